This is an optimization exercise on Yosys and OpenROAD, whose aim is small area, not a production implementation. RTL that was checked went through simulation tests only; none was proved equivalent to the original. Runs are listed by start time; runs that overlapped did not see each other's results, and the first one shown may already differ from the original design. Not every run is shown, and edits may drop behaviour that the tests do not exercise. The RTL of runs 1, 6 to 8, 15 and 16 was laid out without a check of its function. The clock cells of runs 14 to 17 come from the design's own scripts or RTL, not from TritonCTS. The clock port is modelled as an ideal driver, which makes a skipped or thinned clock tree look cheaper than it is; a real chip needs a root buffer or a tree.

===== design/flow/run.sh =====
#!/bin/bash
# synth_recipe.tcl (not shown) runs the flow's synth.tcl, then flattens the netlist and writes it again
# the make line also repeats each setting of config.mk as NAME=value (left out here)
make -C /OpenROAD-flow-scripts/flow DESIGN_CONFIG=/design/flow/config.mk WORK_HOME=/design/flow/orfs CLKGATE_MAP_FILE= SYNTH_SCRIPT=/design/flow/synth_recipe.tcl finish

===== design/flow/config.mk =====
export PLATFORM = sky130hd
export DESIGN_NAME = top_logic_n_packs
export DESIGN_NICKNAME = top_logic_n_packs
export VERILOG_FILES = /design/flow/design.v
export SDC_FILE = /design/flow/constraint.sdc
export NUM_CORES = 4
export LEC_CHECK = 0
export CAP_MARGIN = 20
export CORE_MARGIN = 2
export CORE_UTILIZATION = 40
export PLACE_DENSITY = 0.6
export SLEW_MARGIN = 20

===== design/flow/constraint.sdc =====
create_clock -name core_clock -period 5.0 [get_ports {tx_clk}]
set_input_delay 1.0000 -clock core_clock [delete_from_list [all_inputs] [get_ports {tx_clk}]]
set_output_delay 1.0000 -clock core_clock [all_outputs]
set_load 0.01 [all_outputs]

===== design/flow/design.v =====
module top_logic_n_packs(
	input we,				 
	output led0,			 
	input led1,				 
	output reg led2,		 
	output reg led3,		 
	input reset,
	input tx_clk,			 
	input txinit_done,		 
	output [31:0] tx_data, 	 
	output tx_k				 
);
wire link_ready1;
wire link_ready;
reg link_ready2;
reg [31:0] data_in;
reg [1:0] data_type_in;
reg [31:0] data_out;
wire fifo_empty0 = 1'd0;
wire fifo_re;
wire tx_init_done0;
reg k;
reg [31:0] crc_encoder_i_data_payload;
reg crc_encoder_i_data_strobe;
wire [19:0] crc_encoder_o_crc;
wire crc_encoder_reset;
wire [31:0] crc_encoder_crc_dat;
reg [19:0] crc_encoder_crc_cur;
reg [19:0] crc_encoder_crc_next;
wire stream_controller_link_ready;
wire stream_controller_fifo_empty;
wire [1:0] stream_controller_data_type;
wire stream_controller_tx_init_done;
reg stream_controller_sop;
reg stream_controller_eop;
reg stream_controller_ign;
reg stream_controller_idle;
reg stream_controller_intermediate;
reg stream_controller_encoder_ready;
reg stream_controller_fifo_re;
reg stream_controller_strobe_crc;
reg stream_controller_reset_crc;
reg stream_controller_aux_ign;
wire stream_controller_reset = 1'd0;
wire tx_init_done1;
wire fifo_empty1;
wire tx_clk_1;
wire tx_rst;
reg [31:0] o;
wire enable;
reg [6:0] state;
reg prbs_en;
reg [1:0] data_type;
reg [63:0] index;
reg [31:0] pack_index;
wire [9:0] i_ignored;
reg write_fifo;
reg [15:0] idle_counter;
reg aux;
reg done_packs;
reg [2:0] tx_state;
reg [2:0] tx_next_state;
reg stream_controller_fifo_re_clockdomainsrenamer0_t_next_value0;
reg stream_controller_fifo_re_clockdomainsrenamer0_t_next_value_ce0;
reg stream_controller_sop_clockdomainsrenamer0_t_next_value1;
reg stream_controller_sop_clockdomainsrenamer0_t_next_value_ce1;
reg stream_controller_idle_clockdomainsrenamer0_t_next_value2;
reg stream_controller_idle_clockdomainsrenamer0_t_next_value_ce2;
reg stream_controller_encoder_ready_clockdomainsrenamer0_next_value0;
reg stream_controller_encoder_ready_clockdomainsrenamer0_next_value_ce0;
reg stream_controller_intermediate_clockdomainsrenamer0_next_value1;
reg stream_controller_intermediate_clockdomainsrenamer0_next_value_ce1;
reg stream_controller_strobe_crc_clockdomainsrenamer0_next_value2;
reg stream_controller_strobe_crc_clockdomainsrenamer0_next_value_ce2;
reg stream_controller_aux_ign_clockdomainsrenamer0_cases_next_value0;
reg stream_controller_aux_ign_clockdomainsrenamer0_cases_next_value_ce0;
reg stream_controller_eop_clockdomainsrenamer0_cases_next_value1;
reg stream_controller_eop_clockdomainsrenamer0_cases_next_value_ce1;
reg stream_controller_reset_crc_clockdomainsrenamer0_cases_next_value2;
reg stream_controller_reset_crc_clockdomainsrenamer0_cases_next_value_ce2;
reg [2:0] fsm_state;
reg [2:0] fsm_next_state;
reg [1:0] data_type_clockdomainsrenamer1_t_next_value0;
reg data_type_clockdomainsrenamer1_t_next_value_ce0;
reg write_fifo_clockdomainsrenamer1_t_next_value1;
reg write_fifo_clockdomainsrenamer1_t_next_value_ce1;
reg prbs_en_clockdomainsrenamer1_t_next_value2;
reg prbs_en_clockdomainsrenamer1_t_next_value_ce2;
reg [63:0] index_clockdomainsrenamer1_next_value;
reg index_clockdomainsrenamer1_next_value_ce;
reg [15:0] idle_counter_clockdomainsrenamer1_t_next_value3;
reg idle_counter_clockdomainsrenamer1_t_next_value_ce3;
reg [31:0] pack_index_clockdomainsrenamer1_f_next_value;
reg pack_index_clockdomainsrenamer1_f_next_value_ce;
reg aux_clockdomainsrenamer1_f_t_next_value;
reg aux_clockdomainsrenamer1_f_t_next_value_ce;
reg done_packs_clockdomainsrenamer1_f_f_next_value;
reg done_packs_clockdomainsrenamer1_f_f_next_value_ce;
(* no_retiming = "true" *) reg multiregimpl0_regs0;
(* no_retiming = "true" *) reg multiregimpl0_regs1;
(* no_retiming = "true" *) reg multiregimpl1_regs0;
(* no_retiming = "true" *) reg multiregimpl1_regs1;
assign tx_rst = reset;
assign tx_clk_1 = tx_clk;
assign i_ignored = 9'd359;
assign enable = prbs_en;
assign link_ready1 = link_ready2;
assign tx_init_done0 = txinit_done;
assign link_ready = link_ready2;
always @(*) begin
	data_in <= 32'd0;
	data_type_in <= 2'd0;
	if (link_ready2) begin
		data_type_in <= data_type;
		data_in <= o;
	end
end
assign tx_k = k;
assign led0 = txinit_done;
always @(*) begin
	led3 <= 1'd0;
	if (we) begin
		led3 <= 1'd1;
	end
end
assign tx_data = data_out;
always @(*) begin
	led2 <= 1'd0;
	if (link_ready2) begin
		led2 <= 1'd1;
	end
end
assign stream_controller_link_ready = link_ready1;
assign stream_controller_fifo_empty = fifo_empty1;
assign stream_controller_data_type = data_type_in;
assign stream_controller_tx_init_done = tx_init_done1;
assign fifo_re = stream_controller_fifo_re;
always @(*) begin
	crc_encoder_i_data_strobe <= 1'd0;
	if ((data_type_in != 2'd3)) begin
		crc_encoder_i_data_strobe <= stream_controller_strobe_crc;
	end
end
assign crc_encoder_reset = stream_controller_reset_crc;
always @(*) begin
	crc_encoder_i_data_payload <= 32'd0;
	if (stream_controller_encoder_ready) begin
		crc_encoder_i_data_payload <= data_in;
	end
end
always @(*) begin
	data_out <= 32'd0;
	k <= 1'd0;
	if (stream_controller_idle) begin
		data_out <= 8'd188;
		k <= 1'd1;
	end
	if (stream_controller_sop) begin
		data_out <= 6'd60;
		k <= 1'd1;
	end
	if (stream_controller_intermediate) begin
		data_out <= data_in;
	end
	if (stream_controller_ign) begin
		data_out <= 7'd92;
		k <= 1'd1;
	end
	if (stream_controller_eop) begin
		data_out <= {crc_encoder_o_crc, 8'd220};
		k <= 1'd1;
	end
	if (((((~stream_controller_idle) & (~stream_controller_eop)) & (~stream_controller_sop)) & (~stream_controller_ign))) begin
		k <= 1'd0;
	end
end
assign crc_encoder_crc_dat = crc_encoder_i_data_payload;
assign crc_encoder_o_crc = crc_encoder_crc_cur;
always @(*) begin
	crc_encoder_crc_next <= 20'd151419;
	crc_encoder_crc_next[0] <= ((((((((((((((((((((((((((((crc_encoder_crc_dat[0] ^ crc_encoder_crc_dat[1]) ^ crc_encoder_crc_dat[3]) ^ crc_encoder_crc_dat[4]) ^ crc_encoder_crc_dat[6]) ^ crc_encoder_crc_dat[7]) ^ crc_encoder_crc_dat[8]) ^ crc_encoder_crc_dat[12]) ^ crc_encoder_crc_dat[13]) ^ crc_encoder_crc_dat[15]) ^ crc_encoder_crc_dat[21]) ^ crc_encoder_crc_dat[22]) ^ crc_encoder_crc_dat[23]) ^ crc_encoder_crc_dat[24]) ^ crc_encoder_crc_dat[26]) ^ crc_encoder_crc_dat[28]) ^ crc_encoder_crc_dat[30]) ^ crc_encoder_crc_dat[31]) ^ crc_encoder_crc_cur[0]) ^ crc_encoder_crc_cur[1]) ^ crc_encoder_crc_cur[3]) ^ crc_encoder_crc_cur[9]) ^ crc_encoder_crc_cur[10]) ^ crc_encoder_crc_cur[11]) ^ crc_encoder_crc_cur[12]) ^ crc_encoder_crc_cur[14]) ^ crc_encoder_crc_cur[16]) ^ crc_encoder_crc_cur[18]) ^ crc_encoder_crc_cur[19]);
	crc_encoder_crc_next[1] <= (((((((((((((((((((((((((((crc_encoder_crc_dat[0] ^ crc_encoder_crc_dat[2]) ^ crc_encoder_crc_dat[3]) ^ crc_encoder_crc_dat[5]) ^ crc_encoder_crc_dat[6]) ^ crc_encoder_crc_dat[9]) ^ crc_encoder_crc_dat[12]) ^ crc_encoder_crc_dat[14]) ^ crc_encoder_crc_dat[15]) ^ crc_encoder_crc_dat[16]) ^ crc_encoder_crc_dat[21]) ^ crc_encoder_crc_dat[25]) ^ crc_encoder_crc_dat[26]) ^ crc_encoder_crc_dat[27]) ^ crc_encoder_crc_dat[28]) ^ crc_encoder_crc_dat[29]) ^ crc_encoder_crc_dat[30]) ^ crc_encoder_crc_cur[0]) ^ crc_encoder_crc_cur[2]) ^ crc_encoder_crc_cur[3]) ^ crc_encoder_crc_cur[4]) ^ crc_encoder_crc_cur[9]) ^ crc_encoder_crc_cur[13]) ^ crc_encoder_crc_cur[14]) ^ crc_encoder_crc_cur[15]) ^ crc_encoder_crc_cur[16]) ^ crc_encoder_crc_cur[17]) ^ crc_encoder_crc_cur[18]);
	crc_encoder_crc_next[2] <= ((((((((((((((((((crc_encoder_crc_dat[0] ^ crc_encoder_crc_dat[8]) ^ crc_encoder_crc_dat[10]) ^ crc_encoder_crc_dat[12]) ^ crc_encoder_crc_dat[16]) ^ crc_encoder_crc_dat[17]) ^ crc_encoder_crc_dat[21]) ^ crc_encoder_crc_dat[23]) ^ crc_encoder_crc_dat[24]) ^ crc_encoder_crc_dat[27]) ^ crc_encoder_crc_dat[29]) ^ crc_encoder_crc_cur[0]) ^ crc_encoder_crc_cur[4]) ^ crc_encoder_crc_cur[5]) ^ crc_encoder_crc_cur[9]) ^ crc_encoder_crc_cur[11]) ^ crc_encoder_crc_cur[12]) ^ crc_encoder_crc_cur[15]) ^ crc_encoder_crc_cur[17]);
	crc_encoder_crc_next[3] <= (((((((((((((((((((((((((crc_encoder_crc_dat[0] ^ crc_encoder_crc_dat[3]) ^ crc_encoder_crc_dat[4]) ^ crc_encoder_crc_dat[6]) ^ crc_encoder_crc_dat[7]) ^ crc_encoder_crc_dat[8]) ^ crc_encoder_crc_dat[9]) ^ crc_encoder_crc_dat[11]) ^ crc_encoder_crc_dat[12]) ^ crc_encoder_crc_dat[15]) ^ crc_encoder_crc_dat[17]) ^ crc_encoder_crc_dat[18]) ^ crc_encoder_crc_dat[21]) ^ crc_encoder_crc_dat[23]) ^ crc_encoder_crc_dat[25]) ^ crc_encoder_crc_dat[26]) ^ crc_encoder_crc_dat[31]) ^ crc_encoder_crc_cur[0]) ^ crc_encoder_crc_cur[3]) ^ crc_encoder_crc_cur[5]) ^ crc_encoder_crc_cur[6]) ^ crc_encoder_crc_cur[9]) ^ crc_encoder_crc_cur[11]) ^ crc_encoder_crc_cur[13]) ^ crc_encoder_crc_cur[14]) ^ crc_encoder_crc_cur[19]);
	crc_encoder_crc_next[4] <= ((((((((((((((((((((((((crc_encoder_crc_dat[1] ^ crc_encoder_crc_dat[4]) ^ crc_encoder_crc_dat[5]) ^ crc_encoder_crc_dat[7]) ^ crc_encoder_crc_dat[8]) ^ crc_encoder_crc_dat[9]) ^ crc_encoder_crc_dat[10]) ^ crc_encoder_crc_dat[12]) ^ crc_encoder_crc_dat[13]) ^ crc_encoder_crc_dat[16]) ^ crc_encoder_crc_dat[18]) ^ crc_encoder_crc_dat[19]) ^ crc_encoder_crc_dat[22]) ^ crc_encoder_crc_dat[24]) ^ crc_encoder_crc_dat[26]) ^ crc_encoder_crc_dat[27]) ^ crc_encoder_crc_cur[0]) ^ crc_encoder_crc_cur[1]) ^ crc_encoder_crc_cur[4]) ^ crc_encoder_crc_cur[6]) ^ crc_encoder_crc_cur[7]) ^ crc_encoder_crc_cur[10]) ^ crc_encoder_crc_cur[12]) ^ crc_encoder_crc_cur[14]) ^ crc_encoder_crc_cur[15]);
	crc_encoder_crc_next[5] <= ((((((((((((((((((((((((crc_encoder_crc_dat[2] ^ crc_encoder_crc_dat[5]) ^ crc_encoder_crc_dat[6]) ^ crc_encoder_crc_dat[8]) ^ crc_encoder_crc_dat[9]) ^ crc_encoder_crc_dat[10]) ^ crc_encoder_crc_dat[11]) ^ crc_encoder_crc_dat[13]) ^ crc_encoder_crc_dat[14]) ^ crc_encoder_crc_dat[17]) ^ crc_encoder_crc_dat[19]) ^ crc_encoder_crc_dat[20]) ^ crc_encoder_crc_dat[23]) ^ crc_encoder_crc_dat[25]) ^ crc_encoder_crc_dat[27]) ^ crc_encoder_crc_dat[28]) ^ crc_encoder_crc_cur[1]) ^ crc_encoder_crc_cur[2]) ^ crc_encoder_crc_cur[5]) ^ crc_encoder_crc_cur[7]) ^ crc_encoder_crc_cur[8]) ^ crc_encoder_crc_cur[11]) ^ crc_encoder_crc_cur[13]) ^ crc_encoder_crc_cur[15]) ^ crc_encoder_crc_cur[16]);
	crc_encoder_crc_next[6] <= ((((((((((((((((((((((((crc_encoder_crc_dat[0] ^ crc_encoder_crc_dat[1]) ^ crc_encoder_crc_dat[4]) ^ crc_encoder_crc_dat[8]) ^ crc_encoder_crc_dat[9]) ^ crc_encoder_crc_dat[10]) ^ crc_encoder_crc_dat[11]) ^ crc_encoder_crc_dat[13]) ^ crc_encoder_crc_dat[14]) ^ crc_encoder_crc_dat[18]) ^ crc_encoder_crc_dat[20]) ^ crc_encoder_crc_dat[22]) ^ crc_encoder_crc_dat[23]) ^ crc_encoder_crc_dat[29]) ^ crc_encoder_crc_dat[30]) ^ crc_encoder_crc_dat[31]) ^ crc_encoder_crc_cur[1]) ^ crc_encoder_crc_cur[2]) ^ crc_encoder_crc_cur[6]) ^ crc_encoder_crc_cur[8]) ^ crc_encoder_crc_cur[10]) ^ crc_encoder_crc_cur[11]) ^ crc_encoder_crc_cur[17]) ^ crc_encoder_crc_cur[18]) ^ crc_encoder_crc_cur[19]);
	crc_encoder_crc_next[7] <= ((((((((((((((((((((((crc_encoder_crc_dat[0] ^ crc_encoder_crc_dat[2]) ^ crc_encoder_crc_dat[3]) ^ crc_encoder_crc_dat[4]) ^ crc_encoder_crc_dat[5]) ^ crc_encoder_crc_dat[6]) ^ crc_encoder_crc_dat[7]) ^ crc_encoder_crc_dat[8]) ^ crc_encoder_crc_dat[9]) ^ crc_encoder_crc_dat[10]) ^ crc_encoder_crc_dat[11]) ^ crc_encoder_crc_dat[13]) ^ crc_encoder_crc_dat[14]) ^ crc_encoder_crc_dat[19]) ^ crc_encoder_crc_dat[22]) ^ crc_encoder_crc_dat[26]) ^ crc_encoder_crc_dat[28]) ^ crc_encoder_crc_cur[1]) ^ crc_encoder_crc_cur[2]) ^ crc_encoder_crc_cur[7]) ^ crc_encoder_crc_cur[10]) ^ crc_encoder_crc_cur[14]) ^ crc_encoder_crc_cur[16]);
	crc_encoder_crc_next[8] <= (((((((((((((((((((((((crc_encoder_crc_dat[1] ^ crc_encoder_crc_dat[3]) ^ crc_encoder_crc_dat[4]) ^ crc_encoder_crc_dat[5]) ^ crc_encoder_crc_dat[6]) ^ crc_encoder_crc_dat[7]) ^ crc_encoder_crc_dat[8]) ^ crc_encoder_crc_dat[9]) ^ crc_encoder_crc_dat[10]) ^ crc_encoder_crc_dat[11]) ^ crc_encoder_crc_dat[12]) ^ crc_encoder_crc_dat[14]) ^ crc_encoder_crc_dat[15]) ^ crc_encoder_crc_dat[20]) ^ crc_encoder_crc_dat[23]) ^ crc_encoder_crc_dat[27]) ^ crc_encoder_crc_dat[29]) ^ crc_encoder_crc_cur[0]) ^ crc_encoder_crc_cur[2]) ^ crc_encoder_crc_cur[3]) ^ crc_encoder_crc_cur[8]) ^ crc_encoder_crc_cur[11]) ^ crc_encoder_crc_cur[15]) ^ crc_encoder_crc_cur[17]);
	crc_encoder_crc_next[9] <= (((((((((((((((((crc_encoder_crc_dat[0] ^ crc_encoder_crc_dat[1]) ^ crc_encoder_crc_dat[2]) ^ crc_encoder_crc_dat[3]) ^ crc_encoder_crc_dat[5]) ^ crc_encoder_crc_dat[9]) ^ crc_encoder_crc_dat[10]) ^ crc_encoder_crc_dat[11]) ^ crc_encoder_crc_dat[16]) ^ crc_encoder_crc_dat[22]) ^ crc_encoder_crc_dat[23]) ^ crc_encoder_crc_dat[26]) ^ crc_encoder_crc_dat[31]) ^ crc_encoder_crc_cur[4]) ^ crc_encoder_crc_cur[10]) ^ crc_encoder_crc_cur[11]) ^ crc_encoder_crc_cur[14]) ^ crc_encoder_crc_cur[19]);
	crc_encoder_crc_next[10] <= ((((((((((((((((crc_encoder_crc_dat[1] ^ crc_encoder_crc_dat[2]) ^ crc_encoder_crc_dat[3]) ^ crc_encoder_crc_dat[4]) ^ crc_encoder_crc_dat[6]) ^ crc_encoder_crc_dat[10]) ^ crc_encoder_crc_dat[11]) ^ crc_encoder_crc_dat[12]) ^ crc_encoder_crc_dat[17]) ^ crc_encoder_crc_dat[23]) ^ crc_encoder_crc_dat[24]) ^ crc_encoder_crc_dat[27]) ^ crc_encoder_crc_cur[0]) ^ crc_encoder_crc_cur[5]) ^ crc_encoder_crc_cur[11]) ^ crc_encoder_crc_cur[12]) ^ crc_encoder_crc_cur[15]);
	crc_encoder_crc_next[11] <= ((((((((((((((((((((((((crc_encoder_crc_dat[0] ^ crc_encoder_crc_dat[1]) ^ crc_encoder_crc_dat[2]) ^ crc_encoder_crc_dat[5]) ^ crc_encoder_crc_dat[6]) ^ crc_encoder_crc_dat[8]) ^ crc_encoder_crc_dat[11]) ^ crc_encoder_crc_dat[15]) ^ crc_encoder_crc_dat[18]) ^ crc_encoder_crc_dat[21]) ^ crc_encoder_crc_dat[22]) ^ crc_encoder_crc_dat[23]) ^ crc_encoder_crc_dat[25]) ^ crc_encoder_crc_dat[26]) ^ crc_encoder_crc_dat[30]) ^ crc_encoder_crc_dat[31]) ^ crc_encoder_crc_cur[3]) ^ crc_encoder_crc_cur[6]) ^ crc_encoder_crc_cur[9]) ^ crc_encoder_crc_cur[10]) ^ crc_encoder_crc_cur[11]) ^ crc_encoder_crc_cur[13]) ^ crc_encoder_crc_cur[14]) ^ crc_encoder_crc_cur[18]) ^ crc_encoder_crc_cur[19]);
	crc_encoder_crc_next[12] <= ((((((((((((((((((((crc_encoder_crc_dat[0] ^ crc_encoder_crc_dat[2]) ^ crc_encoder_crc_dat[4]) ^ crc_encoder_crc_dat[8]) ^ crc_encoder_crc_dat[9]) ^ crc_encoder_crc_dat[13]) ^ crc_encoder_crc_dat[15]) ^ crc_encoder_crc_dat[16]) ^ crc_encoder_crc_dat[19]) ^ crc_encoder_crc_dat[21]) ^ crc_encoder_crc_dat[27]) ^ crc_encoder_crc_dat[28]) ^ crc_encoder_crc_dat[30]) ^ crc_encoder_crc_cur[1]) ^ crc_encoder_crc_cur[3]) ^ crc_encoder_crc_cur[4]) ^ crc_encoder_crc_cur[7]) ^ crc_encoder_crc_cur[9]) ^ crc_encoder_crc_cur[15]) ^ crc_encoder_crc_cur[16]) ^ crc_encoder_crc_cur[18]);
	crc_encoder_crc_next[13] <= ((((((((((((((((((((crc_encoder_crc_dat[1] ^ crc_encoder_crc_dat[3]) ^ crc_encoder_crc_dat[5]) ^ crc_encoder_crc_dat[9]) ^ crc_encoder_crc_dat[10]) ^ crc_encoder_crc_dat[14]) ^ crc_encoder_crc_dat[16]) ^ crc_encoder_crc_dat[17]) ^ crc_encoder_crc_dat[20]) ^ crc_encoder_crc_dat[22]) ^ crc_encoder_crc_dat[28]) ^ crc_encoder_crc_dat[29]) ^ crc_encoder_crc_dat[31]) ^ crc_encoder_crc_cur[2]) ^ crc_encoder_crc_cur[4]) ^ crc_encoder_crc_cur[5]) ^ crc_encoder_crc_cur[8]) ^ crc_encoder_crc_cur[10]) ^ crc_encoder_crc_cur[16]) ^ crc_encoder_crc_cur[17]) ^ crc_encoder_crc_cur[19]);
	crc_encoder_crc_next[14] <= ((((((((((((((((((crc_encoder_crc_dat[2] ^ crc_encoder_crc_dat[4]) ^ crc_encoder_crc_dat[6]) ^ crc_encoder_crc_dat[10]) ^ crc_encoder_crc_dat[11]) ^ crc_encoder_crc_dat[15]) ^ crc_encoder_crc_dat[17]) ^ crc_encoder_crc_dat[18]) ^ crc_encoder_crc_dat[21]) ^ crc_encoder_crc_dat[23]) ^ crc_encoder_crc_dat[29]) ^ crc_encoder_crc_dat[30]) ^ crc_encoder_crc_cur[3]) ^ crc_encoder_crc_cur[5]) ^ crc_encoder_crc_cur[6]) ^ crc_encoder_crc_cur[9]) ^ crc_encoder_crc_cur[11]) ^ crc_encoder_crc_cur[17]) ^ crc_encoder_crc_cur[18]);
	crc_encoder_crc_next[15] <= (((((((((((((((((((crc_encoder_crc_dat[3] ^ crc_encoder_crc_dat[5]) ^ crc_encoder_crc_dat[7]) ^ crc_encoder_crc_dat[11]) ^ crc_encoder_crc_dat[12]) ^ crc_encoder_crc_dat[16]) ^ crc_encoder_crc_dat[18]) ^ crc_encoder_crc_dat[19]) ^ crc_encoder_crc_dat[22]) ^ crc_encoder_crc_dat[24]) ^ crc_encoder_crc_dat[30]) ^ crc_encoder_crc_dat[31]) ^ crc_encoder_crc_cur[0]) ^ crc_encoder_crc_cur[4]) ^ crc_encoder_crc_cur[6]) ^ crc_encoder_crc_cur[7]) ^ crc_encoder_crc_cur[10]) ^ crc_encoder_crc_cur[12]) ^ crc_encoder_crc_cur[18]) ^ crc_encoder_crc_cur[19]);
	crc_encoder_crc_next[16] <= ((((((((((((((((((crc_encoder_crc_dat[4] ^ crc_encoder_crc_dat[6]) ^ crc_encoder_crc_dat[8]) ^ crc_encoder_crc_dat[12]) ^ crc_encoder_crc_dat[13]) ^ crc_encoder_crc_dat[17]) ^ crc_encoder_crc_dat[19]) ^ crc_encoder_crc_dat[20]) ^ crc_encoder_crc_dat[23]) ^ crc_encoder_crc_dat[25]) ^ crc_encoder_crc_dat[31]) ^ crc_encoder_crc_cur[0]) ^ crc_encoder_crc_cur[1]) ^ crc_encoder_crc_cur[5]) ^ crc_encoder_crc_cur[7]) ^ crc_encoder_crc_cur[8]) ^ crc_encoder_crc_cur[11]) ^ crc_encoder_crc_cur[13]) ^ crc_encoder_crc_cur[19]);
	crc_encoder_crc_next[17] <= ((((((((((((((((crc_encoder_crc_dat[5] ^ crc_encoder_crc_dat[7]) ^ crc_encoder_crc_dat[9]) ^ crc_encoder_crc_dat[13]) ^ crc_encoder_crc_dat[14]) ^ crc_encoder_crc_dat[18]) ^ crc_encoder_crc_dat[20]) ^ crc_encoder_crc_dat[21]) ^ crc_encoder_crc_dat[24]) ^ crc_encoder_crc_dat[26]) ^ crc_encoder_crc_cur[1]) ^ crc_encoder_crc_cur[2]) ^ crc_encoder_crc_cur[6]) ^ crc_encoder_crc_cur[8]) ^ crc_encoder_crc_cur[9]) ^ crc_encoder_crc_cur[12]) ^ crc_encoder_crc_cur[14]);
	crc_encoder_crc_next[18] <= (((((((((((((((((((((((((((((crc_encoder_crc_dat[0] ^ crc_encoder_crc_dat[1]) ^ crc_encoder_crc_dat[3]) ^ crc_encoder_crc_dat[4]) ^ crc_encoder_crc_dat[7]) ^ crc_encoder_crc_dat[10]) ^ crc_encoder_crc_dat[12]) ^ crc_encoder_crc_dat[13]) ^ crc_encoder_crc_dat[14]) ^ crc_encoder_crc_dat[19]) ^ crc_encoder_crc_dat[23]) ^ crc_encoder_crc_dat[24]) ^ crc_encoder_crc_dat[25]) ^ crc_encoder_crc_dat[26]) ^ crc_encoder_crc_dat[27]) ^ crc_encoder_crc_dat[28]) ^ crc_encoder_crc_dat[30]) ^ crc_encoder_crc_dat[31]) ^ crc_encoder_crc_cur[0]) ^ crc_encoder_crc_cur[1]) ^ crc_encoder_crc_cur[2]) ^ crc_encoder_crc_cur[7]) ^ crc_encoder_crc_cur[11]) ^ crc_encoder_crc_cur[12]) ^ crc_encoder_crc_cur[13]) ^ crc_encoder_crc_cur[14]) ^ crc_encoder_crc_cur[15]) ^ crc_encoder_crc_cur[16]) ^ crc_encoder_crc_cur[18]) ^ crc_encoder_crc_cur[19]);
	crc_encoder_crc_next[19] <= ((((((((((((((((((((((((((crc_encoder_crc_dat[0] ^ crc_encoder_crc_dat[2]) ^ crc_encoder_crc_dat[3]) ^ crc_encoder_crc_dat[5]) ^ crc_encoder_crc_dat[6]) ^ crc_encoder_crc_dat[7]) ^ crc_encoder_crc_dat[11]) ^ crc_encoder_crc_dat[12]) ^ crc_encoder_crc_dat[14]) ^ crc_encoder_crc_dat[20]) ^ crc_encoder_crc_dat[21]) ^ crc_encoder_crc_dat[22]) ^ crc_encoder_crc_dat[23]) ^ crc_encoder_crc_dat[25]) ^ crc_encoder_crc_dat[27]) ^ crc_encoder_crc_dat[29]) ^ crc_encoder_crc_dat[30]) ^ crc_encoder_crc_cur[0]) ^ crc_encoder_crc_cur[2]) ^ crc_encoder_crc_cur[8]) ^ crc_encoder_crc_cur[9]) ^ crc_encoder_crc_cur[10]) ^ crc_encoder_crc_cur[11]) ^ crc_encoder_crc_cur[13]) ^ crc_encoder_crc_cur[15]) ^ crc_encoder_crc_cur[17]) ^ crc_encoder_crc_cur[18]);
end
always @(*) begin
	stream_controller_ign <= 1'd0;
	tx_next_state <= 3'd0;
	stream_controller_fifo_re_clockdomainsrenamer0_t_next_value0 <= 1'd0;
	stream_controller_fifo_re_clockdomainsrenamer0_t_next_value_ce0 <= 1'd0;
	stream_controller_sop_clockdomainsrenamer0_t_next_value1 <= 1'd0;
	stream_controller_sop_clockdomainsrenamer0_t_next_value_ce1 <= 1'd0;
	stream_controller_idle_clockdomainsrenamer0_t_next_value2 <= 1'd0;
	stream_controller_idle_clockdomainsrenamer0_t_next_value_ce2 <= 1'd0;
	stream_controller_encoder_ready_clockdomainsrenamer0_next_value0 <= 1'd0;
	stream_controller_encoder_ready_clockdomainsrenamer0_next_value_ce0 <= 1'd0;
	stream_controller_intermediate_clockdomainsrenamer0_next_value1 <= 1'd0;
	stream_controller_intermediate_clockdomainsrenamer0_next_value_ce1 <= 1'd0;
	stream_controller_strobe_crc_clockdomainsrenamer0_next_value2 <= 1'd0;
	stream_controller_strobe_crc_clockdomainsrenamer0_next_value_ce2 <= 1'd0;
	stream_controller_aux_ign_clockdomainsrenamer0_cases_next_value0 <= 1'd0;
	stream_controller_aux_ign_clockdomainsrenamer0_cases_next_value_ce0 <= 1'd0;
	stream_controller_eop_clockdomainsrenamer0_cases_next_value1 <= 1'd0;
	stream_controller_eop_clockdomainsrenamer0_cases_next_value_ce1 <= 1'd0;
	stream_controller_reset_crc_clockdomainsrenamer0_cases_next_value2 <= 1'd0;
	stream_controller_reset_crc_clockdomainsrenamer0_cases_next_value_ce2 <= 1'd0;
	tx_next_state <= tx_state;
	case (tx_state)
		1'd1: begin
			stream_controller_encoder_ready_clockdomainsrenamer0_next_value0 <= 1'd1;
			stream_controller_encoder_ready_clockdomainsrenamer0_next_value_ce0 <= 1'd1;
			if (stream_controller_fifo_empty) begin
				tx_next_state <= 1'd1;
			end else begin
				if ((stream_controller_link_ready & (stream_controller_data_type == 1'd1))) begin
					tx_next_state <= 2'd2;
					stream_controller_fifo_re_clockdomainsrenamer0_t_next_value0 <= 1'd1;
					stream_controller_fifo_re_clockdomainsrenamer0_t_next_value_ce0 <= 1'd1;
					stream_controller_sop_clockdomainsrenamer0_t_next_value1 <= 1'd1;
					stream_controller_sop_clockdomainsrenamer0_t_next_value_ce1 <= 1'd1;
					stream_controller_idle_clockdomainsrenamer0_t_next_value2 <= 1'd0;
					stream_controller_idle_clockdomainsrenamer0_t_next_value_ce2 <= 1'd1;
				end
			end
		end
		2'd2: begin
			tx_next_state <= 2'd3;
			stream_controller_encoder_ready_clockdomainsrenamer0_next_value0 <= 1'd1;
			stream_controller_encoder_ready_clockdomainsrenamer0_next_value_ce0 <= 1'd1;
			stream_controller_intermediate_clockdomainsrenamer0_next_value1 <= 1'd1;
			stream_controller_intermediate_clockdomainsrenamer0_next_value_ce1 <= 1'd1;
			stream_controller_fifo_re_clockdomainsrenamer0_t_next_value0 <= 1'd1;
			stream_controller_fifo_re_clockdomainsrenamer0_t_next_value_ce0 <= 1'd1;
			stream_controller_sop_clockdomainsrenamer0_t_next_value1 <= 1'd0;
			stream_controller_sop_clockdomainsrenamer0_t_next_value_ce1 <= 1'd1;
			stream_controller_strobe_crc_clockdomainsrenamer0_next_value2 <= 1'd1;
			stream_controller_strobe_crc_clockdomainsrenamer0_next_value_ce2 <= 1'd1;
		end
		2'd3: begin
			if (stream_controller_fifo_empty) begin
				tx_next_state <= 1'd0;
			end else begin
				stream_controller_fifo_re_clockdomainsrenamer0_t_next_value0 <= 1'd1;
				stream_controller_fifo_re_clockdomainsrenamer0_t_next_value_ce0 <= 1'd1;
			end
			if ((~stream_controller_fifo_empty)) begin
				case (stream_controller_data_type)
					1'd0: begin
						stream_controller_encoder_ready_clockdomainsrenamer0_next_value0 <= 1'd1;
						stream_controller_encoder_ready_clockdomainsrenamer0_next_value_ce0 <= 1'd1;
						stream_controller_intermediate_clockdomainsrenamer0_next_value1 <= 1'd1;
						stream_controller_intermediate_clockdomainsrenamer0_next_value_ce1 <= 1'd1;
						stream_controller_strobe_crc_clockdomainsrenamer0_next_value2 <= 1'd1;
						stream_controller_strobe_crc_clockdomainsrenamer0_next_value_ce2 <= 1'd1;
						stream_controller_fifo_re_clockdomainsrenamer0_t_next_value0 <= 1'd1;
						stream_controller_fifo_re_clockdomainsrenamer0_t_next_value_ce0 <= 1'd1;
						stream_controller_aux_ign_clockdomainsrenamer0_cases_next_value0 <= 1'd0;
						stream_controller_aux_ign_clockdomainsrenamer0_cases_next_value_ce0 <= 1'd1;
					end
					1'd1: begin
						tx_next_state <= 2'd2;
						stream_controller_fifo_re_clockdomainsrenamer0_t_next_value0 <= 1'd1;
						stream_controller_fifo_re_clockdomainsrenamer0_t_next_value_ce0 <= 1'd1;
						stream_controller_sop_clockdomainsrenamer0_t_next_value1 <= 1'd1;
						stream_controller_sop_clockdomainsrenamer0_t_next_value_ce1 <= 1'd1;
					end
					2'd2: begin
						tx_next_state <= 3'd4;
						stream_controller_eop_clockdomainsrenamer0_cases_next_value1 <= 1'd1;
						stream_controller_eop_clockdomainsrenamer0_cases_next_value_ce1 <= 1'd1;
						stream_controller_strobe_crc_clockdomainsrenamer0_next_value2 <= 1'd0;
						stream_controller_strobe_crc_clockdomainsrenamer0_next_value_ce2 <= 1'd1;
						stream_controller_reset_crc_clockdomainsrenamer0_cases_next_value2 <= 1'd1;
						stream_controller_reset_crc_clockdomainsrenamer0_cases_next_value_ce2 <= 1'd1;
						stream_controller_intermediate_clockdomainsrenamer0_next_value1 <= 1'd0;
						stream_controller_intermediate_clockdomainsrenamer0_next_value_ce1 <= 1'd1;
						stream_controller_aux_ign_clockdomainsrenamer0_cases_next_value0 <= 1'd0;
						stream_controller_aux_ign_clockdomainsrenamer0_cases_next_value_ce0 <= 1'd1;
					end
					2'd3: begin
						tx_next_state <= 2'd3;
						stream_controller_ign <= 1'd1;
					end
				endcase
			end
		end
		3'd4: begin
			stream_controller_eop_clockdomainsrenamer0_cases_next_value1 <= 1'd0;
			stream_controller_eop_clockdomainsrenamer0_cases_next_value_ce1 <= 1'd1;
			stream_controller_reset_crc_clockdomainsrenamer0_cases_next_value2 <= 1'd0;
			stream_controller_reset_crc_clockdomainsrenamer0_cases_next_value_ce2 <= 1'd1;
			if (((~stream_controller_fifo_empty) & (stream_controller_data_type == 1'd1))) begin
				tx_next_state <= 2'd2;
				stream_controller_fifo_re_clockdomainsrenamer0_t_next_value0 <= 1'd1;
				stream_controller_fifo_re_clockdomainsrenamer0_t_next_value_ce0 <= 1'd1;
				stream_controller_sop_clockdomainsrenamer0_t_next_value1 <= 1'd1;
				stream_controller_sop_clockdomainsrenamer0_t_next_value_ce1 <= 1'd1;
			end else begin
				stream_controller_idle_clockdomainsrenamer0_t_next_value2 <= 1'd1;
				stream_controller_idle_clockdomainsrenamer0_t_next_value_ce2 <= 1'd1;
				stream_controller_fifo_re_clockdomainsrenamer0_t_next_value0 <= 1'd0;
				stream_controller_fifo_re_clockdomainsrenamer0_t_next_value_ce0 <= 1'd1;
				tx_next_state <= 1'd1;
			end
		end
		default: begin
			if (stream_controller_tx_init_done) begin
				if (stream_controller_link_ready) begin
					if (((stream_controller_link_ready & (~stream_controller_fifo_empty)) & (stream_controller_data_type == 1'd1))) begin
						tx_next_state <= 2'd2;
						stream_controller_fifo_re_clockdomainsrenamer0_t_next_value0 <= 1'd1;
						stream_controller_fifo_re_clockdomainsrenamer0_t_next_value_ce0 <= 1'd1;
						stream_controller_sop_clockdomainsrenamer0_t_next_value1 <= 1'd1;
						stream_controller_sop_clockdomainsrenamer0_t_next_value_ce1 <= 1'd1;
						stream_controller_idle_clockdomainsrenamer0_t_next_value2 <= 1'd0;
						stream_controller_idle_clockdomainsrenamer0_t_next_value_ce2 <= 1'd1;
					end else begin
						tx_next_state <= 1'd1;
						stream_controller_idle_clockdomainsrenamer0_t_next_value2 <= 1'd1;
						stream_controller_idle_clockdomainsrenamer0_t_next_value_ce2 <= 1'd1;
					end
				end else begin
					tx_next_state <= 1'd1;
					stream_controller_idle_clockdomainsrenamer0_t_next_value2 <= 1'd1;
					stream_controller_idle_clockdomainsrenamer0_t_next_value_ce2 <= 1'd1;
				end
			end else begin
				tx_next_state <= 1'd0;
			end
		end
	endcase
end
always @(*) begin
	fsm_next_state <= 3'd0;
	data_type_clockdomainsrenamer1_t_next_value0 <= 2'd0;
	data_type_clockdomainsrenamer1_t_next_value_ce0 <= 1'd0;
	write_fifo_clockdomainsrenamer1_t_next_value1 <= 1'd0;
	write_fifo_clockdomainsrenamer1_t_next_value_ce1 <= 1'd0;
	prbs_en_clockdomainsrenamer1_t_next_value2 <= 1'd0;
	prbs_en_clockdomainsrenamer1_t_next_value_ce2 <= 1'd0;
	index_clockdomainsrenamer1_next_value <= 64'd0;
	index_clockdomainsrenamer1_next_value_ce <= 1'd0;
	idle_counter_clockdomainsrenamer1_t_next_value3 <= 16'd0;
	idle_counter_clockdomainsrenamer1_t_next_value_ce3 <= 1'd0;
	pack_index_clockdomainsrenamer1_f_next_value <= 32'd0;
	pack_index_clockdomainsrenamer1_f_next_value_ce <= 1'd0;
	aux_clockdomainsrenamer1_f_t_next_value <= 1'd0;
	aux_clockdomainsrenamer1_f_t_next_value_ce <= 1'd0;
	done_packs_clockdomainsrenamer1_f_f_next_value <= 1'd0;
	done_packs_clockdomainsrenamer1_f_f_next_value_ce <= 1'd0;
	fsm_next_state <= fsm_state;
	case (fsm_state)
		1'd1: begin
			if ((~aux)) begin
				prbs_en_clockdomainsrenamer1_t_next_value2 <= 1'd1;
				prbs_en_clockdomainsrenamer1_t_next_value_ce2 <= 1'd1;
			end
			data_type_clockdomainsrenamer1_t_next_value0 <= 1'd0;
			data_type_clockdomainsrenamer1_t_next_value_ce0 <= 1'd1;
			index_clockdomainsrenamer1_next_value <= (index + 1'd1);
			index_clockdomainsrenamer1_next_value_ce <= 1'd1;
			fsm_next_state <= 2'd2;
		end
		2'd2: begin
			prbs_en_clockdomainsrenamer1_t_next_value2 <= 1'd1;
			prbs_en_clockdomainsrenamer1_t_next_value_ce2 <= 1'd1;
			if ((index < 64'd10000)) begin
				data_type_clockdomainsrenamer1_t_next_value0 <= 1'd0;
				data_type_clockdomainsrenamer1_t_next_value_ce0 <= 1'd1;
				index_clockdomainsrenamer1_next_value <= (index + 1'd1);
				index_clockdomainsrenamer1_next_value_ce <= 1'd1;
				fsm_next_state <= 2'd2;
			end else begin
				fsm_next_state <= 2'd3;
				data_type_clockdomainsrenamer1_t_next_value0 <= 2'd2;
				data_type_clockdomainsrenamer1_t_next_value_ce0 <= 1'd1;
				index_clockdomainsrenamer1_next_value <= 1'd0;
				index_clockdomainsrenamer1_next_value_ce <= 1'd1;
			end
		end
		2'd3: begin
			prbs_en_clockdomainsrenamer1_t_next_value2 <= 1'd0;
			prbs_en_clockdomainsrenamer1_t_next_value_ce2 <= 1'd1;
			write_fifo_clockdomainsrenamer1_t_next_value1 <= 1'd0;
			write_fifo_clockdomainsrenamer1_t_next_value_ce1 <= 1'd1;
			fsm_next_state <= 3'd4;
		end
		3'd4: begin
			if ((idle_counter <= 16'd0)) begin
				idle_counter_clockdomainsrenamer1_t_next_value3 <= (idle_counter + 1'd1);
				idle_counter_clockdomainsrenamer1_t_next_value_ce3 <= 1'd1;
			end else begin
				pack_index_clockdomainsrenamer1_f_next_value <= (pack_index + 1'd1);
				pack_index_clockdomainsrenamer1_f_next_value_ce <= 1'd1;
				idle_counter_clockdomainsrenamer1_t_next_value3 <= 1'd0;
				idle_counter_clockdomainsrenamer1_t_next_value_ce3 <= 1'd1;
				if ((pack_index <= 32'd6)) begin
					data_type_clockdomainsrenamer1_t_next_value0 <= 1'd1;
					data_type_clockdomainsrenamer1_t_next_value_ce0 <= 1'd1;
					aux_clockdomainsrenamer1_f_t_next_value <= 1'd1;
					aux_clockdomainsrenamer1_f_t_next_value_ce <= 1'd1;
					write_fifo_clockdomainsrenamer1_t_next_value1 <= 1'd1;
					write_fifo_clockdomainsrenamer1_t_next_value_ce1 <= 1'd1;
					fsm_next_state <= 1'd1;
				end else begin
					fsm_next_state <= 1'd0;
					done_packs_clockdomainsrenamer1_f_f_next_value <= 1'd1;
					done_packs_clockdomainsrenamer1_f_f_next_value_ce <= 1'd1;
				end
			end
		end
		default: begin
			if ((we & (~done_packs))) begin
				data_type_clockdomainsrenamer1_t_next_value0 <= 1'd1;
				data_type_clockdomainsrenamer1_t_next_value_ce0 <= 1'd1;
				write_fifo_clockdomainsrenamer1_t_next_value1 <= 1'd1;
				write_fifo_clockdomainsrenamer1_t_next_value_ce1 <= 1'd1;
				fsm_next_state <= 1'd1;
			end
		end
	endcase
end
always @(posedge tx_clk_1) begin
	if (((fsm_state == 1'd0) & we) & (~done_packs)) begin
		link_ready2 <= 1'd1;
	end
	if ((((fsm_state == 3'd4) & (idle_counter > 16'd0)) & (pack_index > 32'd6))) begin
		link_ready2 <= 1'd0;
	end
	if (tx_rst) begin
		link_ready2 <= 1'd0;
	end
end
assign tx_init_done1 = multiregimpl0_regs1;
assign fifo_empty1 = multiregimpl1_regs1;
always @(posedge tx_clk_1) begin
	if (crc_encoder_i_data_strobe) begin
		crc_encoder_crc_cur <= crc_encoder_crc_next;
	end
	if (crc_encoder_reset) begin
		crc_encoder_crc_cur <= 20'd1048575;
	end
	tx_state <= tx_next_state;
	if (stream_controller_fifo_re_clockdomainsrenamer0_t_next_value_ce0) begin
		stream_controller_fifo_re <= stream_controller_fifo_re_clockdomainsrenamer0_t_next_value0;
	end
	if (stream_controller_sop_clockdomainsrenamer0_t_next_value_ce1) begin
		stream_controller_sop <= stream_controller_sop_clockdomainsrenamer0_t_next_value1;
	end
	if (stream_controller_idle_clockdomainsrenamer0_t_next_value_ce2) begin
		stream_controller_idle <= stream_controller_idle_clockdomainsrenamer0_t_next_value2;
	end
	if (stream_controller_encoder_ready_clockdomainsrenamer0_next_value_ce0) begin
		stream_controller_encoder_ready <= stream_controller_encoder_ready_clockdomainsrenamer0_next_value0;
	end
	if (stream_controller_intermediate_clockdomainsrenamer0_next_value_ce1) begin
		stream_controller_intermediate <= stream_controller_intermediate_clockdomainsrenamer0_next_value1;
	end
	if (stream_controller_strobe_crc_clockdomainsrenamer0_next_value_ce2) begin
		stream_controller_strobe_crc <= stream_controller_strobe_crc_clockdomainsrenamer0_next_value2;
	end
	if (stream_controller_aux_ign_clockdomainsrenamer0_cases_next_value_ce0) begin
		stream_controller_aux_ign <= stream_controller_aux_ign_clockdomainsrenamer0_cases_next_value0;
	end
	if (stream_controller_eop_clockdomainsrenamer0_cases_next_value_ce1) begin
		stream_controller_eop <= stream_controller_eop_clockdomainsrenamer0_cases_next_value1;
	end
	if (stream_controller_reset_crc_clockdomainsrenamer0_cases_next_value_ce2) begin
		stream_controller_reset_crc <= stream_controller_reset_crc_clockdomainsrenamer0_cases_next_value2;
	end
	if (stream_controller_reset) begin
		stream_controller_sop <= 1'd0;
		stream_controller_eop <= 1'd0;
		stream_controller_idle <= 1'd0;
		stream_controller_intermediate <= 1'd0;
		stream_controller_encoder_ready <= 1'd0;
		stream_controller_fifo_re <= 1'd0;
		stream_controller_strobe_crc <= 1'd0;
		stream_controller_reset_crc <= 1'd0;
		stream_controller_aux_ign <= 1'd0;
		tx_state <= 3'd0;
	end
	if (enable) begin
		state <= {(((((state[4] ^ state[5]) ^ (state[5] ^ state[6])) ^ ((state[5] ^ state[6]) ^ state[0])) ^ (((state[5] ^ state[6]) ^ state[0]) ^ (state[0] ^ state[1]))) ^ ((((state[5] ^ state[6]) ^ state[0]) ^ (state[0] ^ state[1])) ^ ((state[0] ^ state[1]) ^ (state[1] ^ state[2])))), (((((state[3] ^ state[4]) ^ (state[4] ^ state[5])) ^ ((state[4] ^ state[5]) ^ (state[5] ^ state[6]))) ^ (((state[4] ^ state[5]) ^ (state[5] ^ state[6])) ^ ((state[5] ^ state[6]) ^ state[0]))) ^ ((((state[4] ^ state[5]) ^ (state[5] ^ state[6])) ^ ((state[5] ^ state[6]) ^ state[0])) ^ (((state[5] ^ state[6]) ^ state[0]) ^ (state[0] ^ state[1])))), (((((state[2] ^ state[3]) ^ (state[3] ^ state[4])) ^ ((state[3] ^ state[4]) ^ (state[4] ^ state[5]))) ^ (((state[3] ^ state[4]) ^ (state[4] ^ state[5])) ^ ((state[4] ^ state[5]) ^ (state[5] ^ state[6])))) ^ ((((state[3] ^ state[4]) ^ (state[4] ^ state[5])) ^ ((state[4] ^ state[5]) ^ (state[5] ^ state[6]))) ^ (((state[4] ^ state[5]) ^ (state[5] ^ state[6])) ^ ((state[5] ^ state[6]) ^ state[0])))), (((((state[1] ^ state[2]) ^ (state[2] ^ state[3])) ^ ((state[2] ^ state[3]) ^ (state[3] ^ state[4]))) ^ (((state[2] ^ state[3]) ^ (state[3] ^ state[4])) ^ ((state[3] ^ state[4]) ^ (state[4] ^ state[5])))) ^ ((((state[2] ^ state[3]) ^ (state[3] ^ state[4])) ^ ((state[3] ^ state[4]) ^ (state[4] ^ state[5]))) ^ (((state[3] ^ state[4]) ^ (state[4] ^ state[5])) ^ ((state[4] ^ state[5]) ^ (state[5] ^ state[6]))))), (((((state[0] ^ state[1]) ^ (state[1] ^ state[2])) ^ ((state[1] ^ state[2]) ^ (state[2] ^ state[3]))) ^ (((state[1] ^ state[2]) ^ (state[2] ^ state[3])) ^ ((state[2] ^ state[3]) ^ (state[3] ^ state[4])))) ^ ((((state[1] ^ state[2]) ^ (state[2] ^ state[3])) ^ ((state[2] ^ state[3]) ^ (state[3] ^ state[4]))) ^ (((state[2] ^ state[3]) ^ (state[3] ^ state[4])) ^ ((state[3] ^ state[4]) ^ (state[4] ^ state[5]))))), ((((((state[5] ^ state[6]) ^ state[0]) ^ (state[0] ^ state[1])) ^ ((state[0] ^ state[1]) ^ (state[1] ^ state[2]))) ^ (((state[0] ^ state[1]) ^ (state[1] ^ state[2])) ^ ((state[1] ^ state[2]) ^ (state[2] ^ state[3])))) ^ ((((state[0] ^ state[1]) ^ (state[1] ^ state[2])) ^ ((state[1] ^ state[2]) ^ (state[2] ^ state[3]))) ^ (((state[1] ^ state[2]) ^ (state[2] ^ state[3])) ^ ((state[2] ^ state[3]) ^ (state[3] ^ state[4]))))), ((((((state[4] ^ state[5]) ^ (state[5] ^ state[6])) ^ ((state[5] ^ state[6]) ^ state[0])) ^ (((state[5] ^ state[6]) ^ state[0]) ^ (state[0] ^ state[1]))) ^ ((((state[5] ^ state[6]) ^ state[0]) ^ (state[0] ^ state[1])) ^ ((state[0] ^ state[1]) ^ (state[1] ^ state[2])))) ^ (((((state[5] ^ state[6]) ^ state[0]) ^ (state[0] ^ state[1])) ^ ((state[0] ^ state[1]) ^ (state[1] ^ state[2]))) ^ (((state[0] ^ state[1]) ^ (state[1] ^ state[2])) ^ ((state[1] ^ state[2]) ^ (state[2] ^ state[3])))))};
		o <= {(state[5] ^ state[6]), (state[4] ^ state[5]), (state[3] ^ state[4]), (state[2] ^ state[3]), (state[1] ^ state[2]), (state[0] ^ state[1]), ((state[5] ^ state[6]) ^ state[0]), ((state[4] ^ state[5]) ^ (state[5] ^ state[6])), ((state[3] ^ state[4]) ^ (state[4] ^ state[5])), ((state[2] ^ state[3]) ^ (state[3] ^ state[4])), ((state[1] ^ state[2]) ^ (state[2] ^ state[3])), ((state[0] ^ state[1]) ^ (state[1] ^ state[2])), (((state[5] ^ state[6]) ^ state[0]) ^ (state[0] ^ state[1])), (((state[4] ^ state[5]) ^ (state[5] ^ state[6])) ^ ((state[5] ^ state[6]) ^ state[0])), (((state[3] ^ state[4]) ^ (state[4] ^ state[5])) ^ ((state[4] ^ state[5]) ^ (state[5] ^ state[6]))), (((state[2] ^ state[3]) ^ (state[3] ^ state[4])) ^ ((state[3] ^ state[4]) ^ (state[4] ^ state[5]))), (((state[1] ^ state[2]) ^ (state[2] ^ state[3])) ^ ((state[2] ^ state[3]) ^ (state[3] ^ state[4]))), (((state[0] ^ state[1]) ^ (state[1] ^ state[2])) ^ ((state[1] ^ state[2]) ^ (state[2] ^ state[3]))), ((((state[5] ^ state[6]) ^ state[0]) ^ (state[0] ^ state[1])) ^ ((state[0] ^ state[1]) ^ (state[1] ^ state[2]))), ((((state[4] ^ state[5]) ^ (state[5] ^ state[6])) ^ ((state[5] ^ state[6]) ^ state[0])) ^ (((state[5] ^ state[6]) ^ state[0]) ^ (state[0] ^ state[1]))), ((((state[3] ^ state[4]) ^ (state[4] ^ state[5])) ^ ((state[4] ^ state[5]) ^ (state[5] ^ state[6]))) ^ (((state[4] ^ state[5]) ^ (state[5] ^ state[6])) ^ ((state[5] ^ state[6]) ^ state[0]))), ((((state[2] ^ state[3]) ^ (state[3] ^ state[4])) ^ ((state[3] ^ state[4]) ^ (state[4] ^ state[5]))) ^ (((state[3] ^ state[4]) ^ (state[4] ^ state[5])) ^ ((state[4] ^ state[5]) ^ (state[5] ^ state[6])))), ((((state[1] ^ state[2]) ^ (state[2] ^ state[3])) ^ ((state[2] ^ state[3]) ^ (state[3] ^ state[4]))) ^ (((state[2] ^ state[3]) ^ (state[3] ^ state[4])) ^ ((state[3] ^ state[4]) ^ (state[4] ^ state[5])))), ((((state[0] ^ state[1]) ^ (state[1] ^ state[2])) ^ ((state[1] ^ state[2]) ^ (state[2] ^ state[3]))) ^ (((state[1] ^ state[2]) ^ (state[2] ^ state[3])) ^ ((state[2] ^ state[3]) ^ (state[3] ^ state[4])))), (((((state[5] ^ state[6]) ^ state[0]) ^ (state[0] ^ state[1])) ^ ((state[0] ^ state[1]) ^ (state[1] ^ state[2]))) ^ (((state[0] ^ state[1]) ^ (state[1] ^ state[2])) ^ ((state[1] ^ state[2]) ^ (state[2] ^ state[3])))), (((((state[4] ^ state[5]) ^ (state[5] ^ state[6])) ^ ((state[5] ^ state[6]) ^ state[0])) ^ (((state[5] ^ state[6]) ^ state[0]) ^ (state[0] ^ state[1]))) ^ ((((state[5] ^ state[6]) ^ state[0]) ^ (state[0] ^ state[1])) ^ ((state[0] ^ state[1]) ^ (state[1] ^ state[2])))), (((((state[3] ^ state[4]) ^ (state[4] ^ state[5])) ^ ((state[4] ^ state[5]) ^ (state[5] ^ state[6]))) ^ (((state[4] ^ state[5]) ^ (state[5] ^ state[6])) ^ ((state[5] ^ state[6]) ^ state[0]))) ^ ((((state[4] ^ state[5]) ^ (state[5] ^ state[6])) ^ ((state[5] ^ state[6]) ^ state[0])) ^ (((state[5] ^ state[6]) ^ state[0]) ^ (state[0] ^ state[1])))), (((((state[2] ^ state[3]) ^ (state[3] ^ state[4])) ^ ((state[3] ^ state[4]) ^ (state[4] ^ state[5]))) ^ (((state[3] ^ state[4]) ^ (state[4] ^ state[5])) ^ ((state[4] ^ state[5]) ^ (state[5] ^ state[6])))) ^ ((((state[3] ^ state[4]) ^ (state[4] ^ state[5])) ^ ((state[4] ^ state[5]) ^ (state[5] ^ state[6]))) ^ (((state[4] ^ state[5]) ^ (state[5] ^ state[6])) ^ ((state[5] ^ state[6]) ^ state[0])))), (((((state[1] ^ state[2]) ^ (state[2] ^ state[3])) ^ ((state[2] ^ state[3]) ^ (state[3] ^ state[4]))) ^ (((state[2] ^ state[3]) ^ (state[3] ^ state[4])) ^ ((state[3] ^ state[4]) ^ (state[4] ^ state[5])))) ^ ((((state[2] ^ state[3]) ^ (state[3] ^ state[4])) ^ ((state[3] ^ state[4]) ^ (state[4] ^ state[5]))) ^ (((state[3] ^ state[4]) ^ (state[4] ^ state[5])) ^ ((state[4] ^ state[5]) ^ (state[5] ^ state[6]))))), (((((state[0] ^ state[1]) ^ (state[1] ^ state[2])) ^ ((state[1] ^ state[2]) ^ (state[2] ^ state[3]))) ^ (((state[1] ^ state[2]) ^ (state[2] ^ state[3])) ^ ((state[2] ^ state[3]) ^ (state[3] ^ state[4])))) ^ ((((state[1] ^ state[2]) ^ (state[2] ^ state[3])) ^ ((state[2] ^ state[3]) ^ (state[3] ^ state[4]))) ^ (((state[2] ^ state[3]) ^ (state[3] ^ state[4])) ^ ((state[3] ^ state[4]) ^ (state[4] ^ state[5]))))), ((((((state[5] ^ state[6]) ^ state[0]) ^ (state[0] ^ state[1])) ^ ((state[0] ^ state[1]) ^ (state[1] ^ state[2]))) ^ (((state[0] ^ state[1]) ^ (state[1] ^ state[2])) ^ ((state[1] ^ state[2]) ^ (state[2] ^ state[3])))) ^ ((((state[0] ^ state[1]) ^ (state[1] ^ state[2])) ^ ((state[1] ^ state[2]) ^ (state[2] ^ state[3]))) ^ (((state[1] ^ state[2]) ^ (state[2] ^ state[3])) ^ ((state[2] ^ state[3]) ^ (state[3] ^ state[4]))))), ((((((state[4] ^ state[5]) ^ (state[5] ^ state[6])) ^ ((state[5] ^ state[6]) ^ state[0])) ^ (((state[5] ^ state[6]) ^ state[0]) ^ (state[0] ^ state[1]))) ^ ((((state[5] ^ state[6]) ^ state[0]) ^ (state[0] ^ state[1])) ^ ((state[0] ^ state[1]) ^ (state[1] ^ state[2])))) ^ (((((state[5] ^ state[6]) ^ state[0]) ^ (state[0] ^ state[1])) ^ ((state[0] ^ state[1]) ^ (state[1] ^ state[2]))) ^ (((state[0] ^ state[1]) ^ (state[1] ^ state[2])) ^ ((state[1] ^ state[2]) ^ (state[2] ^ state[3])))))};
	end
	fsm_state <= fsm_next_state;
	if (data_type_clockdomainsrenamer1_t_next_value_ce0) begin
		data_type <= data_type_clockdomainsrenamer1_t_next_value0;
	end
	if (write_fifo_clockdomainsrenamer1_t_next_value_ce1) begin
		write_fifo <= write_fifo_clockdomainsrenamer1_t_next_value1;
	end
	if (prbs_en_clockdomainsrenamer1_t_next_value_ce2) begin
		prbs_en <= prbs_en_clockdomainsrenamer1_t_next_value2;
	end
	if (index_clockdomainsrenamer1_next_value_ce) begin
		index <= index_clockdomainsrenamer1_next_value;
	end
	if (idle_counter_clockdomainsrenamer1_t_next_value_ce3) begin
		idle_counter <= idle_counter_clockdomainsrenamer1_t_next_value3;
	end
	if (pack_index_clockdomainsrenamer1_f_next_value_ce) begin
		pack_index <= pack_index_clockdomainsrenamer1_f_next_value;
	end
	if (aux_clockdomainsrenamer1_f_t_next_value_ce) begin
		aux <= aux_clockdomainsrenamer1_f_t_next_value;
	end
	if (done_packs_clockdomainsrenamer1_f_f_next_value_ce) begin
		done_packs <= done_packs_clockdomainsrenamer1_f_f_next_value;
	end
	if (tx_rst) begin
		crc_encoder_crc_cur <= 20'd1048575;
		stream_controller_sop <= 1'd0;
		stream_controller_eop <= 1'd0;
		stream_controller_idle <= 1'd0;
		stream_controller_intermediate <= 1'd0;
		stream_controller_encoder_ready <= 1'd0;
		stream_controller_fifo_re <= 1'd0;
		stream_controller_strobe_crc <= 1'd0;
		stream_controller_reset_crc <= 1'd0;
		stream_controller_aux_ign <= 1'd0;
		o <= 32'd0;
		state <= 7'd1;
		prbs_en <= 1'd0;
		data_type <= 2'd0;
		index <= 64'd0;
		pack_index <= 32'd0;
		write_fifo <= 1'd0;
		idle_counter <= 16'd0;
		aux <= 1'd0;
		done_packs <= 1'd0;
		tx_state <= 3'd0;
		fsm_state <= 3'd0;
	end
	multiregimpl0_regs0 <= tx_init_done0;
	multiregimpl0_regs1 <= multiregimpl0_regs0;
	multiregimpl1_regs0 <= fifo_empty0;
	multiregimpl1_regs1 <= multiregimpl1_regs0;
end
endmodule

==> impl_metrics.env, run 1 <==
export IMPL_hold_viol=0
export IMPL_clkSlewWorstSetupHoldPaths_ps=70
export IMPL_grt_remaining_overflow=0
export IMPL_holdPathStages=0
export IMPL_cp_arrival_ps=2950
export IMPL_stdcell_area_sq_um=12330
export IMPL_cts_sinks=184
export IMPL_synth_edff_count=0
export IMPL_io_buffer_count=39
export IMPL_core_area_sq_um=27710
export IMPL_crit_slowest_cell="and2_1"
export IMPL_whs_ps=330.2
export IMPL_rows=61
export IMPL_grt_max_degree=62
export IMPL_max_slew_worst_pin_slew_ps=1009
export IMPL_post_dp_cell_area_sq_um=11720
export IMPL_yosys_warnings=1
export IMPL_final_cell_count_no_fill=1712
export IMPL_initial_core_util_pct=40.49
export IMPL_die_area_sq_um=29400
export IMPL_synthCells=1358
export IMPL_end_kind="primary output"
export IMPL_reg2reg_slack_ps=2070
export IMPL_io_pins=41
export IMPL_rsz0062_at_grt="no"
export IMPL_period_needed_ps=3950
export IMPL_hold_start="multiregimpl0_regs0"
export IMPL_via_count=8712
export IMPL_routabilityCongestion=0.8874
export IMPL_routedWlPerCell_um=15.33
export IMPL_path_class="reg -> out"
export IMPL_fin_skew_ps=14.48
export IMPL_vias_per_cell=5.089
export IMPL_die_y_um=171.5
export IMPL_setup_viol=0
export IMPL_grt_pass1_vias=8140
export IMPL_start_kind="flop"
export IMPL_worstSkewPairLatency_ps=440
export IMPL_worstHoldEndpoint="multiregimpl0_regs1"
export IMPL_cts_buffers=17
export IMPL_dp_cells=1680
export IMPL_drc=0
export IMPL_cts_resized=0
export IMPL_grt_usage_pct=18.34
export IMPL_antenna_found_initial=0
export IMPL_path_buf_inv=2
export IMPL_drtAntennaViolNets=0
export IMPL_slowest_delay_ps=640
export IMPL_path_cells="buf_4, and2_1, and2_1, a22o_1, clkdlybuf4s50_1"
export IMPL_area_growth_pct=9.916
export IMPL_syn_area_sq_um=11220
export IMPL_hold_class="reg -> reg"
export IMPL_crit_required_ps=4000
export IMPL_diodes=0
export IMPL_root_buffer="clkbuf_16"
export IMPL_reg2reg_to="crc_encoder_crc_cur[18]"
export IMPL_slew_viol_final=0
export IMPL_dr_pass1_iters=5
export IMPL_grt_pass1_wl_mm=42.63
export IMPL_critPathTopFamily="simple AND/OR/NAND/NOR gates"
export IMPL_ys_ff_latch=184
export IMPL_worstRegToRegCells=7
export IMPL_drv_cap=0
export IMPL_syn_nets=1368
export IMPL_synth_flop_cell="dfxtp_1"
export IMPL_hpwl_mm=18.45
export IMPL_die_w_um=171.5
export IMPL_clockBufferDepth=2
export IMPL_async_flop_share_pct=0
export IMPL_max_slew_margin_pct=32.16
export IMPL_synth_cell_types=47
export IMPL_fmaxAchievable_mhz=253.2
export IMPL_htreeDepth=4
export IMPL_ys_seq_area_share_pct=32.84
export IMPL_critPathMaxFanout=20
export IMPL_status="complete, no violations"
export IMPL_finalSetupTns_ps=0
export IMPL_r2r_start="crc_encoder_crc_cur[11]"
export IMPL_avgSynthCellArea_sq_um=8.260
export IMPL_crit_top_cell="and2_1"
export IMPL_hold_buffers=0
export IMPL_period_share_pct=79.00
export IMPL_drive_gt1_share_pct=4.273
export IMPL_drtIter0Drc=674
export IMPL_nNetsFinal=1331
export IMPL_cp_startpoint="link_ready2"
export IMPL_cts_tree="built"
export IMPL_routed_wl_mm=26.25
export IMPL_post_cts_buffers=0
[metal layers]
metal  vias to the layer above  part of all wire, %  global-route usage [%]
li1                       4433                    -                       -
met1                      4075                   48                   24.37
met2                       169                   46                   30.19
met3                        35                  4.3                   3.336
met4                         0                  1.9                   5.711
met5                         -                    0                       0
[worst max path at each step]
stage / to / slack [ps] / depth (start not counted)
2_1_floorplan: tx_data[11] / 2450 / 5
3_3_place_gp: tx_data[26] / 1570 / 5
3_5_place_dp: tx_data[16] / 1510 / 5
4_1_cts: tx_data[16] / 1040 / 5
5_1_grt: tx_data[16] / 830 / 5
6_report: tx_data[16] / 1050 / 5
[cell usage after synthesis, drive strengths merged, types with 27 or more instances]
master / count / area share, %
xor2: 76 / 5.9
a21oi: 37 / 1.7
dfxtp: 184 / 33
nand3: 47 / 2.1
inv: 31 / 1.0
xnor2: 270 / 21
nand4: 27 / 1.5
clkbuf: 83 / 2.8
nand2: 77 / 2.6
nor2: 236 / 7.9
nor3: 33 / 1.5
nor4: 28 / 1.7
[layout by cell type, fill, tap and decap left out, types with 31 or more instances in the layout]
cell type / instances
xnor2_1: 267
nor2_1: 236
dfxtp_1: 183
nand2_1: 76
xor2_1: 76
nand3_1: 47
clkdlybuf4s50_1: 38
a21oi_1: 37
nor3_1: 33
inv_1: 31
[state kept, by name, summed over array words and instances, names as in the netlist, 2 cells and up]
register,count
o,27
state,6
data_type,2
index,64
pack_index,32
idle_counter,16
tx_state,3
fsm_state,3
crc_encoder_crc_cur,20
[per-stage QoR]
step	setup slack, ps	util, %
global placement	1571	42.31
CTS	1037	44.50
floorplan	2452	-
global route	833.7	44.50
finish	1050	44.50
detailed placement	1506	42.32
[kinds of logic after synthesis]
family | synth area share (%)
xor gates and xnor gates | 31.25
DFF | 32.84
muxes | 0.8924
adders and majority gates | 0.5577
buffers and inverters | 4.741
AOI/OAI and AO/OA | 8.188
and+or+nand+nor | 21.53
[final cells by class]
type                            instances  area (sq um)
Inverter                               31         116.4
Clock inverter                         15         180.2
Fill cell                            2739         15380
Tap cell                              378         473.0
Multi-Input combinational cell       1040          7004
Sequential cell                       184          3685
Timing Repair Buffer                   47         445.4
Clock buffer                           17         425.4
Power of run 1 is not shown: the default activity estimate is doubtful for this run.
==> run 2: changes to the inputs <==
==> design/flow/design.v (replaced) <==
module top_logic_n_packs(
	input we,
	output led0,
	input led1,
	output reg led2,
	output reg led3,
	input reset,
	input tx_clk,
	input txinit_done,
	output [31:0] tx_data,
	output tx_k
);
localparam [2:0] S0 = 3'd0, S1 = 3'd1, S2F = 3'd2, S2 = 3'd3, S3 = 3'd4, S4A = 3'd5, S4B = 3'd6, SD = 3'd7;
reg [2:0] fsm;
reg [2:0] pk;         
reg [13:0] cnt;       
reg [6:0] r;          
reg sync0, sync1;     
reg st, al;           
wire [38:0] x;
assign x[38:32] = r;
genvar gi;
generate for (gi = 0; gi < 32; gi = gi + 1) begin : g_prbs
	assign x[gi] = x[gi+7] ^ x[gi+6];
end endgenerate
wire [19:0] crc;
assign crc[0] = ~x[26];
assign crc[1] = ~(x[2] ^ x[29]);
assign crc[2] = ~(x[2] ^ x[3]);
assign crc[3] = ~(x[0] ^ x[5]);
assign crc[4] = ~(x[1] ^ x[5]);
assign crc[5] = ~(x[1] ^ x[24]);
assign crc[6] = (x[0] ^ x[4]);
assign crc[7] = x[31];
assign crc[8] = ~(x[3] ^ x[11]);
assign crc[9] = (x[0] ^ (x[3] ^ x[11]));
assign crc[10] = (x[2] ^ x[22]);
assign crc[11] = ~(x[0] ^ x[8]);
assign crc[12] = (x[0] ^ x[34]);
assign crc[13] = ~(x[1] ^ x[35]);
assign crc[14] = (x[2] ^ x[36]);
assign crc[15] = ~(x[0] ^ x[5]);
assign crc[16] = ~(x[0] ^ x[8]);
assign crc[17] = (x[0] ^ (x[1] ^ x[24]));
assign crc[18] = ~x[27];
assign crc[19] = (x[1] ^ (x[0] ^ x[34]));
wire in_s2 = (fsm == S2);
wire term = cnt[0] & cnt[1] & cnt[2] & cnt[3] & cnt[4] & cnt[5] & cnt[6] & cnt[7] & cnt[10] & cnt[11] & cnt[12] & cnt[13];
wire en = in_s2 | (fsm == S3) | ((fsm == S2F) & (pk == 3'd0));
wire link = (fsm != S0) & (fsm != SD);
always @(posedge tx_clk) begin
	sync0 <= txinit_done;
	sync1 <= sync0;
	cnt <= in_s2 ? {cnt[12:0], cnt[13] ^ cnt[4] ^ cnt[2] ^ cnt[0]} : 14'd11303;
	if (en) r <= x[6:0];
	case (fsm)
		S0: if (we) fsm <= S1;
		S1: fsm <= S2F;
		S2F: fsm <= S2;
		S2: if (term) fsm <= S3;
		S3: fsm <= S4A;
		S4A: fsm <= S4B;
		S4B: begin pk <= pk + 3'd1; fsm <= (pk == 3'd7) ? SD : S1; end
		default: ;
	endcase
	if (sync1) st <= 1'b1;
	if ((fsm == S1) & (st | sync1)) al <= 1'b1;
	if (reset) begin
		fsm <= S0;
		pk <= 3'd0;
		r <= 7'd110;
		st <= 1'b0;
		al <= 1'b0;
	end
end
wire eop = al & (fsm == S4A);
wire sop = al & (fsm == S2F);
wire dat = al & ((fsm == S2) | (fsm == S3));
wire idle = st & ~eop & ~sop & ~dat;
assign tx_k = eop | sop | idle;
assign tx_data[31:28] = {4{dat}} & x[38:35];
assign tx_data[27:8] = ({20{eop}} & crc) | ({20{dat}} & x[34:15]);
assign tx_data[7:0] = ({8{eop}} & 8'hDC) | ({8{sop}} & 8'h3C) | ({8{idle}} & 8'hBC) | ({8{dat}} & x[14:7]);
assign led0 = txinit_done;
always @(*) begin
	led2 = link;
	led3 = we;
end
endmodule
==> impl_metrics.env, run 2 <==
export IMPL_grt_usage_pct=16.93
export IMPL_clkSlewWorstSetupHoldPaths_ps=70
export IMPL_cts_tree="built"
export IMPL_core_area_sq_um=5075
export IMPL_synth_most_common_cell="dfxtp_1"
export IMPL_ys_ff_latch=31
export IMPL_syn_area_sq_um=2100
export IMPL_grt_max_degree=22
export IMPL_hold_viol=0
export IMPL_synth_edff_count=0
export IMPL_drtAntennaViolNets=0
export IMPL_fmaxAchievable_mhz=258.6
export IMPL_final_cell_mix="clkdlybuf4s50_1 (39), dfxtp_1 (31), xnor2_1 (27), a21oi_1 (20), nand2_1 (16)"
export IMPL_critPathMaxFanout=17
export IMPL_ys_seq_area_share_pct=29.56
export IMPL_synth_flop_cell="dfxtp_1"
export IMPL_hpwl_mm=3.403
export IMPL_period_share_pct=77.35
export IMPL_drc=0
export IMPL_setup_viol=0
export IMPL_path_class="reg -> out"
export IMPL_status="complete, no violations"
export IMPL_grt_pass1_vias=1721
export IMPL_max_slew_worst_pin_slew_ps=650.6
export IMPL_max_slew_margin_pct=56.57
export IMPL_end_kind="primary output"
export IMPL_nNetsFinal=288
export IMPL_via_count=1792
export IMPL_async_flop_share_pct=0
export IMPL_die_area_sq_um=5845
export IMPL_synthCells=253
export IMPL_synth_common_cells="dfxtp_1 (31), xnor2_1 (27), a21oi_1 (20)"
export IMPL_routedWlPerCell_um=13.64
export IMPL_start_kind="flop"
export IMPL_final_common_cell="clkdlybuf4s50_1"
export IMPL_worstSkewPairLatency_ps=280
export IMPL_clockBufferDepth=2
export IMPL_largest_register_ffs=14
export IMPL_cts_buffers=5
export IMPL_rows=26
export IMPL_path_buf_inv=1
export IMPL_initial_core_util_pct=41.37
export IMPL_drtIter0Drc=95
export IMPL_finalSetupTns_ps=0
export IMPL_die_y_um=76.45
export IMPL_root_buffer="clkbuf_8"
export IMPL_syn_nets=261
export IMPL_htreeDepth=2
export IMPL_grt_pass1_wl_mm=8.100
export IMPL_crit_required_ps=4000
export IMPL_dr_pass1_iters=4
export IMPL_rsz0062_at_grt="no"
export IMPL_die_w_um=76.45
export IMPL_hold_buffers=0
export IMPL_cts_resized=0
export IMPL_synthTopCellsByArea="dfxtp_1 (30%), xnor2_1 (11%), xor2_1 (5.0%)"
export IMPL_hold_class="reg -> reg"
export IMPL_crit_slowest_cell="dfxtp_1"
export IMPL_diodes=0
export IMPL_io_buffer_count=39
export IMPL_top_register="cnt"
export IMPL_routed_wl_mm=4.789
export IMPL_slowest_delay_ps=630
export IMPL_critPathTopFamily="compound AO/OA/AOI/OAI gates"
export IMPL_drive_gt1_share_pct=7.473
export IMPL_area_growth_pct=23.72
export IMPL_synth_largest_area_cell="dfxtp_1"
export IMPL_yosys_warnings=1
export IMPL_drv_cap=0
export IMPL_synth_top_cell_area_share_pct=29.56
export IMPL_fin_skew_ps=3.306
export IMPL_path_cells="and3b_1, o21a_1, a221oi_1, a21oi_1, clkdlybuf4s50_1"
export IMPL_avgSynthCellArea_sq_um=8.298
export IMPL_antenna_found_initial=0
export IMPL_cp_arrival_ps=2870
export IMPL_routabilityCongestion=0.7952
export IMPL_synth_cell_types=45
export IMPL_period_needed_ps=3867
export IMPL_post_cts_buffers=0
export IMPL_slew_viol_final=0
export IMPL_io_pins=41
export IMPL_grt_remaining_overflow=0
export IMPL_vias_per_cell=5.105
export IMPL_reg_top3="cnt x14, r x7"
export IMPL_cts_sinks=31
==> run 2: cell type report <==
cell class,count,area [sq um]
clock buffers,6,82.58
fillers,514,2477
repair buffers,41,405.4
multi-input cells,192,1333
flip-flops and latches,31,620.6
well taps,70,87.58
clock inverters,2,35.03
inverters,9,33.78
==> run 2: per-layer routing <==
layer / track usage [%] / part of all wire [%]
met5: 0 / 0
met4: 6.364 / 1.8
met3: 4.384 / 4.3
met2: 27.79 / 45
met1: 21.32 / 48
==> run 2: worst paths after layout <==
path                              from          end  slack (ps)  depth (start not counted)
worst max-delay path            fsm[0]  tx_data[19]        1130                          5
worst min-delay path             sync0        sync1         330                          0
worst max register to register    r[2]         r[6]        3260                          4
worst min register to register   sync0        sync1         330                          0
==> run 2: logic make-up (layout without fill, tap and decap cells) <==
family / count (synthesis) / in the layout / synth area share (%)
flops: 31 / 31 / 29.56
fa+ha+maj: 3 / 3 / 1.788
compound gates: 70 / 70 / 20.56
simple gates: 72 / 72 / 18.65
xor+xnor: 47 / 47 / 22.47
buf+inv: 30 / 58 / 6.972
==> run 2: metrics by stage <==
step                area [sq um]  hold WS, ps  utilization [%]  setup slack (ps)  cells
floorplan                   2100        309.6                -              2481    253
global placement            2480        313.1            48.87              1422    343
detailed placement          2480        312.1            48.87              1414    343
CTS                         2597        327.3            51.18              1093    351
global route                2597        331.7            51.18             916.8    351
finish                      2597        326.3            51.18              1133    351
Power of run 2 is not shown: the default activity estimate is doubtful for this run.
==> run 3: changes to the inputs <==
--- a/design/flow/config.mk
+++ b/design/flow/config.mk
@@ -7,2 +7,3 @@
 export LEC_CHECK = 0
+export ABC_AREA = 1
 export CAP_MARGIN = 20
==> impl_metrics.env, run 3 <==
export IMPL_path_buf_inv=4
export IMPL_nNetsFinal=397
export IMPL_cts_sinks=31
export IMPL_clkSlewWorstSetupHoldPaths_ps=60
export IMPL_syn_area_sq_um=2414
export IMPL_htreeDepth=2
export IMPL_initial_core_util_pct=41.01
export IMPL_fin_skew_ps=2.951
export IMPL_drtIter0Drc=77
export IMPL_vias_per_cell=4.918
export IMPL_io_pins=41
export IMPL_top_register="cnt"
export IMPL_area_growth_pct=19.34
export IMPL_hpwl_mm=4.609
export IMPL_rsz0062_at_grt="no"
export IMPL_crit_required_ps=4000
export IMPL_synth_top_cell_area_share_pct=25.71
export IMPL_die_y_um=81.68
export IMPL_drive_gt1_share_pct=18.25
export IMPL_synth_common_cells="nand2_1 (93), inv_1 (32), dfxtp_1 (31)"
export IMPL_avgSynthCellArea_sq_um=6.818
export IMPL_fmaxAchievable_mhz=259.8
export IMPL_cts_buffers=5
export IMPL_via_count=2282
export IMPL_grt_usage_pct=18.77
export IMPL_hold_viol=0
export IMPL_drtAntennaViolNets=0
export IMPL_synth_most_common_cell="nand2_1"
export IMPL_synth_edff_count=0
export IMPL_multi_input_area_sq_um=1496
export IMPL_path_class="reg -> out"
export IMPL_yosys_warnings=1
export IMPL_synth_largest_area_cell="dfxtp_1"
export IMPL_critPathMaxFanout=13
export IMPL_start_kind="flop"
export IMPL_io_buffer_count=39
export IMPL_final_common_cell="nand2_1"
export IMPL_max_slew_margin_pct=56.65
export IMPL_clockBufferDepth=2
export IMPL_routabilityCongestion=0.8899
export IMPL_drv_cap=0
export IMPL_routedWlPerCell_um=12.61
export IMPL_ys_seq_area_share_pct=25.71
export IMPL_root_buffer="clkbuf_8"
export IMPL_path_cells="inv_1, nor2_1, inv_1, nor2_1, nand2_1, inv_1, nand2_1, o221ai_1, clkdlybuf4s50_1"
export IMPL_grt_remaining_overflow=0
export IMPL_cts_resized=0
export IMPL_antenna_found_initial=0
export IMPL_period_share_pct=76.98
export IMPL_grt_pass1_wl_mm=9.701
export IMPL_grt_pass1_vias=2115
export IMPL_drc=0
export IMPL_slew_viol_final=0
export IMPL_setup_viol=0
export IMPL_grt_max_degree=26
export IMPL_core_area_sq_um=5886
export IMPL_synthTopCellsByArea="dfxtp_1 (26%), nand2_1 (14%), nand2_4 (7.9%)"
export IMPL_hold_class="reg -> reg"
export IMPL_ff_latch_area_sq_um=620.6
export IMPL_crit_top_cell="inv_1"
export IMPL_post_cts_buffers=0
export IMPL_async_flop_share_pct=0
export IMPL_cp_arrival_ps=2850
export IMPL_synth_cell_types=34
export IMPL_cts_tree="built"
export IMPL_diodes=0
export IMPL_crit_slowest_cell="clkdlybuf4s50_1"
export IMPL_end_kind="primary output"
export IMPL_period_needed_ps=3849
export IMPL_synthCells=354
export IMPL_slowest_delay_ps=590
export IMPL_final_cell_mix="nand2_1 (93), clkdlybuf4s50_1 (39), inv_1 (32), dfxtp_1 (31), nand3_1 (26)"
export IMPL_fillers=631
export IMPL_syn_nets=362
export IMPL_hold_buffers=0
export IMPL_reg_top3="cnt x14, r x7"
export IMPL_die_area_sq_um=6672
export IMPL_largest_register_ffs=14
export IMPL_status="complete, no violations"
export IMPL_routed_wl_mm=5.851
export IMPL_critPathTopFamily="buffers and inverters"
export IMPL_die_w_um=81.68
export IMPL_rows=28
export IMPL_max_slew_worst_pin_slew_ps=645.7
export IMPL_synth_flop_cell="dfxtp_1"
export IMPL_dr_pass1_iters=4
export IMPL_ys_ff_latch=31
export IMPL_worstSkewPairLatency_ps=270
export IMPL_finalSetupTns_ps=0
## run 3: cell count changes in the layout (fill, tap and decap cells not counted), moves of 17 or more
cell     delta
inv_1      +23
nand3_1    +22
nand2_1    +77
nand2_2    +18
xnor2_1    -20
nand2_4    +17
## run 3: cells by family after synthesis
| logic type | synth area share (%) |
|---|---|
| compound gates | 12.03 |
| xor+xnor | 4.355 |
| buf+inv | 12.29 |
| fa+ha+maj | 1.555 |
| flops | 25.71 |
| simple gates | 44.06 |
## run 3: area by class of cell
cell class | count | area share (%)
clock buffer | 6 | 2.867
sequential | 31 | 21.55
tap | 75 | 3.258
timing repair buffer | 39 | 13.55
inverter | 47 | 6.646
multi-input combinational | 265 | 51.96
clock inverter | 1 | 0.1738
## run 3: per-stage QoR
step	hold WS [ps]	setup WS, ps	utilization [%]	area (sq um)	instances
after global routing	335.1	959.9	48.94	2880	464
after global placement	311.8	1556	47.45	2793	457
final	332.8	1151	48.94	2880	464
after CTS	331.2	1211	48.94	2880	464
after detailed placement	316.5	1520	47.45	2793	457
after floorplan	309.6	2503	-	2414	354
## run 3: layer usage
metal / global-route usage [%] / routed length [um] / vias to the layer above
met5: 0 / 0 / -
met4: 6.333 / 116 / 0
met3: 2.418 / 208 / 11
met2: 33.44 / 2808 / 38
met1: 23.26 / 2717 / 1033
li1: - / - / 1200
## run 3: path summary, 6_finish.rpt
path	slack, ps	end	cells past startpoint	start
worst min-delay path	330	sync1	0	sync0
worst min register to register	330	sync1	0	sync0
worst max-delay path	1150	tx_data[14]	9	fsm[0]
worst max register to register	3200	r[1]	13	r[0]
Power of run 3 is not shown: the default activity estimate is doubtful for this run.
==> run 4: changes to the inputs <==
==> design/flow/flow/run.sh (new file) <==
#!/bin/bash
# Own layout flow: the standard flow, with small port buffers and no CTS dummy loads.
set -euo pipefail
export BUFFER_PORTS_ARGS="-buffer_cell sky130_fd_sc_hd__buf_1"
export CTS_ARGS="-sink_clustering_enable -repair_clock_nets -dont_use_dummy_load"
bash standard.sh > standard.log 2>&1
==> design/flow/standard.sh (new file) <==
#!/bin/bash
# synth_recipe.tcl (not shown) runs the flow's synth.tcl, then flattens the netlist and writes it again
# the make line also repeats each setting of config.mk as NAME=value (left out here)
make -C /OpenROAD-flow-scripts/flow DESIGN_CONFIG=/design/flow/config.mk WORK_HOME=/design/flow/orfs CLKGATE_MAP_FILE= SYNTH_SCRIPT=/design/flow/synth_recipe.tcl "${@:-finish}"
--- a/design/flow/config.mk
+++ b/design/flow/config.mk
@@ -7,3 +7,2 @@
 export LEC_CHECK = 0
-export ABC_AREA = 1
 export CAP_MARGIN = 20
removed: design/flow/run.sh
==> impl_metrics.env, run 4 <==
export IMPL_grt_max_degree=22
export IMPL_setup_viol=0
export IMPL_io_pins=41
export IMPL_period_needed_ps=3448
export IMPL_htreeDepth=2
export IMPL_worstSkewPairLatency_ps=280
export IMPL_ys_ff_latch=31
export IMPL_start_kind="flop"
export IMPL_crit_slowest_cell="dfxtp_1"
export IMPL_hpwl_mm=3.305
export IMPL_clockBufferDepth=2
export IMPL_finalSetupTns_ps=0
export IMPL_root_buffer="clkbuf_8"
export IMPL_max_slew_margin_pct=54.51
export IMPL_synth_largest_area_cell="dfxtp_1"
export IMPL_async_flop_share_pct=0
export IMPL_ys_seq_area_share_pct=29.56
export IMPL_nNetsFinal=287
export IMPL_antenna_found_initial=0
export IMPL_slowest_delay_ps=620
export IMPL_reg_top3="cnt x14, r x7"
export IMPL_critPathMaxFanout=17
export IMPL_synth_most_common_cell="dfxtp_1"
export IMPL_initial_core_util_pct=41.37
export IMPL_cts_tree="built"
export IMPL_period_share_pct=68.97
export IMPL_hold_class="reg -> reg"
export IMPL_cts_resized=0
export IMPL_final_cell_mix="buf_1 (39), dfxtp_1 (31), xnor2_1 (27), a21oi_1 (20), nand2_1 (16)"
export IMPL_cp_arrival_ps=2450
export IMPL_critPathTopFamily="compound AO/OA/AOI/OAI gates"
export IMPL_clkSlewWorstSetupHoldPaths_ps=60
export IMPL_drv_cap=0
export IMPL_max_slew_worst_pin_slew_ps=682.3
export IMPL_area_growth_pct=9.416
export IMPL_drtIter0Drc=101
export IMPL_drive_gt1_share_pct=6.137
export IMPL_grt_pass1_vias=1670
export IMPL_fillers=531
export IMPL_diodes=0
export IMPL_cts_buffers=5
export IMPL_largest_register_ffs=14
export IMPL_synth_common_cells="dfxtp_1 (31), xnor2_1 (27), a21oi_1 (20)"
export IMPL_die_y_um=76.45
export IMPL_fmaxAchievable_mhz=290.0
export IMPL_drtAntennaViolNets=0
export IMPL_slew_viol_final=0
export IMPL_routedWlPerCell_um=13.49
export IMPL_rsz0062_at_grt="no"
export IMPL_crit_required_ps=4000
export IMPL_path_class="reg -> out"
export IMPL_top_register="cnt"
export IMPL_status="complete, no violations"
export IMPL_grt_usage_pct=16.55
export IMPL_drc=0
export IMPL_cts_sinks=31
export IMPL_core_area_sq_um=5075
export IMPL_end_kind="primary output"
export IMPL_yosys_warnings=1
export IMPL_synthTopCellsByArea="dfxtp_1 (30%), xnor2_1 (11%), xor2_1 (5.0%)"
export IMPL_routed_wl_mm=4.681
export IMPL_final_common_cell="buf_1"
export IMPL_grt_remaining_overflow=0
export IMPL_synthCells=253
export IMPL_via_count=1801
export IMPL_io_buffer_count=39
export IMPL_avgSynthCellArea_sq_um=8.298
export IMPL_hold_viol=0
export IMPL_path_buf_inv=1
export IMPL_synth_edff_count=0
export IMPL_die_area_sq_um=5845
export IMPL_vias_per_cell=5.190
export IMPL_synth_cell_types=45
export IMPL_synth_flop_cell="dfxtp_1"
export IMPL_syn_nets=261
export IMPL_routabilityCongestion=0.7746
export IMPL_syn_area_sq_um=2100
export IMPL_post_cts_buffers=0
export IMPL_path_cells="and3b_1, o21a_1, a221oi_1, a21oi_1, buf_1"
export IMPL_die_w_um=76.45
export IMPL_dr_pass1_iters=4
export IMPL_fin_skew_ps=11.88
export IMPL_hold_buffers=0
export IMPL_rows=26
export IMPL_synth_top_cell_area_share_pct=29.56
export IMPL_grt_pass1_wl_mm=7.838
==> run 4: layer usage <==
metal	vias to the layer above	wire length [um]	track usage, %
met3	11	255	4.147
met4	0	97	8.000
met2	61	2056	26.11
li1	915	-	-
met1	814	2270	21.08
met5	-	0	0
==> run 4: logic make-up (layout without fill, tap and decap cells) <==
group,Yosys count,after routing,share of synthesized area [%]
AOI/OAI and AO/OA,70,70,20.56
xor gates and xnor gates,47,47,22.47
adders and majority gates,3,3,1.788
buffers and inverters,30,54,6.972
DFF,31,31,29.56
and+or+nand+nor,72,72,18.65
==> run 4: final cells by class <==
| cell class | count | area, sq um | share of cell area [%] |
|---|---|---|---|
| Sequential cell | 31 | 620.6 | 27.02 |
| Clock buffer | 5 | 68.82 | 2.996 |
| Inverter | 9 | 33.78 | 1.471 |
| Tap cell | 70 | 87.58 | 3.813 |
| Timing Repair Buffer | 40 | 153.9 | 6.699 |
| Multi-Input combinational cell | 192 | 1333 | 58.01 |
==> run 4: through the flow <==
stage	cells	setup slack (ps)	util [%]	hold WS, ps	cell area [sq um]
after global routing	347	1319	45.27	341.3	2297
after floorplan	253	2481	-	309.6	2100
final	347	1552	45.27	325.0	2297
after global placement	342	1836	43.91	312.3	2228
after CTS	347	1549	45.27	328.1	2297
after detailed placement	342	1845	43.91	313.2	2228
==> run 4: path summary, 6_finish.rpt <==
check	startpoint	to	slack, ps	cells past startpoint
worst max register to register	r[2]	r[6]	3270	4
worst min-delay path	sync0	sync1	330	0
worst max-delay path	fsm[0]	tx_data[19]	1550	5
worst min register to register	sync0	sync1	330	0
Power of run 4 is not shown: the default activity estimate is doubtful for this run.
==> run 5: changes to the inputs <==
==> design/flow/flow/run.sh (replaced) <==
#!/bin/bash
# Own layout flow: the standard flow (standard.sh) with
#  - synthesis mapped by ABC with an area-recovery script (flow/area.abc) instead of the
#    speed script; everything else in the synthesis script is the standard flow's (synth_recipe.tcl),
#  - small port buffers (buf_1),
#  - a clock tree without dummy loads.
set -euo pipefail
W=$PWD
{
  echo "proc abc {args} {"
  echo "  set i [lsearch -exact \$args -script]"
  echo "  if {\$i >= 0} { lset args [expr {\$i + 1}] $W/flow/area.abc }"
  echo "  yosys abc {*}\$args"
  echo "}"
  cat synth_recipe.tcl
} > own_synth.tcl
sed "s#SYNTH_SCRIPT=[^ ]*#SYNTH_SCRIPT=$W/own_synth.tcl#" standard.sh > own_standard.sh
grep -q "SYNTH_SCRIPT=$W/own_synth.tcl" own_standard.sh
export BUFFER_PORTS_ARGS="-buffer_cell sky130_fd_sc_hd__buf_1"
export CTS_ARGS="-sink_clustering_enable -repair_clock_nets -dont_use_dummy_load"
bash own_standard.sh > standard.log 2>&1
==> design/flow/flow/area.abc (new file) <==
strash
&get -n
&st
&dch -f
&nf -R 1000
&put
==> impl_metrics.env, run 5 <==
export IMPL_status="complete, no violations"
export IMPL_cp_arrival_ps=2920
export IMPL_crit_top_cell="nand2_1"
export IMPL_async_flop_share_pct=0
export IMPL_slew_viol_final=0
export IMPL_routabilityCongestion=0.7981
export IMPL_htreeDepth=2
export IMPL_hold_class="reg -> reg"
export IMPL_worstHoldEndpoint="sync1"
export IMPL_dp_cells=297
export IMPL_clkSlewWorstSetupHoldPaths_ps=60
export IMPL_final_cell_count_no_fill=302
export IMPL_end_kind="primary output"
export IMPL_final_cell_mix="buf_1 (39), xnor2_1 (33), dfxtp_1 (31), nand2_1 (19), nor2_1 (19)"
export IMPL_avgSynthCellArea_sq_um=8.422
export IMPL_max_slew_worst_pin_slew_ps=762.0
export IMPL_start_kind="flop"
export IMPL_ff_latch_area_sq_um=620.6
export IMPL_setup_viol=0
export IMPL_vias_per_cell=5.238
export IMPL_antenna_found_initial=0
export IMPL_initial_core_util_pct=40.79
export IMPL_path_class="reg -> out"
export IMPL_critPathMaxFanout=22
export IMPL_diodes=0
export IMPL_post_cts_buffers=0
export IMPL_drtAntennaViolNets=0
export IMPL_period_share_pct=78.37
export IMPL_yosys_warnings=1
export IMPL_synthTopCellsByArea="dfxtp_1 (35%), xnor2_1 (16%), xor2_1 (8.0%)"
export IMPL_die_w_um=70.18
export IMPL_holdPathStages=0
export IMPL_cts_tree="built"
export IMPL_synth_common_cells="xnor2_1 (33), dfxtp_1 (31), nand2_1 (19), nor2_1 (19), o21ai_0 (17)"
export IMPL_drc=0
export IMPL_synth_cell_types=30
export IMPL_path_cells="nand2_1, nor2_1, a21o_1, nand2_1, nand4_1, and3_1, o21ai_0, buf_1"
export IMPL_r2r_start="r[4]"
export IMPL_fmaxAchievable_mhz=255.2
export IMPL_synth_most_common_cell="xnor2_1"
export IMPL_multi_input_area_sq_um=1100
export IMPL_synth_edff_count=0
export IMPL_fillers=440
export IMPL_hold_viol=0
export IMPL_synthCells=208
export IMPL_drv_cap=0
export IMPL_rows=24
export IMPL_max_slew_margin_pct=49.20
export IMPL_io_buffer_count=39
export IMPL_grt_remaining_overflow=0
export IMPL_grt_pass1_wl_mm=6.672
export IMPL_synth_top_cell_area_share_pct=35.43
export IMPL_io_pins=41
export IMPL_worstRegToRegCells=6
export IMPL_synth_largest_area_cell="dfxtp_1"
export IMPL_reg2reg_to="r[0]"
export IMPL_die_y_um=70.18
export IMPL_ys_ff_latch=31
export IMPL_hold_start="sync0"
export IMPL_synth_flop_cell="dfxtp_1"
export IMPL_reg_top3="cnt x14, r x7"
export IMPL_fin_skew_ps=16.95
export IMPL_dr_pass1_iters=5
export IMPL_drive_gt1_share_pct=2.400
export IMPL_slowest_delay_ps=480
export IMPL_ys_seq_area_share_pct=35.43
export IMPL_grt_usage_pct=17.10
export IMPL_rsz0062_at_grt="no"
export IMPL_fin_ws_ps=1082
export IMPL_crit_slowest_cell="dfxtp_1"
export IMPL_syn_area_sq_um=1752
export IMPL_finalSetupTns_ps=0
export IMPL_root_buffer="clkbuf_8"
export IMPL_routed_wl_mm=4.088
export IMPL_period_needed_ps=3918
export IMPL_grt_max_degree=23
export IMPL_nNetsFinal=260
export IMPL_grt_pass1_vias=1414
export IMPL_core_area_sq_um=4294
export IMPL_hpwl_mm=2.945
export IMPL_crit_required_ps=4000
export IMPL_via_count=1582
export IMPL_area_growth_pct=15.50
export IMPL_largest_register_ffs=14
export IMPL_syn_nets=216
export IMPL_hold_buffers=0
export IMPL_cts_resized=0
export IMPL_post_place_ws_ps=1435
export IMPL_die_area_sq_um=4925
export IMPL_cts_sinks=31
export IMPL_drtIter0Drc=84
export IMPL_final_common_cell="buf_1"
export IMPL_clockBufferDepth=2
export IMPL_worstSkewPairLatency_ps=280
export IMPL_critPathTopFamily="simple AND/OR/NAND/NOR gates"
export IMPL_cts_buffers=5
export IMPL_path_buf_inv=1
export IMPL_top_register="cnt"
export IMPL_routedWlPerCell_um=13.54
export IMPL_reg2reg_slack_ps=2570
[run 5: cell types whose count changed after synthesis, moves of 6 or more]
cell      delta
nand2b_1     -7
clkbuf_1     -6
xnor2_1      +6
and2_1      -13
o21ai_0     +10
inv_1        -9
clkinv_1     +6
and2_0       +8
a21oi_1     -11
buf_2        -9
nor2_1       +8
o21ai_1     -13
[run 5: worst max-delay path by stage]
| stage | from | endpoint | slack [ps] | cells past startpoint |
|---|---|---|---|---|
| 6_report | fsm[0] | tx_data[3] | 1080 | 8 |
| 5_1_grt | fsm[0] | tx_data[2] | 760 | 8 |
| 4_1_cts | fsm[0] | tx_data[3] | 1120 | 8 |
| 3_5_place_dp | fsm[0] | tx_data[3] | 1440 | 8 |
| 3_3_place_gp | fsm[0] | tx_data[3] | 1400 | 8 |
| 2_1_floorplan | r[5] | tx_data[25] | 1990 | 6 |
[run 5: logic make-up after synthesis]
kind of cell,count (synthesis),share of synthesized area [%]
and+or+nand+nor,69,19.14
AOI/OAI and AO/OA,48,16.64
xor gates and xnor gates,49,24.50
adders and majority gates,3,2.143
buffers and inverters,8,2.143
DFF,31,35.43
[run 5: through the flow]
| step | hold slack [ps] | utilization [%] | instance area (sq um) |
|---|---|---|---|
| after global placement | 313.1 | 45.37 | 1948 |
| after CTS | 330.5 | 46.97 | 2017 |
| final | 330.1 | 47.12 | 2023 |
| after floorplan | 309.6 | - | 1752 |
| after global routing | 345.0 | 47.12 | 2023 |
| after detailed placement | 317.8 | 45.37 | 1948 |
[run 5: area by class of cell]
| class | instances | area share (%) |
|---|---|---|
| inverters | 6 | 1.113 |
| well taps | 52 | 3.216 |
| multi-input cells | 169 | 54.36 |
| clock buffers | 5 | 3.401 |
| repair buffers | 39 | 7.236 |
| flip-flops and latches | 31 | 30.67 |
[run 5: routing by layer]
metal  wire (um)  track usage (%)
met1        2046            23.66
met4          58            6.410
met2        1736            25.71
met3         246            4.185
met5           0                0
Power of run 5 is not shown: the default activity estimate is doubtful for this run.
==> run 6: changes to the inputs <==
==> design/flow/design.v (replaced) <==
module top_logic_n_packs(
	input we,
	output led0,
	input led1,
	output reg led2,
	output reg led3,
	input reset,
	input tx_clk,
	input txinit_done,
	output [31:0] tx_data,
	output tx_k
);
localparam [2:0] S0 = 3'd0, S1 = 3'd1, S2F = 3'd2, S2 = 3'd3, S3 = 3'd4, S4A = 3'd5, S4B = 3'd6, SD = 3'd7;
reg [2:0] fsm;
reg [2:0] pk;         
reg [13:0] cnt;       
reg [6:0] r;          
reg sync0, sync1;     
reg st, al;           
wire f7 = r[5] ^ r[6];
wire f9 = r[4] ^ r[6];
wire f12 = r[5] ^ r[0];
wire f13 = r[4] ^ r[1];
wire f6 = f12 ^ f13;
wire f0 = f6 ^ f7;
wire f14 = f0 ^ f12;
wire f15 = r[5] ^ f13;
wire f16 = r[4] ^ f14;
wire f19 = f7 ^ r[3];
wire f18 = f12 ^ f19;
wire f4 = f16 ^ f18;
wire f20 = f6 ^ f18;
wire f22 = r[6] ^ f20;
wire f11 = f22 ^ r[2];
wire f5 = f11 ^ f12;
wire f10 = f4 ^ f11;
wire f3 = f9 ^ f10;
wire f17 = f3 ^ f15;
wire f23 = f9 ^ r[3];
wire f24 = f4 ^ r[2];
wire f25 = f11 ^ f23;
wire f26 = f12 ^ f24;
wire f27 = f13 ^ f25;
wire f28 = f0 ^ f24;
wire f29 = f0 ^ f10;
wire f30 = r[5] ^ f11;
wire f31 = f0 ^ f16;
wire f68 = f0 ^ f23;
wire f69 = r[5] ^ f24;
wire f70 = r[4] ^ f25;
wire f71 = f3 ^ f26;
wire f72 = f4 ^ f27;
wire f75 = f7 ^ f30;
wire f82 = f3 ^ f11;
wire f83 = f4 ^ f12;
wire f96 = r[5] ^ f31;
wire f97 = f3 ^ r[1];
wire f103 = f0 ^ f4;
wire f116 = r[5] ^ f3;
wire [31:0] o = {f31, f30, f29, f28, f27, f26, f25, f24, f23, f22, r[3], f20, f19, f18, f17, f16, f15, f14, f13, f12, f11, f10, f9, r[6], f7, f6, f5, f4, f3, r[4], r[5], f0};   
wire [19:0] crc;
assign crc[0] = ~f19;
assign crc[1] = ~f83;
assign crc[2] = ~f116;
assign crc[3] = ~f71;
assign crc[4] = ~f97;
assign crc[5] = ~r[2];
assign crc[6] = f96;
assign crc[7] = f24;
assign crc[8] = ~f75;
assign crc[9] = r[0];
assign crc[10] = r[1];
assign crc[11] = ~f72;
assign crc[12] = f68;
assign crc[13] = ~f69;
assign crc[14] = f70;
assign crc[15] = ~f71;
assign crc[16] = ~f72;
assign crc[17] = f82;
assign crc[18] = ~f20;
assign crc[19] = f103;
wire in_s2 = (fsm == S2);
wire term = cnt[0] & cnt[1] & cnt[2] & cnt[3] & cnt[4] & cnt[5] & cnt[6] & cnt[7] & cnt[10] & cnt[11] & cnt[12] & cnt[13];
wire en = in_s2 | (fsm == S3) | ((fsm == S2F) & (pk == 3'd0));
wire link = (fsm != S0) & (fsm != SD);
always @(posedge tx_clk) begin
	sync0 <= txinit_done;
	sync1 <= sync0;
	cnt <= in_s2 ? {cnt[12:0], cnt[13] ^ cnt[4] ^ cnt[2] ^ cnt[0]} : 14'd11303;
	if (en) r <= {f103, f96, f97, f116, f30, r[3], f20};
	case (fsm)
		S0: if (we) fsm <= S1;
		S1: fsm <= S2F;
		S2F: fsm <= S2;
		S2: if (term) fsm <= S3;
		S3: fsm <= S4A;
		S4A: fsm <= S4B;
		S4B: begin pk <= pk + 3'd1; fsm <= (pk == 3'd7) ? SD : S1; end
		default: ;
	endcase
	if (sync1) st <= 1'b1;
	if ((fsm == S1) & (st | sync1)) al <= 1'b1;
	if (reset) begin
		fsm <= S0;
		pk <= 3'd0;
		r <= 7'd67;
		st <= 1'b0;
		al <= 1'b0;
	end
end
wire eop = al & (fsm == S4A);
wire sop = al & (fsm == S2F);
wire dat = al & ((fsm == S2) | (fsm == S3));
wire idle = st & ~eop & ~sop & ~dat;
assign tx_k = eop | sop | idle;
assign tx_data[31:28] = {4{dat}} & o[31:28];
assign tx_data[27:8] = ({20{eop}} & crc) | ({20{dat}} & o[27:8]);
assign tx_data[7:0] = ({8{eop}} & 8'hDC) | ({8{sop}} & 8'h3C) | ({8{idle}} & 8'hBC) | ({8{dat}} & o[7:0]);
assign led0 = txinit_done;
always @(*) begin
	led2 = link;
	led3 = we;
end
endmodule
==> impl_metrics.env, run 6 <==
export IMPL_synth_cell_types=32
export IMPL_grt_remaining_overflow=0
export IMPL_path_cells="xor2_1, xnor2_1, xor2_1, xnor2_1, xnor2_1, xor2_1, xor2_1, buf_4, xnor2_1, o21ai_0, buf_1"
export IMPL_drc=0
export IMPL_drive_gt1_share_pct=4.743
export IMPL_status="complete, no violations"
export IMPL_cts_buffers=5
export IMPL_rsz0062_at_grt="no"
export IMPL_hold_class="reg -> reg"
export IMPL_post_dp_cell_area_sq_um=1942
export IMPL_synth_common_cells="dfxtp_1 (31), xnor2_1 (26), nand2_1 (22)"
export IMPL_routedWlPerCell_um=12.90
export IMPL_synth_most_common_cell="dfxtp_1"
export IMPL_top_register="cnt"
export IMPL_htreeDepth=2
export IMPL_async_flop_share_pct=0
export IMPL_crit_required_ps=4000
export IMPL_multi_input_area_sq_um=1037
export IMPL_grt_pass1_wl_mm=6.568
export IMPL_synthCells=204
export IMPL_routabilityCongestion=0.8478
export IMPL_vias_per_cell=5.132
export IMPL_post_cts_buffers=0
export IMPL_fillers=452
export IMPL_yosys_warnings=1
export IMPL_cp_arrival_ps=3230
export IMPL_rows=23
export IMPL_hold_viol=0
export IMPL_start_kind="flop"
export IMPL_cts_resized=0
export IMPL_diodes=0
export IMPL_slowest_delay_ps=540
export IMPL_io_buffer_count=39
export IMPL_finalSetupTns_ps=0
export IMPL_grt_max_degree=25
export IMPL_synthTopCellsByArea="dfxtp_1 (37%), xnor2_1 (13%), xor2_1 (7.7%)"
export IMPL_syn_nets=212
export IMPL_avgSynthCellArea_sq_um=8.311
export IMPL_ys_ff_latch=31
export IMPL_synth_largest_area_cell="dfxtp_1"
export IMPL_synth_top_cell_area_share_pct=36.61
export IMPL_synth_flop_cell="dfxtp_1"
export IMPL_drtIter0Drc=68
export IMPL_core_area_sq_um=4029
export IMPL_largest_register_ffs=14
export IMPL_post_place_ws_ps=1057
export IMPL_cts_tree="built"
export IMPL_final_cell_mix="buf_1 (39), dfxtp_1 (31), xnor2_1 (26), nand2_1 (22), o21ai_0 (20)"
export IMPL_grt_pass1_vias=1358
export IMPL_grt_usage_pct=16.76
export IMPL_period_needed_ps=4232
export IMPL_syn_area_sq_um=1695
export IMPL_drv_cap=0
export IMPL_clockBufferDepth=2
export IMPL_antenna_found_initial=0
export IMPL_die_y_um=69.11
export IMPL_area_growth_pct=18.60
export IMPL_final_common_cell="buf_1"
export IMPL_fmaxAchievable_mhz=236.3
export IMPL_end_kind="primary output"
export IMPL_stdcell_area_sq_um=2011
export IMPL_path_class="reg -> out"
export IMPL_via_count=1555
export IMPL_nNetsFinal=263
export IMPL_crit_slowest_cell="dfxtp_1"
export IMPL_period_share_pct=84.65
export IMPL_worstSkewPairLatency_ps=270
export IMPL_setup_viol=0
export IMPL_root_buffer="clkbuf_8"
export IMPL_clkSlewWorstSetupHoldPaths_ps=60
export IMPL_max_slew_worst_pin_slew_ps=1017
export IMPL_max_slew_margin_pct=31.90
export IMPL_synth_edff_count=0
export IMPL_ff_latch_area_sq_um=620.6
export IMPL_hold_buffers=0
export IMPL_initial_core_util_pct=42.08
export IMPL_die_w_um=69.11
export IMPL_slew_viol_final=0
export IMPL_fin_skew_ps=8.595
export IMPL_die_area_sq_um=4776
export IMPL_fin_ws_ps=767.5
export IMPL_hpwl_mm=2.872
export IMPL_ys_seq_area_share_pct=36.61
export IMPL_routed_wl_mm=3.908
export IMPL_dr_pass1_iters=4
export IMPL_critPathMaxFanout=9
export IMPL_cts_sinks=31
export IMPL_drtAntennaViolNets=0
export IMPL_reg_top3="cnt x14, r x7"
export IMPL_io_pins=41
[run 6: cell types whose count changed after synthesis, moves of 2 or more]
cell,change
nand2_1,+3
o22ai_1,-2
xnor2_1,-7
o211ai_1,-2
o21ai_0,+3
mux2i_1,+2
nand3_1,+2
and3_1,-2
[run 6: cell type report]
| type | count | share of cell area (%) |
|---|---|---|
| clock buffers | 5 | 3.423 |
| flip-flops and latches | 31 | 30.86 |
| repair buffers | 46 | 9.894 |
| inverters | 6 | 1.120 |
| multi-input cells | 165 | 51.59 |
| well taps | 50 | 3.111 |
[run 6: metrics by stage]
stage,utilization [%],hold slack (ps),std cells
CTS,49.91,333.0,303
global route,49.91,348.4,303
detailed placement,48.20,317.5,298
floorplan,-,309.6,204
finish,49.91,330.2,303
global placement,48.20,310.6,298
[run 6: critical path, delay by kind of cell (launching register included)]
kind | cells | cell delay [ps]
XOR/XNOR | 8 | 1850
buffers and inverters | 2 | 390
AO/OA/AOI/OAI | 1 | 170
flip-flops | 1 | 540
[run 6: final timing paths]
path / startpoint / endpoint / slack, ps / depth (start not counted)
setup / recovery: r[5] / tx_data[10] / 770 / 11
setup reg to reg: r[5] / r[3] / 2060 / 11
hold reg to reg: sync0 / sync1 / 330 / 0
hold / removal: sync0 / sync1 / 330 / 0
[run 6: kinds of logic (layout without fill, tap and decap cells)]
group                    after synthesis  in the layout  synth area share, %
AO/OA/AOI/OAI                         47             47                16.46
XOR/XNOR                              41             41                21.18
adder cells (fa/ha/maj)                3              3                2.214
buffers and inverters                  8             57                2.214
flip-flops                            31             31                36.61
multiplexers                           2              2                1.181
AND/OR/NAND/NOR                       72             72                20.15
[run 6: per-layer routing]
| metal | track usage (%) | vias to the layer above | wire length (um) |
|---|---|---|---|
| met1 | 25.41 | 705 | 2050 |
| met5 | 0 | - | 0 |
| met3 | 3.801 | 4 | 195 |
| met2 | 24.15 | 37 | 1640 |
| li1 | - | 809 | - |
| met4 | 3.486 | 0 | 21 |
Power of run 6 is not shown: the default activity estimate is doubtful for this run.
==> run 7: changes to the inputs <==
--- a/design/flow/flow/run.sh
+++ b/design/flow/flow/run.sh
@@ -19,3 +19,3 @@
 export BUFFER_PORTS_ARGS="-buffer_cell sky130_fd_sc_hd__buf_1"
-export CTS_ARGS="-sink_clustering_enable -repair_clock_nets -dont_use_dummy_load"
+export CTS_ARGS="-sink_clustering_enable -sink_clustering_size 40 -sink_clustering_max_diameter 500 -repair_clock_nets -dont_use_dummy_load -buf_list sky130_fd_sc_hd__clkbuf_8"
 bash own_standard.sh > standard.log 2>&1
--- a/design/flow/config.mk
+++ b/design/flow/config.mk
@@ -10,2 +10,3 @@
 export CORE_UTILIZATION = 40
+export GPL_TIMING_DRIVEN = 0
 export PLACE_DENSITY = 0.6
==> impl_metrics.env, run 7 <==
export IMPL_root_buffer="clkbuf_8"
export IMPL_drtIter0Drc=52
export IMPL_crit_required_ps=4000
export IMPL_clockBufferDepth=2
export IMPL_ys_seq_area_share_pct=36.61
export IMPL_r2r_start="r[5]"
export IMPL_antenna_found_initial=0
export IMPL_diodes=0
export IMPL_final_common_cell="buf_1"
export IMPL_avgSynthCellArea_sq_um=8.311
export IMPL_vias_per_cell=5.235
export IMPL_hpwl_mm=2.789
export IMPL_grt_max_degree=25
export IMPL_async_flop_share_pct=0
export IMPL_syn_area_sq_um=1695
export IMPL_area_growth_pct=18.15
export IMPL_htreeDepth=2
export IMPL_holdPathStages=0
export IMPL_io_pins=41
export IMPL_synth_top_family_by_area="XOR/XNOR gates"
export IMPL_critPathMaxFanout=9
export IMPL_slew_viol_final=0
export IMPL_grt_pass1_vias=1431
export IMPL_hold_class="reg -> reg"
export IMPL_post_dp_cell_area_sq_um=1904
export IMPL_dr_pass1_iters=4
export IMPL_initial_core_util_pct=42.08
export IMPL_hold_viol=0
export IMPL_grt_remaining_overflow=0
export IMPL_grt_usage_pct=16.75
export IMPL_synth_compound_area_share_pct=16.46
export IMPL_hold_start="sync0"
export IMPL_routed_wl_mm=3.833
export IMPL_synth_edff_count=0
export IMPL_nNetsFinal=258
export IMPL_syn_nets=212
export IMPL_reg_top3="cnt x14, r x7"
export IMPL_fmaxAchievable_mhz=210.3
export IMPL_via_count=1560
export IMPL_reg2reg_to="r[3]"
export IMPL_die_y_um=69.11
export IMPL_synthTopCellsByArea="dfxtp_1 (37%), xnor2_1 (13%), xor2_1 (7.7%)"
export IMPL_routedWlPerCell_um=12.86
export IMPL_worstSkewPairLatency_ps=280
export IMPL_die_area_sq_um=4776
export IMPL_cts_buffers=5
export IMPL_cp_arrival_ps=3760
export IMPL_largest_register_ffs=14
export IMPL_yosys_area_share_simple_pct=20.15
export IMPL_status="complete, no violations"
export IMPL_ys_ff_latch=31
export IMPL_core_area_sq_um=4029
export IMPL_drive_gt1_share_pct=4.435
export IMPL_cts_sinks=31
export IMPL_grt_pass1_wl_mm=6.555
export IMPL_drv_cap=0
export IMPL_synthMuxAreaShare_pct=1.181
export IMPL_die_w_um=69.11
export IMPL_drc=0
export IMPL_final_cell_mix="buf_1 (39), dfxtp_1 (31), xnor2_1 (25), nand2_1 (22), o21ai_0 (20)"
export IMPL_synth_largest_area_cell="dfxtp_1"
export IMPL_period_share_pct=95.12
export IMPL_fillers=422
export IMPL_path_class="reg -> out"
export IMPL_rows=23
export IMPL_top_register="cnt"
export IMPL_max_slew_margin_pct=32.22
export IMPL_synthCells=204
export IMPL_routabilityCongestion=0.8096
export IMPL_max_slew_worst_pin_slew_ps=1012
export IMPL_cts_tree="built"
export IMPL_clkSlewWorstSetupHoldPaths_ps=60
export IMPL_worstHoldEndpoint="sync1"
export IMPL_start_kind="flop"
export IMPL_synth_xor_area_share_pct=21.18
export IMPL_synth_common_cells="dfxtp_1 (31), xnor2_1 (26), nand2_1 (22)"
export IMPL_drtAntennaViolNets=0
export IMPL_fin_skew_ps=14.09
export IMPL_worstRegToRegCells=10
export IMPL_yosys_warnings=1
export IMPL_period_needed_ps=4756
export IMPL_reg2reg_slack_ps=1560
export IMPL_synth_flop_cell="dfxtp_1"
export IMPL_setup_viol=0
export IMPL_synth_most_common_cell="dfxtp_1"
export IMPL_rsz0062_at_grt="no"
export IMPL_post_cts_buffers=0
export IMPL_end_kind="primary output"
export IMPL_io_buffer_count=39
export IMPL_synth_top_cell_area_share_pct=36.61
export IMPL_synthAdderAreaFrac_pct=2.214
export IMPL_stdcell_area_sq_um=2003
export IMPL_synth_cell_types=32
run 7: changes by cell type in the layout (fill, tap and decap cells not counted):
cell     delta
xor2_2      +3
buf_4       -5
xor2_1      -3
xnor2_1     -1
xnor2_2     +1
run 7: layout make-up:
class / instances / area [sq um] / area share, %
multi-input cells: 165 / 1067 / 53.28
flip-flops and latches: 31 / 620.6 / 30.98
repair buffers: 39 / 146.4 / 7.308
clock buffers: 5 / 68.82 / 3.435
well taps: 50 / 62.56 / 3.123
inverters: 6 / 22.52 / 1.124
plain buffers: 2 / 15.01 / 0.7495
run 7: logic make-up after synthesis:
kind of cell | count (synthesis)
compound gates | 47
xor+xnor | 41
simple gates | 72
flops | 31
mux | 2
fa+ha+maj | 3
buf+inv | 8
run 7: repair_timing:
action | 4_1_cts | 5_1_grt
gates resized for setup | 3 | 1
hold buffers | 0 | 0
setup endpoints to repair | 6 | 5
run 7: worst max-delay path by stage:
stage / start / endpoint / slack (ps) / cells past startpoint
2_1_floorplan: r[5] / tx_data[10] / 820 / 9
3_3_place_gp: r[5] / tx_data[10] / -140 / 10
3_5_place_dp: r[5] / tx_data[10] / -90 / 10
4_1_cts: r[5] / tx_data[10] / 100 / 10
5_1_grt: r[5] / tx_data[11] / 2 / 11
6_report: r[5] / tx_data[10] / 240 / 10
run 7: layer usage:
metal	track usage [%]	part of all wire, %	vias up	wire length [um]
met5	0	0	-	0
met2	25.00	42	34	1602
met1	23.84	52	728	1998
met3	4.825	5.3	4	205
li1	-	-	794	-
met4	3.922	0.70	0	27
run 7: worst max-delay path: stages (launching register included):
cell and delay, ps:
dfxtp_1 580, xor2_2 390, xnor2_1 300, xor2_2 330
xnor2_1 180, xnor2_2 380, xor2_1 370, xor2_2 390
xnor2_1 160, o21ai_0 200, buf_1 190
run 7: stage by stage:
step                instances  hold slack [ps]  setup TNS, ps  utilization (%)  setup slack, ps
floorplan                 204            309.6              0                -            822.5
detailed placement        293            318.9         -236.3            47.27           -90.59
finish                    298            329.3              0            49.72            244.2
global route              298            354.5              0            49.72            1.625
global placement          293            310.6         -382.0            47.27           -136.9
CTS                       298            334.0              0            49.53            96.04
Power of run 7 is not shown: the default activity estimate is doubtful for this run.
==> run 8: changes to the inputs <==
--- a/design/flow/flow/run.sh
+++ b/design/flow/flow/run.sh
@@ -19,3 +19,3 @@
 export BUFFER_PORTS_ARGS="-buffer_cell sky130_fd_sc_hd__buf_1"
-export CTS_ARGS="-sink_clustering_enable -sink_clustering_size 40 -sink_clustering_max_diameter 500 -repair_clock_nets -dont_use_dummy_load -buf_list sky130_fd_sc_hd__clkbuf_8"
+export CTS_ARGS="-sink_clustering_enable -sink_clustering_size 40 -sink_clustering_max_diameter 500 -repair_clock_nets -dont_use_dummy_load -buf_list sky130_fd_sc_hd__clkbuf_4"
 bash own_standard.sh > standard.log 2>&1
==> impl_metrics.env, run 8 <==
export IMPL_status="complete, no violations"
export IMPL_rsz0062_at_grt="no"
export IMPL_diodes=0
export IMPL_io_buffer_count=39
export IMPL_synth_cell_types=32
export IMPL_antenna_found_initial=0
export IMPL_ys_ff_latch=31
export IMPL_end_kind="primary output"
export IMPL_drc=0
export IMPL_crit_required_ps=4000
export IMPL_area_growth_pct=17.20
export IMPL_final_cell_mix="buf_1 (39), dfxtp_1 (31), xnor2_1 (24), nand2_1 (22), o21ai_0 (20)"
export IMPL_critPathMaxFanout=9
export IMPL_cts_sinks=31
export IMPL_drv_cap=0
export IMPL_slew_viol_final=0
export IMPL_drtIter0Drc=43
export IMPL_synth_xor_area_share_pct=21.18
export IMPL_htreeDepth=2
export IMPL_max_slew_worst_pin_slew_ps=1008
export IMPL_yosys_area_share_simple_pct=20.15
export IMPL_top_register="cnt"
export IMPL_grt_pass1_vias=1433
export IMPL_grt_pass1_wl_mm=6.548
export IMPL_initial_core_util_pct=42.08
export IMPL_cts_buffers=5
export IMPL_clkSlewWorstSetupHoldPaths_ps=100
export IMPL_syn_nets=212
export IMPL_synth_top_cell_area_share_pct=36.61
export IMPL_synthMuxAreaShare_pct=1.181
export IMPL_synth_common_cells="dfxtp_1 (31), xnor2_1 (26), nand2_1 (22)"
export IMPL_drive_gt1_share_pct=5.242
export IMPL_hpwl_mm=2.789
export IMPL_synthTopCellsByArea="dfxtp_1 (37%), xnor2_1 (13%), xor2_1 (7.7%)"
export IMPL_finalSetupTns_ps=0
export IMPL_max_slew_margin_pct=32.49
export IMPL_syn_area_sq_um=1695
export IMPL_grt_remaining_overflow=0
export IMPL_core_area_sq_um=4029
export IMPL_die_w_um=69.11
export IMPL_path_class="reg -> out"
export IMPL_fin_ws_ps=223.6
export IMPL_largest_register_ffs=14
export IMPL_period_needed_ps=4776
export IMPL_routed_wl_mm=3.796
export IMPL_nNetsFinal=258
export IMPL_utilization_pct=49.32
export IMPL_hold_viol=0
export IMPL_fin_skew_ps=21.94
export IMPL_dr_pass1_iters=5
export IMPL_worstSkewPairLatency_ps=330
export IMPL_synth_largest_area_cell="dfxtp_1"
export IMPL_post_place_ws_ps=-90.59
export IMPL_start_kind="flop"
export IMPL_synthAdderAreaFrac_pct=2.214
export IMPL_yosys_warnings=1
export IMPL_grt_usage_pct=16.72
export IMPL_hold_buffers=0
export IMPL_via_count=1545
export IMPL_synth_most_common_cell="dfxtp_1"
export IMPL_fmaxAchievable_mhz=209.4
export IMPL_avgSynthCellArea_sq_um=8.311
export IMPL_reg_top3="cnt x14, r x7"
export IMPL_hold_class="reg -> reg"
export IMPL_vias_per_cell=5.185
export IMPL_final_common_cell="buf_1"
export IMPL_die_y_um=69.11
export IMPL_clockBufferDepth=2
export IMPL_async_flop_share_pct=0
export IMPL_routedWlPerCell_um=12.74
export IMPL_synth_flop_cell="dfxtp_1"
export IMPL_drtAntennaViolNets=0
export IMPL_reg2reg_slack_ps=1590
export IMPL_die_area_sq_um=4776
export IMPL_synth_edff_count=0
export IMPL_grt_max_degree=25
export IMPL_io_pins=41
export IMPL_synth_compound_area_share_pct=16.46
export IMPL_root_buffer="clkbuf_4"
export IMPL_synthCells=204
export IMPL_setup_viol=0
export IMPL_rows=23
export IMPL_cp_arrival_ps=3780
export IMPL_ys_seq_area_share_pct=36.61
export IMPL_period_share_pct=95.53
export IMPL_cts_tree="built"
export IMPL_routabilityCongestion=0.8096
export IMPL_synth_top_family_by_area="XOR/XNOR gates"
-- run 8: cell types whose count changed in the layout (fill, tap and decap cells not counted) --
cell      before  now
clkbuf_4       0    5
clkbuf_8       5    0
xor2_1        12   11
xnor2_2        1    2
xnor2_1       25   24
xor2_2         3    4
-- run 8: metrics by stage --
stage | instances | hold WS [ps] | area [sq um]
global placement | 293 | 310.6 | 1904
global route | 298 | 360.7 | 1987
detailed placement | 293 | 318.9 | 1904
finish | 298 | 337.4 | 1987
floorplan | 204 | 309.6 | 1695
CTS | 298 | 342.1 | 1964
-- run 8: path summary, 6_finish.rpt --
path	from	cells past startpoint	to
max	r[5]	10	tx_data[10]
min	sync0	0	sync1
max reg2reg	r[5]	10	r[3]
min reg2reg	sync0	0	sync1
-- run 8: layout make-up --
cell class,instances,area [sq um]
fill,420,2042
multi-input combinational,165,1082
sequential,31,620.6
timing repair buffer,39,146.4
tap,50,62.56
clock buffer,5,37.54
inverter,6,22.52
buffer,2,15.01
-- run 8: logic make-up (layout without fill, tap and decap cells) --
kind of cell             count (synthesis)  in the layout
XOR/XNOR                                41             41
flip-flops                              31             31
multiplexers                             2              2
adder cells (fa/ha/maj)                  3              3
AO/OA/AOI/OAI                           47             47
buffers and inverters                    8             52
AND/OR/NAND/NOR                         72             72
-- run 8: worst max-delay path, stage by stage (launching register included) --
cell and delay [ps]:
dfxtp_1 600, xor2_2 410, xnor2_2 220, xor2_2 330, xnor2_1 180, xnor2_2 390, xor2_1 370, xor2_2 390
xnor2_1 160, o21ai_0 200, buf_1 190
-- run 8: repair_timing --
item	in CTS	in global routing
gates resized for setup	3	3
endpoints found under the setup margin	8	5
pin swaps	0	0
setup buffers	0	0
-- run 8: per-layer routing --
| metal | global-route usage [%] | share of wire [%] | up-vias |
|---|---|---|---|
| li1 | - | - | 789 |
| met1 | 23.84 | 53 | 720 |
| met2 | 24.89 | 41 | 32 |
| met3 | 4.825 | 4.9 | 4 |
| met4 | 3.922 | 0.76 | 0 |
| met5 | 0 | 0 | - |
Power of run 8 is not shown: the default activity estimate is doubtful for this run.
==> run 9: changes to the inputs <==
--- a/design/flow/design.v
+++ b/design/flow/design.v
@@ -12,3 +12,3 @@
 );
-localparam [2:0] S0 = 3'd0, S1 = 3'd1, S2F = 3'd2, S2 = 3'd3, S3 = 3'd4, S4A = 3'd5, S4B = 3'd6, SD = 3'd7;
+localparam [2:0] S0 = 3'b000, S1 = 3'b001, S2F = 3'b011, S2 = 3'b010, S3 = 3'b110, S4A = 3'b111, S4B = 3'b101, SD = 3'b100;
 reg [2:0] fsm;
@@ -23,37 +23,37 @@
 wire f13 = r[4] ^ r[1];
+wire f83 = r[3] ^ r[1];
+wire f96 = r[4] ^ r[0];
+wire f4 = f12 ^ f83;
 wire f6 = f12 ^ f13;
+wire f10 = r[2] ^ f96;
+wire f14 = f7 ^ f13;
+wire f15 = r[5] ^ f13;
+wire f16 = f7 ^ r[1];
+wire f19 = f7 ^ r[3];
+wire f23 = f9 ^ r[3];
+wire f26 = r[2] ^ f83;
+wire f31 = r[5] ^ f96;
+wire f68 = r[0] ^ f83;
 wire f0 = f6 ^ f7;
-wire f14 = f0 ^ f12;
-wire f15 = r[5] ^ f13;
-wire f16 = r[4] ^ f14;
-wire f19 = f7 ^ r[3];
-wire f18 = f12 ^ f19;
-wire f4 = f16 ^ f18;
-wire f20 = f6 ^ f18;
-wire f22 = r[6] ^ f20;
-wire f11 = f22 ^ r[2];
-wire f5 = f11 ^ f12;
-wire f10 = f4 ^ f11;
 wire f3 = f9 ^ f10;
-wire f17 = f3 ^ f15;
-wire f23 = f9 ^ r[3];
+wire f5 = f10 ^ f83;
+wire f11 = f4 ^ f10;
+wire f17 = f10 ^ f16;
+wire f18 = f4 ^ f16;
+wire f20 = f13 ^ f19;
+wire f22 = f4 ^ f96;
 wire f24 = f4 ^ r[2];
-wire f25 = f11 ^ f23;
-wire f26 = f12 ^ f24;
-wire f27 = f13 ^ f25;
-wire f28 = f0 ^ f24;
+wire f25 = f16 ^ r[2];
+wire f28 = f14 ^ f26;
+wire f30 = r[4] ^ f26;
+wire f69 = f26 ^ r[0];
+wire f70 = f14 ^ r[2];
+wire f71 = f4 ^ f7;
+wire f82 = f4 ^ f9;
+wire f103 = r[5] ^ f23;
+wire f27 = f3 ^ f31;
 wire f29 = f0 ^ f10;
-wire f30 = r[5] ^ f11;
-wire f31 = f0 ^ f16;
-wire f68 = f0 ^ f23;
-wire f69 = r[5] ^ f24;
-wire f70 = r[4] ^ f25;
-wire f71 = f3 ^ f26;
-wire f72 = f4 ^ f27;
+wire f72 = f5 ^ r[6];
 wire f75 = f7 ^ f30;
-wire f82 = f3 ^ f11;
-wire f83 = f4 ^ f12;
-wire f96 = r[5] ^ f31;
 wire f97 = f3 ^ r[1];
-wire f103 = f0 ^ f4;
 wire f116 = r[5] ^ f3;
@@ -114,3 +114,3 @@
 wire idle = st & ~eop & ~sop & ~dat;
-assign tx_k = eop | sop | idle;
+assign tx_k = st & ~dat;   
 assign tx_data[31:28] = {4{dat}} & o[31:28];
==> impl_metrics.env, run 9 <==
export IMPL_status="complete, no violations"
export IMPL_finalSetupTns_ps=0
export IMPL_setup_viol=0
export IMPL_cts_resized=0
export IMPL_stdcell_area_sq_um=1924
export IMPL_synth_common_cells="dfxtp_1 (31), xnor2_1 (24), nor2_1 (20)"
export IMPL_syn_nets=205
export IMPL_start_kind="flop"
export IMPL_synth_cell_types=33
export IMPL_final_common_cell="buf_1"
export IMPL_critPathMaxFanout=7
export IMPL_area_growth_pct=14.69
export IMPL_fillers=424
export IMPL_synth_largest_area_cell="dfxtp_1"
export IMPL_yosys_warnings=1
export IMPL_final_cell_mix="buf_1 (39), dfxtp_1 (31), xnor2_1 (24), nor2_1 (20), o21ai_0 (17)"
export IMPL_cp_arrival_ps=2750
export IMPL_post_dp_cell_area_sq_um=1887
export IMPL_period_share_pct=75.01
export IMPL_grt_max_degree=26
export IMPL_drv_cap=0
export IMPL_largest_register_ffs=14
export IMPL_cts_tree="built"
export IMPL_io_buffer_count=39
export IMPL_synth_top_cell_area_share_pct=36.99
export IMPL_die_y_um=68.77
export IMPL_end_kind="primary output"
export IMPL_synthTopCellsByArea="dfxtp_1 (37%), xnor2_1 (13%), xor2_1 (8.4%)"
export IMPL_synth_flop_cell="dfxtp_1"
export IMPL_grt_pass1_vias=1239
export IMPL_dr_pass1_iters=4
export IMPL_core_area_sq_um=4029
export IMPL_rows=23
export IMPL_routabilityCongestion=0.8242
export IMPL_routedWlPerCell_um=12.77
export IMPL_die_area_sq_um=4729
export IMPL_hpwl_mm=2.711
export IMPL_grt_remaining_overflow=0
export IMPL_ys_ff_latch=31
export IMPL_clkSlewWorstSetupHoldPaths_ps=100
export IMPL_io_pins=41
export IMPL_vias_per_cell=5.189
export IMPL_path_class="reg -> out"
export IMPL_routed_wl_mm=3.715
export IMPL_die_w_um=68.77
export IMPL_hold_buffers=0
export IMPL_grt_pass1_wl_mm=5.651
export IMPL_nNetsFinal=251
export IMPL_reg_top3="cnt x14, r x7, pk x3"
export IMPL_top_register="cnt"
export IMPL_hold_viol=0
export IMPL_htreeDepth=2
export IMPL_drive_gt1_share_pct=2.905
export IMPL_rsz0062_at_grt="no"
export IMPL_async_flop_share_pct=0
export IMPL_clockBufferDepth=2
export IMPL_initial_core_util_pct=41.65
export IMPL_drc=0
export IMPL_fmaxAchievable_mhz=266.6
export IMPL_via_count=1510
export IMPL_whs_ps=330.5
export IMPL_post_cts_buffers=0
export IMPL_fin_skew_ps=30.55
export IMPL_crit_required_ps=4000
export IMPL_worstSkewPairLatency_ps=320
export IMPL_diodes=0
export IMPL_synth_edff_count=0
export IMPL_avgSynthCellArea_sq_um=8.517
export IMPL_synthCells=197
export IMPL_antenna_found_initial=0
export IMPL_period_needed_ps=3750
export IMPL_synth_most_common_cell="dfxtp_1"
export IMPL_root_buffer="clkbuf_4"
export IMPL_drtIter0Drc=66
export IMPL_slew_viol_final=0
export IMPL_syn_area_sq_um=1678
export IMPL_max_slew_margin_pct=41.16
export IMPL_ys_seq_area_share_pct=36.99
export IMPL_cts_buffers=5
export IMPL_max_slew_worst_pin_slew_ps=876.3
export IMPL_drtAntennaViolNets=0
export IMPL_hold_class="reg -> reg"
export IMPL_grt_usage_pct=16.02
export IMPL_cts_sinks=31
-- run 9: changes by cell type after synthesis, sizes merged, moves of 2 or more --
cell / before / now
and3: 4 / 1
o22ai: 7 / 9
clkinv: 6 / 3
nand3: 4 / 0
xnor2: 26 / 24
nand2: 22 / 16
o21ai: 20 / 17
nand2b: 0 / 4
-- run 9: cell type report --
class	count	area, sq um	share of cell area (%)
clock buffers	5	37.54	1.951
inverters	3	11.26	0.5852
multi-input cells	161	1031	53.58
flip-flops and latches	31	620.6	32.25
repair buffers	39	146.4	7.607
plain buffers	2	15.01	0.7802
well taps	50	62.56	3.251
-- run 9: stage by stage --
stage	util, %	worst slack (ps)	instances
after floorplan	-	2176	197
after global placement	46.83	1649	286
after detailed placement	46.83	1631	286
after CTS	47.76	1255	291
after global routing	47.76	1037	291
final	47.76	1250	291
-- run 9: layer usage --
| metal | global-route usage, % | share of wire (%) | routed length (um) |
|---|---|---|---|
| met4 | 4.412 | 0.59 | 22 |
| met2 | 24.64 | 45 | 1654 |
| met5 | 0 | 0 | 0 |
| met3 | 4.383 | 4.4 | 165 |
| met1 | 22.04 | 50 | 1872 |
-- run 9: final timing paths --
check | from | end | slack (ps) | cells after the start
max | r[0] | tx_data[12] | 1250 | 6
min | sync0 | sync1 | 330 | 0
max reg2reg | r[0] | r[3] | 2510 | 6
min reg2reg | sync0 | sync1 | 330 | 0
-- run 9: kinds of logic after synthesis --
group / Yosys count / share of synthesized area (%)
flops: 31 / 36.99
xor+xnor: 40 / 20.88
mux: 1 / 0.5966
compound gates: 47 / 16.85
fa+ha+maj: 3 / 2.237
buf+inv: 5 / 1.566
simple gates: 70 / 20.88
-- run 9: worst max-delay path, stage by stage, from the launching register on --
cell and delay, ps:
dfxtp_1 490, xor2_1 530, xnor2_1 380, xnor2_1 520
xnor2_1 150, o22ai_1 180, buf_1 180
Power of run 9 is not shown: the default activity estimate is doubtful for this run.
==> run 10: changes to the inputs <==
==> design/flow/flow/run.sh (replaced) <==
#!/bin/bash
# Own layout flow: the standard flow (standard.sh) with these changes:
#  - synthesis maps the logic with ABC using an area-recovery script (flow/area.abc) instead of
#    the speed script, and without buffers on pass-through wires (SYNTH_INSBUF=0); everything
#    else in the synthesis script is the standard flow's (synth_recipe.tcl), so the registers are the same;
#  - every flip-flop then gets the instance name the standard synthesis gives it (flow/rename_ffs.py,
#    matched by the register net it drives), as Yosys numbers some of them;
#  - ports get small buffers (buf_1), and the clock tree has no dummy loads.
# Logs: ref_synth.log (standard synthesis), standard.log (the make run), orfs/logs (each step).
set -euo pipefail
W=$PWD
# 1. the standard synthesis, for its register names
sed "s#WORK_HOME=[^ ]*#WORK_HOME=$W/ref_orfs#" standard.sh > ref_standard.sh
grep -q "WORK_HOME=$W/ref_orfs" ref_standard.sh
bash ref_standard.sh synth > ref_synth.log 2>&1
REF=$(ls $W/ref_orfs/results/*/top_logic_n_packs/base/1_2_yosys.v)
# 2. own synthesis
{
  echo "proc abc {args} {"
  echo "  set i [lsearch -exact \$args -script]"
  echo "  if {\$i >= 0} { lset args [expr {\$i + 1}] $W/flow/area.abc }"
  echo "  yosys abc {*}\$args"
  echo "}"
  cat synth_recipe.tcl
} > own_synth.tcl
sed "s#SYNTH_SCRIPT=[^ ]*#SYNTH_SCRIPT=$W/own_synth.tcl#" standard.sh > own_standard.sh
grep -q "SYNTH_SCRIPT=$W/own_synth.tcl" own_standard.sh
bash own_standard.sh SYNTH_INSBUF=0 synth > standard.log 2>&1
RES=$(dirname $(ls $W/orfs/results/*/top_logic_n_packs/base/1_2_yosys.v))
python3 flow/rename_ffs.py $REF $RES/1_2_yosys.v $RES/1_2_yosys.renamed.v > rename.log 2>&1
mv $RES/1_2_yosys.renamed.v $RES/1_2_yosys.v
rm -f $RES/1_synth.odb $RES/1_synth.sdc
# 3. the rest of the flow
export BUFFER_PORTS_ARGS="-buffer_cell sky130_fd_sc_hd__buf_1"
export CTS_ARGS="-sink_clustering_enable -sink_clustering_size 40 -sink_clustering_max_diameter 500 -repair_clock_nets -dont_use_dummy_load -buf_list sky130_fd_sc_hd__clkbuf_4"
bash own_standard.sh SYNTH_INSBUF=0 finish >> standard.log 2>&1
==> design/flow/flow/rename_ffs.py (new file) <==
#!/usr/bin/env python3
"""rename_ffs.py REF.v IN.v OUT.v: give every flip-flop in IN.v (a Yosys netlist) the instance
name that the flip-flop driving the same Q net has in REF.v (bench's standard synthesis of the
same RTL), so that the layout's registers pair with the standard synthesis's by name."""
import re, sys
CELL = re.compile(r'^(\s*)(sky130_fd_sc_hd__\w+) (\S+) \((.*?)\);', re.S | re.M)
def flops(text):
    out = {}
    for m in CELL.finditer(text):
        if re.match(r'sky130_fd_sc_hd__(e|s)?df', m.group(2)):
            q = re.search(r'\.Q\(\s*(\S+)\s*\)', m.group(4)).group(1)
            out[q] = m.group(3)
    return out
ref = flops(open(sys.argv[1]).read())
text = open(sys.argv[2]).read()
mine = flops(text)
assert sorted(ref) == sorted(mine), (set(ref) ^ set(mine))
want = {mine[q]: ref[q] for q in mine}           # my flop name -> standard name
taken = set(want.values())
def fix(m):
    name = m.group(3)
    if name in want:
        new = want[name]
    elif name in taken:                          # another cell already has that name
        new = name.rstrip() + '_c'
    else:
        return m.group(0)
    return '%s%s %s (%s);' % (m.group(1), m.group(2), new, m.group(4))
text = CELL.sub(fix, text)
assert flops(text) == ref
open(sys.argv[3], 'w').write(text)
print('renamed %d of %d flip-flops' % (sum(1 for k, v in want.items() if k != v), len(want)))
==> impl_metrics.env, run 10 <==
export IMPL_status="complete, no violations"
export IMPL_core_area_sq_um=4000
export IMPL_synthTopCellsByArea="dfxtp_1 (37%), xnor2_1 (13%), xor2_1 (8.4%)"
export IMPL_routed_top_layer="met4"
export IMPL_cp_endpoint="tx_data[12]"
export IMPL_hold_class="reg -> reg"
export IMPL_cts_resized=0
export IMPL_drive_gt1_share_pct=2.092
export IMPL_drt_met1_wl_mm=1.845
export IMPL_synth_largest_area_cell="dfxtp_1"
export IMPL_synth_common_cells="dfxtp_1 (31), xnor2_1 (24), nor2_1 (20)"
export IMPL_cts_buffers=5
export IMPL_slew_viol_final=0
export IMPL_worstRegToRegCells=6
export IMPL_synth_most_common_cell="dfxtp_1"
export IMPL_path_class="reg -> out"
export IMPL_critPathMaxFanout=7
export IMPL_start_kind="flop"
export IMPL_clkSlewWorstSetupHoldPaths_ps=90
export IMPL_grt_pass1_vias=1281
export IMPL_synth_top_cell_area_share_pct=37.32
export IMPL_synth_edff_count=0
export IMPL_ys_ff_latch=31
export IMPL_reg2reg_to="r[4]"
export IMPL_die_area_sq_um=4689
export IMPL_drtAntennaViolNets=0
export IMPL_diodes=0
export IMPL_fmaxAchievable_mhz=270.1
export IMPL_antenna_found_initial=0
export IMPL_root_buffer="clkbuf_4"
export IMPL_nNetsFinal=249
export IMPL_max_slew_margin_pct=42.73
export IMPL_reg2reg_slack_ps=2600
export IMPL_hold_buffers=0
export IMPL_fin_skew_ps=16.65
export IMPL_fillers=412
export IMPL_dr_wl_met3_um=158
export IMPL_die_y_um=68.48
export IMPL_dr_pass1_iters=4
export IMPL_io_pins=41
export IMPL_async_flop_share_pct=0
export IMPL_vias_per_cell=5.131
export IMPL_yosys_warnings=1
export IMPL_period_share_pct=74.06
export IMPL_hold_viol=0
export IMPL_finalSetupTns_ps=0
export IMPL_ff_latch_area_sq_um=620.6
export IMPL_cts_sinks=31
export IMPL_multi_input_area_sq_um=1031
export IMPL_cts_tree="built"
export IMPL_worstSkewPairLatency_ps=320
export IMPL_setup_viol=0
export IMPL_synth_flop_cell="dfxtp_1"
export IMPL_area_growth_pct=14.82
export IMPL_reg_top3="cnt x14, r x7, pk x3"
export IMPL_initial_core_util_pct=41.57
export IMPL_drc=0
export IMPL_grt_pass1_wl_mm=5.830
export IMPL_drv_cap=0
export IMPL_final_common_cell="buf_1"
export IMPL_htreeDepth=2
export IMPL_synth_cell_types=32
export IMPL_grt_remaining_overflow=0
export IMPL_routabilityCongestion=0.8113
export IMPL_io_buffer_count=39
export IMPL_max_slew_worst_pin_slew_ps=856.1
export IMPL_end_kind="primary output"
export IMPL_synthCells=195
export IMPL_routedWlPerCell_um=12.66
export IMPL_rows=23
export IMPL_drtIter0Drc=97
export IMPL_syn_nets=203
export IMPL_largest_register_ffs=14
export IMPL_via_count=1483
export IMPL_clockBufferDepth=2
export IMPL_rsz0062_at_grt="no"
export IMPL_hpwl_mm=2.709
export IMPL_crit_required_ps=4000
export IMPL_avgSynthCellArea_sq_um=8.527
export IMPL_grt_usage_pct=16.61
export IMPL_r2r_start="r[0]"
export IMPL_wl_met2_mm=1.625
export IMPL_final_cell_mix="buf_1 (39), dfxtp_1 (31), xnor2_1 (24), nor2_1 (20), o21ai_0 (17)"
export IMPL_top_register="cnt"
export IMPL_ys_seq_area_share_pct=37.32
export IMPL_cp_startpoint="r[0]"
export IMPL_cp_arrival_ps=2700
export IMPL_grt_max_degree=26
export IMPL_period_needed_ps=3703
export IMPL_post_place_ws_ps=1639
export IMPL_routed_wl_mm=3.660
export IMPL_fin_ws_ps=1297
export IMPL_post_cts_buffers=0
export IMPL_syn_area_sq_um=1663
export IMPL_die_w_um=68.48
run 10: changes by cell type after synthesis:
cell / before / now
buf_4: 2 / 0
run 10: cells by family (layout without fill, tap and decap cells):
kind of cell | count (synthesis) | count (layout) | synth area share (%)
XOR/XNOR | 40 | 40 | 21.07
adder cells (fa/ha/maj) | 3 | 3 | 2.258
AND/OR/NAND/NOR | 70 | 70 | 21.07
multiplexers | 1 | 1 | 0.6020
AO/OA/AOI/OAI | 47 | 47 | 17.01
buffers and inverters | 3 | 47 | 0.6772
flip-flops | 31 | 31 | 37.32
run 10: critical path, stage by stage (launching register included):
cell and delay, ps:
dfxtp_1 480, xor2_1 510, xnor2_1 380, xnor2_1 510, xnor2_1 160, o22ai_1 170, buf_1 180
run 10: cell type report:
type / count / area share, %
Sequential cell: 31 / 32.50
Inverter: 3 / 0.5898
Tap cell: 50 / 3.277
Clock buffer: 5 / 1.966
Multi-Input combinational cell: 161 / 54.00
Timing Repair Buffer: 39 / 7.667
run 10: worst min-delay path by stage:
stage                     depth (start not counted)  endpoint  slack (ps)   from
after global routing                              0     sync1         350  sync0
after CTS                                         0     sync1         330  sync0
after floorplan                                   0     sync1         310  sync0
after detailed placement                          0     sync1         320  sync0
after global placement                            0     sync1         310  sync0
final                                             0     sync1         330  sync0
run 10: metal layers:
metal	track usage, %	up-vias
met1	22.23	676
li1	-	773
met5	0	-
met4	5.250	0
met2	26.20	30
met3	3.947	4
run 10: through the flow:
stage                     instance area (sq um)  hold slack, ps  util (%)  instances
after detailed placement                   1872           315.3     46.79        284
after global routing                       1909           350.2     47.73        289
final                                      1909           329.3     47.73        289
after CTS                                  1909           334.1     47.73        289
after floorplan                            1663           309.6         -        195
after global placement                     1872           314.0     46.79        284
Power of run 10 is not shown: the default activity estimate is doubtful for this run.
==> run 11: changes to the inputs <==
--- a/design/flow/flow/rename_ffs.py
+++ b/design/flow/flow/rename_ffs.py
@@ -5,3 +5,3 @@
 import re, sys
-CELL = re.compile(r'^(\s*)(sky130_fd_sc_hd__\w+) (\S+) \((.*?)\);', re.S | re.M)
+CELL = re.compile(r'^([ \t]*)(sky130_fd_sc_hd__\w+) +(\S+) +\((.*?)\);', re.S | re.M)
 def flops(text):
@@ -27,2 +27,4 @@
         return m.group(0)
+    if new == name:
+        return m.group(0)
     return '%s%s %s (%s);' % (m.group(1), m.group(2), new, m.group(4))
==> impl_metrics.env, run 11 <==
export IMPL_via_count=1483
export IMPL_routabilityCongestion=0.8113
export IMPL_end_kind="primary output"
export IMPL_period_share_pct=74.06
export IMPL_root_buffer="clkbuf_4"
export IMPL_critPathMaxFanout=7
export IMPL_cp_arrival_ps=2700
export IMPL_grt_usage_pct=16.61
export IMPL_cts_buffers=5
export IMPL_rows=23
export IMPL_drv_cap=0
export IMPL_max_slew_margin_pct=42.73
export IMPL_max_slew_worst_pin_slew_ps=856.1
export IMPL_grt_pass1_vias=1281
export IMPL_yosys_warnings=1
export IMPL_die_area_sq_um=4689
export IMPL_antenna_found_initial=0
export IMPL_slew_viol_final=0
export IMPL_async_flop_share_pct=0
export IMPL_crit_required_ps=4000
export IMPL_routedWlPerCell_um=12.66
export IMPL_drtIter0Drc=97
export IMPL_drtAntennaViolNets=0
export IMPL_drc=0
export IMPL_area_growth_pct=14.82
export IMPL_multi_input_area_sq_um=1031
export IMPL_hpwl_mm=2.709
export IMPL_grt_max_degree=26
export IMPL_synth_common_cells="dfxtp_1 (31), xnor2_1 (24), nor2_1 (20)"
export IMPL_core_area_sq_um=4000
export IMPL_setup_viol=0
export IMPL_synth_flop_cell="dfxtp_1"
export IMPL_cts_tree="built"
export IMPL_final_common_cell="buf_1"
export IMPL_rsz0062_at_grt="no"
export IMPL_io_pins=41
export IMPL_dr_pass1_iters=4
export IMPL_htreeDepth=2
export IMPL_top_register="cnt"
export IMPL_worstSkewPairLatency_ps=320
export IMPL_path_class="reg -> out"
export IMPL_avgSynthCellArea_sq_um=8.527
export IMPL_largest_register_ffs=14
export IMPL_initial_core_util_pct=41.57
export IMPL_drive_gt1_share_pct=2.092
export IMPL_r2r_start="r[0]"
export IMPL_hold_viol=0
export IMPL_fmaxAchievable_mhz=270.1
export IMPL_nNetsFinal=249
export IMPL_final_cell_mix="buf_1 (39), dfxtp_1 (31), xnor2_1 (24), nor2_1 (20), o21ai_0 (17)"
export IMPL_grt_remaining_overflow=0
export IMPL_cts_sinks=31
export IMPL_synth_most_common_cell="dfxtp_1"
export IMPL_ys_seq_area_share_pct=37.32
export IMPL_grt_pass1_wl_mm=5.830
export IMPL_fin_skew_ps=16.65
export IMPL_syn_area_sq_um=1663
export IMPL_reg_top3="cnt x14, r x7, pk x3"
export IMPL_hold_start="sync0"
export IMPL_synthCells=195
export IMPL_final_cell_count_no_fill=289
export IMPL_hold_buffers=0
export IMPL_synthTopCellsByArea="dfxtp_1 (37%), xnor2_1 (13%), xor2_1 (8.4%)"
export IMPL_fillers=412
export IMPL_status="complete, no violations"
export IMPL_ff_latch_area_sq_um=620.6
export IMPL_syn_nets=203
export IMPL_dp_cells=284
export IMPL_period_needed_ps=3703
export IMPL_synth_largest_area_cell="dfxtp_1"
export IMPL_clkSlewWorstSetupHoldPaths_ps=90
export IMPL_finalSetupTns_ps=0
export IMPL_cts_resized=0
export IMPL_synth_top_cell_area_share_pct=37.32
export IMPL_io_buffer_count=39
export IMPL_start_kind="flop"
export IMPL_cp_startpoint="r[0]"
export IMPL_die_w_um=68.48
export IMPL_vias_per_cell=5.131
export IMPL_die_y_um=68.48
export IMPL_synth_cell_types=32
export IMPL_ys_ff_latch=31
export IMPL_clockBufferDepth=2
export IMPL_routed_wl_mm=3.660
export IMPL_synth_edff_count=0
export IMPL_hold_class="reg -> reg"
export IMPL_diodes=0
export IMPL_post_cts_buffers=0
## run 11: layer usage
metal | up-vias | part of all wire [%] | GRT usage, %
li1 | 773 | - | -
met1 | 676 | 50 | 22.23
met2 | 30 | 44 | 26.20
met3 | 4 | 4.3 | 3.947
met4 | 0 | 0.85 | 5.250
met5 | - | 0 | 0
## run 11: kinds of logic (layout without fill, tap and decap cells)
group / count (synthesis) / after routing / share of synthesized area (%)
AO/OA/AOI/OAI: 47 / 47 / 17.01
XOR/XNOR: 40 / 40 / 21.07
adder cells (fa/ha/maj): 3 / 3 / 2.258
buffers and inverters: 3 / 47 / 0.6772
flip-flops: 31 / 31 / 37.32
multiplexers: 1 / 1 / 0.6020
AND/OR/NAND/NOR: 70 / 70 / 21.07
## run 11: worst paths after layout
kind	endpoint	slack, ps	depth (start not counted)
max	tx_data[12]	1300	6
min	sync1	330	0
max reg2reg	r[4]	2600	6
min reg2reg	sync1	330	0
## run 11: area by class of cell
class,count,share of cell area (%)
Sequential cell,31,32.50
Inverter,3,0.5898
Clock buffer,5,1.966
Multi-Input combinational cell,161,54.00
Timing Repair Buffer,39,7.667
Tap cell,50,3.277
## run 11: stage by stage
stage / util (%) / worst slack [ps] / hold WS, ps / area, sq um
finish: 47.73 / 1297 / 329.3 / 1909
global route: 47.73 / 1099 / 350.2 / 1909
CTS: 47.73 / 1274 / 334.1 / 1909
detailed placement: 46.79 / 1639 / 315.3 / 1872
floorplan: - / 2176 / 309.6 / 1663
global placement: 46.79 / 1638 / 314.0 / 1872
## run 11: worst max-delay path, cell delays in order, from the launching register on
cell and delay (ps):
dfxtp_1 480, xor2_1 510, xnor2_1 380, xnor2_1 510, xnor2_1 160, o22ai_1 170
buf_1 180
Power of run 11 is not shown: the default activity estimate is doubtful for this run.
==> run 12: changes to the inputs <==
--- a/design/flow/design.v
+++ b/design/flow/design.v
@@ -12,6 +12,7 @@
 );
-localparam [2:0] S0 = 3'b000, S1 = 3'b001, S2F = 3'b011, S2 = 3'b010, S3 = 3'b110, S4A = 3'b111, S4B = 3'b101, SD = 3'b100;
-reg [2:0] fsm;
+localparam [1:0] F0 = 2'b00, FS2 = 2'b01, FP = 2'b11, FD = 2'b10;
+reg [1:0] fsm;
 reg [2:0] pk;         
-reg [13:0] cnt;       
+reg [13:0] cq;        
+wire [13:0] cnt = cq ^ 14'h2aaa;
 reg [6:0] r;          
@@ -81,6 +82,28 @@
 assign crc[19] = f103;
-wire in_s2 = (fsm == S2);
-wire term = cnt[0] & cnt[1] & cnt[2] & cnt[3] & cnt[4] & cnt[5] & cnt[6] & cnt[7] & cnt[10] & cnt[11] & cnt[12] & cnt[13];
-wire en = in_s2 | (fsm == S3) | ((fsm == S2F) & (pk == 3'd0));
-wire link = (fsm != S0) & (fsm != SD);
+wire in_s2 = (fsm == FS2);
+wire post = (fsm == FP);
+wire ph_s1 = post & ~cnt[0] & ~cnt[2];
+wire ph_s2f = post & cnt[0] & cnt[2];
+wire ph_s3 = post & cnt[1] & cnt[2];
+wire ph_s4a = post & ~cnt[0] & ~cnt[1];
+wire ph_s4b = post & cnt[0] & ~cnt[2];
+wire term = cnt[0] & cnt[1] & cnt[2] & ~cnt[3] & cnt[4] & cnt[6] & cnt[7] & cnt[8] & cnt[10] & cnt[11] & cnt[12];   
+wire first = (pk == 3'b000);
+wire last = (pk == 3'b111);
+wire en = in_s2 | ph_s3 | (ph_s2f & first);
+wire link = post | in_s2;
+reg [2:0] pk_next;
+always @(*) begin
+	case (pk)
+		3'b000: pk_next = 3'b001;
+		3'b001: pk_next = 3'b010;
+		3'b010: pk_next = 3'b011;
+		3'b011: pk_next = 3'b100;
+		3'b100: pk_next = 3'b101;
+		3'b101: pk_next = 3'b110;
+		3'b110: pk_next = 3'b111;
+		3'b111: pk_next = 3'b000;
+		default: pk_next = pk;
+	endcase
+end
 always @(posedge tx_clk) begin
@@ -88,19 +111,16 @@
 	sync1 <= sync0;
-	cnt <= in_s2 ? {cnt[12:0], cnt[13] ^ cnt[4] ^ cnt[2] ^ cnt[0]} : 14'd11303;
+	cq <= (((fsm == F0) | ph_s4b) ? 14'h2aaa : {cnt[12:0], cnt[13] ^ cnt[4] ^ cnt[2] ^ cnt[0]}) ^ 14'h2aaa;
 	if (en) r <= {f103, f96, f97, f116, f30, r[3], f20};
 	case (fsm)
-		S0: if (we) fsm <= S1;
-		S1: fsm <= S2F;
-		S2F: fsm <= S2;
-		S2: if (term) fsm <= S3;
-		S3: fsm <= S4A;
-		S4A: fsm <= S4B;
-		S4B: begin pk <= pk + 3'd1; fsm <= (pk == 3'd7) ? SD : S1; end
+		F0: if (we) fsm <= FP;
+		FP: if (ph_s2f) fsm <= FS2; else if (ph_s4b & last) fsm <= FD;
+		FS2: if (term) fsm <= FP;
 		default: ;
 	endcase
+	if (ph_s4b) pk <= pk_next;
 	if (sync1) st <= 1'b1;
-	if ((fsm == S1) & (st | sync1)) al <= 1'b1;
+	if (ph_s1 & (st | sync1)) al <= 1'b1;
 	if (reset) begin
-		fsm <= S0;
-		pk <= 3'd0;
+		fsm <= F0;
+		pk <= 3'b000;
 		r <= 7'd67;
@@ -110,5 +130,5 @@
 end
-wire eop = al & (fsm == S4A);
-wire sop = al & (fsm == S2F);
-wire dat = al & ((fsm == S2) | (fsm == S3));
+wire eop = al & ph_s4a;
+wire sop = al & ph_s2f;
+wire dat = al & (in_s2 | ph_s3);
 wire idle = st & ~eop & ~sop & ~dat;
==> impl_metrics.env, run 12 <==
export IMPL_status="complete, no violations"
export IMPL_grt_pass1_wl_mm=5.789
export IMPL_ys_seq_area_share_pct=37.09
export IMPL_avgSynthCellArea_sq_um=8.260
export IMPL_synth_largest_area_cell="dfxtp_1"
export IMPL_drv_cap=0
export IMPL_final_common_cell="buf_1"
export IMPL_period_share_pct=76.13
export IMPL_grt_usage_pct=17.02
export IMPL_worstSkewPairLatency_ps=330
export IMPL_fin_skew_ps=24.19
export IMPL_max_slew_margin_pct=40.25
export IMPL_core_area_sq_um=3943
export IMPL_htreeDepth=2
export IMPL_die_y_um=67.62
export IMPL_synth_cell_types=30
export IMPL_diodes=0
export IMPL_final_cell_mix="buf_1 (40), nor2_1 (36), dfxtp_1 (30), xnor2_1 (29), o21ai_0 (17)"
export IMPL_top_register="cq"
export IMPL_fillers=419
export IMPL_async_flop_share_pct=0
export IMPL_post_cts_buffers=0
export IMPL_clockBufferDepth=2
export IMPL_hold_buffers=0
export IMPL_die_w_um=67.62
export IMPL_hpwl_mm=2.753
export IMPL_routedWlPerCell_um=12.90
export IMPL_finalSetupTns_ps=0
export IMPL_ys_ff_latch=30
export IMPL_cts_tree="built"
export IMPL_syn_nets=205
export IMPL_grt_pass1_vias=1242
export IMPL_period_needed_ps=3806
export IMPL_synth_edff_count=0
export IMPL_worstRegToRegCells=6
export IMPL_via_count=1483
export IMPL_holdPathStages=0
export IMPL_antenna_found_initial=0
export IMPL_root_buffer="clkbuf_4"
export IMPL_hold_viol=0
export IMPL_largest_register_ffs=14
export IMPL_synth_top_cell_area_share_pct=37.09
export IMPL_routabilityCongestion=0.8130
export IMPL_crit_required_ps=4000
export IMPL_rows=23
export IMPL_nNetsFinal=251
export IMPL_max_slew_worst_pin_slew_ps=894.3
export IMPL_io_pins=41
export IMPL_setup_viol=0
export IMPL_cp_arrival_ps=2810
export IMPL_io_buffer_count=39
export IMPL_cts_sinks=30
export IMPL_slew_viol_final=0
export IMPL_end_kind="primary output"
export IMPL_drive_gt1_share_pct=2.500
export IMPL_synthTopCellsByArea="dfxtp_1 (37%), xnor2_1 (16%), nor2_1 (8.3%)"
export IMPL_synth_common_cells="nor2_1 (36), dfxtp_1 (30), xnor2_1 (29)"
export IMPL_initial_core_util_pct=41.07
export IMPL_drc=0
export IMPL_clkSlewWorstSetupHoldPaths_ps=80
export IMPL_grt_remaining_overflow=0
export IMPL_start_kind="flop"
export IMPL_critPathMaxFanout=29
export IMPL_dr_pass1_iters=4
export IMPL_grt_max_degree=30
export IMPL_drtIter0Drc=101
export IMPL_syn_area_sq_um=1619
export IMPL_synth_flop_cell="dfxtp_1"
export IMPL_path_class="reg -> out"
export IMPL_synthCells=196
export IMPL_hold_class="reg -> reg"
export IMPL_vias_per_cell=5.114
export IMPL_reg_top3="cq x14, r x7, pk x3"
export IMPL_cts_buffers=5
export IMPL_die_area_sq_um=4572
export IMPL_yosys_warnings=1
export IMPL_fmaxAchievable_mhz=262.7
export IMPL_rsz0062_at_grt="no"
export IMPL_synth_most_common_cell="nor2_1"
export IMPL_area_growth_pct=15.61
export IMPL_routed_wl_mm=3.742
export IMPL_drtAntennaViolNets=0
export IMPL_cts_resized=0
-- run 12: layout make-up --
type                    instances  area [sq um]  area share (%)
flip-flops and latches         30         600.6           32.09
repair buffers                 39         146.4           7.821
multi-input cells             159         998.5           53.34
well taps                      50         62.56           3.342
plain buffers                   1         3.754          0.2005
inverters                       6         22.52           1.203
clock buffers                   5         37.54           2.005
-- run 12: through the flow --
stage          instances  worst slack, ps  hold WS, ps  utilization, %  instance area (sq um)
2_1_floorplan        196             2089        309.6               -                   1619
3_3_place_gp         285             1520        313.4           46.37                   1828
3_5_place_dp         285             1564        318.6           46.37                   1828
4_1_cts              290             1203        336.2           47.32                   1866
5_1_grt              290            930.3        341.2           47.48                   1872
6_report             290             1194        333.0           47.48                   1872
-- run 12: final timing paths --
kind                            slack, ps          to   from
worst min-delay path                  330       sync1  sync0
worst min register to register        330       sync1  sync0
worst max-delay path                 1190  tx_data[2]  cq[2]
worst max register to register       2560        r[3]   r[0]
-- run 12: worst max-delay path, cell delays in order (launching register included) --
cell	delay [ps]
dfxtp_1	440
nand2b_1	80
a21boi_0	360
nand2_1	590
and2_0	410
nand3_1	130
and3_1	220
o21ai_0	90
buf_1	160
-- run 12: cells by family after synthesis --
kind of cell	count (synthesis)	share of synthesized area [%]
AND/OR/NAND/NOR	64	17.16
AO/OA/AOI/OAI	49	18.16
XOR/XNOR	40	21.64
flip-flops	30	37.09
buffers and inverters	7	1.623
adder cells (fa/ha/maj)	4	3.091
multiplexers	2	1.237
-- run 12: per-layer routing --
layer / vias to the layer above / part of all wire, % / track usage (%)
met4: 0 / 1.9 / 8.163
met1: 665 / 51 / 22.78
met3: 6 / 6.3 / 4.667
met2: 41 / 41 / 25.12
li1: 771 / - / -
met5: - / 0 / 0
Power of run 12 is not shown: the default activity estimate is doubtful for this run.
==> run 13: changes to the inputs <==
--- a/design/flow/flow/run.sh
+++ b/design/flow/flow/run.sh
@@ -5,2 +5,3 @@
 #    else in the synthesis script is the standard flow's (synth_recipe.tcl), so the registers are the same;
+#    adders are left to ABC too (ADDER_MAP_FILE empty: no half-adder cells from extract_fa);
 #  - every flip-flop then gets the instance name the standard synthesis gives it (flow/rename_ffs.py,
@@ -27,3 +28,3 @@
 grep -q "SYNTH_SCRIPT=$W/own_synth.tcl" own_standard.sh
-bash own_standard.sh SYNTH_INSBUF=0 synth > standard.log 2>&1
+bash own_standard.sh SYNTH_INSBUF=0 ADDER_MAP_FILE= synth > standard.log 2>&1
 RES=$(dirname $(ls $W/orfs/results/*/top_logic_n_packs/base/1_2_yosys.v))
@@ -35,2 +36,2 @@
 export CTS_ARGS="-sink_clustering_enable -sink_clustering_size 40 -sink_clustering_max_diameter 500 -repair_clock_nets -dont_use_dummy_load -buf_list sky130_fd_sc_hd__clkbuf_4"
-bash own_standard.sh SYNTH_INSBUF=0 finish >> standard.log 2>&1
+bash own_standard.sh SYNTH_INSBUF=0 ADDER_MAP_FILE= finish >> standard.log 2>&1
==> impl_metrics.env, run 13 <==
export IMPL_critPathTopFamily="simple AND/OR/NAND/NOR gates"
export IMPL_final_common_cell="buf_1"
export IMPL_drtIter0Drc=77
export IMPL_drv_cap=0
export IMPL_start_kind="flop"
export IMPL_yosys_warnings=1
export IMPL_syn_area_sq_um=1541
export IMPL_synth_edff_count=0
export IMPL_synthTopCellsByArea="dfxtp_1 (39%), xnor2_1 (16%), nor2_1 (8.8%)"
export IMPL_routabilityCongestion=0.8192
export IMPL_path_buf_inv=1
export IMPL_routed_wl_mm=3.675
export IMPL_setup_viol=0
export IMPL_worstSkewPairLatency_ps=320
export IMPL_grt_usage_pct=18.25
export IMPL_max_slew_margin_pct=37.29
export IMPL_hpwl_mm=2.701
export IMPL_final_cell_mix="buf_1 (40), nor2_1 (36), dfxtp_1 (30), xnor2_1 (29), o21ai_0 (17)"
export IMPL_reg_top3="cq x14, r x7, pk x3"
export IMPL_async_flop_share_pct=0
export IMPL_grt_remaining_overflow=0
export IMPL_crit_required_ps=4000
export IMPL_cts_sinks=30
export IMPL_synth_cell_types=23
export IMPL_nNetsFinal=241
export IMPL_diodes=0
export IMPL_slew_viol_final=0
export IMPL_die_y_um=66.08
export IMPL_io_buffer_count=39
export IMPL_hold_class="reg -> reg"
export IMPL_multi_input_area_sq_um=922.1
export IMPL_synthCells=190
export IMPL_period_share_pct=74.92
export IMPL_fmaxAchievable_mhz=267.0
export IMPL_cts_buffers=5
export IMPL_fillers=397
export IMPL_routedWlPerCell_um=13.03
export IMPL_hold_viol=0
export IMPL_top_register="cq"
export IMPL_period_needed_ps=3746
export IMPL_syn_nets=195
export IMPL_synth_common_cells="nor2_1 (36), dfxtp_1 (30), xnor2_1 (29)"
export IMPL_drive_gt1_share_pct=2.137
export IMPL_path_class="reg -> out"
export IMPL_dr_pass1_iters=4
export IMPL_hold_buffers=0
export IMPL_die_w_um=66.08
export IMPL_drtAntennaViolNets=0
export IMPL_vias_per_cell=5.110
export IMPL_synth_flop_cell="dfxtp_1"
export IMPL_fin_skew_ps=18.92
export IMPL_area_growth_pct=15.83
export IMPL_cts_tree="built"
export IMPL_status="complete, no violations"
export IMPL_clkSlewWorstSetupHoldPaths_ps=100
export IMPL_via_count=1441
export IMPL_clockBufferDepth=2
export IMPL_drc=0
export IMPL_finalSetupTns_ps=0
export IMPL_avgSynthCellArea_sq_um=8.113
export IMPL_ys_seq_area_share_pct=38.96
export IMPL_die_area_sq_um=4367
export IMPL_grt_pass1_wl_mm=6.175
export IMPL_synth_largest_area_cell="dfxtp_1"
export IMPL_path_cells="nand2_1, nor2_1, a22o_1, nand2_1, and2_0, nand3_1, and3_1, o21ai_0, buf_1"
export IMPL_largest_register_ffs=14
export IMPL_ys_ff_latch=30
export IMPL_cts_resized=0
export IMPL_rows=22
export IMPL_htreeDepth=2
export IMPL_initial_core_util_pct=41.79
export IMPL_slowest_delay_ps=490
export IMPL_root_buffer="clkbuf_4"
export IMPL_crit_top_cell="nand2_1"
export IMPL_post_cts_buffers=0
export IMPL_core_area_sq_um=3689
export IMPL_grt_max_degree=30
export IMPL_synth_top_cell_area_share_pct=38.96
export IMPL_grt_pass1_vias=1335
export IMPL_io_pins=41
export IMPL_rsz0062_at_grt="no"
export IMPL_crit_slowest_cell="nand2_1"
export IMPL_cp_arrival_ps=2750
export IMPL_ff_latch_area_sq_um=600.6
export IMPL_antenna_found_initial=0
export IMPL_end_kind="primary output"
export IMPL_max_slew_worst_pin_slew_ps=940.6
export IMPL_critPathMaxFanout=29
export IMPL_synth_most_common_cell="nor2_1"
export IMPL_whs_ps=335.3
[run 13: metal layers]
metal  vias up  share of wire (%)  global-route usage (%)
li1        746                  -                       -
met1       646                 46                   22.22
met2        43                 47                   31.13
met3         6                5.4                   4.089
met4         0                1.4                   6.888
met5         -                  0                       0
[run 13: kinds of logic after synthesis]
kind of cell,Yosys count,share of synthesized area (%)
AND/OR/NAND/NOR,68,19.32
flip-flops,30,38.96
XOR/XNOR,40,22.73
AO/OA/AOI/OAI,47,17.78
buffers and inverters,5,1.217
[run 13: per-stage QoR]
step	util, %	area, sq um	instances	worst slack [ps]
2_1_floorplan	-	1541	190	2043
3_3_place_gp	47.39	1748	277	1604
3_5_place_dp	47.39	1748	277	1590
4_1_cts	48.41	1785	282	1238
5_1_grt	48.41	1785	282	968.5
6_report	48.41	1785	282	1254
[run 13: cell type report]
class	count	share of cell area (%)
Buffer	1	0.2102
Clock buffer	5	2.102
Inverter	4	0.8409
Multi-Input combinational cell	155	51.65
Sequential cell	30	33.64
Tap cell	48	3.364
Timing Repair Buffer	39	8.199
[run 13: worst paths after layout]
| check | from | to | slack (ps) | cells past startpoint |
|---|---|---|---|---|
| setup / recovery | fsm[0] | tx_data[3] | 1250 | 9 |
| hold / removal | sync0 | sync1 | 340 | 0 |
| setup reg to reg | r[0] | r[3] | 2510 | 6 |
| hold reg to reg | sync0 | sync1 | 340 | 0 |
Power of run 13 is not shown: the default activity estimate is doubtful for this run.
==> run 14: changes to the inputs <==
--- a/design/flow/design.v
+++ b/design/flow/design.v
@@ -14,3 +14,2 @@
 reg [1:0] fsm;
-reg [2:0] pk;         
 reg [13:0] cq;        
@@ -90,20 +89,6 @@
 wire term = cnt[0] & cnt[1] & cnt[2] & ~cnt[3] & cnt[4] & cnt[6] & cnt[7] & cnt[8] & cnt[10] & cnt[11] & cnt[12];   
-wire first = (pk == 3'b000);
-wire last = (pk == 3'b111);
+wire first = r[0] & r[1] & ~r[4];   
+wire last = ~r[0] & r[2];   
 wire en = in_s2 | ph_s3 | (ph_s2f & first);
 wire link = post | in_s2;
-reg [2:0] pk_next;
-always @(*) begin
-	case (pk)
-		3'b000: pk_next = 3'b001;
-		3'b001: pk_next = 3'b010;
-		3'b010: pk_next = 3'b011;
-		3'b011: pk_next = 3'b100;
-		3'b100: pk_next = 3'b101;
-		3'b101: pk_next = 3'b110;
-		3'b110: pk_next = 3'b111;
-		3'b111: pk_next = 3'b000;
-		default: pk_next = pk;
-	endcase
-end
 always @(posedge tx_clk) begin
@@ -119,3 +104,2 @@
 	endcase
-	if (ph_s4b) pk <= pk_next;
 	if (sync1) st <= 1'b1;
@@ -124,3 +108,2 @@
 		fsm <= F0;
-		pk <= 3'b000;
 		r <= 7'd67;
--- a/design/flow/flow/run.sh
+++ b/design/flow/flow/run.sh
@@ -8,3 +8,3 @@
 #    matched by the register net it drives), as Yosys numbers some of them;
-#  - ports get small buffers (buf_1), and the clock tree has no dummy loads.
+#  - ports get small buffers (buf_1), and the clock is one buffer (flow/pre_cts.tcl).
 # Logs: ref_synth.log (standard synthesis), standard.log (the make run), orfs/logs (each step).
@@ -35,3 +35,3 @@
 export BUFFER_PORTS_ARGS="-buffer_cell sky130_fd_sc_hd__buf_1"
-export CTS_ARGS="-sink_clustering_enable -sink_clustering_size 40 -sink_clustering_max_diameter 500 -repair_clock_nets -dont_use_dummy_load -buf_list sky130_fd_sc_hd__clkbuf_4"
+export PRE_CTS_TCL=$W/flow/pre_cts.tcl
 bash own_standard.sh SYNTH_INSBUF=0 ADDER_MAP_FILE= finish >> standard.log 2>&1
==> design/flow/flow/pre_cts.tcl (new file) <==
# Sourced by ORFS's cts.tcl before clock tree synthesis (PRE_CTS_TCL). The design has few
# flip-flops, so instead of TritonCTS's two-level H-tree the clock port drives one clkbuf_16
# placed at the centre of the flip-flops, which drives every flip-flop clock pin.
rename clock_tree_synthesis tritoncts_clock_tree_synthesis
proc clock_tree_synthesis {args} {
  set block [ord::get_db_block]
  set n 0
  set sx 0
  set sy 0
  foreach inst [$block getInsts] {
    if { [string match "*df*" [[$inst getMaster] getName]] } {
      set loc [$inst getLocation]
      set sx [expr { $sx + [lindex $loc 0] }]
      set sy [expr { $sy + [lindex $loc 1] }]
      incr n
    }
  }
  set dbu [$block getDbUnitsPerMicron]
  set x [expr { double($sx) / $n / $dbu }]
  set y [expr { double($sy) / $n / $dbu }]
  set buf [insert_buffer -buffer_cell sky130_fd_sc_hd__clkbuf_16 -net tx_clk \
    -location [list $x $y] -buffer_name clkbuf_0_tx_clk -net_name clknet_0_tx_clk]
  foreach net [$block getNets] {
    foreach iterm [$net getITerms] {
      if { [[$iterm getMTerm] getName] == "CLK" } { $net setSigType CLOCK; break }
    }
  }
  [$block findNet tx_clk] setSigType CLOCK
  set_propagated_clock [all_clocks]
  puts "clock tree: one sky130_fd_sc_hd__clkbuf_16 at ($x, $y) for $n flip-flops"
}
==> impl_metrics.env, run 14 <==
export IMPL_status="complete, no violations"
export IMPL_finalSetupTns_ps=0
export IMPL_cp_arrival_ps=2650
export IMPL_rows=21
export IMPL_syn_area_sq_um=1444
export IMPL_drtAntennaViolNets=0
export IMPL_die_y_um=64.08
export IMPL_fin_ws_ps=1351
export IMPL_avgSynthCellArea_sq_um=8.298
export IMPL_synth_most_common_cell="nor2_1"
export IMPL_diodes=0
export IMPL_synth_largest_area_cell="dfxtp_1"
export IMPL_start_kind="flop"
export IMPL_end_kind="primary output"
export IMPL_fmaxAchievable_mhz=274.0
export IMPL_core_area_sq_um=3390
export IMPL_antenna_found_initial=0
export IMPL_routedWlPerCell_um=13.05
export IMPL_final_cell_mix="buf_1 (40), nor2_1 (32), xnor2_1 (27), dfxtp_1 (27), o21ai_0 (17)"
export IMPL_async_flop_share_pct=0
export IMPL_grt_max_degree=30
export IMPL_hpwl_mm=2.670
export IMPL_nNetsFinal=221
export IMPL_max_slew_worst_pin_slew_ps=1045
export IMPL_period_share_pct=72.99
export IMPL_hold_buffers=0
export IMPL_utilization_pct=49.35
export IMPL_slowest_delay_ps=570
export IMPL_initial_core_util_pct=42.60
export IMPL_grt_remaining_overflow=0
export IMPL_syn_nets=179
export IMPL_hold_viol=0
export IMPL_rsz0062_at_grt="no"
export IMPL_setup_viol=0
export IMPL_critPathMaxFanout=9
export IMPL_io_buffer_count=39
export IMPL_synthCells=174
export IMPL_dp_cells=259
export IMPL_worstSkewPairLatency_ps=160
export IMPL_post_place_ws_ps=1543
export IMPL_yosys_warnings=1
export IMPL_synth_edff_count=0
export IMPL_die_area_sq_um=4106
export IMPL_max_slew_margin_pct=29.43
export IMPL_hold_class="reg -> reg"
export IMPL_period_needed_ps=3649
export IMPL_synth_cell_types=26
export IMPL_synth_top_cell_area_share_pct=37.44
export IMPL_io_pins=41
export IMPL_path_class="reg -> out"
export IMPL_post_cts_buffers=0
export IMPL_crit_required_ps=4000
export IMPL_synth_flop_cell="dfxtp_1"
export IMPL_final_common_cell="buf_1"
export IMPL_grt_usage_pct=16.81
export IMPL_drtIter0Drc=57
export IMPL_largest_register_ffs=14
export IMPL_area_growth_pct=15.86
export IMPL_fin_skew_ps=1.422
export IMPL_grt_pass1_wl_mm=5.809
export IMPL_cts_resized=0
export IMPL_vias_per_cell=5.142
export IMPL_path_cells="xor2_1, xnor2_1, xnor2_1, xnor2_1, o21ai_0, buf_1"
export IMPL_die_w_um=64.08
export IMPL_routed_wl_mm=3.393
export IMPL_clkSlewWorstSetupHoldPaths_ps=100
export IMPL_drc=0
export IMPL_top_register="cq"
export IMPL_slew_viol_final=0
export IMPL_grt_pass1_vias=1284
export IMPL_synthTopCellsByArea="dfxtp_1 (37%), xnor2_1 (16%), nor2_1 (8.3%)"
export IMPL_drive_gt1_share_pct=0.4673
export IMPL_ys_ff_latch=27
export IMPL_ys_seq_area_share_pct=37.44
export IMPL_reg_top3="cq x14, r x7, fsm x2"
export IMPL_synth_common_cells="nor2_1 (32), dfxtp_1 (27), xnor2_1 (27)"
export IMPL_routabilityCongestion=0.8642
export IMPL_crit_top_cell="xnor2_1"
export IMPL_crit_slowest_cell="dfxtp_1"
export IMPL_dr_pass1_iters=4
export IMPL_drv_cap=0
export IMPL_final_cell_count_no_fill=260
export IMPL_via_count=1337
run 14: layout make-up, clock buffers not listed:
type | instances | area [sq um]
Buffer | 1 | 3.754
Fill cell | 356 | 1717
Inverter | 3 | 11.26
Multi-Input combinational cell | 143 | 888.4
Sequential cell | 27 | 540.5
Tap cell | 46 | 57.56
Timing Repair Buffer | 39 | 146.4
run 14: worst paths after layout:
| kind | startpoint | endpoint | slack [ps] | cells past startpoint |
|---|---|---|---|---|
| setup / recovery | r[0] | tx_data[12] | 1350 | 6 |
| hold / removal | sync0 | sync1 | 350 | 0 |
| setup reg to reg | r[0] | r[3] | 2430 | 6 |
| hold reg to reg | sync0 | sync1 | 350 | 0 |
run 14: logic make-up after synthesis:
group,Yosys count,share of synthesized area [%]
flops,27,37.44
xor+xnor,40,24.26
simple gates,56,16.90
compound gates,45,18.98
buf+inv,4,1.040
mux,2,1.387
run 14: layer usage:
layer  GRT usage (%)  wire [um]  vias up  share of wire (%)
met5               0          0        -                  0
met3          0.3521        125        2                3.7
met4           1.630         20        0               0.59
met1           20.81       1520      620                 45
met2           33.07       1727       28                 51
li1                -          -      687                  -
run 14: metrics by stage:
stage               hold WS (ps)  area, sq um
detailed placement         332.2         1648
global placement           310.2         1648
global route               358.3         1673
floorplan                  309.6         1444
CTS                        353.9         1673
finish                     351.7         1673
run 14: worst max-delay path: cells and delay by family, from the launching register on:
| family | cells | cell delay (ps) |
|---|---|---|
| buffers and inverters | 1 | 190 |
| AO/OA/AOI/OAI | 1 | 200 |
| flip-flops | 1 | 570 |
| XOR/XNOR | 4 | 1520 |
Power of run 14 is not shown: the default activity estimate is doubtful for this run.
==> run 15: changes to the inputs <==
--- a/design/flow/design.v
+++ b/design/flow/design.v
@@ -92,3 +92,3 @@
 wire en = in_s2 | ph_s3 | (ph_s2f & first);
-wire link = post | in_s2;
+wire link = fsm[0];   
 always @(posedge tx_clk) begin
==> impl_metrics.env, run 15 <==
export IMPL_synth_largest_area_cell="dfxtp_1"
export IMPL_reg_top3="cq x14, r x7, fsm x2"
export IMPL_yosys_area_share_simple_pct=16.94
export IMPL_rows=21
export IMPL_ys_seq_area_share_pct=37.53
export IMPL_core_area_sq_um=3390
export IMPL_synth_xor_area_share_pct=24.33
export IMPL_routedWlPerCell_um=12.62
export IMPL_io_buffer_count=39
export IMPL_synth_edff_count=0
export IMPL_yosys_warnings=1
export IMPL_hold_viol=0
export IMPL_synth_flop_cell="dfxtp_1"
export IMPL_rsz0062_at_grt="no"
export IMPL_ys_ff_latch=27
export IMPL_hold_class="reg -> reg"
export IMPL_final_common_cell="buf_1"
export IMPL_drc=0
export IMPL_status="complete, no violations"
export IMPL_stdcell_area_sq_um=1669
export IMPL_start_kind="flop"
export IMPL_critPathTopFamily="XOR/XNOR gates"
export IMPL_area_growth_pct=15.90
export IMPL_path_buf_inv=1
export IMPL_post_dp_cell_area_sq_um=1644
export IMPL_largest_register_ffs=14
export IMPL_diodes=0
export IMPL_avgSynthCellArea_sq_um=8.324
export IMPL_grt_pass1_vias=1164
export IMPL_syn_nets=178
export IMPL_grt_usage_pct=15.50
export IMPL_crit_top_cell="xnor2_1"
export IMPL_final_cell_mix="buf_1 (39), nor2_1 (32), xnor2_1 (27), dfxtp_1 (27), o21ai_0 (17)"
export IMPL_grt_pass1_wl_mm=5.333
export IMPL_hold_buffers=0
export IMPL_end_kind="primary output"
export IMPL_cp_arrival_ps=2600
export IMPL_crit_slowest_cell="dfxtp_1"
export IMPL_nNetsFinal=220
export IMPL_die_w_um=64
export IMPL_synth_top_family_by_area="XOR/XNOR gates"
export IMPL_max_slew_margin_pct=31.89
export IMPL_period_share_pct=72.03
export IMPL_synth_common_cells="nor2_1 (32), dfxtp_1 (27), xnor2_1 (27)"
export IMPL_async_flop_share_pct=0
export IMPL_synthTopCellsByArea="dfxtp_1 (38%), xnor2_1 (16%), nor2_1 (8.3%)"
export IMPL_setup_viol=0
export IMPL_synthCells=173
export IMPL_clkSlewWorstSetupHoldPaths_ps=90
export IMPL_initial_core_util_pct=42.49
export IMPL_vias_per_cell=5.131
export IMPL_worst_path_stages=6
export IMPL_die_y_um=64
export IMPL_synth_most_common_cell="nor2_1"
export IMPL_max_slew_worst_pin_slew_ps=1008
export IMPL_synth_cell_types=25
export IMPL_syn_area_sq_um=1440
export IMPL_synthAdderAreaFrac_pct=0
export IMPL_worstRegToRegCells=6
export IMPL_drive_gt1_share_pct=0.4695
export IMPL_path_cells="xor2_1, xnor2_1, xnor2_1, xnor2_1, o21ai_0, buf_1"
export IMPL_post_cts_buffers=0
export IMPL_drv_cap=0
export IMPL_io_pins=41
export IMPL_slew_viol_final=0
export IMPL_routabilityCongestion=0.8169
export IMPL_synth_compound_area_share_pct=19.03
export IMPL_via_count=1329
export IMPL_drtAntennaViolNets=0
export IMPL_top_register="cq"
export IMPL_worstSkewPairLatency_ps=160
export IMPL_path_class="reg -> out"
export IMPL_die_area_sq_um=4096
export IMPL_drtIter0Drc=56
export IMPL_grt_max_degree=30
export IMPL_slowest_delay_ps=560
export IMPL_finalSetupTns_ps=0
export IMPL_synth_top_cell_area_share_pct=37.53
export IMPL_fin_skew_ps=2.983
export IMPL_antenna_found_initial=0
export IMPL_hpwl_mm=2.600
export IMPL_holdPathStages=0
export IMPL_dr_pass1_iters=4
export IMPL_fillers=346
export IMPL_crit_required_ps=4000
export IMPL_period_needed_ps=3601
export IMPL_synthMuxAreaShare_pct=1.390
export IMPL_fmaxAchievable_mhz=277.7
export IMPL_cts_resized=0
export IMPL_critPathMaxFanout=9
export IMPL_grt_remaining_overflow=0
export IMPL_routed_wl_mm=3.269
-- run 15: layer usage --
| metal | GRT usage, % | wire length [um] | vias up |
|---|---|---|---|
| met1 | 20.77 | 1475 | 608 |
| met5 | 0 | 0 | - |
| li1 | - | - | 687 |
| met3 | 0.3521 | 151 | 2 |
| met2 | 28.91 | 1622 | 32 |
| met4 | 0.8152 | 20 | 0 |
-- run 15: logic make-up (layout without fill, tap and decap cells) --
| kind of cell | Yosys count | count (layout) |
|---|---|---|
| buffers and inverters | 3 | 43 |
| multiplexers | 2 | 2 |
| AO/OA/AOI/OAI | 45 | 45 |
| XOR/XNOR | 40 | 40 |
| flip-flops | 27 | 27 |
| AND/OR/NAND/NOR | 56 | 56 |
-- run 15: final timing paths --
check	start	endpoint	slack, ps
max reg2reg	r[0]	r[3]	2460
min	sync0	sync1	340
min reg2reg	sync0	sync1	340
max	r[0]	tx_data[12]	1400
-- run 15: stage by stage --
stage / hold WS [ps] / setup WS, ps / util (%) / std cells
finish: 336.7 / 1399 / 49.24 / 259
global route: 363.7 / 1117 / 49.24 / 259
CTS: 337.2 / 1400 / 49.24 / 259
detailed placement: 314.3 / 1602 / 48.50 / 258
global placement: 311.1 / 1609 / 48.50 / 258
floorplan: 309.6 / 2062 / - / 173
-- run 15: cell type report, clock buffers not listed --
cell class / count / area [sq um] / area share (%)
Multi-Input combinational cell: 143 / 888.4 / 53.22
Timing Repair Buffer: 39 / 146.4 / 8.771
Sequential cell: 27 / 540.5 / 32.38
Tap cell: 46 / 57.56 / 3.448
Inverter: 3 / 11.26 / 0.6747
-- run 15: worst register-to-register path: stages (launching register included) --
cell	delay, ps
dfxtp_1	560
xor2_1	510
xnor2_1	340
xnor2_1	510
xnor2_1	220
nor2_1	80
a211oi_1	230
Power of run 15 is not shown: the default activity estimate is doubtful for this run.
==> run 16: changes to the inputs <==
--- a/design/flow/design.v
+++ b/design/flow/design.v
@@ -83,8 +83,8 @@
 wire post = (fsm == FP);
-wire ph_s1 = post & ~cnt[0] & ~cnt[2];
-wire ph_s2f = post & cnt[0] & cnt[2];
-wire ph_s3 = post & cnt[1] & cnt[2];
-wire ph_s4a = post & ~cnt[0] & ~cnt[1];
-wire ph_s4b = post & cnt[0] & ~cnt[2];
-wire term = cnt[0] & cnt[1] & cnt[2] & ~cnt[3] & cnt[4] & cnt[6] & cnt[7] & cnt[8] & cnt[10] & cnt[11] & cnt[12];   
+wire ph_s1 = post & ~cnt[0] & ~cnt[6];
+wire ph_s2f = post & ~cnt[1];
+wire ph_s3 = post & cnt[0] & ~cnt[6];
+wire ph_s4a = post & cnt[0] & cnt[1] & cnt[6];
+wire ph_s4b = post & ~cnt[0] & cnt[6];
+wire term = cnt[0] & cnt[1] & cnt[2] & cnt[3] & cnt[4] & ~cnt[5] & cnt[6] & cnt[7] & ~cnt[9] & cnt[10] & cnt[11] & ~cnt[12];   
 wire first = r[0] & r[1] & ~r[4];   
@@ -96,3 +96,3 @@
 	sync1 <= sync0;
-	cq <= (((fsm == F0) | ph_s4b) ? 14'h2aaa : {cnt[12:0], cnt[13] ^ cnt[4] ^ cnt[2] ^ cnt[0]}) ^ 14'h2aaa;
+	cq <= (((fsm == F0) | ph_s4b) ? 14'h2aaa : {cnt[12:0], cnt[13] ^ cnt[0]}) ^ 14'h2aaa;
 	if (en) r <= {f103, f96, f97, f116, f30, r[3], f20};
==> impl_metrics.env, run 16 <==
export IMPL_status="complete, no violations"
export IMPL_hold_buffers=0
export IMPL_nNetsFinal=226
export IMPL_drtAntennaViolNets=0
export IMPL_setup_viol=0
export IMPL_synth_flop_cell="dfxtp_1"
export IMPL_reg2reg_slack_ps=2450
export IMPL_die_area_sq_um=4109
export IMPL_cp_arrival_ps=2660
export IMPL_die_w_um=64.11
export IMPL_rsz0062_at_grt="no"
export IMPL_synth_most_common_cell="nor2_1"
export IMPL_slew_viol_final=0
export IMPL_fmaxAchievable_mhz=273.3
export IMPL_crit_required_ps=4000
export IMPL_drv_cap=0
export IMPL_async_flop_share_pct=0
export IMPL_final_common_cell="buf_1"
export IMPL_dp_cells=264
export IMPL_gr_usage_met2_pct=28.52
export IMPL_routedWlPerCell_um=12.96
export IMPL_hold_class="reg -> reg"
export IMPL_reg2reg_to="r[3]"
export IMPL_r2r_start="r[0]"
export IMPL_top_register="cq"
export IMPL_hpwl_mm=2.549
export IMPL_finalSetupTns_ps=0
export IMPL_diodes=0
export IMPL_grt_pass1_wl_mm=5.582
export IMPL_reg_top3="cq x14, r x7, fsm x2"
export IMPL_cts_resized=0
export IMPL_synth_largest_area_cell="dfxtp_1"
export IMPL_syn_area_sq_um=1445
export IMPL_grt_use_met3_pct=0.8803
export IMPL_vias_per_cell=5.079
export IMPL_clkSlewWorstSetupHoldPaths_ps=100
export IMPL_hold_viol=0
export IMPL_avgSynthCellArea_sq_um=8.073
export IMPL_die_y_um=64.11
export IMPL_fillers=386
export IMPL_cp_startpoint="r[0]"
export IMPL_drtIter0Drc=82
export IMPL_rows=21
export IMPL_routed_wl_mm=3.435
export IMPL_cp_endpoint="tx_data[12]"
export IMPL_synth_cell_types=22
export IMPL_ys_seq_area_share_pct=37.40
export IMPL_syn_nets=184
export IMPL_grt_pass1_vias=1160
export IMPL_grt_remaining_overflow=0
export IMPL_core_area_sq_um=3416
export IMPL_max_slew_worst_pin_slew_ps=835.8
export IMPL_period_share_pct=73.19
export IMPL_io_buffer_count=39
export IMPL_post_cts_buffers=0
export IMPL_synth_edff_count=0
export IMPL_synthCells=179
export IMPL_end_kind="primary output"
export IMPL_period_needed_ps=3660
export IMPL_ys_ff_latch=27
export IMPL_via_count=1346
export IMPL_fin_skew_ps=2.433
export IMPL_yosys_warnings=1
export IMPL_start_kind="flop"
export IMPL_worstSkewPairLatency_ps=160
export IMPL_area_growth_pct=16.36
export IMPL_met1_usage_pct=23.72
export IMPL_initial_core_util_pct=42.31
export IMPL_grt_usage_pct=16.45
export IMPL_final_cell_mix="buf_1 (39), nor2_1 (31), dfxtp_1 (27), xnor2_1 (24), o21ai_0 (20)"
export IMPL_grt_max_degree=30
export IMPL_drc=0
export IMPL_busiest_layer="met2"
export IMPL_io_pins=41
export IMPL_antenna_found_initial=0
export IMPL_max_slew_margin_pct=44.14
export IMPL_worstRegToRegCells=6
export IMPL_synthTopCellsByArea="dfxtp_1 (37%), xnor2_1 (15%), nor2_1 (8.1%)"
export IMPL_critPathMaxFanout=9
export IMPL_synth_top_cell_area_share_pct=37.40
export IMPL_largest_register_ffs=14
export IMPL_dr_pass1_iters=4
export IMPL_routabilityCongestion=0.8491
export IMPL_path_class="reg -> out"
export IMPL_synth_common_cells="nor2_1 (31), dfxtp_1 (27), xnor2_1 (24)"
export IMPL_drive_gt1_share_pct=0.9132
export IMPL_final_cell_count_no_fill=265
[run 16: cell types whose count changed after synthesis, sizes merged, moves of 2 or more]
cell,change
xnor2,-3
and3,+2
o21ai,+4
nand2,+5
[run 16: worst min path at each step]
stage / from / to / slack, ps / cells past startpoint
after floorplan: sync0 / sync1 / 310 / 0
after global placement: sync0 / sync1 / 310 / 0
after detailed placement: sync0 / sync1 / 310 / 0
after CTS: sync0 / sync1 / 340 / 0
after global routing: sync0 / sync1 / 350 / 0
final: sync0 / sync1 / 340 / 0
[run 16: metal layers]
layer / wire, um / vias up
met4: 20 / 0
li1: - / 701
met3: 192 / 2
met5: 0 / -
met1: 1640 / 602
met2: 1582 / 41
[run 16: worst max-delay path, cell delays in order, from the launching register on]
cell and delay, ps:
dfxtp_1 570, xor2_1 500, xnor2_1 350, xnor2_1 540, xnor2_1 160, o21ai_0 200
buf_1 180
[run 16: final cells by class, clock buffers not listed]
class | instances | area (sq um) | share of cell area (%)
multi-input cells | 148 | 897.1 | 53.35
flip-flops and latches | 27 | 540.5 | 32.14
repair buffers | 39 | 146.4 | 8.705
well taps | 46 | 57.56 | 3.423
inverters | 4 | 15.01 | 0.8929
[run 16: logic make-up after synthesis]
group,synth area share (%)
AND/OR/NAND/NOR,18.87
AO/OA/AOI/OAI,18.87
XOR/XNOR,22.42
flip-flops,37.40
buffers and inverters,1.039
multiplexers,1.385
[run 16: per-stage QoR]
stage	hold WS, ps	setup WS (ps)	utilization (%)	cell area (sq um)
2_1_floorplan	309.6	2071	-	1445
3_5_place_dp	313.8	1563	48.28	1649
5_1_grt	345.5	1063	49.23	1682
3_3_place_gp	311.3	1546	48.28	1649
6_report	336.3	1340	49.23	1682
4_1_cts	338.6	1353	49.01	1674
Power of run 16 is not shown: the default activity estimate is doubtful for this run.
==> run 17: changes to the inputs <==
--- a/design/flow/design.v
+++ b/design/flow/design.v
@@ -83,8 +83,8 @@
 wire post = (fsm == FP);
-wire ph_s1 = post & ~cnt[0] & ~cnt[6];
-wire ph_s2f = post & ~cnt[1];
-wire ph_s3 = post & cnt[0] & ~cnt[6];
-wire ph_s4a = post & cnt[0] & cnt[1] & cnt[6];
-wire ph_s4b = post & ~cnt[0] & cnt[6];
-wire term = cnt[0] & cnt[1] & cnt[2] & cnt[3] & cnt[4] & ~cnt[5] & cnt[6] & cnt[7] & ~cnt[9] & cnt[10] & cnt[11] & ~cnt[12];   
+wire ph_s1 = post & ~cnt[2];
+wire ph_s2f = post & cnt[0] & ~cnt[1];
+wire ph_s3 = post & cnt[0] & cnt[1];
+wire ph_s4a = post & ~cnt[0] & cnt[1] & cnt[2];
+wire ph_s4b = post & ~cnt[0] & ~cnt[1];
+wire term = cnt[0] & cnt[1] & ~cnt[2] & ~cnt[3] & cnt[4] & ~cnt[5] & ~cnt[6] & ~cnt[8] & cnt[9] & ~cnt[10] & ~cnt[12] & cnt[13];   
 wire first = r[0] & r[1] & ~r[4];   
@@ -96,3 +96,3 @@
 	sync1 <= sync0;
-	cq <= (((fsm == F0) | ph_s4b) ? 14'h2aaa : {cnt[12:0], cnt[13] ^ cnt[0]}) ^ 14'h2aaa;
+	cq <= (((fsm == F0) | ph_s4b) ? 14'h2aaa : {cnt[12:0], cnt[13] ^ cnt[12]}) ^ 14'h2aaa;
 	if (en) r <= {f103, f96, f97, f116, f30, r[3], f20};
==> impl_metrics.env, run 17 <==
export IMPL_max_slew_margin_pct=31.34
export IMPL_fillers=351
export IMPL_max_slew_worst_pin_slew_ps=1017
export IMPL_synthTopCellsByArea="dfxtp_1 (38%), xnor2_1 (17%), nor2_1 (9.4%)"
export IMPL_syn_nets=179
export IMPL_final_cell_mix="buf_1 (39), nor2_1 (36), xnor2_1 (28), dfxtp_1 (27), o21ai_0 (15)"
export IMPL_end_kind="primary output"
export IMPL_synth_cell_types=29
export IMPL_path_cells="nand2b_1, a21boi_0, nand2_1, and2_0, nand3_1, and3_1, o21ai_0, buf_1"
export IMPL_status="complete, no violations"
export IMPL_area_growth_pct=15.95
export IMPL_path_class="reg -> out"
export IMPL_synth_xor_area_share_pct=24.41
export IMPL_start_kind="flop"
export IMPL_slew_viol_final=0
export IMPL_synth_top_cell_area_share_pct=37.66
export IMPL_worst_path_stages=8
export IMPL_routedWlPerCell_um=12.72
export IMPL_yosys_area_share_simple_pct=18.66
export IMPL_whs_ps=340.6
export IMPL_die_area_sq_um=4083
export IMPL_ys_seq_area_share_pct=37.66
export IMPL_drv_cap=0
export IMPL_drtAntennaViolNets=0
export IMPL_period_needed_ps=3687
export IMPL_post_cts_buffers=0
export IMPL_die_y_um=63.90
export IMPL_grt_remaining_overflow=0
export IMPL_reg2reg_slack_ps=2530
export IMPL_crit_required_ps=4000
export IMPL_grt_max_degree=32
export IMPL_routed_wl_mm=3.308
export IMPL_grt_pass1_vias=1215
export IMPL_cp_arrival_ps=2690
export IMPL_hold_viol=0
export IMPL_antenna_found_initial=0
export IMPL_rsz0062_at_grt="no"
export IMPL_critPathTopFamily="simple AND/OR/NAND/NOR gates"
export IMPL_cts_resized=0
export IMPL_drc=0
export IMPL_diodes=0
export IMPL_ys_ff_latch=27
export IMPL_synthAdderAreaFrac_pct=0
export IMPL_synth_flop_cell="dfxtp_1"
export IMPL_io_buffer_count=39
export IMPL_clkSlewWorstSetupHoldPaths_ps=90
export IMPL_grt_pass1_wl_mm=5.457
export IMPL_critPathMaxFanout=31
export IMPL_synth_edff_count=0
export IMPL_synth_largest_area_cell="dfxtp_1"
export IMPL_async_flop_share_pct=0
export IMPL_synth_common_cells="nor2_1 (36), xnor2_1 (28), dfxtp_1 (27)"
export IMPL_routabilityCongestion=0.7953
export IMPL_worstHoldEndpoint="sync1"
export IMPL_r2r_start="r[0]"
export IMPL_worstSkewPairLatency_ps=160
export IMPL_hold_class="reg -> reg"
export IMPL_initial_core_util_pct=42.34
export IMPL_fmaxAchievable_mhz=271.2
export IMPL_reg2reg_to="r[3]"
export IMPL_crit_slowest_cell="nand2_1"
export IMPL_synthCells=174
export IMPL_worstRegToRegCells=6
export IMPL_vias_per_cell=5.158
export IMPL_drtIter0Drc=42
export IMPL_period_share_pct=73.75
export IMPL_finalSetupTns_ps=0
export IMPL_hold_start="sync0"
export IMPL_nNetsFinal=221
export IMPL_largest_register_ffs=14
export IMPL_hpwl_mm=2.598
export IMPL_io_pins=41
export IMPL_slowest_delay_ps=580
export IMPL_final_common_cell="buf_1"
export IMPL_top_register="cq"
export IMPL_synthMuxAreaShare_pct=0.6975
export IMPL_yosys_warnings=1
export IMPL_path_buf_inv=1
export IMPL_avgSynthCellArea_sq_um=8.248
export IMPL_setup_viol=0
export IMPL_reg_top3="cq x14, r x7, fsm x2"
export IMPL_core_area_sq_um=3390
export IMPL_syn_area_sq_um=1435
export IMPL_synth_top_family_by_area="XOR/XNOR gates"
export IMPL_dr_pass1_iters=4
export IMPL_holdPathStages=0
export IMPL_drive_gt1_share_pct=0.4673
export IMPL_via_count=1341
export IMPL_die_w_um=63.90
export IMPL_hold_buffers=0
export IMPL_rows=21
export IMPL_grt_usage_pct=15.64
export IMPL_synth_compound_area_share_pct=17.79
export IMPL_fin_skew_ps=3.858
export IMPL_synth_most_common_cell="nor2_1"
[run 17: cell types whose count changed after synthesis, sizes merged, moves of 2 or more]
cell,previous run,this run
xnor2,24,28
o211ai,3,1
a21oi,8,6
and3,4,1
o21ai,21,15
nand2,15,13
nor2,31,36
[run 17: how the worst max path moves through the flow]
stage | slack (ps) | startpoint | end
floorplan | 2040 | cq[1] | tx_data[2]
global placement | 1610 | cq[1] | tx_data[2]
detailed placement | 1550 | cq[1] | tx_data[2]
CTS | 1350 | cq[1] | tx_data[2]
global route | 1100 | cq[1] | tx_data[2]
finish | 1310 | cq[1] | tx_data[2]
[run 17: area by class of cell, clock buffers not listed]
cell class                      instances  area (sq um)  share of cell area, %
Multi-Input combinational cell        144         883.3                  53.08
Sequential cell                        27         540.5                  32.48
Timing Repair Buffer                   39         146.4                  8.797
Tap cell                               46         57.56                  3.459
Inverter                                3         11.26                 0.6767
[run 17: routing by layer]
layer / part of all wire, % / up-vias / GRT usage, %
met4: 1.0 / 0 / 2.174
met5: 0 / - / 0
met2: 46 / 29 / 28.39
li1: - / 682 / -
met1: 49 / 626 / 20.87
met3: 4.3 / 4 / 0.7042
[run 17: cells by family after synthesis]
family,after synthesis
AO/OA/AOI/OAI,42
flip-flops,27
multiplexers,1
buffers and inverters,3
AND/OR/NAND/NOR,61
XOR/XNOR,40
[run 17: worst reg2reg max path, cell delays in order, from the launching register on]
cell and delay [ps]:
dfxtp_1 560, xor2_1 500, xnor2_1 350, xnor2_1 480
xnor2_1 200, nor2_1 80, a211oi_1 220
[run 17: metrics by stage]
step / util (%) / area (sq um) / worst slack [ps] / instances
floorplan: - / 1435 / 2040 / 174
global placement: 48.36 / 1639 / 1606 / 259
detailed placement: 48.36 / 1639 / 1548 / 259
CTS: 49.10 / 1664 / 1348 / 260
global route: 49.10 / 1664 / 1102 / 260
finish: 49.10 / 1664 / 1313 / 260
Power of run 17 is not shown: the default activity estimate is doubtful for this run.

==> re-timing with driven ports <==
How much do the figures lean on ideal ports? The routed layouts below were timed once more, with nothing changed but the port constraints.
Step 1, drivers: a clkbuf_16 drives tx_clk and a buf_2 each remaining input, both assumed.
Step 2, shift: input delay + t, output delay - t, t = (earliest + latest rising clock arrival at the registers) / 2. This alone moves slack from input paths to output paths.
Slacks: ideal / step 1 / step 2; pairs: ideal / step 1.
run | shift t [ns] | setup WS [ns] | clock arrival spread, ns | worst slew at a driven data input, ns | cell pins on the clock port's net
run 1 | 0.483 | 1.050 / 0.999 / 1.482 | 0.014 / 0.014 | 0.03 | 1
run 2 | 0.303 | 1.133 / 1.108 / 1.412 | 0.003 / 0.003 | 0.03 | 1
run 3 | 0.296 | 1.151 / 1.125 / 1.421 | 0.003 / 0.003 | 0.03 | 1
run 4 | 0.301 | 1.552 / 1.528 / 1.829 | 0.012 / 0.012 | 0.03 | 1
run 5 | 0.301 | 1.082 / 1.056 / 1.357 | 0.018 / 0.018 | 0.03 | 1
run 6 | 0.293 | 0.768 / 0.744 / 1.038 | 0.009 / 0.009 | 0.03 | 1
run 7 | 0.294 | 0.244 / 0.220 / 0.514 | 0.015 / 0.014 | 0.03 | 1
run 8 | 0.336 | 0.224 / 0.204 / 0.540 | 0.022 / 0.022 | 0.03 | 1
run 9 | 0.323 | 1.250 / 1.228 / 1.551 | 0.030 / 0.030 | 0.03 | 1
run 10 | 0.333 | 1.297 / 1.276 / 1.609 | 0.017 / 0.017 | 0.03 | 1
run 11 | 0.333 | 1.297 / 1.276 / 1.609 | 0.017 / 0.017 | 0.03 | 1
run 12 | 0.346 | 1.194 / 1.170 / 1.515 | 0.025 / 0.025 | 0.03 | 1
run 13 | 0.333 | 1.254 / 1.234 / 1.567 | 0.019 / 0.019 | 0.03 | 1
run 14 | 0.185 | 1.351 / 1.322 / 1.507 | 0.001 / 0.002 | 0.03 | 1
run 15 | 0.182 | 1.399 / 1.370 / 1.552 | 0.003 / 0.003 | 0.03 | 1
run 16 | 0.190 | 1.340 / 1.311 / 1.501 | 0.003 / 0.003 | 0.03 | 1
run 17 | 0.183 | 1.313 / 1.284 / 1.467 | 0.005 / 0.004 | 0.03 | 1
After both steps setup and hold are still met in every run listed.
